From an optimization exercise on the open Yosys and OpenROAD flow, aimed at small area, a short achievable clock period and few clock cycles per item; shortcuts taken in it are not production practice. At most, simulation tests tie the RTL to the original design; equivalence was not proved. The runs stand in the order in which they began. Some may have run side by side, so a run need not build on the results above it, and the first need not be the original design. Some runs may be left out. An edit can pass the tests and still lose a function that they never use. No functional check of the RTL was part of runs 8, 9, 17, 18 and 22.

File: design/flow/config.mk
export PLATFORM = sky130hd
export DESIGN_NAME = shapipe
export DESIGN_NICKNAME = shapipe
export VERILOG_FILES = /design/flow/design.v
export SDC_FILE = /design/flow/constraint.sdc
export NUM_CORES = 4
export LEC_CHECK = 0
export CAP_MARGIN = 20
export CORE_MARGIN = 2
export CORE_UTILIZATION = 30
export PLACE_DENSITY = 0.4
export SLEW_MARGIN = 20
export TNS_END_PERCENT = 100
File: design/flow/constraint.sdc
create_clock -name core_clock -period 11.0 [get_ports {clk}]
set_input_delay 2.2000 -clock core_clock [delete_from_list [all_inputs] [get_ports {clk}]]
set_output_delay 2.2000 -clock core_clock [all_outputs]
set_load 0.01 [all_outputs]
File: design/flow/design.v
`timescale 1ns/1ns
module shapipe(
    input wire [0:511] message,
    input wire clk,
    input wire reset,
    output wire ready,
    output wire [255:0] hashvalue);
    localparam [31:0] H0 = 32'h6a09e667, H1 = 32'hbb67ae85,
                      H2 = 32'h3c6ef372, H3 = 32'ha54ff53a,
                      H4 = 32'h510e527f, H5 = 32'h9b05688c,
                      H6 = 32'h1f83d9ab, H7 = 32'h5be0cd19;
    function [31:0] ror(input [31:0] x, input integer n);
        ror = (x >> n) | (x << (32 - n));
    endfunction
    function [31:0] bs0(input [31:0] x);    
        bs0 = ror(x, 2) ^ ror(x, 13) ^ ror(x, 22);
    endfunction
    function [31:0] bs1(input [31:0] x);    
        bs1 = ror(x, 6) ^ ror(x, 11) ^ ror(x, 25);
    endfunction
    function [31:0] ss0(input [31:0] x);    
        ss0 = ror(x, 7) ^ ror(x, 18) ^ (x >> 3);
    endfunction
    function [31:0] ss1(input [31:0] x);    
        ss1 = ror(x, 17) ^ ror(x, 19) ^ (x >> 10);
    endfunction
    function [31:0] ch(input [31:0] x, input [31:0] y, input [31:0] z);
        ch = (x & y) ^ (~x & z);
    endfunction
    function [31:0] maj(input [31:0] x, input [31:0] y, input [31:0] z);
        maj = (x & y) | (x & z) | (y & z);
    endfunction
    function [31:0] kc(input [5:0] i);
        case (i)
        6'd00: kc = 32'h428a2f98; 6'd01: kc = 32'h71374491; 6'd02: kc = 32'hb5c0fbcf; 6'd03: kc = 32'he9b5dba5;
        6'd04: kc = 32'h3956c25b; 6'd05: kc = 32'h59f111f1; 6'd06: kc = 32'h923f82a4; 6'd07: kc = 32'hab1c5ed5;
        6'd08: kc = 32'hd807aa98; 6'd09: kc = 32'h12835b01; 6'd10: kc = 32'h243185be; 6'd11: kc = 32'h550c7dc3;
        6'd12: kc = 32'h72be5d74; 6'd13: kc = 32'h80deb1fe; 6'd14: kc = 32'h9bdc06a7; 6'd15: kc = 32'hc19bf174;
        6'd16: kc = 32'he49b69c1; 6'd17: kc = 32'hefbe4786; 6'd18: kc = 32'h0fc19dc6; 6'd19: kc = 32'h240ca1cc;
        6'd20: kc = 32'h2de92c6f; 6'd21: kc = 32'h4a7484aa; 6'd22: kc = 32'h5cb0a9dc; 6'd23: kc = 32'h76f988da;
        6'd24: kc = 32'h983e5152; 6'd25: kc = 32'ha831c66d; 6'd26: kc = 32'hb00327c8; 6'd27: kc = 32'hbf597fc7;
        6'd28: kc = 32'hc6e00bf3; 6'd29: kc = 32'hd5a79147; 6'd30: kc = 32'h06ca6351; 6'd31: kc = 32'h14292967;
        6'd32: kc = 32'h27b70a85; 6'd33: kc = 32'h2e1b2138; 6'd34: kc = 32'h4d2c6dfc; 6'd35: kc = 32'h53380d13;
        6'd36: kc = 32'h650a7354; 6'd37: kc = 32'h766a0abb; 6'd38: kc = 32'h81c2c92e; 6'd39: kc = 32'h92722c85;
        6'd40: kc = 32'ha2bfe8a1; 6'd41: kc = 32'ha81a664b; 6'd42: kc = 32'hc24b8b70; 6'd43: kc = 32'hc76c51a3;
        6'd44: kc = 32'hd192e819; 6'd45: kc = 32'hd6990624; 6'd46: kc = 32'hf40e3585; 6'd47: kc = 32'h106aa070;
        6'd48: kc = 32'h19a4c116; 6'd49: kc = 32'h1e376c08; 6'd50: kc = 32'h2748774c; 6'd51: kc = 32'h34b0bcb5;
        6'd52: kc = 32'h391c0cb3; 6'd53: kc = 32'h4ed8aa4a; 6'd54: kc = 32'h5b9cca4f; 6'd55: kc = 32'h682e6ff3;
        6'd56: kc = 32'h748f82ee; 6'd57: kc = 32'h78a5636f; 6'd58: kc = 32'h84c87814; 6'd59: kc = 32'h8cc70208;
        6'd60: kc = 32'h90befffa; 6'd61: kc = 32'ha4506ceb; 6'd62: kc = 32'hbef9a3f7; default: kc = 32'hc67178f2;
        endcase
    endfunction
    function [31:0] kn(input [5:0] t);
        case (t)
        6'd62: kn = 32'hc67178f2 + H0;
        6'd63: kn = H7;
        default: kn = kc(t + 6'd1);
        endcase
    endfunction
    localparam [31:0] T1C = H7 + bs1(H4) + ch(H4, H5, H6) + 32'h428a2f98;
    localparam [31:0] CA  = T1C + bs0(H0) + maj(H0, H1, H2);
    localparam [31:0] CE  = T1C + H3;
    localparam [31:0] CK1 = H6 + 32'h71374491;
    reg  [6:0]  t;                  
    reg  [31:0] a, b, c, d, e, f, g, hk;
    reg  [31:0] w [0:15];
    wire        run  = ~t[6];
    wire        last = (t[5:0] == 6'd63);
    wire [31:0] s1e = bs1(e);
    wire [31:0] che = ch(e, f, g);
    wire [31:0] s0a = bs0(a);
    wire [31:0] mja = maj(a, b, c);
    wire [31:0] x1 = hk ^ s1e ^ che;
    wire [31:0] y1 = {maj(hk, s1e, che), 1'b0} ;
    wire [31:0] x2 = x1 ^ y1 ^ s0a;
    wire [31:0] y2 = {maj(x1, y1, s0a), 1'b0};
    wire [31:0] x3 = x2 ^ y2 ^ mja;
    wire [31:0] y3 = {maj(x2, y2, mja), 1'b0};
    wire [31:0] xe = x1 ^ y1 ^ d;
    wire [31:0] ye = {maj(x1, y1, d), 1'b0};
    wire [31:0] anew = x3 + y3;
    wire [31:0] enew = xe + ye;
    wire [31:0] wt   = last ? 32'd0 : w[2];
    wire [31:0] hkn  = g + kn(t[5:0]) + wt;
    wire [31:0] wnew = ss1(w[14]) + w[9] + ss0(w[1]) + w[0];
    wire [31:0] dadd = (t[5:0] == 6'd62) ? H4 - H0 : (last ? H3 : 32'd0);
    integer i;
    always @(posedge clk) begin
        if (reset) begin
            t  <= 7'd1;
            a  <= CA + message[0:31];
            b  <= H0;
            c  <= H1;
            d  <= H2;
            e  <= CE + message[0:31];
            f  <= H4;
            g  <= H5;
            hk <= CK1 + message[32:63];
        end else if (run) begin
            t  <= t + 7'd1;
            a  <= anew;
            e  <= enew;
            hk <= hkn;
            d  <= c + dadd;
            if (last) begin
                b <= a + H1;
                c <= b + H2;
                f <= e + H5;
                g <= f + H6;
            end else begin
                b <= a;
                c <= b;
                f <= e;
                g <= f;
            end
        end
    end
    always @(posedge clk) begin
        if (reset) begin
            for (i = 0; i < 16; i = i + 1)
                w[i] <= message[32*i +: 32];
        end else begin
            for (i = 0; i < 15; i = i + 1)
                w[i] <= w[i+1];
            w[15] <= wnew;
        end
    end
    assign ready = t[6];
    assign hashvalue = {a, b, c, d, e, f, g, hk};
endmodule
File: design/flow/run.sh
#!/bin/bash
# synth_recipe.tcl (not shown) runs the flow's synth.tcl, then flattens the netlist and writes it again
# the make line also repeats each setting of config.mk as NAME=value (left out here)
make -C /OpenROAD-flow-scripts/flow DESIGN_CONFIG=/design/flow/config.mk WORK_HOME=/design/flow/orfs CLKGATE_MAP_FILE= SYNTH_SCRIPT=/design/flow/synth_recipe.tcl finish
==> metrics.md, run 1 <==
| Metric | Value |
|---|---|
| Status | complete, no violations |
| Initial core utilization | 30.25% |
| Worst skew pair latency | 0.77 ns |
| Max Buffers Root-to-Sink | 3 |
| Hpwl dp | 197.3 mm |
| Sequence of cells on the critical path | clkinv_1 -> ha_2 -> buf_4 -> buf_4 -> nand2_1 -> a21boi_0 -> a211oi_1 -> a2111oi_0 -> o21ai_0 -> fa_1 -> inv_1 -> ha_1 -> o21a_1 -> o21ai_0 -> o31ai_1 -> buf_4 -> a31oi_1 -> a31oi_1 -> a31oi_1 -> o21ai_0 -> nor4_1 -> a211oi_1 |
| Achievable frequency | 0.1290 GHz |
| Postcts setup bufs | 0 |
| Largest net degree at the start of global routing | 179 |
| Register area share after synthesis | 33.88% |
| Initial DRC count | 3293 |
| Hold Crit Start | w[13][3]$_DFF_P_ |
| Post-synth EDFFs | 96 |
| Synth warn | 2 |
| Hold WC Path Type | reg -> reg |
| Worst Setup Start Kind | flop |
| Synth unique cells | 98 |
| Drt first pass iters | 6 |
| Setup TNS | 0 ns |
| Initial antenna violation count | 54 |
| Share of cells above drive strength 1 | 13.51% |
| Kind of critical path | reg -> reg |
| CTS H-Tree Depth | 3 |
| Vias in the first global route | 40.86k |
| CP Capture Type | flop |
| Crit-path slowest cell | dfxtp_1 |
| # hold bufs at CTS | 0 |
| Cells after Synth | 5158 |
| Avg Cell Area, Syn | 9.428 um2 |
| Core Rows | 147 |
| GPL Wtd Cong | 0.9295 |
| R2r worst-path depth | 22 |
| DR WL/cell | 30.80 um |
| Die Span Y | 406.6 um |
| Final setup skew | 0.06583 ns |
| Syn Nets | 6059 |
| Remaining antenna violation count | 0 |
| Area grow syn2layout | 27.29% |
| Via count | 41.16k |
| WP data required | 11.48 ns |
| Post-Synthesis Cell Area | 48630 um2 |
| Yosys reg bits | 775 |
| # resized after CTS | 0 |
| # clock sinks | 775 |
| First-pass GRT wire length | 338.2 mm |
| Dpl cells | 7851 |
| Most common cell after layout, fill and taps aside | clkdlybuf4s50_1 |
| Post-route DRC | 0 |
| Final Non-Filler Cells | 8049 |
| Boundary Pins | 771 |
| Max Slew Vio Count | 0 |
| Post-synth top flop | dfxtp_1 |
| Root buf cell | clkbuf_16 |
| Most frequent cells in the layout | clkdlybuf4s50_1 (769), dfxtp_1 (677), mux2_2 (489) |
| GRT Util Overall | 29.38% |
| Worst-path clk slew | 0.06 ns |
| Worst Tran Pin Value | 1.087 ns |
| Grt total ovfl | 0 |
| RSZ-0062 raised after global routing | false |
| Die area | 165300 um2 |
| CTS tree | yes |
| Max stage delay on crit path | 0.80 ns |
| Vias per Instance | 5.113 |
| Hold path depth | 1 |
| Relative slew slack | 27.41% |
| Crit path from | t[2]$_SDFFE_PP0N_ |
| Routed wire length | 247.9 mm |
| Crit Path Max Fanout | 55 |
| Num CTS Buffers | 98 |
| Die X | 406.6 um |
| Tmin final | 7.750 ns |
| R2r startpoint | t[2]$_SDFFE_PP0N_ |
| Final net count | 6692 |
| Port Buf Inserts | 770 |
| Async set or reset register ratio after synthesis | 0% |
| Max-cap violations | 0 |
| Core area | 160800 um2 |
| Final period util | 70.45% |
| Final setup viols | 0 |
| Critical path arrival | 8.23 ns |
| Final hold vios | 0 |
==> sequential cells by signal, indices dropped and copies added (netlist names) <==
| register | count |
|---|---|
| a | 32 |
| w | 512 |
| t | 7 |
| hk | 32 |
| g | 32 |
| f | 32 |
| e | 32 |
| b | 32 |
| d | 32 |
| c | 32 |
==> final cells by class <==
class                   instances  area [um2]
fillers                     16480       98850
multi-input cells            3684       29570
flip-flops and latches        775       16480
repair buffers                844        8280
clock buffers                 145        2829
well taps                    2160        2703
inverters                     388        1461
clock inverters                39       538.0
diodes                         14       35.03
==> synthesized netlist by cell type (10+ instances only) <==
library cell,instances,area (um2)
nand3b_1,10,75.07
ha_1,170,2127
nand2b_1,35,219.0
o31ai_1,21,157.7
o21a_1,22,165.2
fa_1,217,4344
buf_2,24,120.1
or3_1,27,168.9
o21bai_1,26,195.2
nor2b_1,14,87.58
and2_1,33,206.5
dfxtp_1,679,13590
o21ai_0,306,1531
mux2i_1,50,500.5
nand3_1,80,400.4
inv_1,382,1434
xor2_1,209,1831
a311oi_1,15,131.4
nor3_1,62,310.3
nand2_1,401,1505
o211ai_1,57,427.9
o22ai_1,11,68.82
edfxtp_1,96,2883
xnor2_1,370,3241
nor4_1,11,68.82
a21o_1,53,397.9
buf_1,25,93.84
clkbuf_1,261,979.7
a31oi_1,40,250.2
a2111oi_0,10,87.58
nand4_1,18,112.6
mux2_2,489,5507
and3_1,38,237.7
a21oi_1,320,1602
maj3_1,32,320.3
nor2_1,299,1122
a211oi_1,65,488.0
o21ai_1,10,50.05
==> layer usage <==
layer  up-vias  global-route usage [%]  routed length [um]
li1      18960                       -                   -
met1     20190                   37.69              104800
met2      1590                   49.10              117200
met3       359                   6.250               17420
met4        60                   9.097                8105
met5         -                       0                 374
==> kinds of logic after synthesis <==
kind of cell / synth area share [%]
adders and majority gates: 13.97
xor gates and xnor gates: 10.49
buffers and inverters: 5.473
and+or+nand+nor: 9.839
AOI/OAI and AO/OA: 13.90
DFF: 33.88
muxes: 12.44
==> metrics by stage <==
step                setup WS, ns  instance area (um2)  hold slack, ns  util [%]
floorplan                  4.968                48630          0.4304         -
global placement           3.432                58500          0.4374     36.39
detailed placement         3.514                58500          0.4407     36.39
CTS                        3.491                61870          0.4391     38.49
global route               2.752                61870          0.4650     38.49
finish                     3.250                61900          0.4341     38.51
==> critical path, delay by kind of cell (launching register included) <==
family	cells	cell delay, ns
compound gates	12	3.07
fa+ha+maj	3	1.23
buf+inv	5	1.76
flops	1	0.80
simple gates	2	0.56
==> final timing paths <==
check,slack (ns),endpoint
min,0.43,w[12][3]$_DFF_P_
max,3.25,hk[30]$_DFFE_PP_
min reg2reg,0.43,w[12][3]$_DFF_P_
max reg2reg,3.25,hk[30]$_DFFE_PP_
Testbench counts, summed over its fixed seeds: cycles 20,800, items 320.
Power of run 1 is not shown: default switching activity piles up to over one toggle a cycle in this logic, so the estimate is an artifact.
==> run 2: changes to the inputs <==
--- a/design/flow/config.mk
+++ b/design/flow/config.mk
@@ -5,9 +5,11 @@
 export SDC_FILE = /design/flow/constraint.sdc
 export NUM_CORES = 4
 export LEC_CHECK = 0
+export ABC_CLOCK_PERIOD_IN_PS = 4500
 export CAP_MARGIN = 20
 export CORE_MARGIN = 2
 export CORE_UTILIZATION = 30
 export PLACE_DENSITY = 0.4
+export SETUP_SLACK_MARGIN = 5
 export SLEW_MARGIN = 20
 export TNS_END_PERCENT = 100
==> run 2 against run 1 <==
  * Still clean
  * Design area grew 1.4%
  * Critical path depth shrank 1
  * Non-clock buffer count grew 41
  * Global-route usage grew 0.25 points
  * First-iteration DRC count grew 8.0%
  * Clock skew shrank 0.016 ns
  * Critical path type unchanged
  * Highest routed layer unchanged
==> metrics.md, run 2 <==
| Metric | Value |
|---|---|
| Status | complete, no violations (unchanged) |
| Worst skew pair latency | 0.75 ns (was 0.77 ns) |
| Via count | 41.32k (was 41.16k) |
| Async set or reset register ratio after synthesis | 0% (unchanged) |
| CP Capture Type | flop (unchanged) |
| Initial antenna violation count | 39 (was 54) |
| CTS tree | yes (unchanged) |
| Avg Cell Area, Syn | 9.428 um2 (unchanged) |
| # hold bufs at CTS | 0 (unchanged) |
| Synth warn | 2 (unchanged) |
| Initial core utilization | 30.25% (unchanged) |
| Root buf cell | clkbuf_16 (unchanged) |
| Grt total ovfl | 0 (unchanged) |
| Area grow syn2layout | 29.05% (was 27.29%) |
| Worst Setup Start Kind | flop (unchanged) |
| Drt first pass iters | 6 (unchanged) |
| Synth unique cells | 98 (unchanged) |
| Vias in the first global route | 41.34k (was 40.86k) |
| Max-cap violations | 0 (unchanged) |
| Final setup skew | 0.04936 ns (was 0.06583 ns) |
| Register area share after synthesis | 33.88% (unchanged) |
| CP bufs+invs | 5 (unchanged) |
| Crit path max-delay family | compound AO/OA/AOI/OAI gates (unchanged) |
| Max Buffers Root-to-Sink | 3 (unchanged) |
| Hpwl dp | 198.6 mm (was 197.3 mm) |
| Crit-path slowest cell | fa_1 (was dfxtp_1) |
| Vias per Instance | 5.111 (was 5.113) |
| Cells after Synth | 5158 (unchanged) |
| Achievable frequency | 0.1718 GHz (was 0.1290 GHz) |
| Kind of critical path | reg -> reg (unchanged) |
| Largest register FFs | 512 (unchanged) |
| Most frequent cells in the layout | clkdlybuf4s50_1 (769), dfxtp_1 (674), mux2_2 (489) (was clkdlybuf4s50_1 (769), dfxtp_1 (677), mux2_2 (489)) |
| Initial DRC count | 3558 (was 3293) |
| Relative slew slack | 27.23% (was 27.41%) |
| Routed wire length | 250.4 mm (was 247.9 mm) |
| GRT Util Overall | 29.63% (was 29.38%) |
| Final setup viols | 0 (unchanged) |
| Tmin final | 5.821 ns (was 7.750 ns) |
| CTS H-Tree Depth | 3 (unchanged) |
| Largest net degree at the start of global routing | 128 (was 179) |
| Die X | 406.6 um (unchanged) |
| WP data required | 11.46 ns (was 11.48 ns) |
| Sequence of cells on the critical path | buf_12 -> and3_2 -> xnor2_4 -> buf_4 -> buf_6 -> nand3_1 -> a311oi_1 -> nor3_4 -> fa_1 -> inv_1 -> ha_1 -> o211ai_1 -> a21oi_2 -> o21bai_2 -> a31oi_1 -> buf_4 -> a211oi_4 -> o31ai_4 -> a221oi_2 -> xnor2_1 -> mux2i_1 (was clkinv_1 -> ha_2 -> buf_4 -> buf_4 -> nand2_1 -> a21boi_0 -> a211oi_1 -> a2111oi_0 -> o21ai_0 -> fa_1 -> inv_1 -> ha_1 -> o21a_1 -> o21ai_0 -> o31ai_1 -> buf_4 -> a31oi_1 -> a31oi_1 -> a31oi_1 -> o21ai_0 -> nor4_1 -> a211oi_1) |
| Post-synth EDFFs | 96 (unchanged) |
| RSZ-0062 raised after global routing | true (was false) |
| Hold WC Path Type | reg -> reg (unchanged) |
| Post-synth top area cell | dfxtp_1 (unchanged) |
| Leading post-synthesis cells by cell area | dfxtp_1 (28%), mux2_2 (11%), fa_1 (8.9%) (unchanged) |
| Num CTS Buffers | 98 (unchanged) |
| Post-route DRC | 0 (unchanged) |
| Syn Nets | 6059 (unchanged) |
| Post-Synthesis Cell Area | 48630 um2 (unchanged) |
| Setup TNS | 0 ns (unchanged) |
| Remaining antenna violation count | 0 (unchanged) |
| # clock sinks | 775 (unchanged) |
| Synth top cells by count | dfxtp_1 (679), mux2_2 (489), nand2_1 (401), inv_1 (382), xnor2_1 (370) (unchanged) |
| Die Span Y | 406.6 um (unchanged) |
| DR WL/cell | 30.97 um (was 30.80 um) |
| GPL Wtd Cong | 0.9702 (was 0.9295) |
| Core Rows | 147 (unchanged) |
| Area share of the largest cell type after synthesis | 27.95% (unchanged) |
| Core area | 160800 um2 (unchanged) |
| Post-synth top flop | dfxtp_1 (unchanged) |
| Final net count | 6735 (was 6692) |
| Yosys reg bits | 775 (unchanged) |
| Cell mode on critical path | buf_4 |
| Die area | 165300 um2 (unchanged) |
| Largest Register | w (unchanged) |
| Worst-path clk slew | 0.06 ns (about the same) |
| Boundary Pins | 771 (unchanged) |
| Max Slew Vio Count | 0 (unchanged) |
| Crit Path Max Fanout | 41 (was 55) |
| Most frequent cell after synthesis | dfxtp_1 (unchanged) |
| Worst Tran Pin Value | 1.084 ns (was 1.087 ns) |
| Final hold vios | 0 (unchanged) |
| Port Buf Inserts | 770 (unchanged) |
| Max stage delay on crit path | 0.52 ns (was 0.80 ns) |
| Most common cell after layout, fill and taps aside | clkdlybuf4s50_1 (unchanged) |
| First-pass GRT wire length | 341.6 mm (was 338.2 mm) |
| Critical path arrival | 6.28 ns (was 8.23 ns) |
| Final period util | 52.92% (was 70.45%) |
| Share of cells above drive strength 1 | 14.90% (was 13.51%) |
[run 2: logic make-up (layout without fill, tap and decap cells)]
kind of cell               after synthesis  after routing  share of synthesized area, %
AOI/OAI and AO/OA                     1082           1082                         13.90
xor gates and xnor gates               581            583                         10.49
adders and majority gates              419            419                         13.97
buffers and inverters                  699           1453                         5.473
DFF                                    775            775                         33.88
muxes                                  541            541                         12.44
other                                    0             11                             0
and+or+nand+nor                       1061           1061                         9.839
[run 2: final cells by class]
class	instances	area, um2
clock inverters	37	425.4
fillers	16330	98000
multi-input cells	3686	29900
inverters	388	1471
flip-flops and latches	775	16490
repair buffers	885	8803
diodes	11	27.53
clock buffers	143	2927
well taps	2160	2703
[run 2: timing repair]
| action | CTS | global route |
|---|---|---|
| cloned | 2 | 2 |
| endpoints found under the setup margin | 24 | 21 |
| pin swaps | 3 | 7 |
| resized for setup | 40 | 61 |
| buffers inserted | 8 | 25 |
[run 2: final timing paths]
kind                       to              start  slack, ns  cells past startpoint
max          hk[31]$_DFFE_PP_  t[1]$_SDFFE_PP0N_       5.18                     21
min          w[12][5]$_DFF_P_   w[13][5]$_DFF_P_       0.43                      1
max reg2reg  hk[31]$_DFFE_PP_  t[1]$_SDFFE_PP0N_       5.18                     21
min reg2reg  w[12][5]$_DFF_P_   w[13][5]$_DFF_P_       0.43                      1
[run 2: worst register-to-register path, delay by kind of cell (launching register included)]
kind,cells,cell delay (ns)
AO/OA/AOI/OAI,8,2.07
buffers and inverters,5,1.10
adder cells (fa/ha/maj),2,0.84
AND/OR/NAND/NOR,3,0.79
flip-flops,1,0.38
XOR/XNOR,2,0.30
multiplexers,1,0.09
[run 2: routing by layer]
layer / wire length [um] / global-route usage [%] / up-vias
li1: - / - / 19050
met1: 105300 / 37.90 / 20290
met2: 118500 / 49.67 / 1617
met3: 18580 / 6.866 / 324
met4: 7759 / 8.252 / 44
met5: 260 / 0 / -
[run 2: per-stage QoR]
stage | util, % | std cells | hold WS (ns) | cell area (um2) | setup slack (ns)
after floorplan | - | 5158 | 0.4304 | 48630 | 5.112
after global placement | 36.43 | 7857 | 0.4372 | 58570 | 3.815
after detailed placement | 36.43 | 7857 | 0.4398 | 58570 | 3.816
after CTS | 38.67 | 8047 | 0.4131 | 62170 | 4.963
after global routing | 39.02 | 8075 | 0.4337 | 62730 | 4.977
final | 39.04 | 8085 | 0.4260 | 62760 | 5.179
Power of run 2 is left out for the same reason.
==> run 3: changes to the inputs <==
==> design/flow/flow/run.sh (new file) <==
#!/bin/bash
set -euo pipefail
export BUFFER_PORTS_ARGS="-buffer_cell sky130_fd_sc_hd__buf_1"
bash standard.sh > make_finish.log 2>&1
==> design/flow/standard.sh (new file) <==
#!/bin/bash
# synth_recipe.tcl (not shown) runs the flow's synth.tcl, then flattens the netlist and writes it again
# the make line also repeats each setting of config.mk as NAME=value (left out here)
make -C /OpenROAD-flow-scripts/flow DESIGN_CONFIG=/design/flow/config.mk WORK_HOME=/design/flow/orfs CLKGATE_MAP_FILE= SYNTH_SCRIPT=/design/flow/synth_recipe.tcl "${@:-finish}"
removed: design/flow/run.sh
==> run 3 against run 2 <==
  * Non-clock buffer count down 17
  * Clock-buffer cell count increased by 3
  * Highest routed layer unchanged
  * Critical endpoint is now a[31]$_DFFE_PP_
  * Critical path type unchanged
  * Flip-flop and latch count unchanged
  * Setup slack improved by 0.0061 ns
  * Area after synthesis unchanged
==> metrics.md, run 3 <==
| Metric | Value |
|---|---|
| Final hold vios | 0 (unchanged) |
| Synth warn | 2 (unchanged) |
| Max Slew Vio Count | 0 (unchanged) |
| Post-route DRC | 0 (unchanged) |
| Most frequent cell after synthesis | dfxtp_1 (unchanged) |
| Largest Register | w (unchanged) |
| Worst skew pair latency | 0.76 ns (was 0.75 ns) |
| Worst Tran Pin Value | 1.058 ns (was 1.084 ns) |
| Initial DRC count | 3292 (was 3558) |
| Tmin final | 5.815 ns (was 5.821 ns) |
| Largest net degree at the start of global routing | 175 (was 128) |
| Post-synth EDFFs | 96 (unchanged) |
| Status | complete, no violations (unchanged) |
| Num CTS Buffers | 97 (was 98) |
| Area grow syn2layout | 18.58% (was 29.05%) |
| RSZ-0062 raised after global routing | false (was true) |
| Routed wire length | 240.2 mm (was 250.4 mm) |
| Final setup skew | 0.06326 ns (was 0.04936 ns) |
| CTS tree | yes (unchanged) |
| Achievable frequency | 0.1720 GHz (was 0.1718 GHz) |
| Remaining antenna violation count | 0 (unchanged) |
| Final net count | 6716 (was 6735) |
| Synth top cells by count | dfxtp_1 (679), mux2_2 (489), nand2_1 (401), inv_1 (382), xnor2_1 (370) (unchanged) |
| Hpwl dp | 189.6 mm (was 198.6 mm) |
| # clock sinks | 775 (unchanged) |
| GR Layer Usage met3 | 5.811% (was 6.866%) |
| Die X | 406.6 um (unchanged) |
| Worst Setup Start Kind | flop (unchanged) |
| Most common cell after layout, fill and taps aside | buf_1 (was clkdlybuf4s50_1) |
| Largest register FFs | 512 (unchanged) |
| Post-Synthesis Cell Area | 48630 um2 (unchanged) |
| Via count | 41.19k (was 41.32k) |
| Initial antenna violation count | 51 (was 39) |
| First-pass GRT wire length | 327.7 mm (was 341.6 mm) |
| Vias per Instance | 5.107 (was 5.111) |
| Share of cells above drive strength 1 | 14.39% (was 14.90%) |
| Hold slack | 0.4204 ns (was 0.4260 ns) |
| CTS H-Tree Depth | 3 (unchanged) |
| Boundary Pins | 771 (unchanged) |
| Met2 Resource Use GR | 47.49% (was 49.67%) |
| Vias in the first global route | 40.63k (was 41.34k) |
| Final setup viols | 0 (unchanged) |
| Grt met1 use | 35.89% (was 37.90%) |
| Grt total ovfl | 0 (unchanged) |
| Kind of critical path | reg -> reg (unchanged) |
| Core area | 160800 um2 (unchanged) |
| Post-synth top flop | dfxtp_1 (unchanged) |
| Hold WC Path Type | reg -> reg (unchanged) |
| Yosys reg bits | 775 (unchanged) |
| DR WL/cell | 29.77 um (was 30.97 um) |
| Max Buffers Root-to-Sink | 3 (unchanged) |
| Root buf cell | clkbuf_16 (unchanged) |
| Synth unique cells | 98 (unchanged) |
| Area share of the largest cell type after synthesis | 27.95% (unchanged) |
| Relative slew slack | 29.44% (was 27.23%) |
| CP Capture Type | flop (unchanged) |
| Cells after Synth | 5158 (unchanged) |
| Initial core utilization | 30.25% (unchanged) |
| GRT Util Overall | 28.33% (was 29.63%) |
| Port Buf Inserts | 770 (unchanged) |
| Avg Cell Area, Syn | 9.428 um2 (unchanged) |
| Die area | 165300 um2 (unchanged) |
| Crit Path Max Fanout | 12 (was 41) |
| Post-synth top area cell | dfxtp_1 (unchanged) |
| Worst-path clk slew | 0.06 ns (about the same) |
| GR peak layer | met2 (unchanged) |
| WP data required | 11.44 ns (was 11.46 ns) |
| Die Span Y | 406.6 um (unchanged) |
| Register area share after synthesis | 33.88% (unchanged) |
| Async set or reset register ratio after synthesis | 0% (unchanged) |
| Max-cap violations | 0 (unchanged) |
| Syn Nets | 6059 (unchanged) |
| Setup slack, reg-to-reg | 5.19 ns (was 5.18 ns) |
| Most frequent cells in the layout | buf_1 (769), dfxtp_1 (675), mux2_2 (489) (was clkdlybuf4s50_1 (769), dfxtp_1 (674), mux2_2 (489)) |
| Final period util | 52.86% (was 52.92%) |
| Setup TNS | 0 ns (unchanged) |
| Core Rows | 147 (unchanged) |
| Drt first pass iters | 5 (was 6) |
| Critical path arrival | 6.26 ns (was 6.28 ns) |
| Leading post-synthesis cells by cell area | dfxtp_1 (28%), mux2_2 (11%), fa_1 (8.9%) (unchanged) |
| GPL Wtd Cong | 0.9587 (was 0.9702) |
run 3: worst paths after layout:
path | start | cells past startpoint | to
worst max-delay path | e[16]$_DFFE_PP_ | 16 | a[31]$_DFFE_PP_
worst max register to register | e[16]$_DFFE_PP_ | 16 | a[31]$_DFFE_PP_
worst min register to register | w[11][3]$_DFF_P_ | 1 | w[10][3]$_DFF_P_
worst min-delay path | w[11][3]$_DFF_P_ | 1 | w[10][3]$_DFF_P_
run 3: critical path, stage by stage (launching register included):
cell      delay (ns)
edfxtp_1        0.66
o21ai_0         0.61
fa_1            0.51
inv_1           0.23
fa_1            0.47
inv_1           0.09
fa_1            0.41
ha_1            0.38
and4_1          0.31
and3_1          0.23
a32oi_1         0.16
nand3_1         0.28
a31o_2          0.37
a211oi_1        0.38
a21oi_1         0.15
xnor2_1         0.20
mux2i_1         0.09
run 3: logic make-up after synthesis:
family	count (synthesis)	share of synthesized area (%)
mux	541	12.44
simple gates	1061	9.839
xor+xnor	581	10.49
fa+ha+maj	419	13.97
compound gates	1082	13.90
buf+inv	699	5.473
flops	775	33.88
run 3: final cells by class:
cell class                 instances  area [um2]
antenna                            8       20.02
clock buffer                     146        2895
clock inverter                    36       421.7
fill                           16850      103100
inverter                         388        1468
multi-input combinational       3685       29820
sequential                       775       16490
tap                             2160        2703
timing repair buffer             868        3856
run 3: repair_timing:
action	in CTS	in global routing
resized for setup	41	41
hold buffers	0	0
cloned	2	3
setup endpoints to repair	26	18
pin swaps	3	9
setup buffers	3	9
run 3: metrics by stage:
stage	instance area, um2	utilization, %	cells	setup WS (ns)
after floorplan	48630	-	5158	5.112
after global placement	53760	33.44	7859	3.497
after detailed placement	53760	33.44	7859	3.575
after CTS	57320	35.66	8046	5.002
after global routing	57650	35.86	8060	4.990
final	57670	35.87	8066	5.185
run 3: layer usage:
metal | vias to the layer above | share of wire [%]
met5 | - | 0.14
met4 | 50 | 4.0
li1 | 19030 | -
met1 | 20080 | 42
met3 | 379 | 6.8
met2 | 1654 | 47
Power of run 3 is left out for the same reason.
==> run 4: changes to the inputs <==
==> design/flow/flow/run.sh (replaced) <==
#!/bin/bash
set -euo pipefail
export BUFFER_PORTS_ARGS="-buffer_cell sky130_fd_sc_hd__buf_1"
export SETUP_SLACK_MARGIN=7
bash standard.sh > make_finish.log 2>&1
==> design/flow/config.mk (replaced) <==
export PLATFORM = sky130hd
export DESIGN_NAME = shapipe
export DESIGN_NICKNAME = shapipe
export VERILOG_FILES = /design/flow/design.v
export SDC_FILE = /design/flow/constraint.sdc
export NUM_CORES = 4
export LEC_CHECK = 0
export ABC_CLOCK_PERIOD_IN_PS = 4000
export CAP_MARGIN = 20
export CORE_MARGIN = 2
export CORE_UTILIZATION = 55
export PLACE_DENSITY = 0.65
export SLEW_MARGIN = 20
export TNS_END_PERCENT = 100
==> run 4 against run 3 <==
  * Die area decreased by 45%
  * First-iteration DRC count increased by 51%
  * Design area increased by 6.4%
  * Largest cell class unchanged
  * Still clean
  * Register-to-register slack improved by 0.77 ns
  * Setup slack improved by 0.77 ns
==> metrics.md, run 4 <==
| Metric | Value |
|---|---|
| Die Span Y | 301.4 um (was 406.6 um) |
| Final setup skew | 0.04109 ns (was 0.06326 ns) |
| Cells after Synth | 5158 (unchanged) |
| Area of the multi-input gates | 32450 um2 (was 29820 um2) |
| GPL Wtd Cong | 1.027 (was 0.9587) |
| Port Buf Inserts | 770 (unchanged) |
| Grt met1 use | 54.98% (was 35.89%) |
| Register area share after synthesis | 33.88% (unchanged) |
| DR WL/cell | 29.00 um (was 29.77 um) |
| Fill count | 6908 (was 16.85k) |
| Most frequent cell after synthesis | dfxtp_1 (unchanged) |
| Worst skew pair latency | 0.71 ns (was 0.76 ns) |
| Achievable frequency | 0.1983 GHz (was 0.1720 GHz) |
| Die area | 90810 um2 (was 165300 um2) |
| Tmin final | 5.044 ns (was 5.815 ns) |
| Grt total ovfl | 0 (unchanged) |
| Most frequent cells in the layout | buf_1 (767), dfxtp_1 (629), mux2_2 (481) (was buf_1 (769), dfxtp_1 (675), mux2_2 (489)) |
| Share of cells above drive strength 1 | 24.92% (was 14.39%) |
| Final hold vios | 0 (unchanged) |
| Post-synth top flop | dfxtp_1 (unchanged) |
| Largest Register | w (unchanged) |
| Async set or reset register ratio after synthesis | 0% (unchanged) |
| Area grow syn2layout | 26.17% (was 18.58%) |
| Post-synth EDFFs | 96 (unchanged) |
| Routed wire length | 211.8 mm (was 240.2 mm) |
| Hold Crit Start | w[12][12]$_DFF_P_ (was w[11][3]$_DFF_P_) |
| WP data required | 11.43 ns (was 11.44 ns) |
| Largest net degree at the start of global routing | 174 (was 175) |
| Synth warn | 2 (unchanged) |
| CTS tree | yes (unchanged) |
| Via count | 44.38k (was 41.19k) |
| # clock sinks | 775 (unchanged) |
| Synth unique cells | 98 (unchanged) |
| Remaining antenna violation count | 0 (unchanged) |
| Setup TNS | 0 ns (unchanged) |
| Status | complete, no violations (unchanged) |
| Max-cap violations | 0 (unchanged) |
| Post-Synthesis Cell Area | 48630 um2 (unchanged) |
| Critical path arrival | 5.47 ns (was 6.26 ns) |
| Max Buffers Root-to-Sink | 3 (unchanged) |
| Num CTS Buffers | 83 (was 97) |
| Final net count | 6951 (was 6716) |
| Syn Nets | 6059 (unchanged) |
| Crit path from | t[2]$_SDFFE_PP0N_ (was e[16]$_DFFE_PP_) |
| Post-route DRC | 0 (unchanged) |
| R2r startpoint | t[2]$_SDFFE_PP0N_ (was e[16]$_DFFE_PP_) |
| Leading post-synthesis cells by cell area | dfxtp_1 (28%), mux2_2 (11%), fa_1 (8.9%) (unchanged) |
| Initial DRC count | 4976 (was 3292) |
| Avg Cell Area, Syn | 9.428 um2 (unchanged) |
| Max Slew Vio Count | 0 (unchanged) |
| FF+latch area | 16570 um2 (was 16490 um2) |
| Post-synth top area cell | dfxtp_1 (unchanged) |
| Most common cell after layout, fill and taps aside | buf_1 (unchanged) |
| Initial core utilization | 55.28% (was 30.25%) |
| Vias per Instance | 6.077 (was 5.107) |
| Core Rows | 109 (was 147) |
| Relative slew slack | 30.47% (was 29.44%) |
| RSZ-0062 raised after global routing | true (was false) |
| Largest register FFs | 512 (unchanged) |
| Die X | 301.4 um (was 406.6 um) |
| Final period util | 45.85% (was 52.86%) |
| GRT Util Overall | 44.94% (was 28.33%) |
| Synth top cells by count | dfxtp_1 (679), mux2_2 (489), nand2_1 (401), inv_1 (382), xnor2_1 (370) (unchanged) |
| Core area | 87970 um2 (was 160800 um2) |
| Vias in the first global route | 42.08k (was 40.63k) |
| Boundary Pins | 771 (unchanged) |
| Root buf cell | clkbuf_16 (unchanged) |
| Worst Tran Pin Value | 1.043 ns (was 1.058 ns) |
| Initial antenna violation count | 23 (was 51) |
| Final setup viols | 0 (unchanged) |
| Drt first pass iters | 9 (was 5) |
| Worst-path clk slew | 0.08 ns (was 0.06 ns) |
| Met2 Resource Use GR | 69.41% (was 47.49%) |
| Hold WC Path Type | reg -> reg (unchanged) |
| Kind of critical path | reg -> reg (unchanged) |
| GR Layer Usage met3 | 13.10% (was 5.811%) |
| Hpwl dp | 154.6 mm (was 189.6 mm) |
| First-pass GRT wire length | 294.1 mm (was 327.7 mm) |
| CP Capture Type | flop (unchanged) |
| Crit Path Max Fanout | 11 (was 12) |
| Area share of the largest cell type after synthesis | 27.95% (unchanged) |
| Worst Setup Start Kind | flop (unchanged) |
| GR peak layer | met2 (unchanged) |
| CTS H-Tree Depth | 3 (unchanged) |
| Yosys reg bits | 775 (unchanged) |
[run 4: changes by cell type in the layout (fill, tap and decap cells not counted), moves of 39 or more]
cell / previous run / this run
buf_4: 77 / 229
o21ai_0: 301 / 203
buf_6: 5 / 73
o21ai_1: 15 / 80
a21oi_1: 317 / 259
ha_1: 165 / 108
a21oi_2: 9 / 56
dfxtp_1: 675 / 629
inv_1: 379 / 334
xnor2_1: 368 / 323
ha_4: 5 / 49
inv_2: 1 / 40
[run 4: final timing paths]
path	to	slack, ns	depth (start not counted)
worst max-delay path	hk[31]$_DFFE_PP_	5.96	19
worst min-delay path	w[11][12]$_DFF_P_	0.44	1
worst max register to register	hk[31]$_DFFE_PP_	5.96	19
worst min register to register	w[11][12]$_DFF_P_	0.44	1
[run 4: layout make-up]
| type | instances | share of cell area [%] |
|---|---|---|
| diodes | 19 | 0.07749 |
| inverters | 388 | 2.500 |
| repair inverters | 3 | 0.05506 |
| multi-input cells | 3684 | 52.88 |
| clock buffers | 114 | 3.938 |
| flip-flops and latches | 775 | 27.01 |
| repair buffers | 1115 | 10.42 |
| well taps | 1165 | 2.376 |
| clock inverters | 40 | 0.7362 |
[run 4: worst max-delay path: stages, from the launching register on]
cell	delay [ns]
dfxtp_4	0.42
clkinv_4	0.13
ha_4	0.29
buf_4	0.15
buf_12	0.14
a21oi_1	0.41
o21ai_0	0.20
nand3_1	0.12
o311ai_0	0.26
o21ai_1	0.40
o21ai_1	0.27
fa_1	0.47
ha_1	0.37
a21oi_1	0.26
nor2b_1	0.08
nor2_1	0.13
a21oi_1	0.11
a221oi_2	0.31
xnor2_1	0.15
mux2i_1	0.08
[run 4: per-layer routing]
metal	vias to the layer above	share of wire, %
met2	2866	44
met3	779	12
met1	21260	36
met4	14	8.0
li1	19460	-
met5	-	0.044
[run 4: cell families (layout without fill, tap and decap cells)]
kind of cell | Yosys count | in the layout | share of synthesized area, %
multiplexers | 541 | 541 | 12.44
other | 0 | 19 | 0
adder cells (fa/ha/maj) | 419 | 419 | 13.97
AO/OA/AOI/OAI | 1082 | 1082 | 13.90
flip-flops | 775 | 775 | 33.88
buffers and inverters | 699 | 1660 | 5.473
XOR/XNOR | 581 | 581 | 10.49
AND/OR/NAND/NOR | 1061 | 1061 | 9.839
[run 4: timing repair]
item | CTS | global route
resized for setup | 416 | 255
setup endpoints to repair | 486 | 321
setup buffers | 218 | 76
hold buffers | 0 | 0
gates cloned | 13 | 2
pin swaps | 189 | 203
[run 4: per-stage QoR]
stage          setup WS, ns  utilization (%)  cell area [um2]  hold slack (ns)  cells
2_1_floorplan         6.102                -            49700           0.4304   5158
3_3_place_gp          4.382            60.16            52920           0.4357   6821
3_5_place_dp          4.305            60.16            52920           0.4404   6821
4_1_cts               5.950            67.64            59500           0.4427   7206
5_1_grt               5.804            69.72            61330           0.4528   7293
6_report              5.956            69.75            61360           0.4436   7303
Power of run 4 is left out for the same reason.
==> run 5: changes to the inputs <==
==> design/flow/flow/run.sh (replaced) <==
#!/bin/bash
set -euo pipefail
export BUFFER_PORTS_ARGS="-buffer_cell sky130_fd_sc_hd__buf_1"
export SETUP_SLACK_MARGIN=6
bash standard.sh > make_finish.log 2>&1
==> run 5 against run 4 <==
  * Critical path type unchanged
  * Area after synthesis stayed put
  * Flip-flop and latch count stayed put
  * First-iteration DRC count is 0.92% lower
  * Maximum frequency is 4.2% lower
  * Utilization is 3.4 points lower
  * Register-to-register slack worse by 0.22 ns
  * Via count is 1.3% lower
  * Worst hold slack hardly changed
  * Final cell count is 1.7% lower
  * Critical path depth is 3 higher
  * Global-route usage is 0.39 points lower
  * Wire length is 1.5% lower
==> metrics.md, run 5 <==
| Metric | Value |
|---|---|
| GRT Util Overall | 44.55% (was 44.94%) |
| Remaining antenna violation count | 0 (unchanged) |
| Worst-path clk slew | 0.06 ns (was 0.08 ns) |
| Die area | 90810 um2 (unchanged) |
| Kind of critical path | reg -> reg (unchanged) |
| Core Rows | 109 (unchanged) |
| Final setup viols | 0 (unchanged) |
| Yosys reg bits | 775 (unchanged) |
| Grt total ovfl | 0 (unchanged) |
| Post-synth EDFFs | 96 (unchanged) |
| Max-cap violations | 0 (unchanged) |
| Avg Cell Area, Syn | 9.428 um2 (unchanged) |
| Hpwl dp | 156.6 mm (was 154.6 mm) |
| Dpl cells | 6837 (was 6821) |
| Drt first pass iters | 6 (was 9) |
| Vias in the first global route | 41.42k (was 42.08k) |
| Share of cells above drive strength 1 | 18.57% (was 24.92%) |
| Post-synth top flop | dfxtp_1 (unchanged) |
| Tmin final | 5.267 ns (was 5.044 ns) |
| Largest net degree at the start of global routing | 205 (was 174) |
| Largest Register | w (unchanged) |
| CTS tree | yes (unchanged) |
| Core area | 87970 um2 (unchanged) |
| # hold bufs at CTS | 0 (unchanged) |
| GR peak layer | met2 (unchanged) |
| R2r worst-path depth | 22 (was 19) |
| Hold WC Path Type | reg -> reg (unchanged) |
| Post-Synthesis Cell Area | 48630 um2 (unchanged) |
| Most common cell after layout, fill and taps aside | buf_1 (unchanged) |
| Initial core utilization | 55.28% (unchanged) |
| Initial antenna violation count | 17 (was 23) |
| Final period util | 47.88% (was 45.85%) |
| Hold Crit Start | w[13][18]$_DFF_P_ (was w[12][12]$_DFF_P_) |
| Final hold vios | 0 (unchanged) |
| Syn Nets | 6059 (unchanged) |
| Synth warn | 2 (unchanged) |
| Hold endpoint | w[12][18]$_DFF_P_ (was w[11][12]$_DFF_P_) |
| Area share of the largest cell type after synthesis | 27.95% (unchanged) |
| Relative slew slack | 25.28% (was 30.47%) |
| Die X | 301.4 um (unchanged) |
| Critical path arrival | 5.69 ns (was 5.47 ns) |
| GPL Wtd Cong | 1.009 (was 1.027) |
| Post-route DRC | 0 (unchanged) |
| R2r startpoint | t[0]$_SDFFE_PP1N_ (was t[2]$_SDFFE_PP0N_) |
| Final Non-Filler Cells | 7179 (was 7303) |
| Worst Tran Pin Value | 1.109 ns (was 1.043 ns) |
| Synth top cells by count | dfxtp_1 (679), mux2_2 (489), nand2_1 (401), inv_1 (382), xnor2_1 (370) (unchanged) |
| Status | complete, no violations (unchanged) |
| Placed cell area | 52390 um2 (was 52920 um2) |
| Cells after Synth | 5158 (unchanged) |
| # clock sinks | 775 (unchanged) |
| CTS H-Tree Depth | 3 (unchanged) |
| Area grow syn2layout | 20.08% (was 26.17%) |
| Worst Setup Start Kind | flop (unchanged) |
| Grt met1 use | 54.40% (was 54.98%) |
| Crit Path Max Fanout | 32 (was 11) |
| Hold path depth | 1 (unchanged) |
| Routed wire length | 208.7 mm (was 211.8 mm) |
| Worst skew pair latency | 0.69 ns (was 0.71 ns) |
| Leading post-synthesis cells by cell area | dfxtp_1 (28%), mux2_2 (11%), fa_1 (8.9%) (unchanged) |
| First-pass GRT wire length | 291.8 mm (was 294.1 mm) |
| Vias per Instance | 6.101 (was 6.077) |
| Root buf cell | clkbuf_16 (unchanged) |
| Hold slack | 0.4438 ns (was 0.4436 ns) |
| Max Slew Vio Count | 0 (unchanged) |
| Setup slack, reg-to-reg | 5.73 ns (was 5.96 ns) |
| Port Buf Inserts | 770 (unchanged) |
| Largest register FFs | 512 (unchanged) |
| GR Layer Usage met3 | 13.76% (was 13.10%) |
| Post-synth top area cell | dfxtp_1 (unchanged) |
| Most frequent cell after synthesis | dfxtp_1 (unchanged) |
| Capturing point of the worst reg2reg path | hk[30]$_DFFE_PP_ (was hk[31]$_DFFE_PP_) |
| Die Span Y | 301.4 um (unchanged) |
| RSZ-0062 raised after global routing | true (unchanged) |
| Synth unique cells | 98 (unchanged) |
| Achievable frequency | 0.1899 GHz (was 0.1983 GHz) |
| Boundary Pins | 771 (unchanged) |
| Initial DRC count | 4930 (was 4976) |
| Met2 Resource Use GR | 67.80% (was 69.41%) |
| Max Buffers Root-to-Sink | 3 (unchanged) |
| Final net count | 6839 (was 6951) |
| CP Capture Type | flop (unchanged) |
| WP data required | 11.42 ns (was 11.43 ns) |
| Num CTS Buffers | 84 (was 83) |
| Final setup skew | 0.03674 ns (was 0.04109 ns) |
| Register area share after synthesis | 33.88% (unchanged) |
| Setup TNS | 0 ns (unchanged) |
| Async set or reset register ratio after synthesis | 0% (unchanged) |
| Design Area, Final | 58400 um2 (was 61360 um2) |
| Most frequent cells in the layout | buf_1 (768), dfxtp_1 (669), mux2_2 (489) (was buf_1 (767), dfxtp_1 (629), mux2_2 (481)) |
| DR WL/cell | 29.07 um (was 29.00 um) |
| Via count | 43.80k (was 44.38k) |
## run 5: worst max path at each step
stage / from / to / slack (ns)
2_1_floorplan: t[0]$_SDFFE_PP1N_ / hk[20]$_DFFE_PP_ / 6.00
3_3_place_gp: t[0]$_SDFFE_PP1N_ / hk[30]$_DFFE_PP_ / 3.83
3_5_place_dp: t[0]$_SDFFE_PP1N_ / hk[30]$_DFFE_PP_ / 3.84
4_1_cts: t[0]$_SDFFE_PP1N_ / hk[30]$_DFFE_PP_ / 5.85
5_1_grt: t[3]$_SDFFE_PP0N_ / hk[30]$_DFFE_PP_ / 5.61
6_report: t[0]$_SDFFE_PP1N_ / hk[30]$_DFFE_PP_ / 5.73
## run 5: routing by layer
layer / routed length, um / up-vias
met5: 77 / -
met2: 91180 / 2777
li1: - / 19280
met1: 76550 / 21020
met4: 16630 / 12
met3: 24250 / 712
## run 5: layout make-up
class	count	area [um2]
clock inverters	36	460.4
multi-input cells	3685	30720
fillers	7261	29570
diodes	10	25.02
repair buffers	1002	5278
flip-flops and latches	775	16500
clock buffers	116	2427
inverters	388	1510
well taps	1165	1458
repair inverters	2	20.02
## run 5: cells by family (layout without fill, tap and decap cells)
kind of cell | count (synthesis) | count (layout) | share of synthesized area [%]
other | 0 | 10 | 0
DFF | 775 | 775 | 33.88
xor gates and xnor gates | 581 | 582 | 10.49
muxes | 541 | 541 | 12.44
adders and majority gates | 419 | 419 | 13.97
AOI/OAI and AO/OA | 1082 | 1082 | 13.90
and+or+nand+nor | 1061 | 1061 | 9.839
buffers and inverters | 699 | 1544 | 5.473
## run 5: repair_timing
item	4_1_cts	5_1_grt
resized for setup	205	122
setup buffers	125	39
pin swaps	53	61
endpoints found under the setup margin	75	104
cloned	15	0
## run 5: per-stage QoR
step,util (%),worst slack (ns)
3_3_place_gp,59.56,3.831
4_1_cts,65.41,5.854
3_5_place_dp,59.56,3.837
6_report,66.39,5.733
5_1_grt,66.38,5.607
2_1_floorplan,-,6.002
## run 5: critical path, cell delays in order (launching register included)
cell and delay (ns):
dfxtp_4 0.35, buf_12 0.14, buf_4 0.13, and3_4 0.22, xnor2_4 0.20, buf_12 0.18
buf_16 0.20, nand2_1 0.22, nand2_1 0.20, a21oi_1 0.06, a211oi_1 0.20, o21ai_0 0.10
a31oi_1 0.68, fa_1 0.55, inv_1 0.07, ha_1 0.27, a21o_1 0.19, a21o_1 0.22
a21o_1 0.19, a31oi_1 0.23, o21ai_1 0.12, nor4_1 0.18, a211oi_1 0.08
Power of run 5 is left out for the same reason.
==> run 6: changes to the inputs <==
--- a/design/flow/design.v
+++ b/design/flow/design.v
@@ -82,7 +82,7 @@
     wire [31:0] enew = xe + ye;
     wire [31:0] wt   = last ? 32'd0 : w[2];
     wire [31:0] hkn  = g + kn(t[5:0]) + wt;
-    wire [31:0] wnew = ss1(w[14]) + w[9] + ss0(w[1]) + w[0];
+    wire [31:0] wnew = ss1(w[14]) + ~w[9] + ss0(~w[1]) + w[0];
     wire [31:0] dadd = (t[5:0] == 6'd62) ? H4 - H0 : (last ? H3 : 32'd0);
     integer i;
     always @(posedge clk) begin
@@ -118,11 +118,11 @@
     always @(posedge clk) begin
         if (reset) begin
             for (i = 0; i < 16; i = i + 1)
-                w[i] <= message[32*i +: 32];
+                w[i] <= (i % 2) ? ~message[32*i +: 32] : message[32*i +: 32];
         end else begin
             for (i = 0; i < 15; i = i + 1)
-                w[i] <= w[i+1];
-            w[15] <= wnew;
+                w[i] <= ~w[i+1];
+            w[15] <= ~wnew;
         end
     end
     assign ready = t[6];
==> run 6 against run 5 <==
  * Area after synthesis shrank 1.6%
  * Critical path type unchanged
  * Worst hold slack lost 0.060 ns
  * Largest cell class unchanged
  * Utilization grew 0.76 points
  * Final cell count grew 3.1%
  * First-iteration DRC count grew 17%
  * Setup slack gained 0.11 ns
  * Via count grew 3.0%
  * Flip-flop and latch count is the same
  * Design area shrank 0.56%
  * Highest routed layer unchanged
  * Global-route usage grew 0.85 points
==> metrics.md, run 6 <==
| Metric | Value |
|---|---|
| Status | complete, no violations (unchanged) |
| Synth top cells by count | dfxtp_1 (679), nand2_1 (611), o21ai_0 (480), xnor2_1 (375), inv_1 (369) (was dfxtp_1 (679), mux2_2 (489), nand2_1 (401), inv_1 (382), xnor2_1 (370)) |
| Worst Setup Start Kind | flop (unchanged) |
| # clock sinks | 775 (unchanged) |
| Leading post-synthesis cells by cell area | dfxtp_1 (28%), fa_1 (9.1%), xnor2_1 (6.9%) (was dfxtp_1 (28%), mux2_2 (11%), fa_1 (8.9%)) |
| Post-synth EDFFs | 96 (unchanged) |
| GPL Wtd Cong | 1.059 (was 1.009) |
| Initial antenna violation count | 30 (was 17) |
| DR WL/cell | 28.56 um (was 29.07 um) |
| Die X | 299.0 um (was 301.4 um) |
| Final period util | 46.89% (was 47.88%) |
| Max-cap violations | 0 (unchanged) |
| Most frequent cell after synthesis | dfxtp_1 (unchanged) |
| Hpwl dp | 156.8 mm (was 156.6 mm) |
| Routed wire length | 211.3 mm (was 208.7 mm) |
| Largest net degree at the start of global routing | 212 (was 205) |
| Critical path arrival | 5.57 ns (was 5.69 ns) |
| CTS tree | yes (unchanged) |
| GRT Util Overall | 45.40% (was 44.55%) |
| CP Capture Type | flop (unchanged) |
| Initial core utilization | 55.33% (was 55.28%) |
| First-pass GRT wire length | 295.3 mm (was 291.8 mm) |
| Port Buf Inserts | 770 (unchanged) |
| Register area share after synthesis | 34.43% (was 33.88%) |
| Simple-Gate Fraction of Synth Area | 11.89% (was 9.839%) |
| XOR/XNOR Fraction of Synth Area | 10.30% (was 10.49%) |
| Post-synth top flop | dfxtp_1 (unchanged) |
| Via count | 45.12k (was 43.80k) |
| Kind of critical path | reg -> reg (unchanged) |
| Crit Path Max Fanout | 6 (was 32) |
| Drt first pass iters | 9 (was 6) |
| Final net count | 7053 (was 6839) |
| Largest register FFs | 512 (unchanged) |
| RSZ-0062 raised after global routing | true (unchanged) |
| Boundary Pins | 771 (unchanged) |
| R2r worst-path depth | 21 (was 22) |
| Core Rows | 108 (was 109) |
| Max Buffers Root-to-Sink | 3 (unchanged) |
| Final setup skew | 0.03369 ns (was 0.03674 ns) |
| Grt total ovfl | 0 (unchanged) |
| Largest Register | w (unchanged) |
| Synth Area in Compound Gates | 16.53% (was 13.90%) |
| Vias per Instance | 6.098 (was 6.101) |
| Synth unique cells | 90 (was 98) |
| Tmin final | 5.158 ns (was 5.267 ns) |
| Final hold vios | 0 (unchanged) |
| Worst skew pair latency | 0.70 ns (was 0.69 ns) |
| Vias in the first global route | 42.28k (was 41.42k) |
| Mux contribution to synthesized area | 6.921% (was 12.45%) |
| CTS H-Tree Depth | 3 (unchanged) |
| Remaining antenna violation count | 0 (unchanged) |
| Initial DRC count | 5766 (was 4930) |
| Cells after Synth | 5402 (was 5158) |
| Core area | 86480 um2 (was 87970 um2) |
| Worst-path clk slew | 0.06 ns (about the same) |
| Largest family of logic cells by synthesized area | compound AO/OA/AOI/OAI gates (was adder cells) |
| Hold path depth | 1 (unchanged) |
| Hold WC Path Type | reg -> reg (unchanged) |
| Relative slew slack | 26.54% (was 25.28%) |
| Post-place setup slack | 4.270 ns (was 3.837 ns) |
| Final setup viols | 0 (unchanged) |
| Syn Nets | 6302 (was 6059) |
| Root buf cell | clkbuf_16 (unchanged) |
| Setup TNS | 0 ns (unchanged) |
| Post-Synthesis Cell Area | 47850 um2 (was 48630 um2) |
| Area share of the largest cell type after synthesis | 28.41% (was 27.95%) |
| Yosys reg bits | 775 (unchanged) |
| Num CTS Buffers | 85 (was 84) |
| Die Span Y | 299.0 um (was 301.4 um) |
| Die area | 89380 um2 (was 90810 um2) |
| PnR worst setup slack | 5.842 ns (was 5.733 ns) |
| Post-synth top area cell | dfxtp_1 (unchanged) |
| Share of cells above drive strength 1 | 11.55% (was 18.57%) |
| Most common cell after layout, fill and taps aside | buf_1 (unchanged) |
| Avg Cell Area, Syn | 8.858 um2 (was 9.428 um2) |
| WP data required | 11.41 ns (was 11.42 ns) |
| Synth warn | 2 (unchanged) |
| Post-route DRC | 0 (unchanged) |
| Most frequent cells in the layout | buf_1 (769), dfxtp_1 (672), nand2_1 (595) (was buf_1 (768), dfxtp_1 (669), mux2_2 (489)) |
| Achievable frequency | 0.1939 GHz (was 0.1899 GHz) |
| Async set or reset register ratio after synthesis | 0% (unchanged) |
| Max Slew Vio Count | 0 (unchanged) |
| Area grow syn2layout | 21.35% (was 20.08%) |
| Worst Tran Pin Value | 1.102 ns (was 1.109 ns) |
| Synth Area in Adders | 14.19% (was 13.97%) |
-- run 6: changes by cell type in the layout (fill, tap and decap cells not counted), moves of 11 or more --
cell	change
mux2_2	-456
xor2_1	-21
o21ai_0	+172
nor2_1	+24
mux2i_1	+228
nand2_1	+205
ha_1	-14
a21oi_1	+23
inv_1	-21
and3_1	-11
-- run 6: path summary, 6_finish.rpt --
kind	slack, ns	end	from
max	5.84	hk[28]$_DFFE_PP_	t[0]$_SDFFE_PP1N_
max reg2reg	5.84	hk[28]$_DFFE_PP_	t[0]$_SDFFE_PP1N_
min reg2reg	0.38	w[3][21]$_DFF_P_	w[4][21]$_DFF_P_
min	0.38	w[3][21]$_DFF_P_	w[4][21]$_DFF_P_
-- run 6: cells by family after synthesis --
| group | count (synthesis) |
|---|---|
| compound gates | 1309 |
| xor+xnor | 563 |
| fa+ha+maj | 419 |
| buf+inv | 715 |
| flops | 775 |
| mux | 320 |
| simple gates | 1301 |
-- run 6: area by class of cell --
type	instances	area (um2)
clock buffer	117	2522
antenna	19	47.55
inverter	372	1438
multi-input combinational	3912	30190
tap	1155	1445
fill	7278	28420
timing repair buffer	1007	5403
clock inverter	42	525.5
sequential	775	16490
-- run 6: stage by stage --
step / util, % / instances / hold slack [ns] / cell area [um2]
after floorplan: - / 5402 / 0.3875 / 47970
after global placement: 59.42 / 7028 / 0.3892 / 51390
after detailed placement: 59.42 / 7028 / 0.3924 / 51390
after CTS: 65.76 / 7332 / 0.3959 / 56870
after global routing: 67.13 / 7395 / 0.4098 / 58060
final: 67.14 / 7399 / 0.3836 / 58070
-- run 6: what timing repair did --
action,in CTS,in global routing
setup buffers,134,43
cloned,11,5
hold buffers,0,0
setup endpoints to repair,76,207
pin swaps,63,78
gates resized for setup,235,174
-- run 6: critical path, stage by stage, from the launching register on --
cell      delay [ns]
dfxtp_4         0.41
ha_4            0.19
inv_6           0.04
ha_4            0.42
inv_8           0.08
buf_12          0.16
ha_2            0.23
a211oi_1        0.22
a21oi_1         0.09
o211ai_1        0.46
fa_1            0.55
ha_4            0.26
a211oi_2        0.21
nor2_2          0.08
a211oi_4        0.31
nand4b_1        0.28
a31oi_4         0.27
buf_6           0.13
o21bai_1        0.05
a21oi_1         0.17
xor2_1          0.18
a21oi_1         0.08
-- run 6: layer usage --
metal | routed length, um | vias up | GRT usage, %
li1 | - | 19960 | -
met1 | 76610 | 21370 | 56.56
met2 | 92340 | 3040 | 69.27
met3 | 25620 | 730 | 12.79
met4 | 16590 | 20 | 29.04
met5 | 127 | - | 0
Testbench counts for the RTL of run 6, summed over its fixed seeds: cycles 20,800, items 320.
Power of run 6 is left out for the same reason.
==> run 7: changes to the inputs <==
--- a/design/flow/config.mk
+++ b/design/flow/config.mk
@@ -9,6 +9,7 @@
 export CAP_MARGIN = 20
 export CORE_MARGIN = 2
 export CORE_UTILIZATION = 55
+export CTS_BUF_LIST = sky130_fd_sc_hd__clkbuf_8 sky130_fd_sc_hd__clkbuf_4
 export PLACE_DENSITY = 0.65
 export SLEW_MARGIN = 20
 export TNS_END_PERCENT = 100
==> run 7 against run 6 <==
  * Still clean
  * Global-route usage is 0.10 points lower
  * Utilization is 0.059 points higher
  * Flip-flop and latch count stayed put
  * Register-to-register slack worse by 0.02 ns
  * Wire length hardly changed
==> metrics.md, run 7 <==
| Metric | Value |
|---|---|
| Area share of the largest cell type after synthesis | 28.41% (unchanged) |
| Tmin final | 5.175 ns (was 5.158 ns) |
| Kind of critical path | reg -> reg (unchanged) |
| Boundary Pins | 771 (unchanged) |
| Fill count | 7339 (was 7278) |
| # clock sinks | 775 (unchanged) |
| Final setup skew | 0.04589 ns (was 0.03369 ns) |
| Initial core utilization | 55.33% (unchanged) |
| Simple-Gate Fraction of Synth Area | 11.89% (unchanged) |
| Status | complete, no violations (unchanged) |
| Final hold vios | 0 (unchanged) |
| Vias per Instance | 6.106 (was 6.098) |
| Final period util | 47.05% (was 46.89%) |
| CP Capture Type | flop (unchanged) |
| Port Buf Inserts | 770 (unchanged) |
| Area grow syn2layout | 21.45% (was 21.35%) |
| Relative slew slack | 26.98% (was 26.54%) |
| DR WL/cell | 28.25 um (was 28.56 um) |
| Worst-path clk slew | 0.06 ns (about the same) |
| Synth Area in Compound Gates | 16.53% (unchanged) |
| Leading post-synthesis cells by cell area | dfxtp_1 (28%), fa_1 (9.1%), xnor2_1 (6.9%) (unchanged) |
| Max Slew Vio Count | 0 (unchanged) |
| Routed wire length | 211.2 mm (was 211.3 mm) |
| Largest register FFs | 512 (unchanged) |
| Setup TNS | 0 ns (unchanged) |
| Final net count | 7106 (was 7053) |
| Crit Path Max Fanout | 4 (was 6) |
| CTS tree | yes (unchanged) |
| WP data required | 11.61 ns (was 11.41 ns) |
| Worst skew pair latency | 0.87 ns (was 0.70 ns) |
| Synth warn | 2 (unchanged) |
| Post-synth EDFFs | 96 (unchanged) |
| Worst Tran Pin Value | 1.095 ns (was 1.102 ns) |
| Root buf cell | clkbuf_8 (was clkbuf_16) |
| Mux contribution to synthesized area | 6.921% (unchanged) |
| CP bufs+invs | 3 (was 4) |
| Grt total ovfl | 0 (unchanged) |
| Die X | 299.0 um (unchanged) |
| Post-route DRC | 0 (unchanged) |
| Hold WC Path Type | reg -> reg (unchanged) |
| Post-synth top flop | dfxtp_1 (unchanged) |
| Critical path arrival | 5.78 ns (was 5.57 ns) |
| Hpwl dp | 156.8 mm (unchanged) |
| Most frequent cells in the layout | buf_1 (769), dfxtp_1 (672), nand2_1 (592) (was buf_1 (769), dfxtp_1 (672), nand2_1 (595)) |
| CTS H-Tree Depth | 4 (was 3) |
| Die Span Y | 299.0 um (unchanged) |
| Via count | 45.65k (was 45.12k) |
| Worst Setup Start Kind | flop (unchanged) |
| Remaining antenna violation count | 0 (unchanged) |
| Syn Nets | 6302 (unchanged) |
| XOR/XNOR Fraction of Synth Area | 10.30% (unchanged) |
| Sequence of cells on the critical path | buf_6 -> mux2_4 -> fa_1 -> inv_2 -> fa_1 -> inv_2 -> fa_2 -> ha_4 -> a211o_1 -> o21bai_1 -> a311o_1 -> or3_1 -> o21ai_2 -> o21ai_1 -> a31oi_1 -> xnor2_1 -> mux2_4 (was ha_4 -> inv_6 -> ha_4 -> inv_8 -> buf_12 -> ha_2 -> a211oi_1 -> a21oi_1 -> o211ai_1 -> fa_1 -> ha_4 -> a211oi_2 -> nor2_2 -> a211oi_4 -> nand4b_1 -> a31oi_4 -> buf_6 -> o21bai_1 -> a21oi_1 -> xor2_1 -> a21oi_1) |
| First-pass GRT wire length | 294.4 mm (was 295.3 mm) |
| Most common cell after layout, fill and taps aside | buf_1 (unchanged) |
| GPL Wtd Cong | 1.059 (unchanged) |
| Avg Cell Area, Syn | 8.858 um2 (unchanged) |
| Post-Synthesis Cell Area | 47850 um2 (unchanged) |
| Final setup viols | 0 (unchanged) |
| Vias in the first global route | 42.55k (was 42.28k) |
| Synth unique cells | 90 (unchanged) |
| Crit-path slowest cell | fa_2 (was fa_1) |
| Largest net degree at the start of global routing | 212 (unchanged) |
| Share of cells above drive strength 1 | 13.09% (was 11.55%) |
| Register area share after synthesis | 34.43% (unchanged) |
| Synth Area in Adders | 14.19% (unchanged) |
| Drt first pass iters | 7 (was 9) |
| Max stage delay on crit path | 0.56 ns (was 0.55 ns) |
| Cells after Synth | 5402 (unchanged) |
| Synth top cells by count | dfxtp_1 (679), nand2_1 (611), o21ai_0 (480), xnor2_1 (375), inv_1 (369) (unchanged) |
| Async set or reset register ratio after synthesis | 0% (unchanged) |
| Initial antenna violation count | 30 (unchanged) |
| Yosys reg bits | 775 (unchanged) |
| Most frequent cell after synthesis | dfxtp_1 (unchanged) |
| Core area | 86480 um2 (unchanged) |
| GRT Util Overall | 45.30% (was 45.40%) |
| Max Buffers Root-to-Sink | 3 (unchanged) |
| Die area | 89380 um2 (unchanged) |
| Achievable frequency | 0.1932 GHz (was 0.1939 GHz) |
| Post-synth top area cell | dfxtp_1 (unchanged) |
| Crit path max-delay family | adder cells (was compound AO/OA/AOI/OAI gates) |
| RSZ-0062 raised after global routing | true (unchanged) |
| Max-cap violations | 0 (unchanged) |
| # hold bufs at CTS | 0 (unchanged) |
| Core Rows | 108 (unchanged) |
| Initial DRC count | 5614 (was 5766) |
| Largest Register | w (unchanged) |
| Largest family of logic cells by synthesized area | compound AO/OA/AOI/OAI gates (unchanged) |
| Num CTS Buffers | 138 (was 85) |
[run 7: cell counts after synthesis]
No cell type changed its count.
[run 7: final timing paths]
path                      endpoint  cells after the start              from  slack [ns]
setup / recovery   a[31]$_DFFE_PP_                     17   e[18]$_DFFE_PP_        5.82
hold / removal    w[4][22]$_DFF_P_                      1  w[5][22]$_DFF_P_        0.39
setup reg to reg   a[31]$_DFFE_PP_                     17   e[18]$_DFFE_PP_        5.82
hold reg to reg   w[4][22]$_DFF_P_                      1  w[5][22]$_DFF_P_        0.39
[run 7: per-stage QoR]
step	cell area, um2	instances	util [%]	hold WS [ns]	setup WS (ns)
after global routing	58100	7470	67.18	0.4040	5.741
after global placement	51390	7028	59.42	0.3892	4.269
after detailed placement	51390	7028	59.42	0.3924	4.270
final	58120	7477	67.20	0.3869	5.825
after CTS	56710	7401	65.58	0.3965	5.920
after floorplan	47970	5402	-	0.3875	5.984
[run 7: timing repair]
item                                    4_1_cts  5_1_grt
buffers inserted                            125       52
gates resized for setup                     228      214
pin swaps                                    59       90
cloned                                       11        5
endpoints found under the setup margin       71      121
[run 7: logic make-up after synthesis]
kind of cell,after synthesis
adders and majority gates,419
AOI/OAI and AO/OA,1309
buffers and inverters,715
DFF,775
muxes,320
xor gates and xnor gates,563
and+or+nand+nor,1301
[run 7: area by class of cell]
cell class | instances | area, um2 | share of cell area [%]
Antenna cell | 19 | 47.55 | 0.08181
Inverter | 372 | 1435 | 2.469
Tap cell | 1155 | 1445 | 2.487
Clock inverter | 41 | 476.7 | 0.8202
Timing Repair Buffer | 1007 | 5370 | 9.240
Clock buffer | 196 | 2504 | 4.308
Multi-Input combinational cell | 3912 | 30350 | 52.21
Sequential cell | 775 | 16490 | 28.38
[run 7: layer usage]
| metal | vias to the layer above | track usage, % | wire, um |
|---|---|---|---|
| met3 | 816 | 14.24 | 26200 |
| li1 | 20060 | - | - |
| met4 | 18 | 28.71 | 16560 |
| met1 | 21560 | 55.73 | 76170 |
| met5 | - | 0 | 127 |
| met2 | 3198 | 68.93 | 92180 |
Power of run 7 is left out for the same reason.
==> run 8: changes to the inputs <==
--- a/design/flow/design.v
+++ b/design/flow/design.v
@@ -64,44 +64,56 @@
     reg  [6:0]  t;                  
     reg  [31:0] a, b, c, d, e, f, g, hk;
     reg  [31:0] w [0:15];
-    wire        run  = ~t[6];
+    wire        done = t[6];
     wire        last = (t[5:0] == 6'd63);
-    wire [31:0] s1e = bs1(e);
-    wire [31:0] che = ch(e, f, g);
-    wire [31:0] s0a = bs0(a);
-    wire [31:0] mja = maj(a, b, c);
-    wire [31:0] x1 = hk ^ s1e ^ che;
-    wire [31:0] y1 = {maj(hk, s1e, che), 1'b0} ;
+    wire [31:0] em  = done ? 32'd0 : e;
+    wire [31:0] am  = done ? 32'd0 : a;
+    wire [31:0] hkm = done ? 32'd0 : hk;
+    wire [31:0] s1e = bs1(em);
+    wire [31:0] che = ch(e, done ? 32'd0 : f, done ? 32'd0 : g);
+    wire [31:0] s0a = bs0(am);
+    wire [31:0] mja = done ? a : maj(a, b, c);
+    wire [31:0] dd  = done ? e : d;
+    wire [31:0] x1 = hkm ^ s1e ^ che;
+    wire [31:0] y1 = {maj(hkm, s1e, che), 1'b0} ;
     wire [31:0] x2 = x1 ^ y1 ^ s0a;
     wire [31:0] y2 = {maj(x1, y1, s0a), 1'b0};
     wire [31:0] x3 = x2 ^ y2 ^ mja;
     wire [31:0] y3 = {maj(x2, y2, mja), 1'b0};
-    wire [31:0] xe = x1 ^ y1 ^ d;
-    wire [31:0] ye = {maj(x1, y1, d), 1'b0};
+    wire [31:0] xe = x1 ^ y1 ^ dd;
+    wire [31:0] ye = {maj(x1, y1, dd), 1'b0};
     wire [31:0] anew = x3 + y3;
     wire [31:0] enew = xe + ye;
-    wire [31:0] wt   = last ? 32'd0 : w[2];
-    wire [31:0] hkn  = g + kn(t[5:0]) + wt;
+    wire [31:0] wt   = (last | done) ? 32'd0 : w[2];
+    wire [31:0] gk   = done ? hk : g;
+    wire [31:0] kk   = done ? 32'd0 : kn(t[5:0]);
+    wire [31:0] hkn  = gk + kk + wt;
     wire [31:0] wnew = ss1(w[14]) + ~w[9] + ss0(~w[1]) + w[0];
     wire [31:0] dadd = (t[5:0] == 6'd62) ? H4 - H0 : (last ? H3 : 32'd0);
+    wire [31:0] dnew = (done ? d : c) + (done ? 32'd0 : dadd);
     integer i;
     always @(posedge clk) begin
         if (reset) begin
-            t  <= 7'd1;
             a  <= CA + message[0:31];
-            b  <= H0;
-            c  <= H1;
+            e  <= CE + message[0:31];
+            hk <= CK1 + message[32:63];
             d  <= H2;
-            e  <= CE + message[0:31];
-            f  <= H4;
-            g  <= H5;
-            hk <= CK1 + message[32:63];
-        end else if (run) begin
-            t  <= t + 7'd1;
+        end else begin
             a  <= anew;
             e  <= enew;
             hk <= hkn;
-            d  <= c + dadd;
+            d  <= dnew;
+        end
+    end
+    always @(posedge clk) begin
+        if (reset) begin
+            t  <= 7'd1;
+            b  <= H0;
+            c  <= H1;
+            f  <= H4;
+            g  <= H5;
+        end else if (!done) begin
+            t  <= t + 7'd1;
             if (last) begin
                 b <= a + H1;
                 c <= b + H2;
@@ -125,6 +137,6 @@
             w[15] <= ~wnew;
         end
     end
-    assign ready = t[6];
+    assign ready = done;
     assign hashvalue = {a, b, c, d, e, f, g, hk};
 endmodule
==> run 8 against run 7 <==
  * Utilization fell by 0.92 points
  * Sequential share of layout area down 1.7 points
  * Clock-buffer cell count increased by 2
  * Global-route usage is 0.96 points higher
  * Clock skew is 0.0073 ns higher
  * Maximum frequency is 0.58% lower
  * Non-clock buffer count fell by 61
  * Register-to-register slack worse by 0.03 ns
  * Synthesized cell count is 6.7% higher
  * Critical endpoint is now a[31]$_DFF_P_
  * Final cell count increased by 3.8%
  * Critical path depth is 2 higher
==> metrics.md, run 8 <==
| Metric | Value |
|---|---|
| Status | complete, no violations (unchanged) |
| Avg Cell Area, Syn | 8.476 um2 (was 8.858 um2) |
| Async set or reset register ratio after synthesis | 0% (unchanged) |
| Syn Nets | 6668 (was 6302) |
| Post-Synthesis Cell Area | 48850 um2 (was 47850 um2) |
| Crit path max-delay family | adder cells (unchanged) |
| Max-cap violations | 0 (unchanged) |
| Remaining antenna violation count | 0 (unchanged) |
| Die X | 302.0 um (was 299.0 um) |
| Achievable frequency | 0.1921 GHz (was 0.1932 GHz) |
| Critical path arrival | 5.95 ns (was 5.78 ns) |
| Initial core utilization | 55.36% (was 55.33%) |
| Yosys reg bits | 775 (unchanged) |
| Crit path from | e[1]$_DFF_P_ (was e[18]$_DFFE_PP_) |
| Setup TNS | 0 ns (unchanged) |
| Final net count | 7372 (was 7106) |
| Largest Register | w (unchanged) |
| Final setup viols | 0 (unchanged) |
| Routed wire length | 219.9 mm (was 211.2 mm) |
| Worst Tran Pin Value | 1.189 ns (was 1.095 ns) |
| Post-synth EDFFs | 0 (was 96) |
| Num CTS Buffers | 133 (was 138) |
| DR WL/cell | 28.34 um (was 28.25 um) |
| Final hold vios | 0 (unchanged) |
| Most common cell after layout, fill and taps aside | buf_1 (unchanged) |
| Post-synth top area cell | dfxtp_1 (unchanged) |
| Worst Setup Start Kind | flop (unchanged) |
| Synth warn | 2 (unchanged) |
| Core area | 88240 um2 (was 86480 um2) |
| Hold WC Path Type | reg -> reg (unchanged) |
| Worst-path clk slew | 0.07 ns (was 0.06 ns) |
| Met2 Resource Use GR | 68.96% (was 68.93%) |
| CTS tree | yes (unchanged) |
| GR peak layer | met2 (unchanged) |
| Levels on crit path | 19 (was 17) |
| Largest net degree at the start of global routing | 201 (was 212) |
| Most frequent cells in the layout | buf_1 (769), dfxtp_1 (732), nand2_1 (674) (was buf_1 (769), dfxtp_1 (672), nand2_1 (592)) |
| Grt total ovfl | 0 (unchanged) |
| Share of cells above drive strength 1 | 11.84% (was 13.09%) |
| Post-route DRC | 0 (unchanged) |
| Via count | 47.96k (was 45.65k) |
| WP data required | 11.74 ns (was 11.61 ns) |
| Die area | 91210 um2 (was 89380 um2) |
| Largest register FFs | 512 (unchanged) |
| CP bufs+invs | 3 (unchanged) |
| Kind of critical path | reg -> reg (unchanged) |
| Tmin final | 5.205 ns (was 5.175 ns) |
| R2r worst-path depth | 19 (was 17) |
| Grt met1 use | 57.10% (was 55.73%) |
| GR Layer Usage met3 | 16.71% (was 14.24%) |
| Cell mode on critical path | fa_1 |
| Vias in the first global route | 44.52k (was 42.55k) |
| Max stage delay on crit path | 0.63 ns (was 0.56 ns) |
| Sequence of cells on the critical path | mux2i_1 -> nor2_1 -> fa_1 -> inv_1 -> fa_1 -> fa_1 -> inv_1 -> ha_2 -> inv_2 -> fa_2 -> nand2b_4 -> a21oi_4 -> o2111ai_4 -> a2111oi_4 -> o2111ai_2 -> a31oi_4 -> o211ai_1 -> a21o_1 -> a31o_2 (was buf_6 -> mux2_4 -> fa_1 -> inv_2 -> fa_1 -> inv_2 -> fa_2 -> ha_4 -> a211o_1 -> o21bai_1 -> a311o_1 -> or3_1 -> o21ai_2 -> o21ai_1 -> a31oi_1 -> xnor2_1 -> mux2_4) |
| PnR worst setup slack | 5.795 ns (was 5.825 ns) |
| Capturing point of the worst reg2reg path | a[31]$_DFF_P_ (was a[31]$_DFFE_PP_) |
| R2r startpoint | e[1]$_DFF_P_ (was e[18]$_DFFE_PP_) |
| Critical path destination | a[31]$_DFF_P_ (was a[31]$_DFFE_PP_) |
| Root buf cell | clkbuf_8 (unchanged) |
| Max Buffers Root-to-Sink | 3 (unchanged) |
| Initial DRC count | 6566 (was 5614) |
| Crit-path slowest cell | dfxtp_2 (was fa_2) |
| Drt first pass iters | 9 (was 7) |
| Final period util | 47.32% (was 47.05%) |
| Most frequent cell after synthesis | dfxtp_1 (unchanged) |
| Post-place setup slack | 3.977 ns (was 4.270 ns) |
| Boundary Pins | 771 (unchanged) |
| Leading post-synthesis cells by cell area | dfxtp_1 (32%), fa_1 (8.9%), mux2i_1 (7.0%) (was dfxtp_1 (28%), fa_1 (9.1%), xnor2_1 (6.9%)) |
| Max Slew Vio Count | 0 (unchanged) |
| Area grow syn2layout | 19.74% (was 21.45%) |
| Synth unique cells | 93 (was 90) |
| Final setup skew | 0.05321 ns (was 0.04589 ns) |
| # clock sinks | 775 (unchanged) |
| Initial antenna violation count | 46 (was 30) |
| Hold Crit Start | w[15][18]$_DFF_P_ (was w[5][22]$_DFF_P_) |
| First-pass GRT wire length | 305.4 mm (was 294.4 mm) |
| Cells after Synth | 5763 (was 5402) |
| Setup slack, reg-to-reg | 5.79 ns (was 5.82 ns) |
| Relative slew slack | 19.74% (was 26.98%) |
| Synth top cells by count | dfxtp_1 (775), nand2_1 (693), o21ai_0 (521), nor2_1 (411), xnor2_1 (370) (was dfxtp_1 (679), nand2_1 (611), o21ai_0 (480), xnor2_1 (375), inv_1 (369)) |
| Area share of the largest cell type after synthesis | 31.76% (was 28.41%) |
| Post-synth top flop | dfxtp_1 (unchanged) |
| CP Capture Type | flop (unchanged) |
| Register area share after synthesis | 31.76% (was 34.43%) |
| Worst skew pair latency | 0.86 ns (was 0.87 ns) |
| GPL Wtd Cong | 1.033 (was 1.059) |
| CTS H-Tree Depth | 4 (unchanged) |
| Port Buf Inserts | 770 (unchanged) |
| Crit Path Max Fanout | 7 (was 4) |
| Hpwl dp | 163.8 mm (was 156.8 mm) |
| Core Rows | 109 (was 108) |
| Die Span Y | 302.0 um (was 299.0 um) |
| RSZ-0062 raised after global routing | true (unchanged) |
| GRT Util Overall | 46.26% (was 45.30%) |
| Final core utilization | 66.28% (was 67.20%) |
| Vias per Instance | 6.181 (was 6.106) |
==> run 8: cell count changes after synthesis, sizes merged, moves of 20 or more <==
cell	delta
edfxtp	-96
nor2b	+51
buf	+21
nor2	+85
maj3	-32
mux2i	+66
and2	-22
dfxtp	+96
nand2	+82
o21ai	+41
a21o	+20
==> run 8: worst reg2reg max path, stage by stage, from the launching register on <==
cell and delay, ns:
dfxtp_2 0.63, mux2i_1 0.25, nor2_1 0.07, fa_1 0.53
inv_1 0.06, fa_1 0.51, fa_1 0.42, inv_1 0.08
ha_2 0.19, inv_2 0.04, fa_2 0.38, nand2b_4 0.16
a21oi_4 0.21, o2111ai_4 0.19, a2111oi_4 0.37, o2111ai_2 0.22
a31oi_4 0.23, o211ai_1 0.17, a21o_1 0.21, a31o_2 0.22
==> run 8: stage by stage <==
stage | hold slack [ns] | cell area [um2] | cells
4_1_cts | 0.3960 | 57000 | 7674
3_5_place_dp | 0.3924 | 52310 | 7367
3_3_place_gp | 0.3889 | 52310 | 7367
2_1_floorplan | 0.3875 | 49040 | 5763
6_report | 0.3956 | 58490 | 7758
5_1_grt | 0.4026 | 58450 | 7743
==> run 8: worst min path at each step <==
stage / to / slack, ns / depth (start not counted)
after CTS: w[11][16]$_DFF_P_ / 0.40 / 1
after detailed placement: w[5][22]$_DFF_P_ / 0.39 / 1
after floorplan: w[11][0]$_DFF_P_ / 0.39 / 1
final: w[14][18]$_DFF_P_ / 0.40 / 1
after global placement: w[12][8]$_DFF_P_ / 0.39 / 1
after global routing: w[6][26]$_DFF_P_ / 0.40 / 1
==> run 8: cell type report <==
cell class / instances / area, um2
Antenna cell: 33 / 82.58
Clock buffer: 198 / 2462
Clock inverter: 30 / 436.7
Fill cell: 7561 / 29750
Inverter: 357 / 1424
Multi-Input combinational cell: 4253 / 32080
Sequential cell: 775 / 15620
Tap cell: 1165 / 1458
Timing Repair Buffer: 946 / 4918
Timing Repair inverter: 1 / 11.26
==> run 8: kinds of logic after synthesis <==
group	synth area share [%]
buffers and inverters	5.728
DFF	31.76
adders and majority gates	13.37
AOI/OAI and AO/OA	17.56
and+or+nand+nor	13.31
muxes	8.141
xor gates and xnor gates	10.13
==> run 8: what timing repair did <==
| item | CTS | global route |
|---|---|---|
| buffers inserted | 69 | 44 |
| cloned | 10 | 7 |
| gates resized for setup | 252 | 216 |
| hold buffers | 0 | 0 |
| pin swaps | 60 | 92 |
| setup endpoints to repair | 102 | 55 |
==> run 8: per-layer routing <==
metal | part of all wire (%) | vias up
li1 | - | 21080
met1 | 37 | 22630
met2 | 43 | 3391
met3 | 13 | 825
met4 | 7.1 | 38
met5 | 0.18 | -
Power of run 8 is left out for the same reason.
==> run 9: changes to the inputs <==
--- a/design/flow/design.v
+++ b/design/flow/design.v
@@ -66,22 +66,23 @@
     reg  [31:0] w [0:15];
     wire        done = t[6];
     wire        last = (t[5:0] == 6'd63);
-    wire [31:0] em  = done ? 32'd0 : e;
-    wire [31:0] am  = done ? 32'd0 : a;
-    wire [31:0] hkm = done ? 32'd0 : hk;
-    wire [31:0] s1e = bs1(em);
-    wire [31:0] che = ch(e, done ? 32'd0 : f, done ? 32'd0 : g);
-    wire [31:0] s0a = bs0(am);
+    wire [31:0] s1e = bs1(e);
+    wire [31:0] che = ch(e, f, g);
+    wire [31:0] s0a = bs0(a);
     wire [31:0] mja = done ? a : maj(a, b, c);
     wire [31:0] dd  = done ? e : d;
-    wire [31:0] x1 = hkm ^ s1e ^ che;
-    wire [31:0] y1 = {maj(hkm, s1e, che), 1'b0} ;
+    wire [31:0] x1 = hk ^ s1e ^ che;
+    wire [31:0] y1 = {maj(hk, s1e, che), 1'b0} ;
     wire [31:0] x2 = x1 ^ y1 ^ s0a;
     wire [31:0] y2 = {maj(x1, y1, s0a), 1'b0};
-    wire [31:0] x3 = x2 ^ y2 ^ mja;
-    wire [31:0] y3 = {maj(x2, y2, mja), 1'b0};
-    wire [31:0] xe = x1 ^ y1 ^ dd;
-    wire [31:0] ye = {maj(x1, y1, dd), 1'b0};
+    wire [31:0] x2m = done ? 32'd0 : x2;
+    wire [31:0] y2m = done ? 32'd0 : y2;
+    wire [31:0] x3 = x2m ^ y2m ^ mja;
+    wire [31:0] y3 = {maj(x2m, y2m, mja), 1'b0};
+    wire [31:0] x1m = done ? 32'd0 : x1;
+    wire [31:0] y1m = done ? 32'd0 : y1;
+    wire [31:0] xe = x1m ^ y1m ^ dd;
+    wire [31:0] ye = {maj(x1m, y1m, dd), 1'b0};
     wire [31:0] anew = x3 + y3;
     wire [31:0] enew = xe + ye;
     wire [31:0] wt   = (last | done) ? 32'd0 : w[2];
==> run 9 against run 8 <==
  * Still clean
  * Worst hold slack got worse by 0.021 ns
  * Maximum frequency rose by 0.14%
  * Design area rose by 0.42%
  * Area after synthesis fell by 0.30%
  * Sequential share of layout area fell by 0.13 points
  * Die area fell by 0.29%
==> metrics.md, run 9 <==
| Metric | Value |
|---|---|
| Hold endpoint | w[11][1]$_DFF_P_ (was w[14][18]$_DFF_P_) |
| Status | complete, no violations (unchanged) |
| Largest net degree at the start of global routing | 230 (was 201) |
| Boundary Pins | 771 (unchanged) |
| Via count | 47.29k (was 47.96k) |
| Root buf cell | clkbuf_8 (unchanged) |
| PnR worst setup slack | 5.802 ns (was 5.795 ns) |
| Hpwl dp | 164.3 mm (was 163.8 mm) |
| Max stage delay on crit path | 0.64 ns (was 0.63 ns) |
| First-pass GRT wire length | 304.9 mm (was 305.4 mm) |
| Most frequent cells in the layout | buf_1 (769), dfxtp_1 (740), nand2_1 (631) (was buf_1 (769), dfxtp_1 (732), nand2_1 (674)) |
| Capturing point of the worst reg2reg path | hk[26]$_DFF_P_ (was a[31]$_DFF_P_) |
| Syn Nets | 6598 (was 6668) |
| Share of cells above drive strength 1 | 13.32% (was 11.84%) |
| Most common cell after layout, fill and taps aside | buf_1 (unchanged) |
| Cells after Synth | 5693 (was 5763) |
| Largest register FFs | 512 (unchanged) |
| Drt first pass iters | 8 (was 9) |
| Post-route DRC | 0 (unchanged) |
| Synth warn | 2 (unchanged) |
| # clock sinks | 775 (unchanged) |
| Grt total ovfl | 0 (unchanged) |
| Synth unique cells | 102 (was 93) |
| Post-synth EDFFs | 0 (unchanged) |
| Leading post-synthesis cells by cell area | dfxtp_1 (32%), fa_1 (8.9%), mux2i_1 (7.3%) (was dfxtp_1 (32%), fa_1 (8.9%), mux2i_1 (7.0%)) |
| Initial antenna violation count | 36 (was 46) |
| Vias in the first global route | 44.20k (was 44.52k) |
| CTS H-Tree Depth | 4 (unchanged) |
| Achievable frequency | 0.1924 GHz (was 0.1921 GHz) |
| R2r worst-path depth | 20 (was 19) |
| Most frequent cell after synthesis | dfxtp_1 (unchanged) |
| Post-synth top flop | dfxtp_1 (unchanged) |
| Kind of critical path | reg -> reg (unchanged) |
| Largest Register | w (unchanged) |
| Initial DRC count | 6073 (was 6566) |
| Vias per Instance | 6.104 (was 6.181) |
| Hold WC Path Type | reg -> reg (unchanged) |
| GPL Wtd Cong | 1.016 (was 1.033) |
| GRT Util Overall | 46.33% (was 46.26%) |
| Async set or reset register ratio after synthesis | 0% (unchanged) |
| Register area share after synthesis | 31.86% (was 31.76%) |
| Worst Setup Start Kind | flop (unchanged) |
| Final hold vios | 0 (unchanged) |
| Area grow syn2layout | 20.61% (was 19.74%) |
| Core area | 88100 um2 (was 88240 um2) |
| DR WL/cell | 28.26 um (was 28.34 um) |
| Post-synth top area cell | dfxtp_1 (unchanged) |
| Crit Path Max Fanout | 13 (was 7) |
| Post-Synthesis Cell Area | 48700 um2 (was 48850 um2) |
| Max Slew Vio Count | 0 (unchanged) |
| Worst skew pair latency | 0.88 ns (was 0.86 ns) |
| Setup slack, reg-to-reg | 5.80 ns (was 5.79 ns) |
| RSZ-0062 raised after global routing | true (unchanged) |
| Final setup skew | 0.06501 ns (was 0.05321 ns) |
| Worst-path clk slew | 0.07 ns (about the same) |
| Port Buf Inserts | 770 (unchanged) |
| Routed wire length | 218.9 mm (was 219.9 mm) |
| Setup TNS | 0 ns (unchanged) |
| Crit-path slowest cell | mux4_2 (was dfxtp_2) |
| WP data required | 11.72 ns (was 11.74 ns) |
| Final net count | 7358 (was 7372) |
| R2r startpoint | t[2]$_SDFFE_PP0N_ (was e[1]$_DFF_P_) |
| Hold slack | 0.3741 ns (was 0.3956 ns) |
| Max-cap violations | 0 (unchanged) |
| Final setup viols | 0 (unchanged) |
| CP Capture Type | flop (unchanged) |
| Core Rows | 109 (unchanged) |
| Relative slew slack | 24.82% (was 19.74%) |
| Remaining antenna violation count | 0 (unchanged) |
| Area share of the largest cell type after synthesis | 31.86% (was 31.76%) |
| Initial core utilization | 55.28% (was 55.36%) |
| Sequence of cells on the critical path | inv_1 -> buf_4 -> nor2_4 -> and3_4 -> xor2_4 -> mux4_2 -> nand2_2 -> nand2_2 -> fa_1 -> inv_2 -> ha_4 -> a21o_1 -> a21o_1 -> a221o_1 -> a211o_1 -> o21ai_2 -> nand3_1 -> a21oi_2 -> xor2_1 -> mux2i_1 (was mux2i_1 -> nor2_1 -> fa_1 -> inv_1 -> fa_1 -> fa_1 -> inv_1 -> ha_2 -> inv_2 -> fa_2 -> nand2b_4 -> a21oi_4 -> o2111ai_4 -> a2111oi_4 -> o2111ai_2 -> a31oi_4 -> o211ai_1 -> a21o_1 -> a31o_2) |
| Hold path depth | 1 (unchanged) |
| Worst Tran Pin Value | 1.116 ns (was 1.189 ns) |
| CTS tree | yes (unchanged) |
| Tmin final | 5.198 ns (was 5.205 ns) |
| Die Span Y | 301.6 um (was 302.0 um) |
| Post-place setup slack | 4.232 ns (was 3.977 ns) |
| Die area | 90940 um2 (was 91210 um2) |
| Yosys reg bits | 775 (unchanged) |
| Avg Cell Area, Syn | 8.554 um2 (was 8.476 um2) |
| Synth top cells by count | dfxtp_1 (775), nand2_1 (648), o21ai_0 (524), nor2_1 (439), a21oi_1 (373) (was dfxtp_1 (775), nand2_1 (693), o21ai_0 (521), nor2_1 (411), xnor2_1 (370)) |
| Die X | 301.6 um (was 302.0 um) |
| Final period util | 47.26% (was 47.32%) |
| Critical path arrival | 5.92 ns (was 5.95 ns) |
| Max Buffers Root-to-Sink | 3 (unchanged) |
| Hold Crit Start | w[12][1]$_DFF_P_ (was w[15][18]$_DFF_P_) |
| Num CTS Buffers | 132 (was 133) |
[run 9: changes by cell type in the layout (fill, tap and decap cells not counted), sizes merged, moves of 9 or more]
cell / previous run / this run
mux2i: 344 / 357
nor2: 411 / 439
nand2: 693 / 648
bufbuf: 5 / 14
o21ai: 535 / 553
nor2b: 67 / 15
or2: 9 / 46
inv: 360 / 326
buf: 932 / 984
xnor2: 370 / 337
a21oi: 359 / 378
o211ai: 51 / 42
xor2: 195 / 234
[run 9: final cells by class]
cell class	instances	area, um2
clock inverters	32	402.9
multi-input cells	4221	31920
clock buffers	204	2520
repair buffers	1002	5524
diodes	27	67.56
well taps	1165	1458
flip-flops and latches	775	15610
fillers	7457	29370
inverters	321	1240
[run 9: timing repair]
item / 4_1_cts / 5_1_grt
hold buffers: 0 / 0
pin swaps: 75 / 122
setup endpoints to repair: 76 / 47
gates resized for setup: 275 / 197
gates cloned: 15 / 2
setup buffers: 79 / 69
[run 9: critical path, delay by kind of cell, from the launching register on]
family	cells	cell delay [ns]
muxes	2	0.72
DFF	1	0.41
and+or+nand+nor	5	0.86
adders and majority gates	2	0.82
buffers and inverters	3	0.36
xor gates and xnor gates	2	0.48
AOI/OAI and AO/OA	6	1.38
[run 9: how the worst max path moves through the flow]
stage,startpoint,end,slack (ns)
4_1_cts,t[1]$_SDFFE_PP0N_,hk[30]$_DFF_P_,5.97
3_5_place_dp,t[2]$_SDFFE_PP0N_,hk[29]$_DFF_P_,4.23
5_1_grt,t[2]$_SDFFE_PP0N_,hk[26]$_DFF_P_,5.72
6_report,t[2]$_SDFFE_PP0N_,hk[26]$_DFF_P_,5.80
3_3_place_gp,t[2]$_SDFFE_PP0N_,hk[29]$_DFF_P_,4.25
2_1_floorplan,t[0]$_SDFFE_PP1N_,hk[22]$_DFF_P_,5.98
[run 9: cell families (layout without fill, tap and decap cells)]
| kind of cell | Yosys count | in the layout | synth area share (%) |
|---|---|---|---|
| simple gates | 1455 | 1455 | 12.91 |
| compound gates | 1404 | 1404 | 17.61 |
| flops | 775 | 775 | 31.86 |
| buf+inv | 697 | 1559 | 5.575 |
| xor+xnor | 571 | 571 | 10.30 |
| mux | 397 | 397 | 8.301 |
| fa+ha+maj | 394 | 394 | 13.45 |
| other cells | 0 | 27 | 0 |
[run 9: per-stage QoR]
stage,instance area [um2],utilization [%],std cells
floorplan,48740,-,5693
global placement,52220,59.27,7319
detailed placement,52220,59.27,7319
CTS,57250,64.98,7649
global route,58720,66.65,7739
finish,58740,66.67,7747
[run 9: metal layers]
layer	up-vias	GRT usage [%]	routed length, um
met3	802	16.56	27820
met2	3169	69.95	94250
met5	-	0	135
met4	20	29.24	16400
li1	20990	-	-
met1	22310	56.09	80320
Power of run 9 is left out for the same reason.
==> run 10: changes to the inputs <==
--- a/design/flow/design.v
+++ b/design/flow/design.v
@@ -57,64 +57,71 @@
         default: kn = kc(t + 6'd1);
         endcase
     endfunction
+    function [31:0] knx(input [5:0] t);
+        case (t)
+        6'd61: knx = 32'hc67178f2 + H0;
+        6'd62: knx = H7;
+        default: knx = kc(t + 6'd2);
+        endcase
+    endfunction
     localparam [31:0] T1C = H7 + bs1(H4) + ch(H4, H5, H6) + 32'h428a2f98;
     localparam [31:0] CA  = T1C + bs0(H0) + maj(H0, H1, H2);
     localparam [31:0] CE  = T1C + H3;
     localparam [31:0] CK1 = H6 + 32'h71374491;
     reg  [6:0]  t;                  
-    reg  [31:0] a, b, c, d, e, f, g, hk;
+    reg  [31:0] a, b, c, d, e, f, g, hk, kq;
     reg  [31:0] w [0:15];
-    wire        done = t[6];
-    wire        last = (t[5:0] == 6'd63);
+    wire        run  = ~t[6];
+    reg         last, pen;          
     wire [31:0] s1e = bs1(e);
     wire [31:0] che = ch(e, f, g);
     wire [31:0] s0a = bs0(a);
-    wire [31:0] mja = done ? a : maj(a, b, c);
-    wire [31:0] dd  = done ? e : d;
+    wire [31:0] mja = maj(a, b, c);
     wire [31:0] x1 = hk ^ s1e ^ che;
     wire [31:0] y1 = {maj(hk, s1e, che), 1'b0} ;
     wire [31:0] x2 = x1 ^ y1 ^ s0a;
     wire [31:0] y2 = {maj(x1, y1, s0a), 1'b0};
-    wire [31:0] x2m = done ? 32'd0 : x2;
-    wire [31:0] y2m = done ? 32'd0 : y2;
-    wire [31:0] x3 = x2m ^ y2m ^ mja;
-    wire [31:0] y3 = {maj(x2m, y2m, mja), 1'b0};
-    wire [31:0] x1m = done ? 32'd0 : x1;
-    wire [31:0] y1m = done ? 32'd0 : y1;
-    wire [31:0] xe = x1m ^ y1m ^ dd;
-    wire [31:0] ye = {maj(x1m, y1m, dd), 1'b0};
+    wire [31:0] x3 = x2 ^ y2 ^ mja;
+    wire [31:0] y3 = {maj(x2, y2, mja), 1'b0};
+    wire [31:0] xe = x1 ^ y1 ^ d;
+    wire [31:0] ye = {maj(x1, y1, d), 1'b0};
     wire [31:0] anew = x3 + y3;
     wire [31:0] enew = xe + ye;
-    wire [31:0] wt   = (last | done) ? 32'd0 : w[2];
-    wire [31:0] gk   = done ? hk : g;
-    wire [31:0] kk   = done ? 32'd0 : kn(t[5:0]);
-    wire [31:0] hkn  = gk + kk + wt;
-    wire [31:0] wnew = ss1(w[14]) + ~w[9] + ss0(~w[1]) + w[0];
-    wire [31:0] dadd = (t[5:0] == 6'd62) ? H4 - H0 : (last ? H3 : 32'd0);
-    wire [31:0] dnew = (done ? d : c) + (done ? 32'd0 : dadd);
+    wire [31:0] wt   = last ? 32'd0 : w[2];
+    wire [31:0] xh   = g ^ kq ^ wt;
+    wire [31:0] yh   = {maj(g, kq, wt), 1'b0};
+    wire [31:0] hkn  = xh + yh;
+    wire [31:0] s0w  = ss0(~w[1]);
+    wire [31:0] xw   = ~w[9] ^ s0w ^ w[0];
+    wire [31:0] yw   = {maj(~w[9], s0w, w[0]), 1'b0};
+    wire [31:0] s1w  = ss1(w[14]);
+    wire [31:0] xw2  = xw ^ yw ^ s1w;
+    wire [31:0] yw2  = {maj(xw, yw, s1w), 1'b0};
+    wire [31:0] wnew = xw2 + yw2;
+    wire [31:0] dadd = pen ? H4 - H0 : (last ? H3 : 32'd0);
+    always @(posedge clk) begin
+        pen  <= ~reset & (t == 7'd61);
+        last <= ~reset & (t == 7'd62);
+        kq   <= reset ? kc(6'd2) : knx(t[5:0]);
+    end
     integer i;
     always @(posedge clk) begin
         if (reset) begin
+            t  <= 7'd1;
             a  <= CA + message[0:31];
+            b  <= H0;
+            c  <= H1;
+            d  <= H2;
             e  <= CE + message[0:31];
+            f  <= H4;
+            g  <= H5;
             hk <= CK1 + message[32:63];
-            d  <= H2;
-        end else begin
+        end else if (run) begin
+            t  <= t + 7'd1;
             a  <= anew;
             e  <= enew;
             hk <= hkn;
-            d  <= dnew;
-        end
-    end
-    always @(posedge clk) begin
-        if (reset) begin
-            t  <= 7'd1;
-            b  <= H0;
-            c  <= H1;
-            f  <= H4;
-            g  <= H5;
-        end else if (!done) begin
-            t  <= t + 7'd1;
+            d  <= c + dadd;
             if (last) begin
                 b <= a + H1;
                 c <= b + H2;
@@ -138,6 +145,6 @@
             w[15] <= ~wnew;
         end
     end
-    assign ready = done;
+    assign ready = t[6];
     assign hashvalue = {a, b, c, d, e, f, g, hk};
 endmodule
--- a/design/flow/config.mk
+++ b/design/flow/config.mk
@@ -9,7 +9,6 @@
 export CAP_MARGIN = 20
 export CORE_MARGIN = 2
 export CORE_UTILIZATION = 55
-export CTS_BUF_LIST = sky130_fd_sc_hd__clkbuf_8 sky130_fd_sc_hd__clkbuf_4
 export PLACE_DENSITY = 0.65
 export SLEW_MARGIN = 20
 export TNS_END_PERCENT = 100
==> run 10 against run 9 <==
  * Maximum frequency up 4.0%
  * First-iteration DRC count down 17%
  * Final cell count down 5.9%
  * Critical path type unchanged
==> metrics.md, run 10 <==
| Metric | Value |
|---|---|
| Core area | 87970 um2 (was 88100 um2) |
| Hold Crit Start | w[3][14]$_DFF_P_ (was w[12][1]$_DFF_P_) |
| Max stage delay on crit path | 0.51 ns (was 0.64 ns) |
| Core Rows | 109 (unchanged) |
| Final setup skew | 0.04150 ns (was 0.06501 ns) |
| Die area | 90860 um2 (was 90940 um2) |
| Area grow syn2layout | 14.81% (was 20.61%) |
| Hold path depth | 1 (unchanged) |
| Vias per Instance | 5.975 (was 6.104) |
| Leading post-synthesis cells by cell area | dfxtp_1 (29%), fa_1 (9.1%), xnor2_1 (6.3%) (was dfxtp_1 (32%), fa_1 (8.9%), mux2i_1 (7.3%)) |
| Vias in the first global route | 41.20k (was 44.20k) |
| Max Buffers Root-to-Sink | 3 (unchanged) |
| Num CTS Buffers | 87 (was 132) |
| Crit Path Max Fanout | 6 (was 13) |
| Worst Tran Pin Value | 1.113 ns (was 1.116 ns) |
| Synth unique cells | 97 (was 102) |
| WP data required | 11.50 ns (was 11.72 ns) |
| Relative slew slack | 25.81% (was 24.82%) |
| Cells after Synth | 5406 (was 5693) |
| Most frequent cell after synthesis | dfxtp_1 (unchanged) |
| Capturing point of the worst reg2reg path | a[29]$_DFFE_PP_ (was hk[26]$_DFF_P_) |
| Sequence of cells on the critical path | buf_4 -> xnor2_1 -> xnor2_1 -> fa_1 -> inv_2 -> fa_1 -> inv_1 -> fa_1 -> ha_1 -> nand2_1 -> nand2_1 -> a21o_1 -> a211oi_4 -> o311ai_4 -> o211a_4 -> o31a_1 -> o21a_1 -> o31ai_1 (was inv_1 -> buf_4 -> nor2_4 -> and3_4 -> xor2_4 -> mux4_2 -> nand2_2 -> nand2_2 -> fa_1 -> inv_2 -> ha_4 -> a21o_1 -> a21o_1 -> a221o_1 -> a211o_1 -> o21ai_2 -> nand3_1 -> a21oi_2 -> xor2_1 -> mux2i_1) |
| Register area share after synthesis | 35.26% (was 31.86%) |
| Grt total ovfl | 0 (unchanged) |
| Post-route DRC | 0 (unchanged) |
| R2r worst-path depth | 18 (was 20) |
| Drt first pass iters | 6 (was 8) |
| Initial core utilization | 55.31% (was 55.28%) |
| Most common cell after layout, fill and taps aside | buf_1 (unchanged) |
| Most frequent cells in the layout | buf_1 (769), dfxtp_1 (706), nand2_1 (584) (was buf_1 (769), dfxtp_1 (740), nand2_1 (631)) |
| Max-cap violations | 0 (unchanged) |
| Setup TNS | 0 ns (unchanged) |
| Final setup viols | 0 (unchanged) |
| Kind of critical path | reg -> reg (unchanged) |
| Achievable frequency | 0.2001 GHz (was 0.1924 GHz) |
| Initial DRC count | 5021 (was 6073) |
| Avg Cell Area, Syn | 9.000 um2 (was 8.554 um2) |
| Post-synth top flop | dfxtp_1 (unchanged) |
| Synth warn | 2 (unchanged) |
| Dpl cells | 7073 (was 7319) |
| Hold endpoint | w[2][14]$_DFF_P_ (was w[11][1]$_DFF_P_) |
| Final net count | 6958 (was 7358) |
| Area share of the largest cell type after synthesis | 29.34% (was 31.86%) |
| Cell mode on critical path | fa_1 |
| Share of cells above drive strength 1 | 6.748% (was 13.32%) |
| Synth top cells by count | dfxtp_1 (713), nand2_1 (584), o21ai_0 (451), inv_1 (426), xnor2_1 (350) (was dfxtp_1 (775), nand2_1 (648), o21ai_0 (524), nor2_1 (439), a21oi_1 (373)) |
| # hold bufs at CTS | 0 (unchanged) |
| Largest Register | w (unchanged) |
| Worst skew pair latency | 0.70 ns (was 0.88 ns) |
| CTS tree | yes (unchanged) |
| Status | complete, no violations (unchanged) |
| Die X | 301.4 um (was 301.6 um) |
| Final Non-Filler Cells | 7293 (was 7747) |
| R2r startpoint | e[25]$_DFFE_PP_ (was t[2]$_SDFFE_PP0N_) |
| Largest net degree at the start of global routing | 225 (was 230) |
| CP Capture Type | flop (unchanged) |
| CTS H-Tree Depth | 3 (was 4) |
| Final hold vios | 0 (unchanged) |
| Post-Synthesis Cell Area | 48650 um2 (was 48700 um2) |
| Worst-path clk slew | 0.06 ns (was 0.07 ns) |
| Via count | 43.58k (was 47.29k) |
| Post-synth EDFFs | 96 (was 0) |
| Crit-path slowest cell | fa_1 (was mux4_2) |
| Hold WC Path Type | reg -> reg (unchanged) |
| Boundary Pins | 771 (unchanged) |
| Final period util | 45.44% (was 47.26%) |
| Setup slack, reg-to-reg | 6.00 ns (was 5.80 ns) |
| Async set or reset register ratio after synthesis | 0% (unchanged) |
| RSZ-0062 raised after global routing | true (unchanged) |
| Syn Nets | 6311 (was 6598) |
| Critical path arrival | 5.49 ns (was 5.92 ns) |
| Max Slew Vio Count | 0 (unchanged) |
| Routed wire length | 204.1 mm (was 218.9 mm) |
| Port Buf Inserts | 770 (unchanged) |
| GPL Wtd Cong | 1.021 (was 1.016) |
| First-pass GRT wire length | 285.8 mm (was 304.9 mm) |
| Root buf cell | clkbuf_16 (was clkbuf_8) |
| Hpwl dp | 161.4 mm (was 164.3 mm) |
| Tmin final | 4.999 ns (was 5.198 ns) |
| Die Span Y | 301.4 um (was 301.6 um) |
| Remaining antenna violation count | 0 (unchanged) |
| Yosys reg bits | 809 (was 775) |
| DR WL/cell | 27.99 um (was 28.26 um) |
| GRT Util Overall | 43.66% (was 46.33%) |
| # clock sinks | 809 (was 775) |
| Initial antenna violation count | 22 (was 36) |
| Post-synth top area cell | dfxtp_1 (unchanged) |
| Worst Setup Start Kind | flop (unchanged) |
| Largest register FFs | 512 (unchanged) |
run 10: cell types whose count changed in the layout (fill, tap and decap cells not counted), moves of 76 or more:
cell and change:
clkbuf_16 +86, mux2i_1 -76, inv_1 +112, clkbuf_8 -140
edfxtp_1 +96, nor2_1 -97
run 10: what timing repair did:
item | in CTS | in global routing
pin swaps | 2 | 16
setup endpoints to repair | 24 | 41
buffers inserted | 35 | 21
gates resized for setup | 14 | 48
endpoints found under the hold margin | 0 | 0
run 10: cell families (layout without fill, tap and decap cells):
family / after synthesis / in the layout / share of synthesized area [%]
XOR/XNOR: 563 / 563 / 10.13
multiplexers: 328 / 328 / 7.121
buffers and inverters: 745 / 1459 / 5.830
AND/OR/NAND/NOR: 1281 / 1281 / 11.59
adder cells (fa/ha/maj): 422 / 422 / 14.09
AO/OA/AOI/OAI: 1258 / 1258 / 15.98
other: 0 / 8 / 0
flip-flops: 809 / 809 / 35.26
run 10: metrics by stage:
stage | util, % | hold WS, ns | setup slack, ns | cell area (um2)
CTS | 63.07 | 0.3996 | 5.946 | 55480
global route | 63.49 | 0.4088 | 5.926 | 55850
finish | 63.50 | 0.3867 | 6.002 | 55860
detailed placement | 59.38 | 0.3920 | 5.526 | 52240
global placement | 59.38 | 0.3900 | 5.561 | 52240
floorplan | - | 0.3875 | 6.187 | 48660
run 10: layout make-up:
cell class / count / area [um2]
clock inverters: 37 / 417.9
fillers: 7719 / 32110
multi-input cells: 3852 / 28970
repair buffers: 873 / 3700
clock buffers: 119 / 2499
diodes: 8 / 20.02
inverters: 430 / 1624
well taps: 1165 / 1458
flip-flops and latches: 809 / 17170
run 10: metal layers:
layer / routed length (um) / global-route usage (%) / vias to the layer above
met2: 91360 / 68.02 / 2425
met4: 15070 / 27.75 / 22
met5: 149 / 0 / -
li1: - / - / 19630
met3: 21650 / 11.79 / 593
met1: 75880 / 53.50 / 20900
run 10: worst max path at each step:
| stage | from | endpoint | slack (ns) | depth (start not counted) |
|---|---|---|---|---|
| after detailed placement | e[2]$_DFFE_PP_ | a[28]$_DFFE_PP_ | 5.53 | 16 |
| after floorplan | e[17]$_DFFE_PP_ | a[28]$_DFFE_PP_ | 6.19 | 18 |
| final | e[25]$_DFFE_PP_ | a[29]$_DFFE_PP_ | 6.00 | 18 |
| after global placement | e[2]$_DFFE_PP_ | a[28]$_DFFE_PP_ | 5.56 | 16 |
| after CTS | e[27]$_DFFE_PP_ | a[28]$_DFFE_PP_ | 5.95 | 17 |
| after global routing | e[25]$_DFFE_PP_ | a[29]$_DFFE_PP_ | 5.93 | 18 |
run 10: worst max-delay path: cells and delay by family (launching register included):
family | cells | cell delay (ns)
buf+inv | 3 | 0.33
flops | 1 | 0.45
fa+ha+maj | 4 | 1.84
xor+xnor | 2 | 0.34
compound gates | 7 | 1.68
simple gates | 2 | 0.14
Testbench counts for the RTL of run 10, summed over its fixed seeds: cycles 20,800, items 320.
Power of run 10 is left out for the same reason.
==> run 11: changes to the inputs <==
--- a/design/flow/design.v
+++ b/design/flow/design.v
@@ -57,22 +57,15 @@
         default: kn = kc(t + 6'd1);
         endcase
     endfunction
-    function [31:0] knx(input [5:0] t);
-        case (t)
-        6'd61: knx = 32'hc67178f2 + H0;
-        6'd62: knx = H7;
-        default: knx = kc(t + 6'd2);
-        endcase
-    endfunction
     localparam [31:0] T1C = H7 + bs1(H4) + ch(H4, H5, H6) + 32'h428a2f98;
     localparam [31:0] CA  = T1C + bs0(H0) + maj(H0, H1, H2);
     localparam [31:0] CE  = T1C + H3;
     localparam [31:0] CK1 = H6 + 32'h71374491;
     reg  [6:0]  t;                  
-    reg  [31:0] a, b, c, d, e, f, g, hk, kq;
+    reg  [31:0] a, b, c, d, e, f, g, hk;
     reg  [31:0] w [0:15];
     wire        run  = ~t[6];
-    reg         last, pen;          
+    wire        last = (t[5:0] == 6'd63);
     wire [31:0] s1e = bs1(e);
     wire [31:0] che = ch(e, f, g);
     wire [31:0] s0a = bs0(a);
@@ -88,22 +81,9 @@
     wire [31:0] anew = x3 + y3;
     wire [31:0] enew = xe + ye;
     wire [31:0] wt   = last ? 32'd0 : w[2];
-    wire [31:0] xh   = g ^ kq ^ wt;
-    wire [31:0] yh   = {maj(g, kq, wt), 1'b0};
-    wire [31:0] hkn  = xh + yh;
-    wire [31:0] s0w  = ss0(~w[1]);
-    wire [31:0] xw   = ~w[9] ^ s0w ^ w[0];
-    wire [31:0] yw   = {maj(~w[9], s0w, w[0]), 1'b0};
-    wire [31:0] s1w  = ss1(w[14]);
-    wire [31:0] xw2  = xw ^ yw ^ s1w;
-    wire [31:0] yw2  = {maj(xw, yw, s1w), 1'b0};
-    wire [31:0] wnew = xw2 + yw2;
-    wire [31:0] dadd = pen ? H4 - H0 : (last ? H3 : 32'd0);
-    always @(posedge clk) begin
-        pen  <= ~reset & (t == 7'd61);
-        last <= ~reset & (t == 7'd62);
-        kq   <= reset ? kc(6'd2) : knx(t[5:0]);
-    end
+    wire [31:0] hkn  = g + kn(t[5:0]) + wt;
+    wire [31:0] wnew = ss1(w[14]) + ~w[9] + ss0(~w[1]) + w[0];
+    wire [31:0] dadd = (t[5:0] == 6'd62) ? H4 - H0 : (last ? H3 : 32'd0);
     integer i;
     always @(posedge clk) begin
         if (reset) begin
--- a/design/flow/config.mk
+++ b/design/flow/config.mk
@@ -9,6 +9,8 @@
 export CAP_MARGIN = 20
 export CORE_MARGIN = 2
 export CORE_UTILIZATION = 55
+export CTS_CLUSTER_DIAMETER = 100
+export CTS_CLUSTER_SIZE = 25
 export PLACE_DENSITY = 0.65
 export SLEW_MARGIN = 20
 export TNS_END_PERCENT = 100
==> run 11 against run 10 <==
  * Final cell count down 0.14%
  * Maximum frequency down 2.6%
  * Global-route usage increased by 0.59 points
  * Still clean
  * Register-to-register slack lost 0.13 ns
  * Flip-flop and latch count down 34
  * Non-clock buffer count increased by 108
  * Critical path depth is the same
==> metrics.md, run 11 <==
| Metric | Value |
|---|---|
| # hold bufs at CTS | 0 (unchanged) |
| Sequence of cells on the critical path | buf_4 -> xnor2_1 -> xnor2_1 -> fa_1 -> inv_2 -> fa_1 -> inv_1 -> fa_1 -> ha_4 -> nand3_1 -> or3_1 -> a21o_2 -> and2_1 -> a31oi_2 -> a41oi_2 -> a22oi_1 -> xnor2_1 -> o21ai_0 (was buf_4 -> xnor2_1 -> xnor2_1 -> fa_1 -> inv_2 -> fa_1 -> inv_1 -> fa_1 -> ha_1 -> nand2_1 -> nand2_1 -> a21o_1 -> a211oi_4 -> o311ai_4 -> o211a_4 -> o31a_1 -> o21a_1 -> o31ai_1) |
| Final hold vios | 0 (unchanged) |
| Largest net degree at the start of global routing | 212 (was 225) |
| Area grow syn2layout | 16.89% (was 14.81%) |
| Port Buf Inserts | 770 (unchanged) |
| Core Rows | 108 (was 109) |
| Vias per Instance | 6.112 (was 5.975) |
| Status | complete, no violations (unchanged) |
| Placed cell area | 51390 um2 (was 52240 um2) |
| Worst-path clk slew | 0.10 ns (was 0.06 ns) |
| Most frequent cells in the layout | buf_1 (769), dfxtp_1 (672), nand2_1 (597) (was buf_1 (769), dfxtp_1 (706), nand2_1 (584)) |
| Syn Nets | 6302 (was 6311) |
| Max-cap violations | 0 (unchanged) |
| Crit path max-delay family | adder cells (unchanged) |
| Most frequent cell after synthesis | dfxtp_1 (unchanged) |
| Initial DRC count | 5787 (was 5021) |
| First-pass GRT wire length | 288.3 mm (was 285.8 mm) |
| Initial antenna violation count | 31 (was 22) |
| Max stage delay on crit path | 0.56 ns (was 0.51 ns) |
| Num CTS Buffers | 42 (was 87) |
| Final setup skew | 0.04527 ns (was 0.04150 ns) |
| Worst Setup Start Kind | flop (unchanged) |
| Register area share after synthesis | 34.43% (was 35.26%) |
| Die Span Y | 299.0 um (was 301.4 um) |
| Worst skew pair latency | 0.68 ns (was 0.70 ns) |
| WP data required | 11.38 ns (was 11.50 ns) |
| Post-synth top flop | dfxtp_1 (unchanged) |
| Grt total ovfl | 0 (unchanged) |
| CTS H-Tree Depth | 2 (was 3) |
| Cells after Synth | 5402 (was 5406) |
| Crit Path Max Fanout | 4 (was 6) |
| Critical path destination | a[20]$_DFFE_PP_ (was a[29]$_DFFE_PP_) |
| CP Capture Type | flop (unchanged) |
| XOR/XNOR Fraction of Synth Area | 10.30% (was 10.13%) |
| Post-route DRC | 0 (unchanged) |
| DR WL/cell | 28.48 um (was 27.99 um) |
| Crit path from | e[18]$_DFFE_PP_ (was e[25]$_DFFE_PP_) |
| Area share of the largest cell type after synthesis | 28.41% (was 29.34%) |
| Die X | 299.0 um (was 301.4 um) |
| Relative slew slack | 27.27% (was 25.81%) |
| Setup slack, reg-to-reg | 5.87 ns (was 6.00 ns) |
| Final core utilization | 64.68% (was 63.50%) |
| Remaining antenna violation count | 0 (unchanged) |
| Leading post-synthesis cells by cell area | dfxtp_1 (28%), fa_1 (9.1%), xnor2_1 (6.9%) (was dfxtp_1 (29%), fa_1 (9.1%), xnor2_1 (6.3%)) |
| Post-synth top area cell | dfxtp_1 (unchanged) |
| Post-synth EDFFs | 96 (unchanged) |
| Synth Area in Adders | 14.19% (was 14.09%) |
| Drt first pass iters | 7 (was 6) |
| Die area | 89380 um2 (was 90860 um2) |
| Simple-Gate Fraction of Synth Area | 11.89% (was 11.59%) |
| Final net count | 6984 (was 6958) |
| Hold WC Path Type | reg -> reg (unchanged) |
| Tmin final | 5.133 ns (was 4.999 ns) |
| Share of cells above drive strength 1 | 9.663% (was 6.748%) |
| Capturing point of the worst reg2reg path | a[20]$_DFFE_PP_ (was a[29]$_DFFE_PP_) |
| Kind of critical path | reg -> reg (unchanged) |
| Async set or reset register ratio after synthesis | 0% (unchanged) |
| RSZ-0062 raised after global routing | true (unchanged) |
| Achievable frequency | 0.1948 GHz (was 0.2001 GHz) |
| Fill count | 7577 (was 7719) |
| Avg Cell Area, Syn | 8.858 um2 (was 9.000 um2) |
| Synth unique cells | 90 (was 97) |
| Final Non-Filler Cells | 7283 (was 7293) |
| Core area | 86480 um2 (was 87970 um2) |
| # clock sinks | 775 (was 809) |
| Largest register FFs | 512 (unchanged) |
| Boundary Pins | 771 (unchanged) |
| Largest Register | w (unchanged) |
| Vias in the first global route | 41.13k (was 41.20k) |
| R2r startpoint | e[18]$_DFFE_PP_ (was e[25]$_DFFE_PP_) |
| Setup TNS | 0 ns (unchanged) |
| Synth top cells by count | dfxtp_1 (679), nand2_1 (611), o21ai_0 (480), xnor2_1 (375), inv_1 (369) (was dfxtp_1 (713), nand2_1 (584), o21ai_0 (451), inv_1 (426), xnor2_1 (350)) |
| Synth warn | 2 (unchanged) |
| Most common cell after layout, fill and taps aside | buf_1 (unchanged) |
| Critical path arrival | 5.51 ns (was 5.49 ns) |
| Post-Synthesis Cell Area | 47850 um2 (was 48650 um2) |
| Max Slew Vio Count | 0 (unchanged) |
| Yosys reg bits | 775 (was 809) |
| Levels on crit path | 18 (unchanged) |
| Largest family of logic cells by synthesized area | compound AO/OA/AOI/OAI gates (unchanged) |
| Design Area, Final | 55940 um2 (was 55860 um2) |
| Initial core utilization | 55.33% (was 55.31%) |
| R2r worst-path depth | 18 (unchanged) |
| GRT Util Overall | 44.25% (was 43.66%) |
| Final period util | 46.67% (was 45.44%) |
| CTS tree | yes (unchanged) |
| Synth Area in Compound Gates | 16.53% (was 15.98%) |
| Dpl cells | 7028 (was 7073) |
| Routed wire length | 207.4 mm (was 204.1 mm) |
| CP bufs+invs | 3 (unchanged) |
| Hpwl dp | 156.8 mm (was 161.4 mm) |
| Crit-path slowest cell | edfxtp_1 (was fa_1) |
| Via count | 44.52k (was 43.58k) |
| Worst Tran Pin Value | 1.091 ns (was 1.113 ns) |
| Mux contribution to synthesized area | 6.921% (was 7.121%) |
| GPL Wtd Cong | 1.059 (was 1.021) |
| Final setup viols | 0 (unchanged) |
| Root buf cell | clkbuf_16 (unchanged) |
| Max Buffers Root-to-Sink | 3 (unchanged) |
==> run 11: cell count changes after synthesis, sizes merged, moves of 13 or more <==
cell | before | now
or3 | 19 | 35
nor2b | 49 | 16
xnor2 | 350 | 375
clkbuf | 235 | 264
xor2 | 213 | 188
a21o | 74 | 58
a21oi | 323 | 340
dfxtp | 713 | 679
and2 | 17 | 36
inv | 427 | 372
nand2 | 584 | 611
nor3 | 78 | 60
o21ai | 470 | 494
nand3 | 65 | 78
==> run 11: logic make-up after synthesis <==
group           count (synthesis)
compound gates               1309
simple gates                 1301
flops                         775
buf+inv                       715
xor+xnor                      563
fa+ha+maj                     419
mux                           320
==> run 11: layout make-up <==
type / instances / area, um2 / area share [%]
antenna: 22 / 55.05 / 0.09842
multi-input combinational: 3912 / 30120 / 53.85
timing repair buffer: 981 / 5030 / 8.992
clock inverter: 17 / 262.8 / 0.4697
clock buffer: 49 / 1097 / 1.962
tap: 1155 / 1445 / 2.584
inverter: 372 / 1429 / 2.554
sequential: 775 / 16490 / 29.49
==> run 11: layer usage <==
layer	vias up	track usage, %	part of all wire (%)
met4	14	25.68	7.5
met5	-	0	0.040
li1	19770	-	-
met2	2959	68.31	44
met1	21080	55.75	37
met3	698	12.01	12
==> run 11: worst reg2reg max path, stage by stage, from the launching register on <==
cell,delay [ns]
edfxtp_1,0.56
buf_4,0.23
xnor2_1,0.18
xnor2_1,0.12
fa_1,0.54
inv_2,0.07
fa_1,0.47
inv_1,0.05
fa_1,0.48
ha_4,0.32
nand3_1,0.11
or3_1,0.38
a21o_2,0.27
and2_1,0.19
a31oi_2,0.24
a41oi_2,0.21
a22oi_1,0.23
xnor2_1,0.14
o21ai_0,0.08
==> run 11: worst min-delay path by stage <==
| stage | slack [ns] | depth (start not counted) | startpoint | endpoint |
|---|---|---|---|---|
| 2_1_floorplan | 0.39 | 1 | w[12][0]$_DFF_P_ | w[11][0]$_DFF_P_ |
| 3_3_place_gp | 0.39 | 1 | w[4][25]$_DFF_P_ | w[3][25]$_DFF_P_ |
| 3_5_place_dp | 0.39 | 1 | w[6][15]$_DFF_P_ | w[5][15]$_DFF_P_ |
| 4_1_cts | 0.39 | 1 | w[3][0]$_DFF_P_ | w[2][0]$_DFF_P_ |
| 5_1_grt | 0.41 | 1 | w[6][19]$_DFF_P_ | w[5][19]$_DFF_P_ |
| 6_report | 0.38 | 1 | w[3][0]$_DFF_P_ | w[2][0]$_DFF_P_ |
==> run 11: per-stage QoR <==
stage	hold WS, ns	setup slack (ns)
finish	0.3843	5.867
CTS	0.3948	5.866
global placement	0.3892	4.269
floorplan	0.3875	5.984
detailed placement	0.3924	4.270
global route	0.4102	5.745
==> run 11: timing repair <==
action	4_1_cts	5_1_grt
pin swaps	57	68
cloned	6	6
setup buffers	123	32
gates resized for setup	202	181
endpoints found under the setup margin	80	101
Testbench counts for the RTL of run 11, summed over its fixed seeds: cycles 20,800, items 320.
Power of run 11 is left out for the same reason.
==> run 12: changes to the inputs <==
--- a/design/flow/design.v
+++ b/design/flow/design.v
@@ -57,15 +57,22 @@
         default: kn = kc(t + 6'd1);
         endcase
     endfunction
+    function [31:0] knx(input [5:0] t);
+        case (t)
+        6'd61: knx = 32'hc67178f2 + H0;
+        6'd62: knx = H7;
+        default: knx = kc(t + 6'd2);
+        endcase
+    endfunction
     localparam [31:0] T1C = H7 + bs1(H4) + ch(H4, H5, H6) + 32'h428a2f98;
     localparam [31:0] CA  = T1C + bs0(H0) + maj(H0, H1, H2);
     localparam [31:0] CE  = T1C + H3;
     localparam [31:0] CK1 = H6 + 32'h71374491;
     reg  [6:0]  t;                  
-    reg  [31:0] a, b, c, d, e, f, g, hk;
+    reg  [31:0] a, b, c, d, e, f, g, hk, kq;
     reg  [31:0] w [0:15];
     wire        run  = ~t[6];
-    wire        last = (t[5:0] == 6'd63);
+    reg         last, pen;          
     wire [31:0] s1e = bs1(e);
     wire [31:0] che = ch(e, f, g);
     wire [31:0] s0a = bs0(a);
@@ -81,9 +88,22 @@
     wire [31:0] anew = x3 + y3;
     wire [31:0] enew = xe + ye;
     wire [31:0] wt   = last ? 32'd0 : w[2];
-    wire [31:0] hkn  = g + kn(t[5:0]) + wt;
-    wire [31:0] wnew = ss1(w[14]) + ~w[9] + ss0(~w[1]) + w[0];
-    wire [31:0] dadd = (t[5:0] == 6'd62) ? H4 - H0 : (last ? H3 : 32'd0);
+    wire [31:0] xh   = g ^ kq ^ wt;
+    wire [31:0] yh   = {maj(g, kq, wt), 1'b0};
+    wire [31:0] hkn  = xh + yh;
+    wire [31:0] s0w  = ss0(~w[1]);
+    wire [31:0] xw   = ~w[9] ^ s0w ^ w[0];
+    wire [31:0] yw   = {maj(~w[9], s0w, w[0]), 1'b0};
+    wire [31:0] s1w  = ss1(w[14]);
+    wire [31:0] xw2  = xw ^ yw ^ s1w;
+    wire [31:0] yw2  = {maj(xw, yw, s1w), 1'b0};
+    wire [31:0] wnew = xw2 + yw2;
+    wire [31:0] dadd = pen ? H4 - H0 : (last ? H3 : 32'd0);
+    always @(posedge clk) begin
+        pen  <= ~reset & (t == 7'd61);
+        last <= ~reset & (t == 7'd62);
+        kq   <= reset ? kc(6'd2) : knx(t[5:0]);
+    end
     integer i;
     always @(posedge clk) begin
         if (reset) begin
==> design/flow/flow/run.sh (replaced) <==
#!/bin/bash
set -euo pipefail
export BUFFER_PORTS_ARGS="-buffer_cell sky130_fd_sc_hd__buf_1"
export SETUP_SLACK_MARGIN=7
bash standard.sh > make_finish.log 2>&1
--- a/design/flow/config.mk
+++ b/design/flow/config.mk
@@ -9,8 +9,6 @@
 export CAP_MARGIN = 20
 export CORE_MARGIN = 2
 export CORE_UTILIZATION = 55
-export CTS_CLUSTER_DIAMETER = 100
-export CTS_CLUSTER_SIZE = 25
 export PLACE_DENSITY = 0.65
 export SLEW_MARGIN = 20
 export TNS_END_PERCENT = 100
==> run 12 against run 11 <==
  * Clock-buffer cell count increased by 67
  * Utilization grew 1.8 points
  * Critical path depth shrank 1
  * Critical endpoint is now a[27]$_DFFE_PP_
  * Still clean
  * First-iteration DRC count up 4.9%
  * Wire length increased by 3.0%
  * Area after synthesis rose by 1.7%
  * Via count increased by 1.5%
  * Maximum frequency is 4.7% higher
  * Design area grew 4.6%
  * Non-clock buffer count down 17
==> metrics.md, run 12 <==
| Metric | Value |
|---|---|
| Crit path from | e[24]$_DFFE_PP_ (was e[18]$_DFFE_PP_) |
| Vias per Instance | 6.101 (was 6.112) |
| Yosys reg bits | 809 (was 775) |
| Boundary Pins | 771 (unchanged) |
| GPL Wtd Cong | 1.057 (was 1.059) |
| Register area share after synthesis | 35.26% (was 34.43%) |
| Post-synth top area cell | dfxtp_1 (unchanged) |
| Initial DRC count | 6068 (was 5787) |
| Hold WC Path Type | reg -> reg (unchanged) |
| Leading post-synthesis cells by cell area | dfxtp_1 (29%), fa_1 (9.1%), xnor2_1 (6.3%) (was dfxtp_1 (28%), fa_1 (9.1%), xnor2_1 (6.9%)) |
| Critical path arrival | 5.34 ns (was 5.51 ns) |
| Core Rows | 109 (was 108) |
| Hpwl dp | 163.6 mm (was 156.8 mm) |
| DR WL/cell | 28.86 um (was 28.48 um) |
| Most frequent cells in the layout | buf_1 (762), dfxtp_1 (686), nand2_1 (581) (was buf_1 (769), dfxtp_1 (672), nand2_1 (597)) |
| Worst Tran Pin Value | 1.192 ns (was 1.091 ns) |
| Achievable frequency | 0.2039 GHz (was 0.1948 GHz) |
| Largest net degree at the start of global routing | 230 (was 212) |
| Final net count | 7051 (was 6984) |
| Synth unique cells | 97 (was 90) |
| Max Slew Vio Count | 0 (unchanged) |
| # hold bufs at CTS | 0 (unchanged) |
| Remaining antenna violation count | 0 (unchanged) |
| Capturing point of the worst reg2reg path | a[27]$_DFFE_PP_ (was a[20]$_DFFE_PP_) |
| Share of cells above drive strength 1 | 12.07% (was 9.663%) |
| Area grow syn2layout | 20.27% (was 16.89%) |
| Post-place setup slack | 5.825 ns (was 4.270 ns) |
| Worst Setup Start Kind | flop (unchanged) |
| Die X | 301.4 um (was 299.0 um) |
| GRT Util Overall | 45.10% (was 44.25%) |
| PnR worst setup slack | 6.095 ns (was 5.867 ns) |
| Tmin final | 4.905 ns (was 5.133 ns) |
| Root buf cell | clkbuf_16 (unchanged) |
| Most frequent cell after synthesis | dfxtp_1 (unchanged) |
| Largest register FFs | 512 (unchanged) |
| Final setup skew | 0.05446 ns (was 0.04527 ns) |
| Async set or reset register ratio after synthesis | 0% (unchanged) |
| Kind of critical path | reg -> reg (unchanged) |
| Critical path destination | a[27]$_DFFE_PP_ (was a[20]$_DFFE_PP_) |
| Placed cell area | 52540 um2 (was 51390 um2) |
| Relative slew slack | 20.50% (was 27.27%) |
| Initial antenna violation count | 25 (was 31) |
| Post-synth EDFFs | 96 (unchanged) |
| Crit Path Max Fanout | 6 (was 4) |
| Drt first pass iters | 6 (was 7) |
| Setup TNS | 0 ns (unchanged) |
| Post-synth top flop | dfxtp_1 (unchanged) |
| First-pass GRT wire length | 294.5 mm (was 288.3 mm) |
| Routed wire length | 213.7 mm (was 207.4 mm) |
| Port Buf Inserts | 770 (unchanged) |
| Post-Synthesis Cell Area | 48650 um2 (was 47850 um2) |
| Via count | 45.17k (was 44.52k) |
| Post-route DRC | 0 (unchanged) |
| Initial core utilization | 55.31% (was 55.33%) |
| CTS H-Tree Depth | 3 (was 2) |
| Max-cap violations | 0 (unchanged) |
| Design Area, Final | 58520 um2 (was 55940 um2) |
| Die area | 90860 um2 (was 89380 um2) |
| RSZ-0062 raised after global routing | true (unchanged) |
| Max Buffers Root-to-Sink | 3 (unchanged) |
| CTS tree | yes (unchanged) |
| Avg Cell Area, Syn | 9.000 um2 (was 8.858 um2) |
| Cells after Synth | 5406 (was 5402) |
| Final period util | 44.59% (was 46.67%) |
| R2r startpoint | e[24]$_DFFE_PP_ (was e[18]$_DFFE_PP_) |
| Synth top cells by count | dfxtp_1 (713), nand2_1 (584), o21ai_0 (451), inv_1 (426), xnor2_1 (350) (was dfxtp_1 (679), nand2_1 (611), o21ai_0 (480), xnor2_1 (375), inv_1 (369)) |
| Largest Register | w (unchanged) |
| Final hold vios | 0 (unchanged) |
| Setup slack, reg-to-reg | 6.10 ns (was 5.87 ns) |
| Die Span Y | 301.4 um (was 299.0 um) |
| # clock sinks | 809 (was 775) |
| Num CTS Buffers | 89 (was 42) |
| Status | complete, no violations (unchanged) |
| Core area | 87970 um2 (was 86480 um2) |
| Worst skew pair latency | 0.71 ns (was 0.68 ns) |
| Grt total ovfl | 0 (unchanged) |
| Area share of the largest cell type after synthesis | 29.34% (was 28.41%) |
| Worst-path clk slew | 0.06 ns (was 0.10 ns) |
| R2r worst-path depth | 17 (was 18) |
| CP Capture Type | flop (unchanged) |
| Syn Nets | 6311 (was 6302) |
| Final setup viols | 0 (unchanged) |
| WP data required | 11.43 ns (was 11.38 ns) |
| Synth warn | 2 (unchanged) |
| Vias in the first global route | 42.03k (was 41.13k) |
| Most common cell after layout, fill and taps aside | buf_1 (unchanged) |
[run 12: cell count changes in the layout (fill, tap and decap cells not counted), sizes merged, moves of 24 or more]
cell and delta:
o21ai -24, xor2 +25, nor2b +33, clkinv +26, dfxtp +34, nand2 -27, clkbuf +66, xnor2 -25
inv +55
[run 12: cell families after synthesis]
group	Yosys count	share of synthesized area, %
AND/OR/NAND/NOR	1281	11.59
adder cells (fa/ha/maj)	422	14.09
flip-flops	809	35.26
AO/OA/AOI/OAI	1258	15.98
XOR/XNOR	563	10.13
multiplexers	328	7.121
buffers and inverters	745	5.830
[run 12: worst min path at each step]
stage          cells after the start         startpoint                end  slack, ns
4_1_cts                            1  w[12][31]$_DFF_P_  w[11][31]$_DFF_P_       0.40
3_3_place_gp                       1   w[8][28]$_DFF_P_   w[7][28]$_DFF_P_       0.39
6_report                           1   w[15][3]$_DFF_P_   w[14][3]$_DFF_P_       0.39
3_5_place_dp                       1  w[12][15]$_DFF_P_  w[11][15]$_DFF_P_       0.39
2_1_floorplan                      1   w[12][0]$_DFF_P_   w[11][0]$_DFF_P_       0.39
5_1_grt                            1   w[15][3]$_DFF_P_   w[14][3]$_DFF_P_       0.40
[run 12: layout make-up]
| cell class | instances | area, um2 |
|---|---|---|
| clock buffers | 116 | 2526 |
| diodes | 19 | 47.55 |
| clock inverters | 49 | 625.6 |
| fillers | 7434 | 29450 |
| flip-flops and latches | 809 | 17230 |
| inverters | 430 | 1630 |
| repair buffers | 964 | 4612 |
| well taps | 1165 | 1458 |
| multi-input cells | 3852 | 30390 |
[run 12: repair_timing]
item / in CTS / in global routing
setup buffers: 87 / 62
pin swaps: 73 / 100
endpoints found under the hold margin: 0 / 0
endpoints found under the setup margin: 122 / 221
gates resized for setup: 175 / 191
cloned: 0 / 2
[run 12: through the flow]
stage | cells | utilization [%] | hold slack (ns)
floorplan | 5406 | - | 0.3875
global placement | 7068 | 59.72 | 0.3883
detailed placement | 7069 | 59.73 | 0.3920
CTS | 7321 | 64.85 | 0.3989
global route | 7399 | 66.51 | 0.4022
finish | 7404 | 66.52 | 0.3942
[run 12: worst max-delay path, stage by stage (launching register included)]
cell and delay [ns]:
edfxtp_1 0.53, xnor2_1 0.29, xnor2_1 0.19, fa_1 0.46, inv_1 0.18, fa_1 0.44, inv_1 0.07, fa_1 0.41
ha_1 0.46, a21o_1 0.21, a21o_1 0.18, a21oi_1 0.20, nor2b_2 0.10, a21o_1 0.19, o211a_4 0.17, o31ai_2 0.27
nor3b_2 0.20, o31ai_1 0.07
[run 12: layer usage]
layer	vias up	global-route usage (%)	wire (um)
met2	2975	68.09	93200
met4	14	28.55	16830
li1	19830	-	-
met1	21690	55.99	78130
met3	665	14.02	25350
met5	-	0	138
Testbench counts for the RTL of run 12, summed over its fixed seeds: cycles 20,800, items 320.
Power of run 12 is left out for the same reason.
==> run 13: changes to the inputs <==
==> design/flow/flow/run.sh (replaced) <==
#!/bin/bash
set -euo pipefail
export BUFFER_PORTS_ARGS="-buffer_cell sky130_fd_sc_hd__buf_1"
export SETUP_SLACK_MARGIN=6
bash standard.sh > make_finish.log 2>&1
--- a/design/flow/config.mk
+++ b/design/flow/config.mk
@@ -8,7 +8,9 @@
 export ABC_CLOCK_PERIOD_IN_PS = 4000
 export CAP_MARGIN = 20
 export CORE_MARGIN = 2
-export CORE_UTILIZATION = 55
-export PLACE_DENSITY = 0.65
+export CORE_UTILIZATION = 65
+export CTS_CLUSTER_DIAMETER = 100
+export CTS_CLUSTER_SIZE = 25
+export PLACE_DENSITY = 0.75
 export SLEW_MARGIN = 20
 export TNS_END_PERCENT = 100
==> run 13 against run 12 <==
  * Maximum frequency shrank 2.5%
  * Sequential share of layout area rose by 2.3 points
  * Flip-flop and latch count is the same
  * Design area down 7.6%
  * Critical path type unchanged
  * Largest cell class unchanged
==> metrics.md, run 13 <==
| Metric | Value |
|---|---|
| Status | complete, no violations (unchanged) |
| Vias per Instance | 6.389 (was 6.101) |
| # hold bufs at CTS | 0 (unchanged) |
| Achievable frequency | 0.1988 GHz (was 0.2039 GHz) |
| Synth unique cells | 97 (unchanged) |
| Max Slew Vio Count | 0 (unchanged) |
| Hold slack | 0.3874 ns (was 0.3942 ns) |
| Core area | 74320 um2 (was 87970 um2) |
| Vias in the first global route | 41.83k (was 42.03k) |
| Post-synth EDFFs | 96 (unchanged) |
| Tmin final | 5.029 ns (was 4.905 ns) |
| Drt first pass iters | 18 (was 6) |
| Relative slew slack | 23.36% (was 20.50%) |
| Final Non-Filler Cells | 7016 (was 7404) |
| Dpl cells | 6867 (was 7069) |
| Synth warn | 2 (unchanged) |
| Worst Tran Pin Value | 1.150 ns (was 1.192 ns) |
| Setup TNS | 0 ns (unchanged) |
| Post-synth top area cell | dfxtp_1 (unchanged) |
| Post-Synthesis Cell Area | 48650 um2 (unchanged) |
| CP Capture Type | flop (unchanged) |
| Synth top cells by count | dfxtp_1 (713), nand2_1 (584), o21ai_0 (451), inv_1 (426), xnor2_1 (350) (unchanged) |
| Die X | 277.6 um (was 301.4 um) |
| CTS tree | yes (unchanged) |
| Hold WC Path Type | reg -> reg (unchanged) |
| Final setup viols | 0 (unchanged) |
| Core Rows | 100 (was 109) |
| Worst Setup Start Kind | flop (unchanged) |
| Cells after Synth | 5406 (unchanged) |
| Share of cells above drive strength 1 | 5.372% (was 12.07%) |
| Kind of critical path | reg -> reg (unchanged) |
| Largest Register | w (unchanged) |
| Root buf cell | clkbuf_16 (unchanged) |
| # clock sinks | 809 (unchanged) |
| Hpwl dp | 152.9 mm (was 163.6 mm) |
| Boundary Pins | 771 (unchanged) |
| WP data required | 11.47 ns (was 11.43 ns) |
| Leading post-synthesis cells by cell area | dfxtp_1 (29%), fa_1 (9.1%), xnor2_1 (6.3%) (unchanged) |
| Syn Nets | 6311 (unchanged) |
| Most frequent cells in the layout | buf_1 (769), dfxtp_1 (711), nand2_1 (583) (was buf_1 (762), dfxtp_1 (686), nand2_1 (581)) |
| Via count | 44.82k (was 45.17k) |
| DR WL/cell | 28.15 um (was 28.86 um) |
| Initial core utilization | 65.46% (was 55.31%) |
| Routed wire length | 197.5 mm (was 213.7 mm) |
| Grt total ovfl | 0 (unchanged) |
| Post-place setup slack | 5.461 ns (was 5.825 ns) |
| PnR worst setup slack | 5.971 ns (was 6.095 ns) |
| Most common cell after layout, fill and taps aside | buf_1 (unchanged) |
| Max Buffers Root-to-Sink | 3 (unchanged) |
| Num CTS Buffers | 41 (was 89) |
| Worst skew pair latency | 0.68 ns (was 0.71 ns) |
| Final net count | 6916 (was 7051) |
| First-pass GRT wire length | 277.9 mm (was 294.5 mm) |
| GRT Util Overall | 49.34% (was 45.10%) |
| Initial antenna violation count | 23 (was 25) |
| Final setup skew | 0.05262 ns (was 0.05446 ns) |
| Most frequent cell after synthesis | dfxtp_1 (unchanged) |
| Async set or reset register ratio after synthesis | 0% (unchanged) |
| Critical path arrival | 5.50 ns (was 5.34 ns) |
| Avg Cell Area, Syn | 9.000 um2 (unchanged) |
| Crit Path Max Fanout | 6 (unchanged) |
| Port Buf Inserts | 770 (unchanged) |
| Largest net degree at the start of global routing | 218 (was 230) |
| CTS H-Tree Depth | 2 (was 3) |
| Final hold vios | 0 (unchanged) |
| Remaining antenna violation count | 0 (unchanged) |
| Post-synth top flop | dfxtp_1 (unchanged) |
| RSZ-0062 raised after global routing | true (unchanged) |
| Die Span Y | 277.6 um (was 301.4 um) |
| Yosys reg bits | 809 (unchanged) |
| Area grow syn2layout | 11.08% (was 20.27%) |
| Final period util | 45.72% (was 44.59%) |
| Max-cap violations | 0 (unchanged) |
| Register area share after synthesis | 35.26% (unchanged) |
| Initial DRC count | 6467 (was 6068) |
| Worst-path clk slew | 0.11 ns (was 0.06 ns) |
| Die area | 77060 um2 (was 90860 um2) |
| Post-route DRC | 0 (unchanged) |
| Largest register FFs | 512 (unchanged) |
| GPL Wtd Cong | 1.096 (was 1.057) |
| Area share of the largest cell type after synthesis | 29.34% (unchanged) |
-- run 13: cell counts after synthesis --
Identical to the previous run, type by type.
-- run 13: layout make-up --
class	count	area, um2
fill	5708	20280
multi-input combinational	3852	28990
timing repair buffer	877	3750
tap	969	1212
clock buffer	51	1064
antenna	16	40.04
sequential	809	17160
inverter	430	1622
clock inverter	12	198.9
-- run 13: critical path: stages (launching register included) --
cell and delay [ns]:
edfxtp_1 0.52, buf_6 0.18, xnor2_4 0.12, xnor2_2 0.15, fa_1 0.54, inv_2 0.05, fa_1 0.49, inv_2 0.04
fa_1 0.54, ha_4 0.21, a21o_1 0.16, or3_4 0.39, o211ai_4 0.23, o311ai_4 0.20, o211a_4 0.33, o31a_1 0.31
o21a_1 0.17, o31ai_1 0.18
-- run 13: repair_timing --
item                                    in CTS  in global routing
pin swaps                                    4                 35
endpoints found under the setup margin      19                 21
hold endpoints to repair                     0                  0
buffers inserted                            46                 24
cloned                                       0                  0
gates resized for setup                     11                 46
-- run 13: cells by family after synthesis --
logic type | after synthesis | synth area share, %
AO/OA/AOI/OAI | 1258 | 15.98
XOR/XNOR | 563 | 10.13
adder cells (fa/ha/maj) | 422 | 14.09
buffers and inverters | 745 | 5.830
flip-flops | 809 | 35.26
multiplexers | 328 | 7.121
AND/OR/NAND/NOR | 1281 | 11.59
-- run 13: layer usage --
| layer | GRT usage, % | routed length [um] |
|---|---|---|
| met3 | 15.35 | 26600 |
| met4 | 36.37 | 18250 |
| met5 | 0 | 80 |
| met2 | 74.67 | 84820 |
| met1 | 59.34 | 67720 |
-- run 13: final timing paths --
path,startpoint,to,slack (ns),cells past startpoint
setup / recovery,e[12]$_DFFE_PP_,a[29]$_DFFE_PP_,5.97,17
hold reg to reg,w[3][23]$_DFF_P_,w[2][23]$_DFF_P_,0.39,1
setup reg to reg,e[12]$_DFFE_PP_,a[29]$_DFFE_PP_,5.97,17
hold / removal,w[3][23]$_DFF_P_,w[2][23]$_DFF_P_,0.39,1
-- run 13: stage by stage --
stage               util (%)  area, um2
global route           72.70      54030
detailed placement     69.87      51930
global placement       69.87      51930
floorplan                  -      48660
finish                 72.72      54040
CTS                    72.11      53600
Power of run 13 is left out for the same reason.
==> run 14: changes to the inputs <==
--- a/design/flow/config.mk
+++ b/design/flow/config.mk
@@ -8,9 +8,9 @@
 export ABC_CLOCK_PERIOD_IN_PS = 4000
 export CAP_MARGIN = 20
 export CORE_MARGIN = 2
-export CORE_UTILIZATION = 65
+export CORE_UTILIZATION = 55
 export CTS_CLUSTER_DIAMETER = 100
 export CTS_CLUSTER_SIZE = 25
-export PLACE_DENSITY = 0.75
+export PLACE_DENSITY = 0.65
 export SLEW_MARGIN = 20
 export TNS_END_PERCENT = 100
==> run 14 against run 13 <==
  * Critical path depth increased by 2
  * Flip-flop and latch count did not move
  * Synthesized cell count did not move
  * Die area rose by 18%
  * Via count shrank 3.6%
  * Design area rose by 0.67%
  * Largest cell class unchanged
==> metrics.md, run 14 <==
| Metric | Value |
|---|---|
| Status | complete, no violations (unchanged) |
| Post-synth top area cell | dfxtp_1 (unchanged) |
| Worst-path clk slew | 0.11 ns (about the same) |
| Vias in the first global route | 40.48k (was 41.83k) |
| Setup TNS | 0 ns (unchanged) |
| Max Buffers Root-to-Sink | 3 (unchanged) |
| Synth unique cells | 97 (unchanged) |
| Critical path arrival | 5.53 ns (was 5.50 ns) |
| Largest Register | w (unchanged) |
| Placed cell area | 52240 um2 (was 51930 um2) |
| Final setup viols | 0 (unchanged) |
| Largest register FFs | 512 (unchanged) |
| Final net count | 6922 (was 6916) |
| Drt first pass iters | 14 (was 18) |
| GRT Util Overall | 43.02% (was 49.34%) |
| Worst Setup Start Kind | flop (unchanged) |
| Hpwl dp | 161.4 mm (was 152.9 mm) |
| DR WL/cell | 28.07 um (was 28.15 um) |
| First-pass GRT wire length | 282.1 mm (was 277.9 mm) |
| Avg Cell Area, Syn | 9.000 um2 (unchanged) |
| Area share of the largest cell type after synthesis | 29.34% (unchanged) |
| Grt total ovfl | 0 (unchanged) |
| Sequence of cells on the critical path | buf_4 -> xnor2_1 -> xnor2_1 -> fa_1 -> inv_1 -> fa_1 -> inv_1 -> fa_1 -> ha_1 -> nand4_1 -> buf_4 -> nor2_2 -> o211ai_4 -> o311ai_4 -> buf_4 -> o2111ai_2 -> a21bo_2 -> a2111o_1 -> o21ai_0 (was buf_6 -> xnor2_4 -> xnor2_2 -> fa_1 -> inv_2 -> fa_1 -> inv_2 -> fa_1 -> ha_4 -> a21o_1 -> or3_4 -> o211ai_4 -> o311ai_4 -> o211a_4 -> o31a_1 -> o21a_1 -> o31ai_1) |
| Final setup skew | 0.02293 ns (was 0.05262 ns) |
| Final hold vios | 0 (unchanged) |
| Worst Tran Pin Value | 1.144 ns (was 1.150 ns) |
| Crit path max-delay family | adder cells (unchanged) |
| Post-route DRC | 0 (unchanged) |
| Die X | 301.4 um (was 277.6 um) |
| Async set or reset register ratio after synthesis | 0% (unchanged) |
| Achievable frequency | 0.1983 GHz (was 0.1988 GHz) |
| Post-Synthesis Cell Area | 48650 um2 (unchanged) |
| Worst skew pair latency | 0.65 ns (was 0.68 ns) |
| Die area | 90860 um2 (was 77060 um2) |
| Max Slew Vio Count | 0 (unchanged) |
| # hold bufs at CTS | 0 (unchanged) |
| Fill count | 7920 (was 5708) |
| Crit Path Max Fanout | 9 (was 6) |
| Synth top cells by count | dfxtp_1 (713), nand2_1 (584), o21ai_0 (451), inv_1 (426), xnor2_1 (350) (unchanged) |
| Cells after Synth | 5406 (unchanged) |
| Synth warn | 2 (unchanged) |
| Synth Area in Adders | 14.09% (unchanged) |
| Vias per Instance | 5.988 (was 6.389) |
| Largest family of logic cells by synthesized area | compound AO/OA/AOI/OAI gates (unchanged) |
| Core area | 87970 um2 (was 74320 um2) |
| WP data required | 11.48 ns (was 11.47 ns) |
| Routed wire length | 202.5 mm (was 197.5 mm) |
| CP bufs+invs | 5 (was 3) |
| Yosys reg bits | 809 (unchanged) |
| Share of cells above drive strength 1 | 5.800% (was 5.372%) |
| CP Capture Type | flop (unchanged) |
| Largest net degree at the start of global routing | 225 (was 218) |
| Synth Area in Compound Gates | 15.98% (unchanged) |
| Tmin final | 5.043 ns (was 5.029 ns) |
| XOR/XNOR Fraction of Synth Area | 10.13% (unchanged) |
| CTS H-Tree Depth | 2 (unchanged) |
| Crit-path slowest cell | edfxtp_1 (was fa_1) |
| Simple-Gate Fraction of Synth Area | 11.59% (unchanged) |
| Leading post-synthesis cells by cell area | dfxtp_1 (29%), fa_1 (9.1%), xnor2_1 (6.3%) (unchanged) |
| Post-synth EDFFs | 96 (unchanged) |
| Most frequent cell after synthesis | dfxtp_1 (unchanged) |
| Initial core utilization | 55.31% (was 65.46%) |
| Post-synth top flop | dfxtp_1 (unchanged) |
| Most frequent cells in the layout | buf_1 (769), dfxtp_1 (705), nand2_1 (584) (was buf_1 (769), dfxtp_1 (711), nand2_1 (583)) |
| Max-cap violations | 0 (unchanged) |
| Port Buf Inserts | 770 (unchanged) |
| CTS tree | yes (unchanged) |
| Hold slack | 0.4041 ns (was 0.3874 ns) |
| GPL Wtd Cong | 1.021 (was 1.096) |
| Mux contribution to synthesized area | 7.121% (unchanged) |
| Hold WC Path Type | reg -> reg (unchanged) |
| Root buf cell | clkbuf_16 (unchanged) |
| Initial DRC count | 5075 (was 6467) |
| Relative slew slack | 23.73% (was 23.36%) |
| # clock sinks | 809 (unchanged) |
| Final period util | 45.84% (was 45.72%) |
| Boundary Pins | 771 (unchanged) |
| Design Area, Final | 54410 um2 (was 54040 um2) |
| Max stage delay on crit path | 0.51 ns (was 0.54 ns) |
| Die Span Y | 301.4 um (was 277.6 um) |
| Syn Nets | 6311 (unchanged) |
| Kind of critical path | reg -> reg (unchanged) |
| Num CTS Buffers | 42 (was 41) |
| Register area share after synthesis | 35.26% (unchanged) |
| Most common cell after layout, fill and taps aside | buf_1 (unchanged) |
| Initial antenna violation count | 22 (was 23) |
| Core Rows | 109 (was 100) |
| Area grow syn2layout | 11.82% (was 11.08%) |
| Via count | 43.20k (was 44.82k) |
| RSZ-0062 raised after global routing | true (unchanged) |
| Remaining antenna violation count | 0 (unchanged) |
==> run 14: cell count changes in the layout (fill, tap and decap cells not counted), sizes merged <==
cell / delta
diode: -2
clkbuf: -1
buf: +5
inv: +4
clkinv: -4
==> run 14: worst reg2reg max path, stage by stage, from the launching register on <==
cell,delay [ns]
edfxtp_1,0.51
buf_4,0.23
xnor2_1,0.16
xnor2_1,0.15
fa_1,0.38
inv_1,0.22
fa_1,0.45
inv_1,0.08
fa_1,0.41
ha_1,0.41
nand4_1,0.24
buf_4,0.21
nor2_2,0.16
o211ai_4,0.12
o311ai_4,0.17
buf_4,0.21
o2111ai_2,0.10
a21bo_2,0.23
a2111o_1,0.36
o21ai_0,0.07
==> run 14: layout make-up <==
| class | instances | area, um2 | share of cell area [%] |
|---|---|---|---|
| antenna | 14 | 35.03 | 0.06439 |
| clock buffer | 50 | 1155 | 2.123 |
| clock inverter | 12 | 167.7 | 0.3082 |
| inverter | 430 | 1624 | 2.985 |
| multi-input combinational | 3852 | 29020 | 53.34 |
| sequential | 809 | 17170 | 31.56 |
| tap | 1165 | 1458 | 2.679 |
| timing repair buffer | 882 | 3775 | 6.938 |
==> run 14: logic make-up (layout without fill, tap and decap cells) <==
kind of cell	count (synthesis)	count (layout)
buffers and inverters	745	1374
flip-flops	809	809
adder cells (fa/ha/maj)	422	422
multiplexers	328	328
AO/OA/AOI/OAI	1258	1258
XOR/XNOR	563	563
AND/OR/NAND/NOR	1281	1281
other	0	14
==> run 14: per-layer routing <==
layer	up-vias	wire length [um]	GRT usage, %	share of wire (%)
met5	-	124	0	0.061
met4	18	14160	25.33	7.0
met3	508	20800	11.08	10
met2	2423	91200	67.76	45
met1	20730	76190	53.24	38
li1	19510	-	-	-
==> run 14: path summary, 6_finish.rpt <==
kind | from | endpoint | depth (start not counted) | slack [ns]
worst max-delay path | e[26]$_DFFE_PP_ | a[25]$_DFFE_PP_ | 19 | 5.96
worst min-delay path | w[15][19]$_DFF_P_ | w[14][19]$_DFF_P_ | 1 | 0.40
worst max register to register | e[26]$_DFFE_PP_ | a[25]$_DFFE_PP_ | 19 | 5.96
worst min register to register | w[15][19]$_DFF_P_ | w[14][19]$_DFF_P_ | 1 | 0.40
==> run 14: timing repair <==
action	4_1_cts	5_1_grt
pin swaps	1	31
buffers inserted	23	42
gates resized for setup	14	66
setup endpoints to repair	24	42
==> run 14: metrics by stage <==
stage	worst slack, ns	instances	util, %
finish	5.957	7214	61.85
global route	5.871	7207	61.83
CTS	5.954	7158	61.16
detailed placement	5.526	7073	59.38
global placement	5.561	7073	59.38
floorplan	6.187	5406	-
Power of run 14 is left out for the same reason.
==> run 15: changes to the inputs <==
==> design/flow/flow/run.sh (replaced) <==
#!/bin/bash
set -euo pipefail
export BUFFER_PORTS_ARGS="-buffer_cell sky130_fd_sc_hd__buf_1"
export SETUP_SLACK_MARGIN=5.5
bash standard.sh > make_finish.log 2>&1
==> run 15 against run 14 <==
  * Still clean on timing, DRC and antenna
  * Register-to-register slack got worse by 0.30 ns
  * Via count fell by 0.75%
  * Design area fell by 1.4%
  * Critical endpoint is now e[18]$_DFFE_PP_
  * Largest cell class unchanged
  * Highest routed layer unchanged
==> metrics.md, run 15 <==
| Metric | Value |
|---|---|
| Status | complete, no violations (unchanged) |
| Worst skew pair latency | 0.65 ns (about the same) |
| Area share of the largest cell type after synthesis | 29.34% (unchanged) |
| DR WL/cell | 28.00 um (was 28.07 um) |
| Cells after Synth | 5406 (unchanged) |
| Largest family of logic cells by synthesized area | compound AO/OA/AOI/OAI gates (unchanged) |
| Post-synth top flop | dfxtp_1 (unchanged) |
| Boundary Pins | 771 (unchanged) |
| R2r worst-path depth | 15 (was 19) |
| Hpwl dp | 161.4 mm (unchanged) |
| Tmin final | 5.340 ns (was 5.043 ns) |
| Async set or reset register ratio after synthesis | 0% (unchanged) |
| Synth top cells by count | dfxtp_1 (713), nand2_1 (584), o21ai_0 (451), inv_1 (426), xnor2_1 (350) (unchanged) |
| Worst Setup Start Kind | flop (unchanged) |
| CTS tree | yes (unchanged) |
| Die area | 90860 um2 (unchanged) |
| Remaining antenna violation count | 0 (unchanged) |
| WL met3 | 21.03 mm (was 20.80 mm) |
| # clock sinks | 809 (unchanged) |
| CTS H-Tree Depth | 2 (unchanged) |
| Core area | 87970 um2 (unchanged) |
| Relative slew slack | 25.22% (was 23.73%) |
| Highest metal used | met5 (unchanged) |
| Num CTS Buffers | 42 (unchanged) |
| Sequence of cells on the critical path | mux2_2 -> fa_1 -> inv_1 -> fa_1 -> inv_1 -> ha_1 -> a211oi_1 -> o211a_1 -> nor3_4 -> nor3_1 -> o21ai_0 -> a21oi_1 -> xnor2_1 -> nor2_1 -> a31oi_1 (was buf_4 -> xnor2_1 -> xnor2_1 -> fa_1 -> inv_1 -> fa_1 -> inv_1 -> fa_1 -> ha_1 -> nand4_1 -> buf_4 -> nor2_2 -> o211ai_4 -> o311ai_4 -> buf_4 -> o2111ai_2 -> a21bo_2 -> a2111o_1 -> o21ai_0) |
| Synth Area in Adders | 14.09% (unchanged) |
| Yosys reg bits | 809 (unchanged) |
| Initial DRC count | 4892 (was 5075) |
| Synth warn | 2 (unchanged) |
| Hold endpoint | w[14][19]$_DFF_P_ (unchanged) |
| Synth unique cells | 97 (unchanged) |
| Most frequent cells in the layout | buf_1 (769), dfxtp_1 (711), nand2_1 (584) (was buf_1 (769), dfxtp_1 (705), nand2_1 (584)) |
| Post-synth EDFFs | 96 (unchanged) |
| Final period util | 48.54% (was 45.84%) |
| Core Rows | 109 (unchanged) |
| Max Slew Vio Count | 0 (unchanged) |
| CP Capture Type | flop (unchanged) |
| RSZ-0062 raised after global routing | false (was true) |
| Setup slack, reg-to-reg | 5.66 ns (was 5.96 ns) |
| Worst Tran Pin Value | 1.122 ns (was 1.144 ns) |
| Area grow syn2layout | 10.29% (was 11.82%) |
| First-pass GRT wire length | 281.2 mm (was 282.1 mm) |
| Die Span Y | 301.4 um (unchanged) |
| Max Buffers Root-to-Sink | 3 (unchanged) |
| Capturing point of the worst reg2reg path | e[18]$_DFFE_PP_ (was a[25]$_DFFE_PP_) |
| Initial antenna violation count | 24 (was 22) |
| XOR/XNOR Fraction of Synth Area | 10.13% (unchanged) |
| CP bufs+invs | 2 (was 5) |
| Largest net degree at the start of global routing | 225 (unchanged) |
| Simple-Gate Fraction of Synth Area | 11.59% (unchanged) |
| Register area share after synthesis | 35.26% (unchanged) |
| Largest register FFs | 512 (unchanged) |
| Placed cell area | 52240 um2 (unchanged) |
| Post-route DRC | 0 (unchanged) |
| Port Buf Inserts | 770 (unchanged) |
| Synth Area in Compound Gates | 15.98% (unchanged) |
| Final net count | 6865 (was 6922) |
| Achievable frequency | 0.1873 GHz (was 0.1983 GHz) |
| Hold Crit Start | w[15][19]$_DFF_P_ (unchanged) |
| Fill count | 8007 (was 7920) |
| Avg Cell Area, Syn | 9.000 um2 (unchanged) |
| Share of cells above drive strength 1 | 3.981% (was 5.800%) |
| Setup TNS | 0 ns (unchanged) |
| Die X | 301.4 um (unchanged) |
| Mux contribution to synthesized area | 7.121% (unchanged) |
| GRT Util Overall | 42.88% (was 43.02%) |
| Critical path arrival | 5.70 ns (was 5.53 ns) |
| Drt first pass iters | 6 (was 14) |
| Crit Path Max Fanout | 9 (unchanged) |
| Final setup skew | 0.02554 ns (was 0.02293 ns) |
| R2r startpoint | e[2]$_DFFE_PP_ (was e[26]$_DFFE_PP_) |
| Vias in the first global route | 40.33k (was 40.48k) |
| Hold WC Path Type | reg -> reg (unchanged) |
| Final setup viols | 0 (unchanged) |
| Root buf cell | clkbuf_16 (unchanged) |
| Grt total ovfl | 0 (unchanged) |
| Post-Synthesis Cell Area | 48650 um2 (unchanged) |
| Hold path depth | 1 (unchanged) |
| Worst-path clk slew | 0.11 ns (about the same) |
| Crit path max-delay family | compound AO/OA/AOI/OAI gates (was adder cells) |
| WP data required | 11.36 ns (was 11.48 ns) |
| Vias per Instance | 5.991 (was 5.988) |
| Final hold vios | 0 (unchanged) |
| GPL Wtd Cong | 1.021 (unchanged) |
| Met2 WL post-DR | 90.07 mm (was 91.20 mm) |
| Routed wire length | 200.4 mm (was 202.5 mm) |
| Kind of critical path | reg -> reg (unchanged) |
| Most common cell after layout, fill and taps aside | buf_1 (unchanged) |
| Max stage delay on crit path | 0.62 ns (was 0.51 ns) |
| M1 wire length | 74.95 mm (was 76.19 mm) |
| Largest Register | w (unchanged) |
| Hold slack | 0.4018 ns (was 0.4041 ns) |
| Most frequent cell after synthesis | dfxtp_1 (unchanged) |
| Via count | 42.87k (was 43.20k) |
| Max-cap violations | 0 (unchanged) |
| Crit-path slowest cell | edfxtp_1 (unchanged) |
| # hold bufs at CTS | 0 (unchanged) |
| Design Area, Final | 53660 um2 (was 54410 um2) |
| Initial core utilization | 55.31% (unchanged) |
| Leading post-synthesis cells by cell area | dfxtp_1 (29%), fa_1 (9.1%), xnor2_1 (6.3%) (unchanged) |
| Syn Nets | 6311 (unchanged) |
| Post-synth top area cell | dfxtp_1 (unchanged) |
-- run 15: worst max-delay path by stage --
| stage | startpoint | end | depth (start not counted) |
|---|---|---|---|
| after floorplan | e[17]$_DFFE_PP_ | a[28]$_DFFE_PP_ | 18 |
| after global placement | e[2]$_DFFE_PP_ | a[28]$_DFFE_PP_ | 16 |
| after detailed placement | e[2]$_DFFE_PP_ | a[28]$_DFFE_PP_ | 16 |
| after CTS | e[12]$_DFFE_PP_ | a[27]$_DFFE_PP_ | 19 |
| after global routing | e[17]$_DFFE_PP_ | a[28]$_DFFE_PP_ | 16 |
| final | e[2]$_DFFE_PP_ | e[18]$_DFFE_PP_ | 15 |
-- run 15: repair_timing --
item	in CTS	in global routing
setup endpoints to repair	1	7
pin swaps	0	0
resized for setup	1	2
cloned	0	0
setup buffers	0	8
-- run 15: per-layer routing --
layer / vias to the layer above / track usage (%)
met3: 505 / 10.89
met1: 20550 / 53.28
met4: 20 / 25.27
met5: - / 0
met2: 2389 / 67.40
li1: 19400 / -
-- run 15: area by class of cell --
type / instances / area [um2] / area share (%)
flip-flops and latches: 809 / 17160 / 31.99
repair buffers: 825 / 3332 / 6.209
well taps: 1165 / 1458 / 2.716
multi-input cells: 3852 / 28730 / 53.54
clock inverters: 12 / 167.7 / 0.3124
clock buffers: 50 / 1155 / 2.152
diodes: 13 / 32.53 / 0.06062
inverters: 430 / 1624 / 3.026
-- run 15: worst register-to-register path: cells and delay by family (launching register included) --
kind            cells  cell delay [ns]
mux                 1             0.41
flops               1             0.62
fa+ha+maj           3             1.31
simple gates        3             0.49
compound gates      5             1.89
xor+xnor            1             0.21
buf+inv             2             0.14
-- run 15: logic make-up after synthesis --
logic type / after synthesis
buffers and inverters: 745
and+or+nand+nor: 1281
adders and majority gates: 422
DFF: 809
muxes: 328
AOI/OAI and AO/OA: 1258
xor gates and xnor gates: 563
-- run 15: per-stage QoR --
stage / setup WS [ns] / instances / util (%)
after detailed placement: 5.526 / 7073 / 59.38
final: 5.660 / 7156 / 61.00
after global placement: 5.561 / 7073 / 59.38
after global routing: 5.515 / 7151 / 60.99
after CTS: 5.586 / 7135 / 60.89
after floorplan: 6.187 / 5406 / -
Power of run 15 is left out for the same reason.
==> run 16: changes to the inputs <==
==> design/flow/flow/run.sh (replaced) <==
#!/bin/bash
set -euo pipefail
export BUFFER_PORTS_ARGS="-buffer_cell sky130_fd_sc_hd__buf_1"
export SETUP_SLACK_MARGIN=6.5
bash standard.sh > make_finish.log 2>&1
==> run 16 against run 15 <==
  * Still clean
  * Clock skew rose by 0.020 ns
  * Die area unchanged
  * Via count up 2.9%
  * Clock-buffer cell count up 5
==> metrics.md, run 16 <==
| Metric | Value |
|---|---|
| GPL Wtd Cong | 1.037 (was 1.021) |
| Area share of the largest cell type after synthesis | 29.34% (unchanged) |
| Final net count | 6985 (was 6865) |
| Tmin final | 4.914 ns (was 5.340 ns) |
| Capturing point of the worst reg2reg path | a[19]$_DFFE_PP_ (was e[18]$_DFFE_PP_) |
| Relative slew slack | 20.17% (was 25.22%) |
| Achievable frequency | 0.2035 GHz (was 0.1873 GHz) |
| Boundary Pins | 771 (unchanged) |
| Register area share after synthesis | 35.26% (unchanged) |
| Vias in the first global route | 41.00k (was 40.33k) |
| Crit Path Max Fanout | 4 (was 9) |
| Hold WC Path Type | reg -> reg (unchanged) |
| Hold slack | 0.3990 ns (was 0.4018 ns) |
| Via count | 44.13k (was 42.87k) |
| Cells after Synth | 5406 (unchanged) |
| R2r worst-path depth | 19 (was 15) |
| GR Layer Usage met3 | 11.66% (was 10.89%) |
| # clock sinks | 809 (unchanged) |
| Worst-path clk slew | 0.11 ns (about the same) |
| CTS tree | yes (unchanged) |
| Max-cap violations | 0 (unchanged) |
| Hold Crit Start | w[11][29]$_DFF_P_ (was w[15][19]$_DFF_P_) |
| Remaining antenna violation count | 0 (unchanged) |
| Initial antenna violation count | 22 (was 24) |
| CP bufs+invs | 6 (was 2) |
| Post-Synthesis Cell Area | 48650 um2 (unchanged) |
| Status | complete, no violations (unchanged) |
| Critical path arrival | 5.33 ns (was 5.70 ns) |
| Most common cell after layout, fill and taps aside | buf_1 (unchanged) |
| Most frequent cells in the layout | buf_1 (768), dfxtp_1 (704), nand2_1 (581) (was buf_1 (769), dfxtp_1 (711), nand2_1 (584)) |
| Area grow syn2layout | 14.75% (was 10.29%) |
| Hold endpoint | w[10][29]$_DFF_P_ (was w[14][19]$_DFF_P_) |
| Largest register FFs | 512 (unchanged) |
| Die Span Y | 301.4 um (unchanged) |
| Post-synth top area cell | dfxtp_1 (unchanged) |
| Largest net degree at the start of global routing | 218 (was 225) |
| Initial DRC count | 5524 (was 4892) |
| Yosys reg bits | 809 (unchanged) |
| WP data required | 11.42 ns (was 11.36 ns) |
| Synth top cells by count | dfxtp_1 (713), nand2_1 (584), o21ai_0 (451), inv_1 (426), xnor2_1 (350) (unchanged) |
| Grt met1 use | 55.62% (was 53.28%) |
| Avg Cell Area, Syn | 9.000 um2 (unchanged) |
| DR WL/cell | 28.84 um (was 28.00 um) |
| Final setup skew | 0.04545 ns (was 0.02554 ns) |
| Share of cells above drive strength 1 | 8.650% (was 3.981%) |
| Port Buf Inserts | 770 (unchanged) |
| Setup TNS | 0 ns (unchanged) |
| Post-synth EDFFs | 96 (unchanged) |
| CP Capture Type | flop (unchanged) |
| GR peak layer | met2 (unchanged) |
| Final hold vios | 0 (unchanged) |
| Core area | 87970 um2 (unchanged) |
| Async set or reset register ratio after synthesis | 0% (unchanged) |
| Initial core utilization | 55.31% (unchanged) |
| Num CTS Buffers | 44 (was 42) |
| RSZ-0062 raised after global routing | true (was false) |
| Grt total ovfl | 0 (unchanged) |
| R2r startpoint | e[14]$_DFFE_PP_ (was e[2]$_DFFE_PP_) |
| Max Buffers Root-to-Sink | 3 (unchanged) |
| Die area | 90860 um2 (unchanged) |
| GRT Util Overall | 44.47% (was 42.88%) |
| Kind of critical path | reg -> reg (unchanged) |
| Worst skew pair latency | 0.67 ns (was 0.65 ns) |
| Sequence of cells on the critical path | buf_4 -> buf_4 -> xnor2_1 -> xnor2_1 -> fa_1 -> inv_1 -> fa_1 -> inv_1 -> fa_1 -> ha_1 -> or3_4 -> o211ai_4 -> o311ai_4 -> buf_4 -> buf_6 -> a21o_1 -> a21oi_2 -> xor2_1 -> o21ai_1 (was mux2_2 -> fa_1 -> inv_1 -> fa_1 -> inv_1 -> ha_1 -> a211oi_1 -> o211a_1 -> nor3_4 -> nor3_1 -> o21ai_0 -> a21oi_1 -> xnor2_1 -> nor2_1 -> a31oi_1) |
| Die X | 301.4 um (unchanged) |
| Synth unique cells | 97 (unchanged) |
| Post-place setup slack | 5.653 ns (was 5.526 ns) |
| Leading post-synthesis cells by cell area | dfxtp_1 (29%), fa_1 (9.1%), xnor2_1 (6.3%) (unchanged) |
| Vias per Instance | 6.060 (was 5.991) |
| Max Slew Vio Count | 0 (unchanged) |
| Most frequent cell after synthesis | dfxtp_1 (unchanged) |
| Drt first pass iters | 7 (was 6) |
| Root buf cell | clkbuf_16 (unchanged) |
| Crit-path slowest cell | edfxtp_1 (unchanged) |
| Final setup viols | 0 (unchanged) |
| Synth warn | 2 (unchanged) |
| Max stage delay on crit path | 0.45 ns (was 0.62 ns) |
| Largest Register | w (unchanged) |
| Syn Nets | 6311 (unchanged) |
| Met2 Resource Use GR | 68.15% (was 67.40%) |
| Setup slack, reg-to-reg | 6.09 ns (was 5.66 ns) |
| Routed wire length | 210.0 mm (was 200.4 mm) |
| Final period util | 44.67% (was 48.54%) |
| Post-synth top flop | dfxtp_1 (unchanged) |
| Worst Setup Start Kind | flop (unchanged) |
| Worst Tran Pin Value | 1.196 ns (was 1.122 ns) |
| Core Rows | 109 (unchanged) |
| Hpwl dp | 162.6 mm (was 161.4 mm) |
| CTS H-Tree Depth | 2 (unchanged) |
| First-pass GRT wire length | 290.1 mm (was 281.2 mm) |
| Crit path max-delay family | adder cells (was compound AO/OA/AOI/OAI gates) |
| Post-route DRC | 0 (unchanged) |
| PnR worst setup slack | 6.086 ns (was 5.660 ns) |
| Hold path depth | 1 (unchanged) |
[run 16: cell count changes in the layout (fill, tap and decap cells not counted), moves of 19 or more]
cell / previous run / this run
xnor2_2: 2 / 34
o21ai_0: 450 / 421
a21oi_1: 320 / 298
xnor2_1: 348 / 315
a21oi_2: 3 / 22
buf_4: 53 / 146
o21ai_1: 18 / 38
ha_1: 170 / 147
[run 16: kinds of logic (layout without fill, tap and decap cells)]
family                   Yosys count  in the layout  synth area share [%]
multiplexers                     328            328                 7.121
XOR/XNOR                         563            563                 10.13
AND/OR/NAND/NOR                 1281           1281                 11.59
other                              0             12                     0
buffers and inverters            745           1443                 5.830
AO/OA/AOI/OAI                   1258           1258                 15.98
flip-flops                       809            809                 35.26
adder cells (fa/ha/maj)          422            422                 14.09
[run 16: routing by layer]
layer / vias to the layer above / part of all wire [%]
met4: 12 / 7.9
met1: 20980 / 37
met3: 656 / 11
li1: 19630 / -
met5: - / 0.040
met2: 2840 / 44
[run 16: layout make-up]
cell class | count | area (um2)
timing repair buffer | 943 | 4377
clock buffer | 55 | 1206
inverter | 430 | 1628
sequential | 809 | 17180
fill | 7731 | 32140
multi-input combinational | 3852 | 29720
clock inverter | 15 | 232.7
antenna | 12 | 30.03
tap | 1165 | 1458
[run 16: what timing repair did]
action | 4_1_cts | 5_1_grt
setup endpoints to repair | 125 | 255
gates resized for setup | 106 | 137
pin swaps | 57 | 66
setup buffers | 94 | 31
hold buffers | 0 | 0
[run 16: how the worst max path moves through the flow]
stage                          from               to  slack [ns]  depth (start not counted)
finish              e[14]$_DFFE_PP_  a[19]$_DFFE_PP_        6.09                         19
global route        e[11]$_DFFE_PP_  a[19]$_DFFE_PP_        5.98                         19
CTS                  e[1]$_DFFE_PP_  a[27]$_DFFE_PP_        6.22                         19
detailed placement  e[26]$_DFFE_PP_  e[27]$_DFFE_PP_        5.65                         17
global placement    e[26]$_DFFE_PP_  e[27]$_DFFE_PP_        5.65                         17
floorplan            e[6]$_DFFE_PP_  a[29]$_DFFE_PP_        6.39                         16
[run 16: worst reg2reg max path: stages (launching register included)]
cell	delay (ns)
edfxtp_1	0.45
buf_4	0.16
buf_4	0.15
xnor2_1	0.18
xnor2_1	0.16
fa_1	0.45
inv_1	0.16
fa_1	0.44
inv_1	0.07
fa_1	0.42
ha_1	0.25
or3_4	0.41
o211ai_4	0.21
o311ai_4	0.20
buf_4	0.19
buf_6	0.11
a21o_1	0.17
a21oi_2	0.15
xor2_1	0.23
o21ai_1	0.10
[run 16: through the flow]
| stage | util [%] | area, um2 | instances |
|---|---|---|---|
| 2_1_floorplan | - | 48750 | 5406 |
| 6_report | 63.47 | 55830 | 7281 |
| 5_1_grt | 63.46 | 55830 | 7280 |
| 3_3_place_gp | 59.45 | 52300 | 7073 |
| 3_5_place_dp | 59.46 | 52300 | 7073 |
| 4_1_cts | 62.46 | 54950 | 7237 |
Power of run 16 is left out for the same reason.
==> run 17: changes to the inputs <==
--- a/design/flow/design.v
+++ b/design/flow/design.v
@@ -77,14 +77,16 @@
     wire [31:0] che = ch(e, f, g);
     wire [31:0] s0a = bs0(a);
     wire [31:0] mja = maj(a, b, c);
-    wire [31:0] x1 = hk ^ s1e ^ che;
-    wire [31:0] y1 = {maj(hk, s1e, che), 1'b0} ;
-    wire [31:0] x2 = x1 ^ y1 ^ s0a;
-    wire [31:0] y2 = {maj(x1, y1, s0a), 1'b0};
-    wire [31:0] x3 = x2 ^ y2 ^ mja;
-    wire [31:0] y3 = {maj(x2, y2, mja), 1'b0};
-    wire [31:0] xe = x1 ^ y1 ^ d;
-    wire [31:0] ye = {maj(x1, y1, d), 1'b0};
+    wire [31:0] x1 = hk ^ che ^ mja;
+    wire [31:0] y1 = {maj(hk, che, mja), 1'b0};
+    wire [31:0] x2 = x1 ^ y1 ^ s1e;
+    wire [31:0] y2 = {maj(x1, y1, s1e), 1'b0};
+    wire [31:0] x3 = x2 ^ y2 ^ s0a;
+    wire [31:0] y3 = {maj(x2, y2, s0a), 1'b0};
+    wire [31:0] x1e = hk ^ che ^ d;
+    wire [31:0] y1e = {maj(hk, che, d), 1'b0};
+    wire [31:0] xe = x1e ^ y1e ^ s1e;
+    wire [31:0] ye = {maj(x1e, y1e, s1e), 1'b0};
     wire [31:0] anew = x3 + y3;
     wire [31:0] enew = xe + ye;
     wire [31:0] wt   = last ? 32'd0 : w[2];
==> design/flow/flow/run.sh (replaced) <==
#!/bin/bash
set -euo pipefail
export BUFFER_PORTS_ARGS="-buffer_cell sky130_fd_sc_hd__buf_1"
export SETUP_SLACK_MARGIN=6
bash standard.sh > make_finish.log 2>&1
==> run 17 against run 16 <==
  * Still clean on timing, DRC and antenna
  * Via count grew 0.70%
  * Final cell count increased by 1.1%
  * Register-to-register slack lost 0.21 ns
  * Wire length increased by 0.20%
  * Die area increased by 2.6%
  * Largest cell class unchanged
  * Setup slack got worse by 0.21 ns
  * Utilization decreased by 1.2 points
==> metrics.md, run 17 <==
| Metric | Value |
|---|---|
| Status | complete, no violations (unchanged) |
| CP bufs+invs | 5 (was 6) |
| Crit path max-delay family | adder cells (unchanged) |
| Async set or reset register ratio after synthesis | 0% (unchanged) |
| Capturing point of the worst reg2reg path | a[31]$_DFFE_PP_ (was a[19]$_DFFE_PP_) |
| First-pass GRT wire length | 295.0 mm (was 290.1 mm) |
| Achievable frequency | 0.1951 GHz (was 0.2035 GHz) |
| Synth unique cells | 114 (was 97) |
| Share of cells above drive strength 1 | 6.646% (was 8.650%) |
| Hold path depth | 1 (unchanged) |
| Critical path arrival | 5.50 ns (was 5.33 ns) |
| Syn Nets | 6446 (was 6311) |
| Worst Setup Start Kind | flop (unchanged) |
| Final setup skew | 0.04112 ns (was 0.04545 ns) |
| Core area | 90010 um2 (was 87970 um2) |
| R2r worst-path depth | 20 (was 19) |
| Post-synth top flop | dfxtp_1 (unchanged) |
| Setup slack, reg-to-reg | 5.88 ns (was 6.09 ns) |
| WP data required | 11.38 ns (was 11.42 ns) |
| CP Capture Type | flop (unchanged) |
| Final period util | 46.59% (was 44.67%) |
| Sequence of cells on the critical path | buf_6 -> maj3_2 -> fa_1 -> inv_1 -> fa_1 -> inv_2 -> fa_1 -> ha_4 -> inv_2 -> fa_2 -> nor2b_2 -> o31a_1 -> o211ai_2 -> nand3_2 -> o31ai_4 -> o31a_2 -> buf_4 -> a21oi_2 -> mux2i_1 -> o32ai_2 (was buf_4 -> buf_4 -> xnor2_1 -> xnor2_1 -> fa_1 -> inv_1 -> fa_1 -> inv_1 -> fa_1 -> ha_1 -> or3_4 -> o211ai_4 -> o311ai_4 -> buf_4 -> buf_6 -> a21o_1 -> a21oi_2 -> xor2_1 -> o21ai_1) |
| GPL Wtd Cong | 1.067 (was 1.037) |
| GRT Util Overall | 43.68% (was 44.47%) |
| Synth warn | 2 (unchanged) |
| Most frequent cells in the layout | buf_1 (769), dfxtp_1 (710), nand2_1 (559) (was buf_1 (768), dfxtp_1 (704), nand2_1 (581)) |
| Initial antenna violation count | 37 (was 22) |
| Initial core utilization | 55.45% (was 55.31%) |
| Most common cell after layout, fill and taps aside | buf_1 (unchanged) |
| Max Slew Vio Count | 0 (unchanged) |
| Initial DRC count | 5403 (was 5524) |
| Worst Tran Pin Value | 1.098 ns (was 1.196 ns) |
| Root buf cell | clkbuf_16 (unchanged) |
| Post-synth top area cell | dfxtp_1 (unchanged) |
| Max Buffers Root-to-Sink | 3 (unchanged) |
| Setup TNS | 0 ns (unchanged) |
| Area grow syn2layout | 12.29% (was 14.75%) |
| CTS tree | yes (unchanged) |
| Largest Register | w (unchanged) |
| Crit Path Max Fanout | 4 (unchanged) |
| Final core utilization | 62.27% (was 63.47%) |
| Register area share after synthesis | 34.37% (was 35.26%) |
| Num CTS Buffers | 45 (was 44) |
| Vias in the first global route | 41.88k (was 41.00k) |
| Yosys reg bits | 809 (unchanged) |
| Die Span Y | 305.3 um (was 301.4 um) |
| Post-synth EDFFs | 96 (unchanged) |
| Most frequent cell after synthesis | dfxtp_1 (unchanged) |
| Max stage delay on crit path | 0.53 ns (was 0.45 ns) |
| RSZ-0062 raised after global routing | true (unchanged) |
| Tmin final | 5.125 ns (was 4.914 ns) |
| Via count | 44.43k (was 44.13k) |
| Port Buf Inserts | 770 (unchanged) |
| DR WL/cell | 28.58 um (was 28.84 um) |
| Die X | 305.3 um (was 301.4 um) |
| Cell mode on critical path | fa_1 |
| Kind of critical path | reg -> reg (unchanged) |
| R2r startpoint | a[1]$_DFFE_PP_ (was e[14]$_DFFE_PP_) |
| Hold endpoint | w[14][30]$_DFF_P_ (was w[10][29]$_DFF_P_) |
| Area share of the largest cell type after synthesis | 28.60% (was 29.34%) |
| Worst-path clk slew | 0.10 ns (was 0.11 ns) |
| Grt total ovfl | 0 (unchanged) |
| Design Area, Final | 56050 um2 (was 55830 um2) |
| Final net count | 7067 (was 6985) |
| Avg Cell Area, Syn | 9.059 um2 (was 9.000 um2) |
| Final hold vios | 0 (unchanged) |
| Die area | 93180 um2 (was 90860 um2) |
| Vias per Instance | 6.036 (was 6.060) |
| Synth top cells by count | dfxtp_1 (713), nand2_1 (560), inv_1 (450), o21ai_0 (428), xnor2_1 (368) (was dfxtp_1 (713), nand2_1 (584), o21ai_0 (451), inv_1 (426), xnor2_1 (350)) |
| Worst skew pair latency | 0.68 ns (was 0.67 ns) |
| Hold WC Path Type | reg -> reg (unchanged) |
| Drt first pass iters | 10 (was 7) |
| Routed wire length | 210.4 mm (was 210.0 mm) |
| Post-Synthesis Cell Area | 49910 um2 (was 48650 um2) |
| Largest register FFs | 512 (unchanged) |
| CTS H-Tree Depth | 2 (unchanged) |
| # clock sinks | 809 (unchanged) |
| Cells after Synth | 5510 (was 5406) |
| Largest net degree at the start of global routing | 154 (was 218) |
| Placed cell area | 53680 um2 (was 52300 um2) |
| Relative slew slack | 26.56% (was 20.17%) |
| Core Rows | 110 (was 109) |
| Crit-path slowest cell | fa_1 (was edfxtp_1) |
| Max-cap violations | 0 (unchanged) |
| Boundary Pins | 771 (unchanged) |
| Post-route DRC | 0 (unchanged) |
| Final setup viols | 0 (unchanged) |
| Remaining antenna violation count | 0 (unchanged) |
| Hold Crit Start | w[15][30]$_DFF_P_ (was w[11][29]$_DFF_P_) |
| Hpwl dp | 166.2 mm (was 162.6 mm) |
| Leading post-synthesis cells by cell area | dfxtp_1 (29%), fa_1 (10%), xnor2_1 (6.5%) (was dfxtp_1 (29%), fa_1 (9.1%), xnor2_1 (6.3%)) |
[run 17: cell types whose count changed after synthesis, sizes merged, moves of 15 or more]
cell   before  now
fa        220  251
nor3       78   60
nand2     584  560
mux2i     273  288
nand3      65   81
xnor2     350  369
nor2      329  346
inv       427  452
[run 17: how the worst max path moves through the flow]
| stage | slack (ns) | depth (start not counted) | to | from |
|---|---|---|---|---|
| after floorplan | 6.15 | 19 | a[31]$_DFFE_PP_ | a[1]$_DFFE_PP_ |
| after global placement | 4.88 | 9 | b[30]$_SDFFE_PP1N_ | reset |
| after detailed placement | 4.82 | 9 | b[30]$_SDFFE_PP1N_ | reset |
| after CTS | 5.84 | 17 | a[25]$_DFFE_PP_ | a[14]$_DFFE_PP_ |
| after global routing | 5.78 | 19 | a[31]$_DFFE_PP_ | e[1]$_DFFE_PP_ |
| final | 5.88 | 20 | a[31]$_DFFE_PP_ | a[1]$_DFFE_PP_ |
[run 17: kinds of logic (layout without fill, tap and decap cells)]
| group | Yosys count | count (layout) | synth area share, % |
|---|---|---|---|
| DFF | 809 | 809 | 34.37 |
| and+or+nand+nor | 1270 | 1270 | 11.31 |
| other | 0 | 31 | 0 |
| AOI/OAI and AO/OA | 1263 | 1263 | 15.60 |
| muxes | 360 | 360 | 7.693 |
| xor gates and xnor gates | 574 | 574 | 10.09 |
| adders and majority gates | 452 | 452 | 14.96 |
| buffers and inverters | 782 | 1426 | 5.983 |
[run 17: metal layers]
layer,wire [um],share of wire (%),vias to the layer above,GRT usage [%]
met2,96180,46,2723,70.23
met1,76390,36,21220,52.88
met3,20410,9.7,656,8.729
met5,53,0.025,-,0
met4,17360,8.3,8,30.08
li1,-,-,19820,-
[run 17: area by class of cell]
type,instances,area [um2]
Inverter,455,1719
Fill cell,8007,33960
Clock inverter,22,320.3
Timing Repair Buffer,901,3990
Clock buffer,48,1137
Multi-Input combinational cell,3919,30170
Tap cell,1176,1471
Sequential cell,809,17170
Antenna cell,31,77.57
[run 17: repair_timing]
item / 4_1_cts / 5_1_grt
resized for setup: 46 / 55
setup buffers: 33 / 26
endpoints found under the setup margin: 89 / 26
pin swaps: 23 / 28
hold buffers: 0 / 0
[run 17: worst register-to-register path, stage by stage, from the launching register on]
cell      delay (ns)
edfxtp_1        0.40
buf_6           0.16
maj3_2          0.37
fa_1            0.50
inv_1           0.05
fa_1            0.49
inv_2           0.06
fa_1            0.53
ha_4            0.16
inv_2           0.04
fa_2            0.34
nor2b_2         0.14
o31a_1          0.27
o211ai_2        0.12
nand3_2         0.14
o31ai_4         0.08
o31a_2          0.37
buf_4           0.16
a21oi_2         0.12
mux2i_1         0.24
o32ai_2         0.12
[run 17: stage by stage]
stage	instances	setup slack (ns)	hold WS [ns]
2_1_floorplan	5510	6.146	0.3875
3_3_place_gp	7201	4.877	0.3899
3_5_place_dp	7201	4.815	0.3928
4_1_cts	7304	5.839	0.4046
5_1_grt	7355	5.780	0.4109
6_report	7361	5.875	0.4029
Power of run 17 is left out for the same reason.
==> run 18: changes to the inputs <==
--- a/design/flow/design.v
+++ b/design/flow/design.v
@@ -76,22 +76,26 @@
     wire [31:0] s1e = bs1(e);
     wire [31:0] che = ch(e, f, g);
     wire [31:0] s0a = bs0(a);
-    wire [31:0] mja = maj(a, b, c);
-    wire [31:0] x1 = hk ^ che ^ mja;
-    wire [31:0] y1 = {maj(hk, che, mja), 1'b0};
-    wire [31:0] x2 = x1 ^ y1 ^ s1e;
-    wire [31:0] y2 = {maj(x1, y1, s1e), 1'b0};
-    wire [31:0] x3 = x2 ^ y2 ^ s0a;
-    wire [31:0] y3 = {maj(x2, y2, s0a), 1'b0};
-    wire [31:0] x1e = hk ^ che ^ d;
-    wire [31:0] y1e = {maj(hk, che, d), 1'b0};
-    wire [31:0] xe = x1e ^ y1e ^ s1e;
-    wire [31:0] ye = {maj(x1e, y1e, s1e), 1'b0};
+    wire [31:0] mja = run ? maj(a, b, c) : a;
+    wire [31:0] dd  = run ? d : e;
+    wire [31:0] x1 = hk ^ s1e ^ che;
+    wire [31:0] y1 = {maj(hk, s1e, che), 1'b0} ;
+    wire [31:0] x2 = x1 ^ y1 ^ s0a;
+    wire [31:0] y2 = {maj(x1, y1, s0a), 1'b0};
+    wire [31:0] x2m = run ? x2 : 32'd0;
+    wire [31:0] y2m = run ? y2 : 32'd0;
+    wire [31:0] x3 = x2m ^ y2m ^ mja;
+    wire [31:0] y3 = {maj(x2m, y2m, mja), 1'b0};
+    wire [31:0] x1m = run ? x1 : 32'd0;
+    wire [31:0] y1m = run ? y1 : 32'd0;
+    wire [31:0] xe = x1m ^ y1m ^ dd;
+    wire [31:0] ye = {maj(x1m, y1m, dd), 1'b0};
     wire [31:0] anew = x3 + y3;
     wire [31:0] enew = xe + ye;
-    wire [31:0] wt   = last ? 32'd0 : w[2];
-    wire [31:0] xh   = g ^ kq ^ wt;
-    wire [31:0] yh   = {maj(g, kq, wt), 1'b0};
+    wire [31:0] wt   = (last | ~run) ? 32'd0 : w[2];
+    wire [31:0] gh   = run ? g : hk;
+    wire [31:0] xh   = gh ^ kq ^ wt;
+    wire [31:0] yh   = {maj(gh, kq, wt), 1'b0};
     wire [31:0] hkn  = xh + yh;
     wire [31:0] s0w  = ss0(~w[1]);
     wire [31:0] xw   = ~w[9] ^ s0w ^ w[0];
@@ -104,26 +108,31 @@
     always @(posedge clk) begin
         pen  <= ~reset & (t == 7'd61);
         last <= ~reset & (t == 7'd62);
-        kq   <= reset ? kc(6'd2) : knx(t[5:0]);
+        kq   <= reset ? kc(6'd2) : ((t[6] | t[5:0] == 6'd63) ? 32'd0 : knx(t[5:0]));
     end
     integer i;
     always @(posedge clk) begin
         if (reset) begin
-            t  <= 7'd1;
             a  <= CA + message[0:31];
-            b  <= H0;
-            c  <= H1;
+            e  <= CE + message[0:31];
+            hk <= CK1 + message[32:63];
             d  <= H2;
-            e  <= CE + message[0:31];
-            f  <= H4;
-            g  <= H5;
-            hk <= CK1 + message[32:63];
-        end else if (run) begin
-            t  <= t + 7'd1;
+        end else begin
             a  <= anew;
             e  <= enew;
             hk <= hkn;
-            d  <= c + dadd;
+            d  <= (run ? c : d) + dadd;
+        end
+    end
+    always @(posedge clk) begin
+        if (reset) begin
+            t  <= 7'd1;
+            b  <= H0;
+            c  <= H1;
+            f  <= H4;
+            g  <= H5;
+        end else if (run) begin
+            t  <= t + 7'd1;
             if (last) begin
                 b <= a + H1;
                 c <= b + H2;
==> run 18 against run 17 <==
  * Maximum frequency rose by 0.11%
  * Still clean on timing, DRC and antenna
  * First-iteration DRC count increased by 15%
  * Largest cell class unchanged
  * Global-route usage about the same
  * Sequential share of layout area decreased by 1.1 points
==> metrics.md, run 18 <==
| Metric | Value |
|---|---|
| Most frequent cells in the layout | buf_1 (769), dfxtp_1 (760), nand2_1 (640) (was buf_1 (769), dfxtp_1 (710), nand2_1 (559)) |
| # clock sinks | 809 (unchanged) |
| Max-cap violations | 0 (unchanged) |
| GRT Util Overall | 43.67% (was 43.68%) |
| Hold path depth | 1 (unchanged) |
| Hold WC Path Type | reg -> reg (unchanged) |
| Post-synth top flop | dfxtp_1 (unchanged) |
| Routed wire length | 211.9 mm (was 210.4 mm) |
| Final setup skew | 0.04891 ns (was 0.04112 ns) |
| Vias in the first global route | 41.98k (was 41.88k) |
| CTS H-Tree Depth | 2 (unchanged) |
| Max Buffers Root-to-Sink | 3 (unchanged) |
| Largest net degree at the start of global routing | 245 (was 154) |
| Tmin final | 5.119 ns (was 5.125 ns) |
| Synth top cells by count | dfxtp_1 (809), nand2_1 (640), o21ai_0 (507), nor2_1 (409), a21oi_1 (337) (was dfxtp_1 (713), nand2_1 (560), inv_1 (450), o21ai_0 (428), xnor2_1 (368)) |
| Vias per Instance | 6.156 (was 6.036) |
| Core area | 89870 um2 (was 90010 um2) |
| Num CTS Buffers | 43 (was 45) |
| Largest register FFs | 512 (unchanged) |
| Crit path from | g[22]$_SDFFE_PP0N_ (was a[1]$_DFFE_PP_) |
| Register area share after synthesis | 32.54% (was 34.37%) |
| Yosys reg bits | 809 (unchanged) |
| Crit Path Max Fanout | 6 (was 4) |
| Avg Cell Area, Syn | 8.689 um2 (was 9.059 um2) |
| Final period util | 46.54% (was 46.59%) |
| Hpwl dp | 167.9 mm (was 166.2 mm) |
| Core Rows | 110 (unchanged) |
| Area share of the largest cell type after synthesis | 32.54% (was 28.60%) |
| Cells after Synth | 5728 (was 5510) |
| Syn Nets | 6646 (was 6446) |
| Post-route DRC | 0 (unchanged) |
| Die area | 92910 um2 (was 93180 um2) |
| Worst skew pair latency | 0.65 ns (was 0.68 ns) |
| RSZ-0062 raised after global routing | true (unchanged) |
| Port Buf Inserts | 770 (unchanged) |
| Max stage delay on crit path | 0.74 ns (was 0.53 ns) |
| R2r startpoint | g[22]$_SDFFE_PP0N_ (was a[1]$_DFFE_PP_) |
| Crit-path slowest cell | fa_1 (unchanged) |
| Final hold vios | 0 (unchanged) |
| WP data required | 11.53 ns (was 11.38 ns) |
| Relative slew slack | 26.45% (was 26.56%) |
| Initial antenna violation count | 30 (was 37) |
| Boundary Pins | 771 (unchanged) |
| CTS tree | yes (unchanged) |
| Worst Setup Start Kind | flop (unchanged) |
| Grt total ovfl | 0 (unchanged) |
| Largest Register | w (unchanged) |
| Initial core utilization | 55.38% (was 55.45%) |
| Kind of critical path | reg -> reg (unchanged) |
| Post-Synthesis Cell Area | 49770 um2 (was 49910 um2) |
| Share of cells above drive strength 1 | 6.271% (was 6.646%) |
| Critical path arrival | 5.65 ns (was 5.50 ns) |
| Worst Tran Pin Value | 1.103 ns (was 1.098 ns) |
| Worst-path clk slew | 0.10 ns (about the same) |
| Achievable frequency | 0.1954 GHz (was 0.1951 GHz) |
| Most frequent cell after synthesis | dfxtp_1 (unchanged) |
| Sequence of cells on the critical path | mux2i_1 -> fa_1 -> fa_1 -> nor2_1 -> fa_1 -> ha_1 -> o21ai_0 -> a21oi_1 -> a21boi_0 -> or4b_1 -> o21ai_2 -> nor2_1 -> a2111oi_2 -> o32ai_1 -> a211oi_2 (was buf_6 -> maj3_2 -> fa_1 -> inv_1 -> fa_1 -> inv_2 -> fa_1 -> ha_4 -> inv_2 -> fa_2 -> nor2b_2 -> o31a_1 -> o211ai_2 -> nand3_2 -> o31ai_4 -> o31a_2 -> buf_4 -> a21oi_2 -> mux2i_1 -> o32ai_2) |
| Setup TNS | 0 ns (unchanged) |
| Synth warn | 2 (unchanged) |
| Hold Crit Start | w[6][28]$_DFF_P_ (was w[15][30]$_DFF_P_) |
| Via count | 45.91k (was 44.43k) |
| Most common cell after layout, fill and taps aside | buf_1 (unchanged) |
| Leading post-synthesis cells by cell area | dfxtp_1 (33%), fa_1 (9.0%), mux2i_1 (6.7%) (was dfxtp_1 (29%), fa_1 (10%), xnor2_1 (6.5%)) |
| GPL Wtd Cong | 1.076 (was 1.067) |
| Async set or reset register ratio after synthesis | 0% (unchanged) |
| Final setup viols | 0 (unchanged) |
| Die Span Y | 304.8 um (was 305.3 um) |
| Initial DRC count | 6240 (was 5403) |
| DR WL/cell | 28.42 um (was 28.58 um) |
| CP Capture Type | flop (unchanged) |
| Max Slew Vio Count | 0 (unchanged) |
| R2r worst-path depth | 15 (was 20) |
| First-pass GRT wire length | 296.4 mm (was 295.0 mm) |
| Post-synth top area cell | dfxtp_1 (unchanged) |
| # hold bufs at CTS | 0 (unchanged) |
| Drt first pass iters | 7 (was 10) |
| Final net count | 7168 (was 7067) |
| Status | complete, no violations (unchanged) |
| Synth unique cells | 92 (was 114) |
| Remaining antenna violation count | 0 (unchanged) |
| Root buf cell | clkbuf_16 (unchanged) |
| Cell mode on critical path | fa_1 (unchanged) |
| Post-synth EDFFs | 0 (was 96) |
| Die X | 304.8 um (was 305.3 um) |
| Area grow syn2layout | 10.88% (was 12.29%) |
==> run 18: repair_timing <==
| item | in CTS | in global routing |
|---|---|---|
| gates cloned | 1 | 1 |
| gates resized for setup | 79 | 58 |
| pin swaps | 4 | 14 |
| setup endpoints to repair | 44 | 41 |
| buffers inserted | 6 | 11 |
==> run 18: layout make-up <==
cell class / instances / area (um2)
timing repair buffer: 838 / 3535
antenna: 15 / 37.54
clock inverter: 14 / 225.2
fill: 8190 / 34690
sequential: 809 / 16320
inverter: 293 / 1110
tap: 1176 / 1471
clock buffer: 48 / 1125
multi-input combinational: 4265 / 31370
==> run 18: path summary, 6_finish.rpt <==
path / slack, ns / end
worst min-delay path: 0.41 / w[5][28]$_DFF_P_
worst max register to register: 5.88 / a[31]$_DFF_P_
worst min register to register: 0.41 / w[5][28]$_DFF_P_
worst max-delay path: 5.88 / a[31]$_DFF_P_
==> run 18: cells by family after synthesis <==
logic type | Yosys count | share of synthesized area, %
mux | 413 | 8.630
buf+inv | 654 | 5.025
compound gates | 1361 | 16.66
fa+ha+maj | 405 | 13.56
simple gates | 1522 | 13.66
xor+xnor | 564 | 9.925
flops | 809 | 32.54
==> run 18: metal layers <==
metal / vias to the layer above / routed length [um] / track usage, %
li1: 20500 / - / -
met1: 21990 / 84590 / 59.67
met2: 2810 / 89330 / 64.05
met3: 580 / 24240 / 10.19
met4: 28 / 13580 / 23.13
met5: - / 192 / 0
==> run 18: per-stage QoR <==
step / area, um2 / utilization (%) / setup slack (ns) / hold slack, ns / std cells
after floorplan: 49770 / - / 6.035 / 0.3875 / 5728
after global placement: 53210 / 59.21 / 5.455 / 0.3895 / 7362
after detailed placement: 53210 / 59.21 / 5.426 / 0.3924 / 7362
after CTS: 54820 / 61.00 / 6.000 / 0.4053 / 7431
after global routing: 55170 / 61.39 / 5.711 / 0.4067 / 7452
final: 55190 / 61.40 / 5.881 / 0.4052 / 7458
==> run 18: worst max-delay path, delay by kind of cell (launching register included) <==
| kind | cells | cell delay, ns |
|---|---|---|
| fa+ha+maj | 4 | 2.06 |
| compound gates | 7 | 1.39 |
| simple gates | 3 | 0.73 |
| flops | 1 | 0.60 |
| mux | 1 | 0.23 |
Power of run 18 is left out for the same reason.
==> run 19: changes to the inputs <==
==> design/flow/design.v: back to that of run 10 <==
--- a/design/flow/config.mk
+++ b/design/flow/config.mk
@@ -11,6 +11,7 @@
 export CORE_UTILIZATION = 55
 export CTS_CLUSTER_DIAMETER = 100
 export CTS_CLUSTER_SIZE = 25
+export GPL_ROUTABILITY_DRIVEN = 0
 export PLACE_DENSITY = 0.65
 export SLEW_MARGIN = 20
 export TNS_END_PERCENT = 100
==> run 19 against run 18 <==
  * Design area down 1.5%
  * Critical path depth up 2
  * Register-to-register slack about the same
  * First-iteration DRC count down 4.0%
  * Sequential share of layout area up 2.0 points
  * Final cell count down 3.4%
  * Die area down 2.2%
  * Wire length down 7.6%
  * Clock skew down 0.013 ns
  * Utilization up 0.37 points
  * Largest cell class unchanged
==> metrics.md, run 19 <==
| Metric | Value |
|---|---|
| Status | complete, no violations (unchanged) |
| # clock sinks | 809 (unchanged) |
| CP Capture Type | flop (unchanged) |
| Most frequent cells in the layout | buf_1 (769), dfxtp_1 (710), nand2_1 (584) (was buf_1 (769), dfxtp_1 (760), nand2_1 (640)) |
| Sequence of cells on the critical path | buf_4 -> xnor2_1 -> xnor2_1 -> fa_1 -> inv_1 -> fa_1 -> inv_1 -> ha_1 -> a211oi_1 -> o211a_1 -> nor3_4 -> nor3_1 -> o21ai_0 -> a21oi_1 -> xnor2_1 -> nor2_1 -> a31oi_1 (was mux2i_1 -> fa_1 -> fa_1 -> nor2_1 -> fa_1 -> ha_1 -> o21ai_0 -> a21oi_1 -> a21boi_0 -> or4b_1 -> o21ai_2 -> nor2_1 -> a2111oi_2 -> o32ai_1 -> a211oi_2) |
| Synth unique cells | 97 (was 92) |
| Crit-path slowest cell | a31oi_1 (was fa_1) |
| Synth warn | 2 (unchanged) |
| Final setup skew | 0.03621 ns (was 0.04891 ns) |
| Final net count | 6914 (was 7168) |
| Die area | 90860 um2 (was 92910 um2) |
| Grt total ovfl | 0 (unchanged) |
| Boundary Pins | 771 (unchanged) |
| Area of the multi-input gates | 28980 um2 (was 31370 um2) |
| Drt first pass iters | 8 (was 7) |
| Worst Setup Start Kind | flop (unchanged) |
| Core Rows | 109 (was 110) |
| Port Buf Inserts | 770 (unchanged) |
| Achievable frequency | 0.1957 GHz (was 0.1954 GHz) |
| Leading post-synthesis cells by cell area | dfxtp_1 (29%), fa_1 (9.1%), xnor2_1 (6.3%) (was dfxtp_1 (33%), fa_1 (9.0%), mux2i_1 (6.7%)) |
| RSZ-0062 raised after global routing | true (unchanged) |
| Die X | 301.4 um (was 304.8 um) |
| Via count | 43.26k (was 45.91k) |
| Worst Tran Pin Value | 1.103 ns (about the same) |
| Routed wire length | 195.7 mm (was 211.9 mm) |
| Relative slew slack | 26.44% (was 26.45%) |
| CTS tree | yes (unchanged) |
| Die Span Y | 301.4 um (was 304.8 um) |
| Num CTS Buffers | 42 (was 43) |
| Area share of the largest cell type after synthesis | 29.34% (was 32.54%) |
| Post-Synthesis Cell Area | 48650 um2 (was 49770 um2) |
| Async set or reset register ratio after synthesis | 0% (unchanged) |
| Max Buffers Root-to-Sink | 3 (unchanged) |
| Yosys reg bits | 809 (unchanged) |
| Worst skew pair latency | 0.66 ns (was 0.65 ns) |
| Share of cells above drive strength 1 | 5.440% (was 6.271%) |
| Initial antenna violation count | 20 (was 30) |
| FF+latch area | 17170 um2 (was 16320 um2) |
| Vias in the first global route | 40.28k (was 41.98k) |
| Cell mode on critical path | xnor2_1 (was fa_1) |
| Synth top cells by count | dfxtp_1 (713), nand2_1 (584), o21ai_0 (451), inv_1 (426), xnor2_1 (350) (was dfxtp_1 (809), nand2_1 (640), o21ai_0 (507), nor2_1 (409), a21oi_1 (337)) |
| Largest Register | w (unchanged) |
| CTS H-Tree Depth | 2 (unchanged) |
| Largest net degree at the start of global routing | 205 (was 245) |
| Hpwl dp | 153.5 mm (was 167.9 mm) |
| Final period util | 46.44% (was 46.54%) |
| # hold bufs at CTS | 0 (unchanged) |
| Worst-path clk slew | 0.11 ns (was 0.10 ns) |
| Post-route DRC | 0 (unchanged) |
| Core area | 87970 um2 (was 89870 um2) |
| Initial core utilization | 55.31% (was 55.38%) |
| Setup TNS | 0 ns (unchanged) |
| GRT Util Overall | 41.46% (was 43.67%) |
| Vias per Instance | 6.003 (was 6.156) |
| Post-synth top area cell | dfxtp_1 (unchanged) |
| Kind of critical path | reg -> reg (unchanged) |
| Most common cell after layout, fill and taps aside | buf_1 (unchanged) |
| Crit Path Max Fanout | 4 (was 6) |
| Max-cap violations | 0 (unchanged) |
| Tmin final | 5.109 ns (was 5.119 ns) |
| Largest register FFs | 512 (unchanged) |
| CP bufs+invs | 3 (was 0) |
| Remaining antenna violation count | 0 (unchanged) |
| Post-synth top flop | dfxtp_1 (unchanged) |
| Area grow syn2layout | 11.68% (was 10.88%) |
| Max Slew Vio Count | 0 (unchanged) |
| Critical path arrival | 5.47 ns (was 5.65 ns) |
| Final setup viols | 0 (unchanged) |
| WP data required | 11.36 ns (was 11.53 ns) |
| DR WL/cell | 27.16 um (was 28.42 um) |
| Cells after Synth | 5406 (was 5728) |
| Register area share after synthesis | 35.26% (was 32.54%) |
| Final hold vios | 0 (unchanged) |
| Most frequent cell after synthesis | dfxtp_1 (unchanged) |
| Initial DRC count | 5990 (was 6240) |
| Fill count | 7868 (was 8190) |
| Syn Nets | 6311 (was 6646) |
| Max stage delay on crit path | 0.57 ns (was 0.74 ns) |
| Avg Cell Area, Syn | 9.000 um2 (was 8.689 um2) |
| Hold WC Path Type | reg -> reg (unchanged) |
| Crit path max-delay family | compound AO/OA/AOI/OAI gates (was adder cells) |
| First-pass GRT wire length | 274.0 mm (was 296.4 mm) |
| Post-synth EDFFs | 96 (was 0) |
| Root buf cell | clkbuf_16 (unchanged) |
## run 19: what timing repair did
action	in CTS	in global routing
pin swaps	0	19
setup endpoints to repair	30	96
gates resized for setup	13	53
buffers inserted	35	32
## run 19: metal layers
metal	track usage [%]	part of all wire, %	up-vias
met2	65.75	45	2675
met3	10.83	11	614
met4	25.17	7.4	14
met5	0	0.048	-
met1	50.55	36	20440
li1	-	-	19520
## run 19: worst paths after layout
check                          from                 to  slack [ns]  cells after the start
setup / recovery    e[27]$_DFFE_PP_    e[18]$_DFFE_PP_        5.89                     17
hold / removal    w[13][20]$_DFF_P_  w[12][20]$_DFF_P_        0.39                      1
setup reg to reg    e[27]$_DFFE_PP_    e[18]$_DFFE_PP_        5.89                     17
hold reg to reg   w[13][20]$_DFF_P_  w[12][20]$_DFF_P_        0.39                      1
## run 19: cells by family (layout without fill, tap and decap cells)
family,after synthesis,in the layout,share of synthesized area (%)
flops,809,809,35.26
compound gates,1258,1258,15.98
buf+inv,745,1368,5.830
mux,328,328,7.121
xor+xnor,563,563,10.13
fa+ha+maj,422,422,14.09
other cells,0,12,0
simple gates,1281,1281,11.59
## run 19: per-stage QoR
step | hold slack [ns] | cell area [um2] | instances | setup WS (ns) | utilization (%)
5_1_grt | 0.4112 | 54330 | 7201 | 5.854 | 61.76
6_report | 0.3920 | 54340 | 7206 | 5.891 | 61.77
4_1_cts | 0.3991 | 53810 | 7162 | 5.997 | 61.17
2_1_floorplan | 0.3875 | 48660 | 5406 | 6.187 | -
3_5_place_dp | 0.3924 | 52180 | 7063 | 5.394 | 59.32
3_3_place_gp | 0.3896 | 52180 | 7063 | 5.437 | 59.31
## run 19: area by class of cell
type / count / area share [%]
Sequential cell: 809 / 31.59
Antenna cell: 12 / 0.05526
Clock buffer: 50 / 2.068
Inverter: 430 / 2.989
Multi-Input combinational cell: 3852 / 53.34
Tap cell: 1165 / 2.683
Timing Repair Buffer: 874 / 6.903
Clock inverter: 14 / 0.3753
Testbench counts for the RTL of run 19, summed over its fixed seeds: cycles 20,800, items 320.
Power of run 19 is left out for the same reason.
==> run 20: changes to the inputs <==
--- a/design/flow/config.mk
+++ b/design/flow/config.mk
@@ -11,7 +11,6 @@
 export CORE_UTILIZATION = 55
 export CTS_CLUSTER_DIAMETER = 100
 export CTS_CLUSTER_SIZE = 25
-export GPL_ROUTABILITY_DRIVEN = 0
 export PLACE_DENSITY = 0.65
 export SLEW_MARGIN = 20
-export TNS_END_PERCENT = 100
+export TNS_END_PERCENT = 50
==> run 20 against run 19 <==
  * Still clean
  * Final cell count about the same
  * Sequential share of layout area about the same
  * Utilization about the same
  * Area after synthesis unchanged
  * First-iteration DRC count decreased by 20%
  * Flip-flop and latch count unchanged
  * Largest cell class unchanged
==> metrics.md, run 20 <==
| Metric | Value |
|---|---|
| Die Span Y | 301.4 um (unchanged) |
| Grt total ovfl | 0 (unchanged) |
| Synth unique cells | 97 (unchanged) |
| Post-place setup slack | 5.526 ns (was 5.394 ns) |
| Crit Path Max Fanout | 6 (was 4) |
| R2r worst-path depth | 17 (unchanged) |
| Drt first pass iters | 8 (unchanged) |
| Tmin final | 5.003 ns (was 5.109 ns) |
| Share of cells above drive strength 1 | 5.638% (was 5.440%) |
| Relative slew slack | 24.06% (was 26.44%) |
| Critical path destination | a[29]$_DFFE_PP_ (was e[18]$_DFFE_PP_) |
| Synth warn | 2 (unchanged) |
| Max-cap violations | 0 (unchanged) |
| GRT Util Overall | 43.02% (was 41.46%) |
| Area grow syn2layout | 11.72% (was 11.68%) |
| Largest Register | w (unchanged) |
| Register area share after synthesis | 35.26% (unchanged) |
| Most frequent cells in the layout | buf_1 (769), dfxtp_1 (705), nand2_1 (584) (was buf_1 (769), dfxtp_1 (710), nand2_1 (584)) |
| Setup TNS | 0 ns (unchanged) |
| Initial antenna violation count | 22 (was 20) |
| DR WL/cell | 28.06 um (was 27.16 um) |
| Dpl cells | 7073 (was 7063) |
| WP data required | 11.48 ns (was 11.36 ns) |
| Fill count | 7931 (was 7868) |
| R2r startpoint | e[12]$_DFFE_PP_ (was e[27]$_DFFE_PP_) |
| Hpwl dp | 161.4 mm (was 153.5 mm) |
| Port Buf Inserts | 770 (unchanged) |
| Largest net degree at the start of global routing | 225 (was 205) |
| Vias per Instance | 6.008 (was 6.003) |
| Avg Cell Area, Syn | 9.000 um2 (unchanged) |
| Worst Tran Pin Value | 1.134 ns (was 1.103 ns) |
| Final Non-Filler Cells | 7205 (was 7206) |
| Kind of critical path | reg -> reg (unchanged) |
| Final hold vios | 0 (unchanged) |
| Post-synth top flop | dfxtp_1 (unchanged) |
| Max Slew Vio Count | 0 (unchanged) |
| # clock sinks | 809 (unchanged) |
| Hold slack | 0.4016 ns (was 0.3920 ns) |
| Achievable frequency | 0.1999 GHz (was 0.1957 GHz) |
| Post-synth top area cell | dfxtp_1 (unchanged) |
| Post-route DRC | 0 (unchanged) |
| Cells after Synth | 5406 (unchanged) |
| Synth top cells by count | dfxtp_1 (713), nand2_1 (584), o21ai_0 (451), inv_1 (426), xnor2_1 (350) (unchanged) |
| Most frequent cell after synthesis | dfxtp_1 (unchanged) |
| PnR worst setup slack | 5.997 ns (was 5.891 ns) |
| FF+latch area | 17170 um2 (about the same) |
| Via count | 43.29k (was 43.26k) |
| Vias in the first global route | 40.48k (was 40.28k) |
| Final setup viols | 0 (unchanged) |
| Max Buffers Root-to-Sink | 3 (unchanged) |
| Highest metal used | met5 (unchanged) |
| M1 wire length | 75.29 mm (was 70.67 mm) |
| Largest register FFs | 512 (unchanged) |
| Core area | 87970 um2 (unchanged) |
| Final setup skew | 0.02393 ns (was 0.03621 ns) |
| First-pass GRT wire length | 282.1 mm (was 274.0 mm) |
| Setup slack, reg-to-reg | 6.00 ns (was 5.89 ns) |
| Worst-path clk slew | 0.10 ns (was 0.11 ns) |
| Root buf cell | clkbuf_16 (unchanged) |
| Final net count | 6917 (was 6914) |
| Met2 WL post-DR | 91.03 mm (was 88.26 mm) |
| Status | complete, no violations (unchanged) |
| WL met3 | 21.43 mm (was 22.18 mm) |
| Capturing point of the worst reg2reg path | a[29]$_DFFE_PP_ (was e[18]$_DFFE_PP_) |
| CTS tree | yes (unchanged) |
| Yosys reg bits | 809 (unchanged) |
| Area share of the largest cell type after synthesis | 29.34% (unchanged) |
| Syn Nets | 6311 (unchanged) |
| Boundary Pins | 771 (unchanged) |
| Most common cell after layout, fill and taps aside | buf_1 (unchanged) |
| GPL Wtd Cong | 1.021 |
| CTS H-Tree Depth | 2 (unchanged) |
| Leading post-synthesis cells by cell area | dfxtp_1 (29%), fa_1 (9.1%), xnor2_1 (6.3%) (unchanged) |
| Crit path from | e[12]$_DFFE_PP_ (was e[27]$_DFFE_PP_) |
| Worst skew pair latency | 0.65 ns (was 0.66 ns) |
| Routed wire length | 202.2 mm (was 195.7 mm) |
| Post-synth EDFFs | 96 (unchanged) |
| CP Capture Type | flop (unchanged) |
| Critical path arrival | 5.49 ns (was 5.47 ns) |
| Area of the multi-input gates | 29020 um2 (was 28980 um2) |
| Die area | 90860 um2 (unchanged) |
| Initial DRC count | 4766 (was 5990) |
| RSZ-0062 raised after global routing | true (unchanged) |
| Num CTS Buffers | 42 (unchanged) |
| Core Rows | 109 (unchanged) |
| Async set or reset register ratio after synthesis | 0% (unchanged) |
| Final period util | 45.48% (was 46.44%) |
| Hold WC Path Type | reg -> reg (unchanged) |
| Remaining antenna violation count | 0 (unchanged) |
| Initial core utilization | 55.31% (unchanged) |
| Die X | 301.4 um (unchanged) |
| Post-Synthesis Cell Area | 48650 um2 (unchanged) |
| Worst Setup Start Kind | flop (unchanged) |
-- run 20: worst max-delay path, stage by stage (launching register included) --
cell and delay, ns:
edfxtp_1 0.52, buf_6 0.20, xnor2_2 0.13, xnor2_1 0.14, fa_1 0.52, inv_2 0.05
fa_1 0.47, inv_1 0.05, fa_1 0.49, ha_4 0.29, a21o_1 0.20, or3_4 0.36
o211ai_4 0.21, o311ai_4 0.22, o211a_4 0.34, o31a_1 0.29, o21a_1 0.17, o31ai_1 0.19
-- run 20: worst min-delay path by stage --
| stage | startpoint | to | slack [ns] | cells past startpoint |
|---|---|---|---|---|
| finish | w[4][30]$_DFF_P_ | w[3][30]$_DFF_P_ | 0.40 | 1 |
| global route | w[8][28]$_DFF_P_ | w[7][28]$_DFF_P_ | 0.41 | 1 |
| CTS | w[4][4]$_DFF_P_ | w[3][4]$_DFF_P_ | 0.41 | 1 |
| detailed placement | w[6][11]$_DFF_P_ | w[5][11]$_DFF_P_ | 0.39 | 1 |
| global placement | w[6][3]$_DFF_P_ | w[5][3]$_DFF_P_ | 0.39 | 1 |
| floorplan | w[12][0]$_DFF_P_ | w[11][0]$_DFF_P_ | 0.39 | 1 |
-- run 20: layer usage --
metal / vias to the layer above / track usage [%]
met2: 2394 / 67.76
met1: 20830 / 53.24
met3: 540 / 11.08
met5: - / 0
met4: 18 / 25.33
li1: 19510 / -
-- run 20: cell families (layout without fill, tap and decap cells) --
group / count (synthesis) / in the layout / synth area share [%]
mux: 328 / 328 / 7.121
fa+ha+maj: 422 / 422 / 14.09
simple gates: 1281 / 1281 / 11.59
compound gates: 1258 / 1258 / 15.98
other cells: 0 / 10 / 0
xor+xnor: 563 / 563 / 10.13
flops: 809 / 809 / 35.26
buf+inv: 745 / 1369 / 5.830
-- run 20: repair_timing --
item,4_1_cts,5_1_grt
setup endpoints to repair,24,43
pin swaps,1,26
setup buffers,23,37
hold buffers,0,0
gates resized for setup,13,60
-- run 20: per-stage QoR --
stage	instance area, um2	util (%)
after floorplan	48660	-
after global placement	52240	59.38
after detailed placement	52240	59.38
after CTS	53790	61.15
after global routing	54350	61.78
final	54350	61.79
-- run 20: area by class of cell --
class	count	share of cell area, %
diodes	10	0.04604
clock buffers	50	2.125
clock inverters	12	0.3085
inverters	430	2.988
multi-input cells	3852	53.39
flip-flops and latches	809	31.59
well taps	1165	2.682
repair buffers	877	6.869
Power of run 20 is left out for the same reason.
==> run 21: changes to the inputs <==
--- a/design/flow/config.mk
+++ b/design/flow/config.mk
@@ -13,4 +13,4 @@
 export CTS_CLUSTER_SIZE = 25
 export PLACE_DENSITY = 0.65
 export SLEW_MARGIN = 20
-export TNS_END_PERCENT = 50
+export TNS_END_PERCENT = 25
==> run 21 against run 20 <==
  * Still clean
  * Setup slack worse by 0.039 ns
  * Global-route usage stayed put
  * Register-to-register slack worse by 0.04 ns
  * Clock-buffer cell count stayed put
  * Flip-flop and latch count stayed put
  * Final cell count hardly changed
  * Highest routed layer unchanged
  * Area after synthesis stayed put
  * Via count is 0.19% lower
==> metrics.md, run 21 <==
| Metric | Value |
|---|---|
| Yosys reg bits | 809 (unchanged) |
| Cells after Synth | 5406 (unchanged) |
| Fill count | 7931 (unchanged) |
| Initial core utilization | 55.31% (unchanged) |
| Routed wire length | 202.1 mm (was 202.2 mm) |
| Boundary Pins | 771 (unchanged) |
| Achievable frequency | 0.1983 GHz (was 0.1999 GHz) |
| Post-synth top flop | dfxtp_1 (unchanged) |
| Final setup skew | 0.02039 ns (was 0.02393 ns) |
| Post-Synthesis Cell Area | 48650 um2 (unchanged) |
| Synth top cells by count | dfxtp_1 (713), nand2_1 (584), o21ai_0 (451), inv_1 (426), xnor2_1 (350) (unchanged) |
| Via count | 43.21k (was 43.29k) |
| Area grow syn2layout | 11.69% (was 11.72%) |
| Share of cells above drive strength 1 | 5.522% (was 5.638%) |
| Worst Tran Pin Value | 1.134 ns (about the same) |
| Status | complete, no violations (unchanged) |
| Most frequent cell after synthesis | dfxtp_1 (unchanged) |
| RSZ-0062 raised after global routing | true (unchanged) |
| Initial antenna violation count | 22 (unchanged) |
| Final hold vios | 0 (unchanged) |
| Leading post-synthesis cells by cell area | dfxtp_1 (29%), fa_1 (9.1%), xnor2_1 (6.3%) (unchanged) |
| Post-synth EDFFs | 96 (unchanged) |
| CP Capture Type | flop (unchanged) |
| DR WL/cell | 28.05 um (was 28.06 um) |
| Largest register FFs | 512 (unchanged) |
| Most common cell after layout, fill and taps aside | buf_1 (unchanged) |
| CTS tree | yes (unchanged) |
| Worst-path clk slew | 0.10 ns (about the same) |
| Relative slew slack | 24.40% (was 24.06%) |
| Hpwl dp | 161.4 mm (unchanged) |
| Crit Path Max Fanout | 4 (was 6) |
| Post-route DRC | 0 (unchanged) |
| Largest net degree at the start of global routing | 225 (unchanged) |
| GRT Util Overall | 43.02% (unchanged) |
| Tmin final | 5.043 ns (was 5.003 ns) |
| Synth warn | 2 (unchanged) |
| Final setup viols | 0 (unchanged) |
| Most frequent cells in the layout | buf_1 (769), dfxtp_1 (709), nand2_1 (584) (was buf_1 (769), dfxtp_1 (705), nand2_1 (584)) |
| Port Buf Inserts | 770 (unchanged) |
| Vias per Instance | 5.995 (was 6.008) |
| Num CTS Buffers | 42 (unchanged) |
| Area share of the largest cell type after synthesis | 29.34% (unchanged) |
| Worst Setup Start Kind | flop (unchanged) |
| Critical path arrival | 5.41 ns (was 5.49 ns) |
| Max Buffers Root-to-Sink | 3 (unchanged) |
| Die area | 90860 um2 (unchanged) |
| Post-place setup slack | 5.526 ns (unchanged) |
| Die Span Y | 301.4 um (unchanged) |
| Max Slew Vio Count | 0 (unchanged) |
| Hold WC Path Type | reg -> reg (unchanged) |
| # hold bufs at CTS | 0 (unchanged) |
| Kind of critical path | reg -> reg (unchanged) |
| Avg Cell Area, Syn | 9.000 um2 (unchanged) |
| Final net count | 6917 (unchanged) |
| Final period util | 45.84% (was 45.48%) |
| Synth unique cells | 97 (unchanged) |
| Setup TNS | 0 ns (unchanged) |
| Drt first pass iters | 8 (unchanged) |
| Hold slack | 0.4019 ns (was 0.4016 ns) |
| Remaining antenna violation count | 0 (unchanged) |
| CTS H-Tree Depth | 2 (unchanged) |
| Syn Nets | 6311 (unchanged) |
| Worst skew pair latency | 0.65 ns (about the same) |
| Max-cap violations | 0 (unchanged) |
| Largest Register | w (unchanged) |
| Root buf cell | clkbuf_16 (unchanged) |
| Grt total ovfl | 0 (unchanged) |
| Vias in the first global route | 40.48k (unchanged) |
| WP data required | 11.37 ns (was 11.48 ns) |
| Register area share after synthesis | 35.26% (unchanged) |
| Core Rows | 109 (unchanged) |
| # clock sinks | 809 (unchanged) |
| Die X | 301.4 um (unchanged) |
| Final core utilization | 61.77% (was 61.79%) |
| Async set or reset register ratio after synthesis | 0% (unchanged) |
| PnR worst setup slack | 5.957 ns (was 5.997 ns) |
| GPL Wtd Cong | 1.021 (unchanged) |
| First-pass GRT wire length | 282.1 mm (unchanged) |
| Post-synth top area cell | dfxtp_1 (unchanged) |
| Initial DRC count | 4858 (was 4766) |
| Core area | 87970 um2 (unchanged) |
run 21: final timing paths:
path                          start                 to  slack (ns)  cells past startpoint
hold reg to reg   w[15][19]$_DFF_P_  w[14][19]$_DFF_P_        0.40                      1
setup reg to reg    e[11]$_DFFE_PP_    e[15]$_DFFE_PP_        5.96                     15
hold / removal    w[15][19]$_DFF_P_  w[14][19]$_DFF_P_        0.40                      1
setup / recovery    e[11]$_DFFE_PP_    e[15]$_DFFE_PP_        5.96                     15
run 21: metal layers:
| layer | global-route usage [%] | part of all wire [%] | wire (um) |
|---|---|---|---|
| met1 | 53.24 | 37 | 75340 |
| met2 | 67.76 | 45 | 91230 |
| met3 | 11.08 | 11 | 21290 |
| met4 | 25.33 | 7.0 | 14150 |
| met5 | 0 | 0.062 | 126 |
run 21: logic make-up (layout without fill, tap and decap cells):
family / after synthesis / after routing / share of synthesized area (%)
xor+xnor: 563 / 563 / 10.13
simple gates: 1281 / 1281 / 11.59
flops: 809 / 809 / 35.26
mux: 328 / 328 / 7.121
buf+inv: 745 / 1369 / 5.830
other cells: 0 / 12 / 0
fa+ha+maj: 422 / 422 / 14.09
compound gates: 1258 / 1258 / 15.98
run 21: per-stage QoR:
stage | instance area, um2 | std cells
after floorplan | 48660 | 5406
after global placement | 52240 | 7073
after detailed placement | 52240 | 7073
after CTS | 53790 | 7158
after global routing | 54330 | 7202
final | 54340 | 7207
run 21: worst max-delay path, cell delays in order, from the launching register on:
cell,delay (ns)
edfxtp_1,0.55
xor2_1,0.22
xnor2_1,0.18
fa_1,0.45
fa_1,0.53
inv_1,0.04
ha_1,0.26
fa_2,0.46
a21o_1,0.20
a221o_2,0.39
a211oi_4,0.33
nor2_1,0.15
a221o_1,0.32
a21oi_1,0.17
xor2_1,0.10
o21ai_0,0.43
run 21: timing repair:
action                                  CTS  global route
buffers inserted                         23            37
pin swaps                                 1            23
endpoints found under the setup margin   24            43
gates resized for setup                  12            50
run 21: cell type report:
class                      count  area, um2  share of cell area [%]
inverter                     430       1624                   2.989
antenna                       12      30.03                 0.05526
clock inverter                12      167.7                  0.3085
clock buffer                  50       1155                   2.125
multi-input combinational   3852      29010                   53.38
sequential                   809      17170                   31.59
tap                         1165       1458                   2.682
timing repair buffer         877       3734                   6.871
Power of run 21 is left out for the same reason.
==> run 22: changes to the inputs <==
--- a/design/flow/design.v
+++ b/design/flow/design.v
@@ -69,7 +69,7 @@
     localparam [31:0] CE  = T1C + H3;
     localparam [31:0] CK1 = H6 + 32'h71374491;
     reg  [6:0]  t;                  
-    reg  [31:0] a, b, c, d, e, f, g, hk, kq;
+    reg  [31:0] a, b, c, d, e, f, g, hk;
     reg  [31:0] w [0:15];
     wire        run  = ~t[6];
     reg         last, pen;          
@@ -88,6 +88,7 @@
     wire [31:0] anew = x3 + y3;
     wire [31:0] enew = xe + ye;
     wire [31:0] wt   = last ? 32'd0 : w[2];
+    wire [31:0] kq   = kn(t[5:0]);
     wire [31:0] xh   = g ^ kq ^ wt;
     wire [31:0] yh   = {maj(g, kq, wt), 1'b0};
     wire [31:0] hkn  = xh + yh;
@@ -102,7 +103,6 @@
     always @(posedge clk) begin
         pen  <= ~reset & (t == 7'd61);
         last <= ~reset & (t == 7'd62);
-        kq   <= reset ? kc(6'd2) : knx(t[5:0]);
     end
     integer i;
     always @(posedge clk) begin
--- a/design/flow/config.mk
+++ b/design/flow/config.mk
@@ -13,4 +13,4 @@
 export CTS_CLUSTER_SIZE = 25
 export PLACE_DENSITY = 0.65
 export SLEW_MARGIN = 20
-export TNS_END_PERCENT = 25
+export TNS_END_PERCENT = 50
==> run 22 against run 21 <==
  * Sequential share of layout area fell by 2.4 points
  * First-iteration DRC count is 0.49% higher
  * Via count grew 4.1%
  * Still clean
==> metrics.md, run 22 <==
| Metric | Value |
|---|---|
| Final net count | 7136 (was 6917) |
| Cells after Synth | 5528 (was 5406) |
| Post-synth EDFFs | 96 (unchanged) |
| Placed cell area | 52160 um2 (was 52240 um2) |
| CP Capture Type | flop (unchanged) |
| Post-synth top flop | dfxtp_1 (unchanged) |
| Fill count | 7673 (was 7931) |
| WP data required | 11.50 ns (was 11.37 ns) |
| Die X | 301.3 um (was 301.4 um) |
| Crit Path Max Fanout | 11 (was 4) |
| Avg Cell Area, Syn | 8.794 um2 (was 9.000 um2) |
| Leading post-synthesis cells by cell area | dfxtp_1 (28%), fa_1 (8.9%), xnor2_1 (6.4%) (was dfxtp_1 (29%), fa_1 (9.1%), xnor2_1 (6.3%)) |
| Root buf cell | clkbuf_16 (unchanged) |
| Syn Nets | 6431 (was 6311) |
| Achievable frequency | 0.1864 GHz (was 0.1983 GHz) |
| Async set or reset register ratio after synthesis | 0% (unchanged) |
| Hold Crit Start | w[5][30]$_DFF_P_ (was w[15][19]$_DFF_P_) |
| Synth unique cells | 101 (was 97) |
| Num CTS Buffers | 42 (unchanged) |
| Setup TNS | 0 ns (unchanged) |
| Hold path depth | 1 (unchanged) |
| Hpwl dp | 157.3 mm (was 161.4 mm) |
| Final setup skew | 0.03567 ns (was 0.02039 ns) |
| Most common cell after layout, fill and taps aside | buf_1 (unchanged) |
| R2r worst-path depth | 24 (was 15) |
| Remaining antenna violation count | 0 (unchanged) |
| Worst Setup Start Kind | flop (unchanged) |
| Levels on crit path | 24 (was 15) |
| GRT Util Overall | 43.35% (was 43.02%) |
| Boundary Pins | 771 (unchanged) |
| Synth warn | 2 (unchanged) |
| First-pass GRT wire length | 286.0 mm (was 282.1 mm) |
| RSZ-0062 raised after global routing | true (unchanged) |
| CTS tree | yes (unchanged) |
| Relative slew slack | 19.29% (was 24.40%) |
| Port Buf Inserts | 770 (unchanged) |
| Die area | 90780 um2 (was 90860 um2) |
| Largest Register | w (unchanged) |
| Core area | 87970 um2 (unchanged) |
| Initial core utilization | 55.26% (was 55.31%) |
| Worst-path clk slew | 0.11 ns (was 0.10 ns) |
| Design Area, Final | 56660 um2 (was 54340 um2) |
| Worst Tran Pin Value | 1.203 ns (was 1.134 ns) |
| Tmin final | 5.366 ns (was 5.043 ns) |
| Final period util | 48.78% (was 45.84%) |
| Post-Synthesis Cell Area | 48610 um2 (was 48650 um2) |
| Drt first pass iters | 7 (was 8) |
| Register area share after synthesis | 33.97% (was 35.26%) |
| Most frequent cells in the layout | buf_1 (769), dfxtp_1 (673), nand2_1 (589) (was buf_1 (769), dfxtp_1 (709), nand2_1 (584)) |
| Largest register FFs | 512 (unchanged) |
| Routed wire length | 205.6 mm (was 202.1 mm) |
| Max stage delay on crit path | 0.60 ns (was 0.55 ns) |
| Crit path max-delay family | compound AO/OA/AOI/OAI gates (unchanged) |
| Post-synth top area cell | dfxtp_1 (unchanged) |
| Kind of critical path | reg -> reg (unchanged) |
| Sequence of cells on the critical path | buf_12 -> ha_4 -> clkinvlp_4 -> ha_4 -> buf_8 -> bufbuf_16 -> nor2_1 -> o21ai_0 -> o311ai_1 -> a21oi_1 -> o21ai_2 -> fa_2 -> inv_1 -> ha_1 -> a21o_1 -> a21oi_2 -> o21a_1 -> o211ai_1 -> buf_4 -> a21oi_4 -> o31ai_4 -> a21oi_2 -> mux2_4 -> a211oi_2 (was xor2_1 -> xnor2_1 -> fa_1 -> fa_1 -> inv_1 -> ha_1 -> fa_2 -> a21o_1 -> a221o_2 -> a211oi_4 -> nor2_1 -> a221o_1 -> a21oi_1 -> xor2_1 -> o21ai_0) |
| Core Rows | 109 (unchanged) |
| Crit-path slowest cell | fa_2 (was edfxtp_1) |
| Initial antenna violation count | 9 (was 22) |
| Most frequent cell after synthesis | dfxtp_1 (unchanged) |
| Worst skew pair latency | 0.66 ns (was 0.65 ns) |
| Final setup viols | 0 (unchanged) |
| Initial DRC count | 4882 (was 4858) |
| Max Buffers Root-to-Sink | 3 (unchanged) |
| Final core utilization | 64.41% (was 61.77%) |
| Hold slack | 0.3858 ns (was 0.4019 ns) |
| Share of cells above drive strength 1 | 10.04% (was 5.522%) |
| Largest net degree at the start of global routing | 127 (was 225) |
| CTS H-Tree Depth | 2 (unchanged) |
| Max Slew Vio Count | 0 (unchanged) |
| R2r startpoint | t[0]$_SDFFE_PP1N_ (was e[11]$_DFFE_PP_) |
| Area share of the largest cell type after synthesis | 28.04% (was 29.34%) |
| Via count | 44.98k (was 43.21k) |
| # clock sinks | 777 (was 809) |
| Hold WC Path Type | reg -> reg (unchanged) |
| Final hold vios | 0 (unchanged) |
| Die Span Y | 301.3 um (was 301.4 um) |
| CP bufs+invs | 6 (was 1) |
| Vias per Instance | 6.057 (was 5.995) |
| Crit path from | t[0]$_SDFFE_PP1N_ (was e[11]$_DFFE_PP_) |
| Synth top cells by count | dfxtp_1 (681), nand2_1 (604), inv_1 (480), o21ai_0 (478), xnor2_1 (357) (was dfxtp_1 (713), nand2_1 (584), o21ai_0 (451), inv_1 (426), xnor2_1 (350)) |
| Post-route DRC | 0 (unchanged) |
| Grt total ovfl | 0 (unchanged) |
| Area grow syn2layout | 16.55% (was 11.69%) |
| Status | complete, no violations (unchanged) |
| Critical path arrival | 5.87 ns (was 5.41 ns) |
| Max-cap violations | 0 (unchanged) |
| Vias in the first global route | 41.92k (was 40.48k) |
| GPL Wtd Cong | 1.037 (was 1.021) |
| Yosys reg bits | 777 (was 809) |
| DR WL/cell | 27.69 um (was 28.05 um) |
==> run 22: kinds of logic after synthesis <==
kind of cell | count (synthesis) | share of synthesized area [%]
AO/OA/AOI/OAI | 1331 | 16.98
AND/OR/NAND/NOR | 1289 | 11.50
buffers and inverters | 825 | 6.522
flip-flops | 777 | 33.97
XOR/XNOR | 571 | 10.32
adder cells (fa/ha/maj) | 421 | 14.02
multiplexers | 314 | 6.687
==> run 22: area by class of cell <==
cell class	instances	area [um2]	share of cell area (%)
Clock inverter	16	241.5	0.4262
Timing Repair inverter	1	7.507	0.01325
Tap cell	1165	1458	2.573
Multi-Input combinational cell	3927	30390	53.63
Timing Repair Buffer	999	5071	8.950
Clock buffer	48	1084	1.912
Sequential cell	777	16540	29.19
Inverter	485	1854	3.273
Antenna cell	8	20.02	0.03533
==> run 22: worst reg2reg max path: cells and delay by family, from the launching register on <==
family	cells	cell delay, ns
compound gates	12	2.11
fa+ha+maj	4	1.38
buf+inv	6	0.98
flops	1	0.37
mux	1	0.32
simple gates	1	0.08
==> run 22: worst paths after layout <==
kind                           end  slack [ns]
hold reg to reg   w[4][30]$_DFF_P_        0.39
setup / recovery  hk[30]$_DFFE_PP_        5.63
hold / removal    w[4][30]$_DFF_P_        0.39
setup reg to reg  hk[30]$_DFFE_PP_        5.63
==> run 22: through the flow <==
step	instances	setup slack, ns
after global routing	7421	5.543
after global placement	7182	3.555
after detailed placement	7182	3.499
after CTS	7342	5.751
after floorplan	5528	5.253
final	7426	5.634
==> run 22: timing repair <==
action                                  in CTS  in global routing
endpoints found under the setup margin      66                125
setup buffers                               87                 75
pin swaps                                   83                 91
cloned                                       9                  1
resized for setup                          223                180
hold buffers                                 0                  0
==> run 22: per-layer routing <==
layer	global-route usage, %	wire length (um)	up-vias
met1	52.06	75040	21430
met3	7.182	18000	657
li1	-	-	20130
met4	31.69	18490	4
met2	70.32	94060	2763
met5	0	28	-
Power of run 22 is left out for the same reason.

==> static timing again, ports no longer ideal <==
No port has a modelled driver above. Below, the same layouts with a new extraction and two added sets of constraints.
Step 1 (the two cells are an assumption about what drives the block):
set clk [get_ports {clk}]
set_driving_cell -lib_cell sky130_fd_sc_hd__clkbuf_16 $clk
set_driving_cell -lib_cell sky130_fd_sc_hd__buf_2 [delete_from_list [all_inputs] $clk]
Step 2 adds t to the input delays and takes it off the output delays; t is the mean of the earliest and latest rising clock arrival at the registers after step 1. Input paths then give back, and output paths get back, about the clock's delay inside the block.
a / b / c = ideal ports / drivers / drivers and shift; a / b = the first two.
run	shift t [ns]	slack for setup (ns)	worst slew at a driven data input, ns
run 1	0.831	3.250 / 3.250 / 3.250	0.18
run 2	0.820	5.179 / 5.179 / 4.981	0.17
run 3	0.812	5.185 / 5.185 / 5.185	0.16
run 4	0.758	5.956 / 5.956 / 5.728	0.14
run 5	0.750	5.733 / 5.733 / 5.389	0.18
run 6	0.762	5.842 / 5.842 / 5.329	0.16
run 7	0.920	5.825 / 5.825 / 5.364	0.15
run 8	0.909	5.795 / 5.795 / 5.399	0.16
run 9	0.923	5.802 / 5.802 / 5.443	0.21
run 10	0.751	6.001 / 6.001 / 5.481	0.18
run 11	0.726	5.867 / 5.867 / 5.405	0.15
run 12	0.760	6.095 / 6.095 / 5.821	0.16
run 13	0.732	5.971 / 5.971 / 5.550	0.21
run 14	0.714	5.957 / 5.957 / 5.443	0.19
run 15	0.716	5.660 / 5.660 / 5.469	0.19
run 16	0.725	6.086 / 6.086 / 5.710	0.15
run 17	0.738	5.875 / 5.875 / 5.486	0.18
run 18	0.689	5.881 / 5.881 / 5.442	0.15
run 19	0.722	5.891 / 5.891 / 5.406	0.16
run 20	0.714	5.997 / 5.997 / 5.476	0.18
run 21	0.712	5.957 / 5.957 / 5.477	0.18
run 22	0.725	5.634 / 5.634 / 5.428	0.11
After both steps every run listed still meets setup and hold. For run 20, which loses most, drivers alone change the setup slack by 0.000 ns; drivers and shift together by -0.521 ns.
